From an optimization exercise on the open Yosys and OpenROAD flow, aimed at small area; shortcuts taken in it are not production practice.
Only simulation tests tie the RTL to the original design; equivalence was not proved.
Order is by start time. A run may have started before the one above it ended, and the first run may already hold edits.
The series may have gaps, and a smaller design here may also do less where the tests do not look.

--- flow/run.sh ---
#!/bin/bash
# synth_recipe.tcl (not shown) runs the flow's synth.tcl, then flattens the netlist and writes it again
# the make line also repeats each setting of config.mk as NAME=value (left out here)
make -C /OpenROAD-flow-scripts/flow DESIGN_CONFIG=/design/flow/config.mk WORK_HOME=/design/flow/orfs CLKGATE_MAP_FILE= SYNTH_SCRIPT=/design/flow/synth_recipe.tcl finish
--- flow/config.mk ---
export PLATFORM = sky130hd
export DESIGN_NAME = calculator_top
export DESIGN_NICKNAME = calculator_top
export VERILOG_FILES = /design/flow/design.v
export SDC_FILE = /design/flow/constraint.sdc
export NUM_CORES = 4
export LEC_CHECK = 0
export CAP_MARGIN = 20
export CORE_MARGIN = 2
export CORE_UTILIZATION = 40
export SLEW_MARGIN = 20
--- flow/constraint.sdc ---
create_clock -name core_clock -period 30.0 [get_ports {clk}]
set_input_delay 6.0000 -clock core_clock [delete_from_list [all_inputs] [get_ports {clk}]]
set_output_delay 6.0000 -clock core_clock [all_outputs]
set_load 0.01 [all_outputs]
--- flow/design.v ---
module pow_module (
    input [3:0] base,
    input [3:0] exp,
    output reg [7:0] result
);
integer i;
always @(*) begin
    result = 8'd1;
    for (i = 0; i < 15; i = i + 1) begin
        if (i < exp)
            result = result * base;
    end
end
endmodule
module alu (
    input [3:0] a,
    input [3:0] b,
    input [2:0] opcode,
    output reg [7:0] result
);
wire [7:0] pow_result;
pow_module u_pow (
    .base(a),
    .exp(b),
    .result(pow_result)
);
always @(*) begin
    case (opcode)
        3'b000: result = a + b;         
        3'b001: result = a - b;         
        3'b010: result = (b != 0) ? (a / b) : 8'b11111111;  
        3'b011: result = a * b;         
        3'b100: result = pow_result;    
        3'b101: result = (a * b) / 4'd100;  
        default: result = 8'b00000000;   
    endcase
end
endmodule
module controller (
    input clk,
    input reset,
    input [3:0] key,
    input key_valid,
    output reg [7:0] result,
    output reg [3:0] op_display  
);
reg [3:0] a, b;
reg [2:0] opcode;
reg [1:0] state;
wire [7:0] alu_result;
localparam STATE_IDLE = 2'b00;
localparam STATE_OP = 2'b01;
localparam STATE_B = 2'b10;
localparam STATE_CALC = 2'b11;
alu u_alu (
    .a(a),
    .b(b),
    .opcode(opcode),
    .result(alu_result)
);
always @(posedge clk or posedge reset) begin
    if (reset) begin
        state <= STATE_IDLE;
        a <= 4'b0000;
        b <= 4'b0000;
        opcode <= 3'b000;
        result <= 8'b00000000;
        op_display <= 4'b0000;  
    end else if (key_valid) begin
        case (state)
            STATE_IDLE: begin
                if (key <= 4'b1001) begin  
                    a <= key;
                    state <= STATE_OP;
                end
            end
            STATE_OP: begin
                if (key >= 4'b1010) begin  
                    case (key)
                        4'b1010: opcode <= 3'b000;  
                        4'b1011: opcode <= 3'b001;  
                        4'b1100: opcode <= 3'b010;  
                        4'b1101: opcode <= 3'b011;  
                        4'b1110: opcode <= 3'b100;  
                        4'b1111: opcode <= 3'b101;  
                    endcase
                    op_display <= key;  
                    state <= STATE_B;
                end
            end
            STATE_B: begin
                if (key <= 4'b1001) begin  
                    b <= key;
                    state <= STATE_CALC;
                end
            end
            STATE_CALC: begin
                result <= alu_result;  
                state <= STATE_IDLE;
            end
        endcase
    end
end
endmodule
module calculator_top (
    input clk,
    input reset,
    input [3:0] row,
    output [3:0] col,
    output [7:0] result,
    output [3:0] op_display  
);
wire [3:0] key;
wire key_valid;
matkey u_keypad (
    .clk(clk),
    .reset(reset),
    .row(row),
    .col(col),
    .key(key),
    .key_valid(key_valid)
);
controller u_controller (
    .clk(clk),
    .reset(reset),
    .key(key),
    .key_valid(key_valid),
    .result(result),
    .op_display(op_display)  
);
endmodule
module matkey (
    input clk,
    input reset,
    input [3:0] row,
    output reg [3:0] col,
    output reg [3:0] key,
    output reg key_valid
);
always @(posedge clk or posedge reset) begin
    if (reset) begin
        col <= 4'b0001;
    end else begin
        col <= {col[2:0], col[3]};     
    end
end
always @(posedge clk) begin
    key_valid <= 0;  
    if (col==4'b0001) begin
        if (row[0]==1) begin key <= 4'b0000; key_valid <= 1; end  
        else if (row[1]==1) begin key <= 4'b0100; key_valid <= 1; end  
        else if (row[2]==1) begin key <= 4'b1000; key_valid <= 1; end  
        else if (row[3]==1) begin key <= 4'b1100; key_valid <= 1; end  
    end
    else if (col==4'b0010) begin
        if (row[0]==1) begin key <= 4'b0001; key_valid <= 1; end  
        else if (row[1]==1) begin key <= 4'b0101; key_valid <= 1; end  
        else if (row[2]==1) begin key <= 4'b1001; key_valid <= 1; end  
        else if (row[3]==1) begin key <= 4'b1101; key_valid <= 1; end  
    end
    else if (col==4'b0100) begin
        if (row[0]==1) begin key <= 4'b0010; key_valid <= 1; end  
        else if (row[1]==1) begin key <= 4'b0110; key_valid <= 1; end  
        else if (row[2]==1) begin key <= 4'b1010; key_valid <= 1; end  
        else if (row[3]==1) begin key <= 4'b1110; key_valid <= 1; end  
    end
    else if (col==4'b1000) begin
        if (row[0]==1) begin key <= 4'b0011; key_valid <= 1; end  
        else if (row[1]==1) begin key <= 4'b0111; key_valid <= 1; end  
        else if (row[2]==1) begin key <= 4'b1011; key_valid <= 1; end  
        else if (row[3]==1) begin key <= 4'b1111; key_valid <= 1; end  
    end
end
endmodule
==> impl_metrics.csv, run 1 <==
group,metric,value,unit
min_path,worstHoldPathType,"reg2reg",
clock_tree,cts_tree,"built",
critical_path,worst_setup_path_start_kind,"register",
synthesis,synth-main-ff-cell,"dfrtp_1",
final_layout,drive_above_1_share,6.190,%
final_layout,final-seq-area,874.6,sq um
clock_tree,cts_buffer_depth,2,
synthesis,ys_seq_elements,34,
clock_tree,ctsResizeCount,0,
floorplan,die_w,185.5,um
place,place_hpwl,25960,um
clock_tree,cts_max_level,2,
synthesis,yosysUniqueCellTypes,87,
sta,finalSetupTns,0,ns
detailed_routing,dr.pass1.iters,5,
synthesis,seq_area_frac_synth,6.580,%
critical_path,end_kind,"register",
clock_tree,cts_setup_buffers,0,
critical_path,cp_slowest_cell,"dfrtp_2",
min_path,holdPathStages,0,
synthesis,async_flop_share,85.29,%
floorplan,rows,66,
critical_path,cp_max_fo,36,
floorplan,start_util,40.60,%
clock_tree,insertion_delay,0.27,ns
place,io_buffers,21,
detailed_routing,vias_per_cell,5.421,
grt,grt_pass1_vias,11570,
critical_path,r2r_cells,106,
clock_tree,clock-sinks,34,
sta,grt_setup_unrepaired,"no",
detailed_routing,drc,0,
detailed_routing,met3_wirelength,1667,um
sta,worst_slew_pin_slew,0.9777,ns
critical_path,worst-r2r-setup-slack,2.73,ns
detailed_routing,drtIter0Drc,767,
floorplan,coreArea,0.03245,sq mm
detailed_routing,met1Wirelength,16490,um
final_layout,final_cell_area,0.01399,sq mm
grt,gr-total-overflow,0,
clock_tree,hold_buffers,0,
final_layout,multi_input_area,0.01132,sq mm
grt,grt_pass1_wl,59310,um
critical_path,critical-path-max-stage-delay,0.79,ns
synthesis,yosys_warnings,5,
synthesis,synth_edf_count,4,
detailed_routing,wl,35050,um
place,placed_cells,2098,
clock_tree,clk_pin_slew_worst_paths,0.05,ns
critical_path,critPathMostFrequentCell,"fa_1",
place,place_congestion,0.8620,
outcome,status,"timing/DRC/antenna clean",
sta,period_share,90.89,%
detailed_routing,num_vias,11420,
sta,clock_skew,0.005150,ns
sta,finalCriticalPeriod,27.27,ns
sta,max_slew_margin,34.82,%
detailed_routing,dr.max_layer_used,"met4",
sta,setup_viol,0,
final_layout,n_fill_cell,3268,
floorplan,pin_count,22,
place,place_area,0.01382,sq mm
final_layout,diodes,0,
grt,grt_usage,21.35,%
synthesis,syn_area,0.01318,sq mm
final_layout,area_delta_synth_final,6.200,%
synthesis,synth_cells,1683,
synthesis,syn_area_per_cell,7.830,sq um
min_path,min_from,"u_keypad.col[0]$_DFF_PP1_",
grt,grt_max_degree,55,
floorplan,die_area,0.03441,sq mm
critical_path,r2r-end,"u_controller.result[7]$_DFFE_PP0P_",
critical_path,timing.rr.start,"u_controller.a[1]$_DFFE_PP0P_",
min_path,min_to,"u_keypad.col[1]$_DFF_PP0_",
sta,max_freq,0.03667,GHz
detailed_routing,met2WireLength,16690,um
detailed_routing,wire_per_inst,16.64,um
final_layout,fin_nets,1965,
final_layout,finalNonFillerCells,2106,
detailed_routing,ant_nets,0,
critical_path,critical_path_class,"reg2reg",
critical_path,cp.required,30.20,ns
grt,grt_antenna_before_repair,0,
critical_path,arrival,27.47,ns
clock_tree,cts_root_buffer,"clkbuf_16",
clock_tree,cts_buffers,5,
sta,finalHoldViolations,0,
job,drv_cap,0,
sta,drv_slew,0,
floorplan,die_y,185.5,um
## logic make-up after synthesis
| kind of cell | after synthesis | share of synthesized area (%) |
|---|---|---|
| AOI/OAI and AO/OA | 316 | 15.95 |
| xor gates and xnor gates | 114 | 7.890 |
| adders and majority gates | 296 | 35.34 |
| buffers and inverters | 263 | 7.710 |
| DFF | 34 | 6.580 |
| muxes | 63 | 5.232 |
| other | 1 | 0.02846 |
| and+or+nand+nor | 596 | 21.27 |
## critical path, delay by kind of cell (launching register included)
kind	cells	cell delay [ns]
fa+ha+maj	32	13.56
compound gates	19	4.92
simple gates	23	3.30
xor+xnor	13	2.49
buf+inv	17	1.30
flops	1	0.79
mux	2	0.79
## through the flow
stage / hold slack (ns) / setup WS [ns] / util (%)
3_3_place_gp: 0.4373 / 3.233 / 42.59
4_1_cts: 0.4491 / 2.769 / 43.12
3_5_place_dp: 0.4418 / 2.850 / 42.59
6_report: 0.4514 / 2.733 / 43.12
2_1_floorplan: 0.4466 / 6.080 / -
5_1_grt: 0.4631 / 0.9812 / 43.12
## final cells by class
class / count / share of cell area (%)
Multi-Input combinational cell: 1389 / 80.87
Sequential cell: 34 / 6.249
Inverter: 193 / 5.177
Tap cell: 442 / 3.952
Timing Repair Buffer: 40 / 2.521
Clock buffer: 7 / 1.019
Clock inverter: 1 / 0.2146
## registers in the layout (all words and copies together) (netlist names)
signal and flops:
u_keypad.col 4, u_controller.op_display 4, u_keypad.key_valid 1, u_controller.result 8
u_keypad.key 4, u_controller.state 2, u_controller.b 4, u_controller.a 4
u_controller.opcode 3
## worst max-delay path by stage
stage | startpoint | endpoint | slack, ns | depth (start not counted)
after detailed placement | u_controller.a[1]$_DFFE_PP0P_ | u_controller.result[7]$_DFFE_PP0P_ | 2.85 | 106
after global routing | u_controller.a[1]$_DFFE_PP0P_ | u_controller.result[7]$_DFFE_PP0P_ | 0.98 | 106
final | u_controller.a[1]$_DFFE_PP0P_ | u_controller.result[7]$_DFFE_PP0P_ | 2.73 | 106
after floorplan | u_controller.b[0]$_DFFE_PP0P_ | u_controller.result[7]$_DFFE_PP0P_ | 6.08 | 105
after global placement | u_controller.a[1]$_DFFE_PP0P_ | u_controller.result[7]$_DFFE_PP0P_ | 3.23 | 106
after CTS | u_controller.a[1]$_DFFE_PP0P_ | u_controller.result[7]$_DFFE_PP0P_ | 2.77 | 106
## layout by cell type, fill, tap and decap left out, types with 6 or more instances in the layout
master	n
and3_1	10
and2_1	92
nor4_1	6
a211oi_1	12
dfrtp_1	24
xor2_1	35
mux2i_1	20
nand2b_1	26
o21bai_1	15
fa_1	127
clkdlybuf4s50_1	21
nor2b_1	7
mux2_2	40
o21a_1	19
buf_4	19
a21o_1	26
a21oi_1	91
nand3_1	27
o21ai_1	14
xnor2_1	76
nor2_1	163
inv_1	187
nor3_1	36
nand2_1	200
o21ai_0	58
o31ai_1	8
o211ai_1	6
ha_1	169
a211o_1	6
or3_1	6
## cell usage after synthesis (19+ instances only)
master	count	area (sq um)
nand3_1	27	135.1
nand2b_1	26	162.7
inv_1	188	705.7
o21a_1	19	142.6
mux2_2	40	450.4
nor3_1	36	180.2
o21ai_0	58	290.3
a21o_1	26	195.2
a21oi_1	91	455.4
and2_1	92	575.6
mux2i_1	20	200.2
ha_1	169	2115
xnor2_1	76	665.6
nand2_1	200	750.7
clkbuf_1	46	172.7
xor2_1	35	306.5
fa_1	127	2542
nor2_1	164	615.6
dfrtp_1	28	700.7
## layer usage
| metal | vias up | GRT usage, % |
|---|---|---|
| li1 | 5564 | - |
| met1 | 5556 | 30.07 |
| met2 | 275 | 37.15 |
| met3 | 21 | 1.291 |
| met4 | 0 | 2.317 |
| met5 | - | 0 |
Power of run 1 is not shown: the default activity estimate is doubtful for this run.
==> run 2, diff against run 1 <==
==> flow/design.v (replaced) <==
module calculator_top (
    input clk,
    input reset,
    input [3:0] row,
    output [3:0] col,
    output [7:0] result,
    output [3:0] op_display
);
reg [1:0] cnt;
reg [3:0] key;
reg key_valid;
reg [1:0] state;
reg [3:0] a;
reg [2:0] op;
reg [7:0] res;
localparam S_IDLE = 2'd0, S_OP = 2'd1, S_B = 2'd2, S_CALC = 2'd3;
assign col = {cnt == 2'd3, cnt == 2'd2, cnt == 2'd1, cnt == 2'd0};
assign op_display = {op[2] | op[1], op};
assign result = res;
wire [1:0] r = row[0] ? 2'd0 : row[1] ? 2'd1 : row[2] ? 2'd2 : 2'd3;
wire digit = (key <= 4'd9);
wire hold_key = (state == S_B && key_valid && digit) || (state == S_CALC && !key_valid);
always @(posedge clk or posedge reset) begin
    if (reset) cnt <= 2'd0;
    else cnt <= cnt + 2'd1;
end
always @(posedge clk) begin
    key_valid <= |row;
    if (!hold_key) key <= {r, cnt};
    if (state == S_IDLE) a <= key;
end
wire [3:0] b = key;
wire [7:0] f;
alu_core u_alu (
    .a0(a[0]), .a1(a[1]), .a2(a[2]), .a3(a[3]),
    .s0(op[0]), .s1(op[1]), .s2(op[2]),
    .b0(b[0]), .b1(b[1]), .b2(b[2]), .b3(b[3]),
    .y0(f[0]), .y1(f[1]), .y2(f[2]), .y3(f[3]),
    .y4(f[4]), .y5(f[5]), .y6(f[6]), .y7(f[7])
);
always @(posedge clk or posedge reset) begin
    if (reset) begin
        state <= S_IDLE;
        op <= 3'd0;
        res <= 8'd0;
    end else if (key_valid) begin
        case (state)
            S_IDLE: if (digit) state <= S_OP;
            S_OP: if (key[3] && (key[2] || key[1])) begin
                op <= key[2:0];
                state <= S_B;
            end
            S_B: if (digit) state <= S_CALC;
            S_CALC: begin
                res <= f;
                state <= S_IDLE;
            end
        endcase
    end
end
endmodule
module alu_core ( 
    a0, a1, a2, a3, s0, s1, s2, b0, b1, b2, b3,
    y0, y1, y2, y3, y4, y5, y6, y7  );
  input  a0, a1, a2, a3, s0, s1, s2, b0, b1, b2, b3;
  output y0, y1, y2, y3, y4, y5, y6, y7;
  wire new_n20, new_n21, new_n22, new_n23, new_n24, new_n25, new_n26,
    new_n27, new_n28, new_n29, new_n30, new_n31, new_n32, new_n33, new_n34,
    new_n35, new_n36, new_n37, new_n38, new_n39, new_n40, new_n41, new_n42,
    new_n43, new_n44, new_n45, new_n46, new_n47, new_n48, new_n49, new_n50,
    new_n51, new_n52, new_n53, new_n54, new_n55, new_n56, new_n57, new_n58,
    new_n59, new_n60, new_n61, new_n62, new_n63, new_n64, new_n65, new_n66,
    new_n67, new_n68, new_n69, new_n70, new_n71, new_n72, new_n73, new_n74,
    new_n75, new_n76, new_n77, new_n78, new_n79, new_n80, new_n81, new_n82,
    new_n83, new_n84, new_n85, new_n86, new_n87, new_n88, new_n89, new_n91,
    new_n92, new_n93, new_n94, new_n95, new_n96, new_n97, new_n98, new_n99,
    new_n100, new_n101, new_n102, new_n103, new_n104, new_n105, new_n106,
    new_n107, new_n108, new_n109, new_n110, new_n111, new_n112, new_n113,
    new_n114, new_n115, new_n116, new_n117, new_n118, new_n119, new_n120,
    new_n121, new_n122, new_n123, new_n124, new_n125, new_n126, new_n127,
    new_n128, new_n129, new_n130, new_n131, new_n132, new_n133, new_n134,
    new_n135, new_n136, new_n137, new_n138, new_n139, new_n140, new_n141,
    new_n142, new_n143, new_n144, new_n145, new_n146, new_n147, new_n148,
    new_n149, new_n150, new_n151, new_n152, new_n153, new_n154, new_n155,
    new_n156, new_n157, new_n158, new_n159, new_n160, new_n161, new_n162,
    new_n163, new_n164, new_n165, new_n166, new_n167, new_n168, new_n169,
    new_n170, new_n171, new_n172, new_n173, new_n174, new_n175, new_n176,
    new_n177, new_n178, new_n179, new_n181, new_n182, new_n183, new_n184,
    new_n185, new_n186, new_n187, new_n188, new_n189, new_n190, new_n191,
    new_n192, new_n193, new_n194, new_n195, new_n196, new_n197, new_n198,
    new_n199, new_n200, new_n201, new_n202, new_n203, new_n204, new_n205,
    new_n206, new_n207, new_n208, new_n209, new_n210, new_n211, new_n212,
    new_n213, new_n214, new_n215, new_n216, new_n217, new_n218, new_n219,
    new_n220, new_n221, new_n222, new_n223, new_n224, new_n225, new_n226,
    new_n227, new_n228, new_n229, new_n230, new_n231, new_n232, new_n233,
    new_n234, new_n235, new_n236, new_n237, new_n238, new_n239, new_n240,
    new_n241, new_n242, new_n243, new_n244, new_n245, new_n247, new_n248,
    new_n249, new_n250, new_n251, new_n252, new_n253, new_n254, new_n255,
    new_n256, new_n257, new_n258, new_n259, new_n260, new_n261, new_n262,
    new_n263, new_n264, new_n265, new_n266, new_n267, new_n268, new_n269,
    new_n270, new_n271, new_n272, new_n273, new_n274, new_n275, new_n276,
    new_n277, new_n278, new_n279, new_n280, new_n281, new_n282, new_n283,
    new_n284, new_n285, new_n286, new_n287, new_n288, new_n289, new_n290,
    new_n291, new_n292, new_n293, new_n294, new_n295, new_n296, new_n297,
    new_n298, new_n299, new_n300, new_n301, new_n302, new_n303, new_n304,
    new_n305, new_n306, new_n307, new_n308, new_n309, new_n310, new_n311,
    new_n312, new_n313, new_n314, new_n315, new_n316, new_n317, new_n318,
    new_n319, new_n320, new_n321, new_n322, new_n323, new_n324, new_n325,
    new_n326, new_n327, new_n328, new_n329, new_n330, new_n331, new_n333,
    new_n334, new_n335, new_n336, new_n337, new_n338, new_n339, new_n340,
    new_n341, new_n342, new_n343, new_n344, new_n345, new_n346, new_n347,
    new_n348, new_n349, new_n350, new_n351, new_n352, new_n353, new_n354,
    new_n355, new_n356, new_n357, new_n358, new_n359, new_n360, new_n361,
    new_n362, new_n363, new_n364, new_n365, new_n366, new_n367, new_n368,
    new_n369, new_n370, new_n371, new_n372, new_n374, new_n375, new_n376,
    new_n377, new_n378, new_n379, new_n380, new_n381, new_n382, new_n383,
    new_n384, new_n385, new_n386, new_n387, new_n388, new_n389, new_n390,
    new_n391, new_n392, new_n393, new_n394, new_n396, new_n397, new_n398,
    new_n399, new_n400, new_n401, new_n402, new_n403, new_n404, new_n405,
    new_n406, new_n407, new_n408, new_n409, new_n410, new_n411, new_n412,
    new_n413, new_n415, new_n416, new_n417, new_n418, new_n419, new_n420,
    new_n421, new_n422, new_n423, new_n424;
  assign new_n20 = a0 & b0;
  assign new_n21 = a2 & ~b2;
  assign new_n22 = b0 & b1;
  assign new_n23 = new_n21 & new_n22;
  assign new_n24 = ~b0 & ~b1;
  assign new_n25 = b2 & ~new_n24;
  assign new_n26 = ~b0 & b3;
  assign new_n27 = ~new_n20 & ~new_n26;
  assign new_n28 = ~a3 & ~s0;
  assign new_n29 = ~new_n25 & new_n27;
  assign new_n30 = ~new_n28 & ~new_n29;
  assign new_n31 = ~a2 & ~b3;
  assign new_n32 = ~b0 & b1;
  assign new_n33 = a0 & new_n31;
  assign new_n34 = ~new_n32 & ~new_n33;
  assign new_n35 = a1 & ~new_n34;
  assign new_n36 = ~b2 & new_n35;
  assign new_n37 = b2 & new_n24;
  assign new_n38 = ~a1 & ~new_n20;
  assign new_n39 = a2 & b2;
  assign new_n40 = ~new_n37 & new_n38;
  assign new_n41 = new_n39 & ~new_n40;
  assign new_n42 = ~new_n22 & new_n41;
  assign new_n43 = ~a1 & new_n23;
  assign new_n44 = ~new_n42 & ~new_n43;
  assign new_n45 = ~new_n36 & new_n44;
  assign new_n46 = ~new_n30 & new_n45;
  assign new_n47 = s0 & ~new_n20;
  assign new_n48 = ~new_n46 & ~new_n47;
  assign new_n49 = ~s1 & new_n48;
  assign new_n50 = a0 & s1;
  assign new_n51 = ~a0 & b0;
  assign new_n52 = ~b1 & ~b3;
  assign new_n53 = ~b2 & new_n52;
  assign new_n54 = ~new_n51 & new_n53;
  assign new_n55 = a1 & b1;
  assign new_n56 = b2 & ~new_n55;
  assign new_n57 = s2 & ~new_n56;
  assign new_n58 = ~b0 & new_n50;
  assign new_n59 = ~new_n57 & new_n58;
  assign new_n60 = a0 & b2;
  assign new_n61 = a2 & b0;
  assign new_n62 = ~new_n60 & ~new_n61;
  assign new_n63 = ~new_n20 & new_n62;
  assign new_n64 = s1 & new_n63;
  assign new_n65 = new_n55 & new_n64;
  assign new_n66 = ~a2 & b2;
  assign new_n67 = new_n20 & new_n66;
  assign new_n68 = s0 & ~new_n67;
  assign new_n69 = ~new_n65 & new_n68;
  assign new_n70 = s2 & ~new_n69;
  assign new_n71 = ~new_n59 & ~new_n70;
  assign new_n72 = ~new_n50 & ~new_n54;
  assign new_n73 = ~s0 & new_n72;
  assign new_n74 = ~new_n71 & ~new_n73;
  assign new_n75 = a1 & ~s1;
  assign new_n76 = s1 & s2;
  assign new_n77 = a0 & new_n76;
  assign new_n78 = new_n60 & new_n75;
  assign new_n79 = ~b2 & new_n77;
  assign new_n80 = ~new_n78 & ~new_n79;
  assign new_n81 = ~a0 & s0;
  assign new_n82 = s1 & ~new_n55;
  assign new_n83 = new_n81 & new_n82;
  assign new_n84 = new_n80 & ~new_n83;
  assign new_n85 = b0 & ~new_n50;
  assign new_n86 = ~s2 & new_n85;
  assign new_n87 = new_n61 & ~new_n84;
  assign new_n88 = ~new_n86 & ~new_n87;
  assign new_n89 = ~new_n49 & ~new_n74;
  assign y0 = ~new_n88 | ~new_n89;
  assign new_n91 = a0 & a2;
  assign new_n92 = b1 & ~b2;
  assign new_n93 = a0 & b1;
  assign new_n94 = b0 & new_n92;
  assign new_n95 = ~new_n93 & ~new_n94;
  assign new_n96 = a1 & new_n76;
  assign new_n97 = ~new_n91 & ~new_n95;
  assign new_n98 = new_n96 & new_n97;
  assign new_n99 = b2 & ~new_n93;
  assign new_n100 = new_n20 & new_n92;
  assign new_n101 = ~new_n99 & ~new_n100;
  assign new_n102 = ~b2 & new_n22;
  assign new_n103 = ~new_n37 & ~new_n102;
  assign new_n104 = a3 & ~s1;
  assign new_n105 = ~s1 & ~b0;
  assign new_n106 = new_n53 & new_n105;
  assign new_n107 = a2 & ~s1;
  assign new_n108 = ~b2 & ~b3;
  assign new_n109 = ~a1 & b0;
  assign new_n110 = new_n107 & new_n108;
  assign new_n111 = ~new_n109 & new_n110;
  assign new_n112 = ~new_n50 & ~new_n53;
  assign new_n113 = ~s2 & ~b1;
  assign new_n114 = a1 & b0;
  assign new_n115 = ~new_n113 & new_n114;
  assign new_n116 = ~new_n112 & new_n115;
  assign new_n117 = ~new_n103 & new_n104;
  assign new_n118 = ~new_n116 & ~new_n117;
  assign new_n119 = ~new_n111 & new_n118;
  assign new_n120 = ~new_n106 & new_n119;
  assign new_n121 = ~s0 & ~new_n120;
  assign new_n122 = ~a1 & ~b1;
  assign new_n123 = ~new_n20 & ~new_n55;
  assign new_n124 = ~new_n122 & ~new_n123;
  assign new_n125 = s0 & b0;
  assign new_n126 = ~new_n124 & ~new_n125;
  assign new_n127 = ~s2 & new_n126;
  assign new_n128 = ~b1 & new_n38;
  assign new_n129 = new_n127 & ~new_n128;
  assign new_n130 = new_n21 & new_n32;
  assign new_n131 = a0 & b3;
  assign new_n132 = a3 & b0;
  assign new_n133 = new_n131 & ~new_n132;
  assign new_n134 = ~new_n130 & ~new_n133;
  assign new_n135 = ~a1 & a2;
  assign new_n136 = b1 & new_n135;
  assign new_n137 = a1 & new_n66;
  assign new_n138 = ~new_n136 & ~new_n137;
  assign new_n139 = ~a0 & ~new_n138;
  assign new_n140 = new_n60 & new_n122;
  assign new_n141 = new_n61 & new_n140;
  assign new_n142 = a3 & ~b3;
  assign new_n143 = b0 & new_n142;
  assign new_n144 = new_n134 & ~new_n139;
  assign new_n145 = ~new_n141 & ~new_n143;
  assign new_n146 = new_n144 & new_n145;
  assign new_n147 = new_n76 & ~new_n146;
  assign new_n148 = new_n99 & new_n114;
  assign new_n149 = ~new_n91 & ~new_n148;
  assign new_n150 = ~new_n32 & new_n91;
  assign new_n151 = s2 & ~new_n150;
  assign new_n152 = ~s1 & ~new_n114;
  assign new_n153 = s2 & ~new_n21;
  assign new_n154 = ~a1 & ~new_n153;
  assign new_n155 = ~new_n152 & ~new_n154;
  assign new_n156 = new_n93 & ~new_n155;
  assign new_n157 = a1 & b2;
  assign new_n158 = ~b0 & new_n157;
  assign new_n159 = a3 & new_n51;
  assign new_n160 = s1 & ~new_n159;
  assign new_n161 = ~new_n158 & new_n160;
  assign new_n162 = ~new_n152 & ~new_n161;
  assign new_n163 = ~b1 & new_n162;
  assign new_n164 = ~a0 & new_n109;
  assign new_n165 = a1 & ~new_n51;
  assign new_n166 = ~new_n164 & ~new_n165;
  assign new_n167 = new_n113 & ~new_n166;
  assign new_n168 = ~new_n76 & new_n115;
  assign new_n169 = ~a0 & new_n168;
  assign new_n170 = ~new_n167 & ~new_n169;
  assign new_n171 = ~new_n163 & new_n170;
  assign new_n172 = ~new_n149 & new_n151;
  assign new_n173 = new_n171 & ~new_n172;
  assign new_n174 = ~new_n156 & new_n173;
  assign new_n175 = ~new_n147 & new_n174;
  assign new_n176 = s0 & ~new_n175;
  assign new_n177 = new_n98 & ~new_n101;
  assign new_n178 = ~new_n176 & ~new_n177;
  assign new_n179 = ~new_n129 & new_n178;
  assign y1 = new_n121 | ~new_n179;
  assign new_n181 = ~new_n21 & ~new_n66;
  assign new_n182 = new_n124 & new_n181;
  assign new_n183 = ~new_n124 & ~new_n181;
  assign new_n184 = ~new_n182 & ~new_n183;
  assign new_n185 = ~s2 & ~new_n184;
  assign new_n186 = new_n61 & ~new_n112;
  assign new_n187 = s1 & new_n36;
  assign new_n188 = ~a0 & new_n187;
  assign new_n189 = ~new_n186 & ~new_n188;
  assign new_n190 = s2 & ~new_n189;
  assign new_n191 = a3 & ~b2;
  assign new_n192 = new_n32 & new_n191;
  assign new_n193 = ~s0 & ~new_n106;
  assign new_n194 = ~s1 & new_n192;
  assign new_n195 = new_n193 & ~new_n194;
  assign new_n196 = new_n39 & ~new_n124;
  assign new_n197 = a1 & new_n23;
  assign new_n198 = ~new_n196 & ~new_n197;
  assign new_n199 = a2 & ~b0;
  assign new_n200 = new_n157 & ~new_n199;
  assign new_n201 = a0 & new_n200;
  assign new_n202 = ~a3 & ~new_n201;
  assign new_n203 = b1 & ~new_n202;
  assign new_n204 = ~a1 & ~a3;
  assign new_n205 = ~new_n38 & ~new_n204;
  assign new_n206 = b3 & new_n205;
  assign new_n207 = new_n198 & ~new_n203;
  assign new_n208 = ~new_n206 & new_n207;
  assign new_n209 = ~new_n32 & new_n166;
  assign new_n210 = ~a2 & ~new_n105;
  assign new_n211 = ~new_n55 & ~new_n105;
  assign new_n212 = b2 & ~new_n211;
  assign new_n213 = new_n55 & ~new_n210;
  assign new_n214 = new_n212 & ~new_n213;
  assign new_n215 = ~new_n197 & ~new_n214;
  assign new_n216 = a0 & ~new_n215;
  assign new_n217 = b0 & ~new_n55;
  assign new_n218 = new_n21 & new_n217;
  assign new_n219 = ~new_n67 & ~new_n218;
  assign new_n220 = ~s1 & ~new_n219;
  assign new_n221 = ~new_n20 & ~new_n61;
  assign new_n222 = new_n75 & new_n221;
  assign new_n223 = b1 & ~new_n60;
  assign new_n224 = new_n222 & new_n223;
  assign new_n225 = s0 & ~new_n220;
  assign new_n226 = ~new_n224 & new_n225;
  assign new_n227 = a1 & new_n113;
  assign new_n228 = ~new_n57 & ~new_n227;
  assign new_n229 = new_n181 & new_n228;
  assign new_n230 = new_n51 & new_n229;
  assign new_n231 = ~a1 & b1;
  assign new_n232 = new_n181 & ~new_n231;
  assign new_n233 = ~a1 & ~new_n181;
  assign new_n234 = ~new_n232 & ~new_n233;
  assign new_n235 = ~new_n22 & new_n234;
  assign new_n236 = ~s2 & new_n235;
  assign new_n237 = ~new_n230 & ~new_n236;
  assign new_n238 = new_n185 & new_n209;
  assign new_n239 = new_n237 & ~new_n238;
  assign new_n240 = new_n226 & new_n239;
  assign new_n241 = ~new_n216 & new_n240;
  assign new_n242 = new_n76 & ~new_n208;
  assign new_n243 = new_n241 & ~new_n242;
  assign new_n244 = ~new_n190 & new_n195;
  assign new_n245 = ~new_n185 & new_n244;
  assign y2 = ~new_n243 & ~new_n245;
  assign new_n247 = ~s2 & b3;
  assign new_n248 = ~a3 & new_n247;
  assign new_n249 = ~a1 & new_n248;
  assign new_n250 = new_n77 & new_n136;
  assign new_n251 = ~new_n249 & ~new_n250;
  assign new_n252 = a0 & a3;
  assign new_n253 = ~new_n150 & ~new_n252;
  assign new_n254 = ~new_n38 & new_n253;
  assign new_n255 = ~new_n39 & ~new_n254;
  assign new_n256 = b1 & ~new_n165;
  assign new_n257 = ~b3 & new_n164;
  assign new_n258 = ~new_n256 & ~new_n257;
  assign new_n259 = new_n39 & new_n258;
  assign new_n260 = ~new_n52 & ~new_n108;
  assign new_n261 = new_n253 & ~new_n260;
  assign new_n262 = ~new_n38 & new_n261;
  assign new_n263 = ~new_n259 & ~new_n262;
  assign new_n264 = b0 & b2;
  assign new_n265 = ~b3 & ~new_n264;
  assign new_n266 = ~new_n99 & ~new_n265;
  assign new_n267 = ~s0 & ~new_n266;
  assign new_n268 = ~new_n54 & ~new_n267;
  assign new_n269 = a3 & ~new_n268;
  assign new_n270 = ~new_n255 & new_n263;
  assign new_n271 = ~new_n269 & ~new_n270;
  assign new_n272 = ~s2 & ~new_n271;
  assign new_n273 = ~new_n55 & new_n101;
  assign new_n274 = a2 & ~new_n273;
  assign new_n275 = ~a2 & new_n131;
  assign new_n276 = ~new_n24 & new_n60;
  assign new_n277 = ~new_n275 & ~new_n276;
  assign new_n278 = a1 & ~new_n277;
  assign new_n279 = new_n91 & new_n114;
  assign new_n280 = ~b3 & new_n279;
  assign new_n281 = ~new_n278 & ~new_n280;
  assign new_n282 = ~new_n274 & new_n281;
  assign new_n283 = ~s2 & ~new_n282;
  assign new_n284 = ~new_n98 & new_n193;
  assign new_n285 = new_n251 & new_n284;
  assign new_n286 = ~new_n20 & ~new_n32;
  assign new_n287 = new_n157 & new_n286;
  assign new_n288 = ~new_n133 & ~new_n287;
  assign new_n289 = ~s1 & ~new_n288;
  assign new_n290 = s0 & ~new_n289;
  assign new_n291 = ~b1 & ~new_n20;
  assign new_n292 = new_n157 & ~new_n291;
  assign new_n293 = s2 & new_n292;
  assign new_n294 = ~b3 & ~new_n293;
  assign new_n295 = s1 & ~new_n294;
  assign new_n296 = a0 & ~s1;
  assign new_n297 = ~new_n24 & new_n296;
  assign new_n298 = a2 & ~new_n297;
  assign new_n299 = new_n61 & ~new_n140;
  assign new_n300 = ~new_n298 & ~new_n299;
  assign new_n301 = ~new_n60 & new_n152;
  assign new_n302 = ~new_n157 & new_n301;
  assign new_n303 = b1 & new_n302;
  assign new_n304 = ~b2 & new_n258;
  assign new_n305 = ~a3 & ~new_n304;
  assign new_n306 = ~s2 & new_n305;
  assign new_n307 = new_n75 & ~new_n101;
  assign new_n308 = ~a2 & ~new_n307;
  assign new_n309 = ~new_n300 & ~new_n303;
  assign new_n310 = ~new_n295 & new_n309;
  assign new_n311 = ~new_n306 & new_n308;
  assign new_n312 = ~new_n310 & ~new_n311;
  assign new_n313 = ~new_n283 & new_n285;
  assign new_n314 = new_n290 & ~new_n312;
  assign new_n315 = ~new_n313 & ~new_n314;
  assign new_n316 = b2 & ~new_n267;
  assign new_n317 = new_n76 & new_n316;
  assign new_n318 = s1 & ~new_n247;
  assign new_n319 = ~new_n131 & ~new_n318;
  assign new_n320 = s0 & ~new_n319;
  assign new_n321 = b0 & ~new_n320;
  assign new_n322 = ~new_n53 & ~new_n77;
  assign new_n323 = ~s0 & new_n322;
  assign new_n324 = a3 & ~new_n323;
  assign new_n325 = ~new_n317 & ~new_n321;
  assign new_n326 = new_n324 & ~new_n325;
  assign new_n327 = new_n26 & ~new_n174;
  assign new_n328 = ~new_n326 & ~new_n327;
  assign new_n329 = new_n174 & ~new_n251;
  assign new_n330 = new_n328 & ~new_n329;
  assign new_n331 = ~new_n315 & new_n330;
  assign y3 = new_n272 | ~new_n331;
  assign new_n333 = ~s1 & ~new_n207;
  assign new_n334 = ~new_n21 & ~new_n258;
  assign new_n335 = ~new_n66 & ~new_n334;
  assign new_n336 = ~b3 & new_n335;
  assign new_n337 = ~a3 & ~s2;
  assign new_n338 = new_n51 & new_n247;
  assign new_n339 = ~new_n337 & ~new_n338;
  assign new_n340 = ~new_n336 & ~new_n339;
  assign new_n341 = s0 & ~new_n340;
  assign new_n342 = ~s1 & ~new_n20;
  assign new_n343 = s2 & ~new_n342;
  assign new_n344 = a3 & new_n343;
  assign new_n345 = ~new_n75 & ~new_n344;
  assign new_n346 = b3 & ~new_n345;
  assign new_n347 = ~new_n333 & new_n341;
  assign new_n348 = ~new_n346 & new_n347;
  assign new_n349 = new_n95 & ~new_n231;
  assign new_n350 = ~b2 & ~new_n51;
  assign new_n351 = ~a1 & ~new_n350;
  assign new_n352 = ~new_n349 & ~new_n351;
  assign new_n353 = ~new_n140 & ~new_n352;
  assign new_n354 = a2 & new_n76;
  assign new_n355 = ~new_n22 & ~new_n91;
  assign new_n356 = b2 & new_n355;
  assign new_n357 = ~a0 & new_n25;
  assign new_n358 = new_n356 & ~new_n357;
  assign new_n359 = ~new_n177 & ~new_n358;
  assign new_n360 = ~s2 & ~new_n264;
  assign new_n361 = s1 & new_n93;
  assign new_n362 = ~new_n360 & new_n361;
  assign new_n363 = ~new_n247 & ~new_n362;
  assign new_n364 = a3 & ~new_n363;
  assign new_n365 = new_n193 & ~new_n364;
  assign new_n366 = ~new_n353 & new_n354;
  assign new_n367 = new_n96 & ~new_n359;
  assign new_n368 = ~new_n366 & ~new_n367;
  assign new_n369 = new_n365 & new_n368;
  assign new_n370 = new_n91 & new_n247;
  assign new_n371 = new_n114 & new_n370;
  assign new_n372 = ~new_n348 & ~new_n369;
  assign y4 = new_n371 | new_n372;
  assign new_n374 = ~b1 & new_n264;
  assign new_n375 = ~new_n275 & ~new_n374;
  assign new_n376 = ~new_n130 & new_n375;
  assign new_n377 = new_n96 & ~new_n376;
  assign new_n378 = b2 & new_n76;
  assign new_n379 = ~new_n253 & new_n378;
  assign new_n380 = new_n107 & new_n124;
  assign new_n381 = ~new_n104 & ~new_n380;
  assign new_n382 = b2 & ~new_n381;
  assign new_n383 = new_n341 & ~new_n382;
  assign new_n384 = ~new_n377 & ~new_n379;
  assign new_n385 = new_n193 & new_n384;
  assign new_n386 = ~new_n383 & ~new_n385;
  assign new_n387 = s0 & new_n107;
  assign new_n388 = b3 & new_n387;
  assign new_n389 = ~s0 & new_n76;
  assign new_n390 = ~b3 & ~new_n22;
  assign new_n391 = new_n389 & ~new_n390;
  assign new_n392 = new_n91 & new_n391;
  assign new_n393 = ~a1 & new_n392;
  assign new_n394 = ~new_n386 & ~new_n388;
  assign y5 = new_n393 | ~new_n394;
  assign new_n396 = new_n52 & new_n63;
  assign new_n397 = new_n356 & ~new_n396;
  assign new_n398 = ~new_n31 & ~new_n52;
  assign new_n399 = new_n20 & new_n398;
  assign new_n400 = ~new_n397 & ~new_n399;
  assign new_n401 = ~b3 & ~new_n37;
  assign new_n402 = new_n91 & ~new_n401;
  assign new_n403 = ~new_n52 & new_n252;
  assign new_n404 = ~new_n192 & ~new_n403;
  assign new_n405 = a1 & ~new_n400;
  assign new_n406 = new_n404 & ~new_n405;
  assign new_n407 = ~new_n402 & new_n406;
  assign new_n408 = ~new_n23 & new_n407;
  assign new_n409 = new_n389 & ~new_n408;
  assign new_n410 = ~new_n193 & ~new_n341;
  assign new_n411 = b3 & new_n104;
  assign new_n412 = s0 & new_n411;
  assign new_n413 = ~new_n409 & ~new_n412;
  assign y6 = new_n410 | ~new_n413;
  assign new_n415 = new_n26 & new_n91;
  assign new_n416 = ~a2 & ~b2;
  assign new_n417 = new_n55 & ~new_n416;
  assign new_n418 = new_n51 & new_n417;
  assign new_n419 = ~new_n184 & new_n252;
  assign new_n420 = ~new_n418 & ~new_n419;
  assign new_n421 = ~new_n415 & new_n420;
  assign new_n422 = ~new_n278 & new_n421;
  assign new_n423 = new_n76 & ~new_n422;
  assign new_n424 = ~s0 & new_n423;
  assign y7 = new_n410 | new_n424;
endmodule
--- a/flow/config.mk
+++ b/flow/config.mk
@@ -5,6 +5,7 @@
 export SDC_FILE = /design/flow/constraint.sdc
 export NUM_CORES = 4
 export LEC_CHECK = 0
+export ABC_AREA = 1
 export CAP_MARGIN = 20
 export CORE_MARGIN = 2
 export CORE_UTILIZATION = 40
==> impl_metrics.csv, run 2 <==
group,metric,value,unit
detailed_routing,wl,8757,um
sta,finalCriticalPeriod,7.800,ns
job,drv_cap,0,
clock_tree,hold_buffers,0,
final_layout,final_common_cell,"nand2_1",
clock_tree,cts_max_level,1,
final_layout,largest_register_ffs,8,
grt,grt_max_degree,20,
clock_tree,cts_tree,"built",
detailed_routing,vias_per_cell,6.053,
synthesis,yosys.area.top_type,"nand2_1",
sta,max_slew_margin,51.76,%
critical_path,cp.required,24.00,ns
synthesis,synth-main-ff-cell,"dfrtp_1",
floorplan,start_util,41.53,%
min_path,worstHoldPathType,"reg2reg",
sta,drv_slew,0,
final_layout,final_cell_mix,"115 x nand2_1, 53 x nor2_1, 34 x nand3_1",
critical_path,arrival,1.80,ns
final_layout,final_cell_area,0.002735,sq mm
clock_tree,cts_root_buffer,"clkbuf_8",
synthesis,yosysUniqueCellTypes,33,
sta,finalHoldViolations,0,
synthesis,synthTopCellsByArea,"nand2_1 18%, dfrtp_1 15%, edfxtp_1 9.8%",
clock_tree,insertion_delay,0.28,ns
synthesis,synth_common_cells,"115 x nand2_1, 53 x nor2_1, 34 x nand3_1, 24 x a21oi_1, 24 x o21ai_0",
detailed_routing,drtIter0Drc,561,
detailed_routing,ant_nets,0,
place,place_hpwl,6536,um
synthesis,synth_cells,403,
detailed_routing,drc,0,
grt,grt_antenna_before_repair,0,
synthesis,synth_edf_count,8,
place,place_congestion,1.085,
floorplan,die_w,82.40,um
critical_path,critical_path_class,"reg2out",
grt,gr-total-overflow,0,
critical_path,worst_setup_path_start_kind,"register",
floorplan,coreArea,0.005921,sq mm
floorplan,rows,28,
critical_path,worst-r2r-setup-slack,27.57,ns
final_layout,fin_nets,431,
clock_tree,ctsResizeCount,0,
final_layout,drive_above_1_share,8.252,%
sta,grt_setup_unrepaired,"no",
synthesis,yosysMostFrequentCell,"nand2_1",
synthesis,syn_area_per_cell,6.101,sq um
floorplan,die_area,0.006790,sq mm
grt,grt_pass1_wl,14100,um
synthesis,synth_top_area_share,17.56,%
final_layout,diodes,0,
final_layout,largestRegisters,"res: 8 flops, a: 4 flops, key: 4 flops",
clock_tree,cts_buffer_depth,2,
clock_tree,cts_setup_buffers,0,
sta,finalSetupTns,0,ns
clock_tree,clk_pin_slew_worst_paths,0.10,ns
final_layout,area_delta_synth_final,11.25,%
sta,clock_skew,0.01232,ns
clock_tree,cts_buffers,3,
synthesis,async_flop_share,62.50,%
place,io_buffers,21,
detailed_routing,wire_per_inst,17.98,um
sta,max_freq,0.1282,GHz
outcome,status,"timing/DRC/antenna clean",
place,place_area,0.002669,sq mm
sta,period_share,26.00,%
critical_path,cp_max_fo,14,
floorplan,pin_count,22,
synthesis,yosys_warnings,1,
synthesis,ys_seq_elements,24,
floorplan,die_y,82.40,um
synthesis,syn_area,0.002459,sq mm
final_layout,top_register,"res",
sta,worst_slew_pin_slew,0.7236,ns
sta,setup_viol,0,
critical_path,end_kind,"output pin",
grt,grt_pass1_vias,2716,
clock_tree,clock-sinks,24,
synthesis,seq_area_frac_synth,25.85,%
detailed_routing,num_vias,2948,
detailed_routing,dr.pass1.iters,5,
grt,grt_usage,27.72,%
## run 2: changes by cell type after synthesis, moves of 85 or more
cell / previous run / this run
ha_1: 169 / 12
fa_1: 127 / 0
and2_1: 92 / 0
inv_1: 188 / 22
nor2_1: 164 / 53
nand2_1: 200 / 115
## run 2: cell type report
class | count | area (sq um)
clock buffers | 4 | 66.31
repair buffers | 22 | 217.7
flip-flops and latches | 24 | 635.6
fillers | 652 | 3186
well taps | 75 | 93.84
inverters | 43 | 161.4
multi-input cells | 319 | 1560
## run 2: critical path: stages (launching register included)
cell,delay (ns)
dfrtp_1,0.68
inv_2,0.19
nand2_1,0.12
clkdlybuf4s50_1,0.53
## run 2: stage by stage
step           instances  worst slack (ns)  hold slack (ns)  util [%]
2_1_floorplan        403             23.26           0.4277         -
3_3_place_gp         483             22.57           0.4699     45.08
3_5_place_dp         483             22.56           0.4725     45.08
4_1_cts              487             22.23           0.5002     46.20
5_1_grt              487             22.13           0.5443     46.20
6_report             487             22.20           0.4966     46.20
## run 2: logic make-up (layout without fill, tap and decap cells)
logic type | Yosys count | after routing | synth area share (%)
AO/OA/AOI/OAI | 82 | 82 | 19.03
XOR/XNOR | 1 | 1 | 0.3563
adder cells (fa/ha/maj) | 12 | 12 | 6.107
buffers and inverters | 60 | 69 | 10.69
flip-flops | 24 | 24 | 25.85
AND/OR/NAND/NOR | 224 | 224 | 37.96
## run 2: final timing paths
kind | cells after the start | end | start
max | 3 | op_display[3] | op[2]$_DFFE_PP0P_
min | 2 | res[2]$_DFFE_PP0P_ | res[2]$_DFFE_PP0P_
max reg2reg | 12 | res[2]$_DFFE_PP0P_ | key[2]$_SDFFCE_PP0N_
min reg2reg | 2 | res[2]$_DFFE_PP0P_ | res[2]$_DFFE_PP0P_
max in group asynchronous | 2 | state[1]$_DFFE_PP0P_ | reset
min in group asynchronous | 2 | res[2]$_DFFE_PP0P_ | reset
## run 2: metal layers
metal | wire length [um] | vias to the layer above | GRT usage (%)
met5 | 0 | - | 0
met2 | 3855 | 229 | 43.06
li1 | - | 1354 | -
met3 | 991 | 52 | 5.543
met4 | 526 | 0 | 16.17
met1 | 3382 | 1313 | 35.56
Power of run 2 is not shown: the default activity estimate is doubtful for this run.
==> run 3, diff against run 2 <==
==> flow/design.v (replaced) <==
module calculator_top (
    input clk,
    input reset,
    input [3:0] row,
    output [3:0] col,
    output [7:0] result,
    output [3:0] op_display
);
reg [1:0] cnt;
reg [3:0] key;
reg key_valid;
reg [1:0] state;
reg [3:0] a;
reg [2:0] op;
reg [7:0] res;
localparam S_IDLE = 2'd0, S_OP = 2'd1, S_B = 2'd2, S_CALC = 2'd3;
assign col = {cnt == 2'd3, cnt == 2'd2, cnt == 2'd1, cnt == 2'd0};
assign op_display = {op[2] | op[1], op};
assign result = res;
wire [1:0] r = row[0] ? 2'd0 : row[1] ? 2'd1 : row[2] ? 2'd2 : 2'd3;
wire digit = (key <= 4'd9);
wire hold_key = (state == S_B && key_valid && digit) || (state == S_CALC && !key_valid);
always @(posedge clk or posedge reset) begin
    if (reset) cnt <= 2'd0;
    else cnt <= cnt + 2'd1;
end
always @(posedge clk) begin
    key_valid <= |row;
    if (!hold_key) key <= {r, cnt};
    if (state == S_IDLE) a <= key;
end
wire [3:0] b = key;
wire [7:0] f;
alu_core u_alu (
    .a0(a[0]), .a1(a[1]), .a2(a[2]), .a3(a[3]),
    .s0(op[0]), .s1(op[1]), .s2(op[2]),
    .b0(b[0]), .b1(b[1]), .b2(b[2]), .b3(b[3]),
    .y0(f[0]), .y1(f[1]), .y2(f[2]), .y3(f[3]),
    .y4(f[4]), .y5(f[5]), .y6(f[6]), .y7(f[7])
);
always @(posedge clk or posedge reset) begin
    if (reset) begin
        state <= S_IDLE;
        op <= 3'd0;
        res <= 8'd0;
    end else if (key_valid) begin
        case (state)
            S_IDLE: if (digit) state <= S_OP;
            S_OP: if (key[3] && (key[2] || key[1])) begin
                op <= key[2:0];
                state <= S_B;
            end
            S_B: if (digit) state <= S_CALC;
            S_CALC: begin
                res <= f;
                state <= S_IDLE;
            end
        endcase
    end
end
endmodule
module alu_core ( 
    a0, a1, a2, a3, s0, s1, s2, b0, b1, b2, b3,
    y0, y1, y2, y3, y4, y5, y6, y7  );
  input  a0, a1, a2, a3, s0, s1, s2, b0, b1, b2, b3;
  output y0, y1, y2, y3, y4, y5, y6, y7;
  wire new_n20, new_n21, new_n22, new_n23, new_n24, new_n25, new_n26,
    new_n27, new_n28, new_n29, new_n30, new_n31, new_n32, new_n33, new_n34,
    new_n35, new_n36, new_n37, new_n38, new_n39, new_n40, new_n41, new_n42,
    new_n43, new_n44, new_n45, new_n46, new_n47, new_n48, new_n49, new_n50,
    new_n51, new_n52, new_n53, new_n54, new_n55, new_n56, new_n57, new_n58,
    new_n59, new_n60, new_n61, new_n62, new_n63, new_n64, new_n65, new_n66,
    new_n67, new_n68, new_n69, new_n70, new_n71, new_n72, new_n73, new_n74,
    new_n75, new_n76, new_n77, new_n78, new_n80, new_n81, new_n82, new_n83,
    new_n84, new_n85, new_n86, new_n87, new_n88, new_n89, new_n90, new_n91,
    new_n92, new_n93, new_n94, new_n95, new_n96, new_n97, new_n98, new_n99,
    new_n100, new_n101, new_n102, new_n103, new_n104, new_n105, new_n106,
    new_n107, new_n108, new_n109, new_n110, new_n111, new_n112, new_n113,
    new_n114, new_n115, new_n116, new_n117, new_n118, new_n119, new_n120,
    new_n121, new_n122, new_n123, new_n124, new_n125, new_n126, new_n127,
    new_n128, new_n129, new_n130, new_n131, new_n132, new_n133, new_n134,
    new_n135, new_n136, new_n137, new_n138, new_n139, new_n140, new_n141,
    new_n142, new_n144, new_n145, new_n146, new_n147, new_n148, new_n149,
    new_n150, new_n151, new_n152, new_n153, new_n154, new_n155, new_n156,
    new_n157, new_n158, new_n159, new_n160, new_n161, new_n162, new_n163,
    new_n164, new_n165, new_n166, new_n167, new_n168, new_n169, new_n170,
    new_n171, new_n172, new_n173, new_n174, new_n176, new_n177, new_n178,
    new_n179, new_n180, new_n181, new_n182, new_n183, new_n184, new_n185,
    new_n186, new_n187, new_n188, new_n189, new_n190, new_n191, new_n192,
    new_n193, new_n194, new_n195, new_n196, new_n197, new_n198, new_n199,
    new_n200, new_n201, new_n203, new_n204, new_n205, new_n206, new_n207,
    new_n208, new_n209, new_n210, new_n211, new_n212, new_n213, new_n214,
    new_n215, new_n216, new_n217, new_n218, new_n219, new_n220, new_n221,
    new_n222, new_n223, new_n224, new_n225, new_n226, new_n227, new_n228,
    new_n229, new_n230, new_n231, new_n233, new_n234, new_n235, new_n236,
    new_n237, new_n238, new_n239, new_n240, new_n241, new_n242, new_n243,
    new_n244, new_n245, new_n246, new_n247, new_n248, new_n249, new_n251,
    new_n252, new_n253, new_n254, new_n255, new_n256, new_n257, new_n258,
    new_n259, new_n260, new_n261, new_n262, new_n263, new_n264, new_n265,
    new_n266, new_n267, new_n268, new_n269, new_n270, new_n271, new_n273,
    new_n274, new_n275, new_n276, new_n277, new_n278, new_n279, new_n280,
    new_n281, new_n282;
  assign new_n20 = ~a2 & b2;
  assign new_n21 = ~b1 & ~b3;
  assign new_n22 = ~new_n20 & new_n21;
  assign new_n23 = ~b0 & ~b3;
  assign new_n24 = a3 & ~new_n23;
  assign new_n25 = ~s0 & ~s1;
  assign new_n26 = s2 & new_n25;
  assign new_n27 = ~new_n22 & ~new_n24;
  assign new_n28 = new_n26 & ~new_n27;
  assign new_n29 = ~b2 & new_n21;
  assign new_n30 = s1 & s2;
  assign new_n31 = ~s0 & new_n30;
  assign new_n32 = ~a0 & ~new_n29;
  assign new_n33 = new_n31 & ~new_n32;
  assign new_n34 = ~a0 & b0;
  assign new_n35 = ~new_n28 & ~new_n33;
  assign new_n36 = ~new_n34 & ~new_n35;
  assign new_n37 = a0 & b2;
  assign new_n38 = a2 & b0;
  assign new_n39 = ~new_n37 & ~new_n38;
  assign new_n40 = a1 & b1;
  assign new_n41 = a0 & b0;
  assign new_n42 = new_n40 & ~new_n41;
  assign new_n43 = a2 & b2;
  assign new_n44 = new_n41 & new_n43;
  assign new_n45 = ~new_n42 & ~new_n44;
  assign new_n46 = ~new_n39 & new_n45;
  assign new_n47 = new_n39 & new_n42;
  assign new_n48 = ~new_n46 & ~new_n47;
  assign new_n49 = s0 & new_n30;
  assign new_n50 = ~new_n48 & new_n49;
  assign new_n51 = s0 & ~s1;
  assign new_n52 = s2 & new_n51;
  assign new_n53 = ~a0 & ~b0;
  assign new_n54 = ~s2 & ~new_n53;
  assign new_n55 = ~new_n41 & new_n54;
  assign new_n56 = new_n41 & new_n52;
  assign new_n57 = ~new_n55 & ~new_n56;
  assign new_n58 = a3 & b2;
  assign new_n59 = b0 & b1;
  assign new_n60 = a2 & ~b2;
  assign new_n61 = new_n59 & new_n60;
  assign new_n62 = a2 & b1;
  assign new_n63 = ~a1 & b0;
  assign new_n64 = ~new_n21 & ~new_n62;
  assign new_n65 = ~new_n63 & ~new_n64;
  assign new_n66 = ~new_n58 & ~new_n61;
  assign new_n67 = ~new_n65 & ~new_n66;
  assign new_n68 = ~b1 & b2;
  assign new_n69 = ~new_n23 & ~new_n68;
  assign new_n70 = b1 & ~new_n60;
  assign new_n71 = a0 & new_n70;
  assign new_n72 = new_n69 & ~new_n71;
  assign new_n73 = a1 & ~new_n20;
  assign new_n74 = ~new_n72 & new_n73;
  assign new_n75 = ~new_n67 & ~new_n74;
  assign new_n76 = new_n26 & ~new_n75;
  assign new_n77 = ~new_n36 & ~new_n50;
  assign new_n78 = new_n57 & new_n77;
  assign y0 = new_n76 | ~new_n78;
  assign new_n80 = a2 & b3;
  assign new_n81 = a1 & b0;
  assign new_n82 = a0 & b1;
  assign new_n83 = ~new_n81 & ~new_n82;
  assign new_n84 = new_n41 & ~new_n83;
  assign new_n85 = ~new_n40 & ~new_n84;
  assign new_n86 = new_n43 & ~new_n85;
  assign new_n87 = ~new_n58 & ~new_n80;
  assign new_n88 = ~new_n86 & new_n87;
  assign new_n89 = ~new_n34 & ~new_n88;
  assign new_n90 = ~new_n20 & ~new_n38;
  assign new_n91 = new_n40 & ~new_n90;
  assign new_n92 = ~a0 & b2;
  assign new_n93 = new_n91 & ~new_n92;
  assign new_n94 = a1 & b3;
  assign new_n95 = ~new_n93 & ~new_n94;
  assign new_n96 = a1 & b2;
  assign new_n97 = new_n40 & new_n41;
  assign new_n98 = ~new_n62 & ~new_n97;
  assign new_n99 = ~new_n44 & new_n98;
  assign new_n100 = ~new_n96 & new_n99;
  assign new_n101 = a3 & b3;
  assign new_n102 = new_n41 & new_n101;
  assign new_n103 = a2 & new_n96;
  assign new_n104 = ~b0 & new_n103;
  assign new_n105 = ~b3 & ~new_n104;
  assign new_n106 = a0 & ~new_n105;
  assign new_n107 = a3 & b0;
  assign new_n108 = ~new_n106 & ~new_n107;
  assign new_n109 = ~new_n102 & ~new_n108;
  assign new_n110 = new_n95 & ~new_n100;
  assign new_n111 = ~new_n89 & new_n110;
  assign new_n112 = ~new_n109 & ~new_n111;
  assign new_n113 = ~b2 & new_n59;
  assign new_n114 = a3 & b1;
  assign new_n115 = b2 & ~new_n59;
  assign new_n116 = ~new_n113 & ~new_n115;
  assign new_n117 = a3 & ~new_n116;
  assign new_n118 = b2 & ~new_n117;
  assign new_n119 = new_n113 & new_n114;
  assign new_n120 = new_n65 & ~new_n118;
  assign new_n121 = ~new_n119 & ~new_n120;
  assign new_n122 = new_n26 & ~new_n121;
  assign new_n123 = s0 & ~b0;
  assign new_n124 = ~new_n41 & ~new_n123;
  assign new_n125 = a1 & ~new_n124;
  assign new_n126 = ~s0 & ~b1;
  assign new_n127 = s0 & b1;
  assign new_n128 = ~new_n126 & ~new_n127;
  assign new_n129 = ~a1 & new_n124;
  assign new_n130 = new_n128 & ~new_n129;
  assign new_n131 = ~new_n125 & ~new_n129;
  assign new_n132 = ~new_n128 & ~new_n131;
  assign new_n133 = ~new_n125 & new_n130;
  assign new_n134 = ~new_n132 & ~new_n133;
  assign new_n135 = ~s2 & new_n134;
  assign new_n136 = new_n33 & new_n81;
  assign new_n137 = new_n52 & ~new_n83;
  assign new_n138 = ~new_n97 & new_n137;
  assign new_n139 = ~new_n136 & ~new_n138;
  assign new_n140 = new_n49 & ~new_n112;
  assign new_n141 = new_n139 & ~new_n140;
  assign new_n142 = ~new_n135 & new_n141;
  assign y1 = new_n122 | ~new_n142;
  assign new_n144 = ~s0 & b2;
  assign new_n145 = s0 & ~b2;
  assign new_n146 = ~new_n144 & ~new_n145;
  assign new_n147 = ~a2 & new_n146;
  assign new_n148 = a2 & ~new_n146;
  assign new_n149 = ~new_n147 & ~new_n148;
  assign new_n150 = ~new_n125 & ~new_n130;
  assign new_n151 = ~new_n149 & new_n150;
  assign new_n152 = ~s2 & ~new_n151;
  assign new_n153 = new_n149 & ~new_n150;
  assign new_n154 = a1 & ~b2;
  assign new_n155 = new_n53 & new_n154;
  assign new_n156 = new_n31 & new_n155;
  assign new_n157 = ~new_n52 & ~new_n156;
  assign new_n158 = ~new_n48 & ~new_n157;
  assign new_n159 = new_n43 & new_n85;
  assign new_n160 = ~new_n102 & ~new_n159;
  assign new_n161 = new_n95 & new_n160;
  assign new_n162 = ~new_n114 & new_n161;
  assign new_n163 = new_n49 & ~new_n162;
  assign new_n164 = new_n26 & new_n29;
  assign new_n165 = b0 & new_n33;
  assign new_n166 = ~new_n164 & ~new_n165;
  assign new_n167 = new_n26 & new_n114;
  assign new_n168 = ~b2 & new_n167;
  assign new_n169 = new_n166 & ~new_n168;
  assign new_n170 = ~a2 & b0;
  assign new_n171 = ~new_n169 & ~new_n170;
  assign new_n172 = new_n152 & ~new_n153;
  assign new_n173 = ~new_n171 & ~new_n172;
  assign new_n174 = ~new_n163 & new_n173;
  assign y2 = new_n158 | ~new_n174;
  assign new_n176 = ~a3 & ~b3;
  assign new_n177 = ~new_n101 & ~new_n176;
  assign new_n178 = s0 & new_n177;
  assign new_n179 = ~s0 & ~new_n177;
  assign new_n180 = ~new_n178 & ~new_n179;
  assign new_n181 = ~new_n148 & ~new_n153;
  assign new_n182 = new_n180 & ~new_n181;
  assign new_n183 = ~new_n180 & new_n181;
  assign new_n184 = ~s2 & ~new_n183;
  assign new_n185 = a0 & a2;
  assign new_n186 = ~new_n53 & ~new_n92;
  assign new_n187 = a1 & new_n186;
  assign new_n188 = ~a1 & new_n185;
  assign new_n189 = ~new_n185 & new_n187;
  assign new_n190 = ~new_n188 & ~new_n189;
  assign new_n191 = ~s0 & b1;
  assign new_n192 = new_n30 & new_n191;
  assign new_n193 = ~a3 & b0;
  assign new_n194 = ~new_n166 & ~new_n193;
  assign new_n195 = ~new_n190 & new_n192;
  assign new_n196 = new_n49 & ~new_n88;
  assign new_n197 = ~new_n195 & ~new_n196;
  assign new_n198 = ~new_n194 & new_n197;
  assign new_n199 = new_n52 & ~new_n112;
  assign new_n200 = ~new_n182 & new_n184;
  assign new_n201 = ~new_n199 & ~new_n200;
  assign y3 = ~new_n198 | ~new_n201;
  assign new_n203 = a3 & ~new_n180;
  assign new_n204 = ~new_n182 & ~new_n203;
  assign new_n205 = ~new_n20 & ~new_n59;
  assign new_n206 = new_n20 & new_n59;
  assign new_n207 = a1 & ~new_n206;
  assign new_n208 = ~new_n205 & new_n207;
  assign new_n209 = ~new_n114 & ~new_n208;
  assign new_n210 = a1 & new_n53;
  assign new_n211 = ~new_n188 & ~new_n210;
  assign new_n212 = ~b2 & ~new_n34;
  assign new_n213 = ~a1 & new_n212;
  assign new_n214 = ~new_n187 & ~new_n213;
  assign new_n215 = new_n62 & ~new_n214;
  assign new_n216 = a0 & ~new_n209;
  assign new_n217 = new_n68 & ~new_n211;
  assign new_n218 = ~new_n216 & ~new_n217;
  assign new_n219 = ~new_n215 & new_n218;
  assign new_n220 = new_n49 & new_n101;
  assign new_n221 = new_n31 & ~new_n219;
  assign new_n222 = new_n52 & ~new_n162;
  assign new_n223 = ~new_n221 & ~new_n222;
  assign new_n224 = ~new_n220 & new_n223;
  assign new_n225 = ~b0 & new_n164;
  assign new_n226 = s0 & ~s2;
  assign new_n227 = new_n204 & new_n226;
  assign new_n228 = ~new_n225 & ~new_n227;
  assign new_n229 = ~s2 & ~new_n204;
  assign new_n230 = ~s0 & new_n229;
  assign new_n231 = new_n224 & ~new_n230;
  assign y4 = ~new_n228 | ~new_n231;
  assign new_n233 = new_n40 & new_n60;
  assign new_n234 = ~new_n81 & ~new_n233;
  assign new_n235 = a1 & ~a2;
  assign new_n236 = b3 & new_n235;
  assign new_n237 = ~b0 & b1;
  assign new_n238 = new_n43 & ~new_n237;
  assign new_n239 = ~new_n58 & ~new_n236;
  assign new_n240 = ~new_n238 & new_n239;
  assign new_n241 = ~b3 & ~new_n59;
  assign new_n242 = new_n188 & ~new_n241;
  assign new_n243 = ~new_n69 & ~new_n234;
  assign new_n244 = a0 & ~new_n240;
  assign new_n245 = ~new_n243 & ~new_n244;
  assign new_n246 = ~new_n242 & new_n245;
  assign new_n247 = new_n31 & ~new_n246;
  assign new_n248 = new_n52 & ~new_n88;
  assign new_n249 = ~new_n247 & ~new_n248;
  assign y5 = ~new_n228 | ~new_n249;
  assign new_n251 = ~new_n80 & ~new_n101;
  assign new_n252 = ~new_n114 & new_n251;
  assign new_n253 = ~b2 & new_n114;
  assign new_n254 = new_n68 & new_n185;
  assign new_n255 = ~new_n253 & ~new_n254;
  assign new_n256 = ~b0 & ~new_n255;
  assign new_n257 = ~a0 & ~b1;
  assign new_n258 = ~new_n38 & new_n257;
  assign new_n259 = ~b3 & ~new_n62;
  assign new_n260 = new_n41 & ~new_n259;
  assign new_n261 = new_n115 & ~new_n258;
  assign new_n262 = ~new_n185 & new_n261;
  assign new_n263 = ~new_n260 & ~new_n262;
  assign new_n264 = a1 & ~new_n263;
  assign new_n265 = a0 & ~new_n252;
  assign new_n266 = ~new_n264 & ~new_n265;
  assign new_n267 = ~new_n256 & new_n266;
  assign new_n268 = ~new_n61 & new_n267;
  assign new_n269 = new_n52 & new_n101;
  assign new_n270 = new_n31 & ~new_n268;
  assign new_n271 = ~new_n269 & ~new_n270;
  assign y6 = ~new_n228 | ~new_n271;
  assign new_n273 = ~new_n40 & ~new_n81;
  assign new_n274 = b2 & ~new_n273;
  assign new_n275 = ~b0 & new_n80;
  assign new_n276 = ~new_n117 & ~new_n275;
  assign new_n277 = ~new_n274 & new_n276;
  assign new_n278 = ~new_n236 & new_n277;
  assign new_n279 = new_n34 & new_n91;
  assign new_n280 = a0 & ~new_n278;
  assign new_n281 = ~new_n279 & ~new_n280;
  assign new_n282 = new_n31 & ~new_n281;
  assign y7 = ~new_n228 | new_n282;
endmodule
==> impl_metrics.csv, run 3 <==
group,metric,value,unit
place,io_buffers,21,
clock_tree,clk_pin_slew_worst_paths,0.10,ns
floorplan,pin_count,22,
detailed_routing,met1Wirelength,2291,um
floorplan,start_util,40.88,%
final_layout,area_delta_synth_final,14.42,%
detailed_routing,num_vias,1974,
sta,worst_slew_pin_slew,0.5989,ns
synthesis,ys_seq_elements,24,
detailed_routing,dr.max_layer_used,"met4",
synthesis,yosysMostFrequentCell,"nand2_1",
synthesis,synth_edf_count,8,
detailed_routing,vias_per_cell,5.062,
final_layout,diodes,0,
critical_path,worst_setup_path_start_kind,"register",
final_layout,final_cell_mix,"86 x nand2_1, 37 x nor2_1, 34 x inv_1",
synthesis,syn_area,0.002048,sq mm
synthesis,synth_common_cells,"86 x nand2_1, 37 x nor2_1, 34 x inv_1, 22 x o21ai_0, 20 x nand3_1",
sta,max_freq,0.1320,GHz
floorplan,rows,26,
clock_tree,insertion_delay,0.28,ns
final_layout,largestRegisters,"res: 8 flops, a: 4 flops, key: 4 flops",
sta,grt_setup_unrepaired,"no",
clock_tree,ctsResizeCount,0,
grt,gr-total-overflow,0,
final_layout,largest_register_ffs,8,
final_layout,final_common_cell,"nand2_1",
clock_tree,cts_max_level,1,
detailed_routing,drtIter0Drc,234,
sta,max_slew_margin,60.07,%
synthesis,syn_area_per_cell,6.715,sq um
critical_path,cp_top_family,"flip-flops",
detailed_routing,wire_per_inst,13.49,um
place,place_congestion,1.004,
clock_tree,cts_buffer_depth,2,
synthesis,synth-main-ff-cell,"dfrtp_1",
sta,period_share,25.26,%
grt,grt_pass1_vias,1832,
detailed_routing,drc,0,
synthesis,synthTopCellsByArea,"dfrtp_1 18%, nand2_1 16%, edfxtp_1 12%",
clock_tree,clock-sinks,24,
critical_path,end_kind,"output pin",
synthesis,synth_top_area_share,18.33,%
place,place_hpwl,4126,um
detailed_routing,ant_nets,0,
critical_path,critical-path-max-stage-delay,0.50,ns
clock_tree,cts_root_buffer,"clkbuf_8",
detailed_routing,wl,5261,um
grt,grt_max_degree,17,
final_layout,drive_above_1_share,6.563,%
floorplan,coreArea,0.005010,sq mm
sta,setup_viol,0,
critical_path,arrival,1.58,ns
job,drv_cap,0,
sta,finalSetupTns,0,ns
outcome,status,"timing/DRC/antenna clean",
synthesis,yosys_warnings,1,
sta,clock_skew,0.005554,ns
synthesis,async_flop_share,62.50,%
critical_path,cp_max_fo,8,
synthesis,yosys.area.top_type,"dfrtp_1",
grt,grt_usage,20.05,%
detailed_routing,met2WireLength,2478,um
floorplan,die_y,75.56,um
synthesis,seq_area_frac_synth,31.03,%
critical_path,cp_cell_sequence,"or2_2 -> clkdlybuf4s50_1",
grt,grt_pass1_wl,8721,um
synthesis,synth_cells,305,
sta,finalCriticalPeriod,7.578,ns
detailed_routing,dr.pass1.iters,5,
critical_path,cp.required,24.00,ns
critical_path,critical_path_class,"reg2out",
final_layout,fin_nets,341,
sta,drv_slew,0,
clock_tree,cts_setup_buffers,0,
floorplan,die_w,75.56,um
critical_path,cp_slowest_cell,"dfrtp_1",
critical_path,cp_num_buf_inv,1,
clock_tree,hold_buffers,0,
sta,finalHoldViolations,0,
synthesis,yosysUniqueCellTypes,36,
grt,grt_antenna_before_repair,0,
detailed_routing,met3_wirelength,349,um
final_layout,top_register,"res",
floorplan,die_area,0.005709,sq mm
min_path,worstHoldPathType,"reg2reg",
clock_tree,cts_buffers,3,
critical_path,worst-r2r-setup-slack,27.50,ns
clock_tree,cts_tree,"built",
[run 3: cell count changes after synthesis, sizes merged, moves of 7 or more]
cell   delta
o21ai    -12
nand2    -29
nand3    -14
nand4     -7
nor2     -18
[run 3: per-stage QoR]
step | worst slack, ns | utilization (%) | hold slack, ns | instance area [sq um] | instances
after detailed placement | 22.75 | 45.45 | 0.5006 | 2277 | 386
after global routing | 22.36 | 46.78 | 0.5434 | 2344 | 390
final | 22.42 | 46.78 | 0.5164 | 2344 | 390
after floorplan | 23.22 | - | 0.4512 | 2048 | 305
after global placement | 22.77 | 45.45 | 0.4900 | 2277 | 386
after CTS | 22.44 | 46.78 | 0.5233 | 2344 | 390
[run 3: path summary, 6_finish.rpt]
path                                 endpoint  cells after the start                from
min reg2reg                res[7]$_DFFE_PP0P_                      2  res[7]$_DFFE_PP0P_
max reg2reg                res[4]$_DFFE_PP0P_                     13    key[0]$_DFFE_PN_
min                        res[7]$_DFFE_PP0P_                      2  res[7]$_DFFE_PP0P_
max in group asynchronous  res[4]$_DFFE_PP0P_                      2               reset
max                             op_display[3]                      2   op[2]$_DFFE_PP0P_
min in group asynchronous   op[1]$_DFFE_PP0P_                      2               reset
[run 3: logic make-up (layout without fill, tap and decap cells)]
| kind of cell | after synthesis | count (layout) | share of synthesized area (%) |
|---|---|---|---|
| adders and majority gates | 14 | 14 | 8.919 |
| DFF | 24 | 24 | 31.03 |
| buffers and inverters | 49 | 64 | 10.51 |
| AOI/OAI and AO/OA | 56 | 56 | 15.27 |
| and+or+nand+nor | 160 | 160 | 33.42 |
| xor gates and xnor gates | 2 | 2 | 0.8554 |
[run 3: routing by layer]
layer / GRT usage [%] / vias to the layer above
met1: 26.31 / 853
met3: 3.307 / 10
met2: 32.95 / 97
li1: - / 1014
met4: 7.992 / 0
met5: 0 / -
[run 3: final cells by class]
cell class                      instances  area, sq um
Clock buffer                            4        66.31
Fill cell                             540         2666
Inverter                               39        146.4
Multi-Input combinational cell        232         1197
Sequential cell                        24        635.6
Tap cell                               70        87.58
Timing Repair Buffer                   21        210.2
[run 3: tightest hold or removal path: stages, from the launching register on]
cell,delay (ns)
dfrtp_1,0.35
nor2_1,0.05
nor2_1,0.08
Power of run 3 is not shown: the default activity estimate is doubtful for this run.
==> run 4, diff against run 3 <==
==> flow/flow/run.sh (new file) <==
#!/bin/bash
# Layout flow: the standard synthesis, then a re-mapping of the combinational logic
# for area (flip-flops untouched), then the standard ORFS flow from the new netlist.
set -euo pipefail
HERE=$(pwd)
R=$HERE/orfs/results/$FLOW_PLATFORM/calculator_top/base
YOSYS=$FLOW_HOME/../tools/install/yosys/bin/yosys
LIB=$FLOW_HOME/platforms/$FLOW_PLATFORM/lib/sky130_fd_sc_hd__tt_025C_1v80.lib

bash standard.sh synth > log_synth.log 2>&1
cp $R/1_2_yosys.v $HERE/netlist_std.v

DU=$(sed 's/^/-dont_use /' flow/dontuse.txt | tr '\n' ' ')
cat > resynth.ys <<YS
read_liberty -ignore_miss_func $LIB
read_verilog $HERE/netlist_std.v
hierarchy -top $FLOW_TOP
setattr -mod -set keep_hierarchy 1 sky130_fd_sc_hd__df* sky130_fd_sc_hd__edf*
flatten
opt_clean -purge
abc -liberty $LIB $DU -script $HERE/flow/area.abc $FLOW_TOP
opt_clean -purge $FLOW_TOP
hilomap -singleton -hicell sky130_fd_sc_hd__conb_1 HI -locell sky130_fd_sc_hd__conb_1 LO $FLOW_TOP
insbuf -buf sky130_fd_sc_hd__buf_4 A X $FLOW_TOP
tee -o $HERE/resynth_stat.txt stat -liberty $LIB $FLOW_TOP
select $FLOW_TOP
write_verilog -noattr -nohex -nodec -selected $HERE/netlist_area.v
YS
$YOSYS -s resynth.ys > log_resynth.log 2>&1

# keep the standard netlist if the re-mapping lost or renamed any flip-flop
grep "sky130_fd_sc_hd__\(df\|edf\)" netlist_std.v | sort > ff_std.txt
grep "sky130_fd_sc_hd__\(df\|edf\)" netlist_area.v | sort > ff_area.txt
if cmp -s ff_std.txt ff_area.txt; then
  cp netlist_area.v $R/1_2_yosys.v
  rm -f $R/1_synth.odb $R/1_synth.sdc
  bash standard.sh synth > log_synth_odb.log 2>&1
fi
bash standard.sh finish > log_finish.log 2>&1
==> flow/flow/area.abc (new file) <==
strash
&get -n
&deepsyn -T 60
&put
dch -f
map -a
topo
==> flow/flow/dontuse.txt (new file) <==
sky130_fd_sc_hd__probe_p_8
sky130_fd_sc_hd__probec_p_8
sky130_fd_sc_hd__lpflow_bleeder_1
sky130_fd_sc_hd__lpflow_clkbufkapwr_1
sky130_fd_sc_hd__lpflow_clkbufkapwr_16
sky130_fd_sc_hd__lpflow_clkbufkapwr_2
sky130_fd_sc_hd__lpflow_clkbufkapwr_4
sky130_fd_sc_hd__lpflow_clkbufkapwr_8
sky130_fd_sc_hd__lpflow_clkinvkapwr_1
sky130_fd_sc_hd__lpflow_clkinvkapwr_16
sky130_fd_sc_hd__lpflow_clkinvkapwr_2
sky130_fd_sc_hd__lpflow_clkinvkapwr_4
sky130_fd_sc_hd__lpflow_clkinvkapwr_8
sky130_fd_sc_hd__lpflow_decapkapwr_12
sky130_fd_sc_hd__lpflow_decapkapwr_3
sky130_fd_sc_hd__lpflow_decapkapwr_4
sky130_fd_sc_hd__lpflow_decapkapwr_6
sky130_fd_sc_hd__lpflow_decapkapwr_8
sky130_fd_sc_hd__lpflow_inputiso0n_1
sky130_fd_sc_hd__lpflow_inputiso0p_1
sky130_fd_sc_hd__lpflow_inputiso1n_1
sky130_fd_sc_hd__lpflow_inputiso1p_1
sky130_fd_sc_hd__lpflow_inputisolatch_1
sky130_fd_sc_hd__lpflow_isobufsrc_1
sky130_fd_sc_hd__lpflow_isobufsrc_16
sky130_fd_sc_hd__lpflow_isobufsrc_2
sky130_fd_sc_hd__lpflow_isobufsrc_4
sky130_fd_sc_hd__lpflow_isobufsrc_8
sky130_fd_sc_hd__lpflow_isobufsrckapwr_16
sky130_fd_sc_hd__lpflow_lsbuf_lh_hl_isowell_tap_1
sky130_fd_sc_hd__lpflow_lsbuf_lh_hl_isowell_tap_2
sky130_fd_sc_hd__lpflow_lsbuf_lh_hl_isowell_tap_4
sky130_fd_sc_hd__lpflow_lsbuf_lh_isowell_4
sky130_fd_sc_hd__lpflow_lsbuf_lh_isowell_tap_1
sky130_fd_sc_hd__lpflow_lsbuf_lh_isowell_tap_2
sky130_fd_sc_hd__lpflow_lsbuf_lh_isowell_tap_4
sky130_fd_sc_hd__fill_1
sky130_fd_sc_hd__fill_2
sky130_fd_sc_hd__fill_4
sky130_fd_sc_hd__fill_8
==> flow/standard.sh (new file) <==
#!/bin/bash
# synth_recipe.tcl (not shown) runs the flow's synth.tcl, then flattens the netlist and writes it again
# the make line also repeats each setting of config.mk as NAME=value (left out here)
make -C /OpenROAD-flow-scripts/flow DESIGN_CONFIG=/design/flow/config.mk WORK_HOME=/design/flow/orfs CLKGATE_MAP_FILE= SYNTH_SCRIPT=/design/flow/synth_recipe.tcl "${@:-finish}"
removed: flow/run.sh
==> impl_metrics.csv, run 4 <==
group,metric,value,unit
final_layout,largest_register_ffs,8,
job,drv_cap,0,
floorplan,pin_count,22,
critical_path,cp.required,24.00,ns
critical_path,cp_cell_sequence,"clkinv_1 -> nand2_1 -> clkdlybuf4s50_1",
sta,max_slew_margin,52.66,%
floorplan,die_area,0.004885,sq mm
sta,setup_viol,0,
sta,finalHoldViolations,0,
grt,gr-total-overflow,0,
clock_tree,cts_buffer_depth,2,
clock_tree,cts_root_buffer,"clkbuf_8",
critical_path,cp_max_fo,7,
critical_path,critical_path_class,"reg2out",
clock_tree,insertion_delay,0.26,ns
sta,hold_slack,0.4969,ns
grt,grt_antenna_before_repair,0,
detailed_routing,wire_per_inst,15.43,um
detailed_routing,drtIter0Drc,260,
critical_path,critical-path-max-stage-delay,0.53,ns
place,placed_cells,313,
final_layout,final-seq-area,635.6,sq um
clock_tree,clk_pin_slew_worst_paths,0.09,ns
grt,grt_usage,20.34,%
synthesis,syn_area_per_cell,6.864,sq um
min_path,min_to,"state[0]$_DFFE_PP0P_",
sta,max_freq,0.1332,GHz
sta,finalSetupTns,0,ns
place,io_buffers,21,
place,place_congestion,0.9880,
final_layout,top_register,"res",
clock_tree,cts_buffers,3,
sta,grt_setup_unrepaired,"no",
detailed_routing,wl,4891,um
sta,worst_slew_pin_slew,0.7046,ns
critical_path,end_kind,"output pin",
min_path,holdPathStages,2,
final_layout,fin_nets,274,
min_path,worstHoldPathType,"reg2reg",
synthesis,synth_cells,253,
synthesis,yosys_warnings,1,
critical_path,worst_setup_path_start_kind,"register",
sta,finalCriticalPeriod,7.507,ns
final_layout,finalNonFillerCells,317,
place,place_hpwl,3701,um
final_layout,area_delta_synth_final,15.06,%
outcome,status,"timing/DRC/antenna clean",
critical_path,r2r_cells,12,
detailed_routing,dr.pass1.iters,5,
final_layout,drive_above_1_share,2.247,%
floorplan,die_y,69.89,um
critical_path,cp_num_buf_inv,2,
clock_tree,cts_max_level,1,
final_layout,multi_input_area,894.6,sq um
floorplan,die_w,69.89,um
clock_tree,hold_buffers,0,
final_layout,n_fill_cell,405,
detailed_routing,ant_nets,0,
sta,period_share,25.02,%
clock_tree,cts_setup_buffers,0,
detailed_routing,num_vias,1872,
floorplan,rows,23,
sta,drv_slew,0,
detailed_routing,vias_per_cell,5.905,
floorplan,coreArea,0.004086,sq mm
sta,clock_skew,0.003551,ns
critical_path,cp_slowest_cell,"clkdlybuf4s50_1",
critical_path,r2r-end,"res[5]$_DFFE_PP0P_",
grt,grt_max_degree,16,
synthesis,syn_area,0.001737,sq mm
min_path,min_from,"key_valid$_DFF_P_",
floorplan,start_util,42.50,%
grt,grt_pass1_wl,8121,um
critical_path,timing.rr.start,"key[0]$_DFFE_PN_",
clock_tree,ctsResizeCount,0,
final_layout,final_common_cell,"nor2_1",
clock_tree,clock-sinks,24,
grt,grt_pass1_vias,1714,
final_layout,diodes,0,
clock_tree,cts_tree,"built",
critical_path,cp_top_family,"buffers and inverters",
final_layout,final_cell_mix,"58 x nor2_1, 35 x nand2_1, 33 x clkinv_1",
final_layout,largestRegisters,"res: 8 flops, a: 4 flops, key: 4 flops",
detailed_routing,drc,0,
critical_path,worst-r2r-setup-slack,26.56,ns
critical_path,arrival,1.51,ns
run 4: changes by cell type in the layout (fill, tap and decap cells not counted), sizes merged, moves of 7 or more:
| cell | before | now |
|---|---|---|
| nand2 | 89 | 35 |
| inv | 38 | 0 |
| clkinv | 1 | 33 |
| nor2 | 39 | 58 |
| nand3 | 20 | 4 |
| ha | 13 | 0 |
| a31oi | 2 | 9 |
run 4: cell type report:
class / instances / share of cell area (%)
Timing Repair Buffer: 21 / 10.52
Clock buffer: 3 / 2.066
Multi-Input combinational cell: 185 / 44.77
Sequential cell: 24 / 31.81
Tap cell: 50 / 3.131
Clock inverter: 1 / 1.503
Inverter: 33 / 6.199
run 4: worst max path at each step:
stage,endpoint,startpoint,slack [ns],cells past startpoint
floorplan,op_display[3],op[2]$_DFFE_PP0P_,23.34,2
global placement,op_display[3],op[2]$_DFFE_PP0P_,22.83,3
global route,op_display[3],op[2]$_DFFE_PP0P_,22.39,3
CTS,op_display[3],op[2]$_DFFE_PP0P_,22.49,3
detailed placement,op_display[3],op[2]$_DFFE_PP0P_,22.78,3
finish,op_display[3],op[2]$_DFFE_PP0P_,22.49,3
run 4: per-stage QoR:
step / utilization [%] / worst slack (ns) / area (sq um)
3_5_place_dp: 47.15 / 22.78 / 1927
3_3_place_gp: 47.15 / 22.83 / 1927
4_1_cts: 48.90 / 22.49 / 1998
6_report: 48.90 / 22.49 / 1998
5_1_grt: 48.90 / 22.39 / 1998
2_1_floorplan: - / 23.34 / 1737
run 4: worst register-to-register path: stages (launching register included):
cell      delay, ns
edfxtp_1       0.68
clkinv_1       0.41
nor2_1         0.41
clkinv_1       0.25
a21oi_1        0.24
clkinv_1       0.10
o21ai_0        0.33
nand2_1        0.10
a21oi_1        0.25
nor2_1         0.07
nor2_1         0.15
a21boi_0       0.21
a31oi_1        0.18
run 4: per-layer routing:
layer / part of all wire, % / wire [um] / global-route usage [%] / vias up
met2: 46 / 2243 / 33.44 / 138
met4: 3.3 / 162 / 4.701 / 0
met1: 42 / 2052 / 27.87 / 808
li1: - / - / - / 904
met3: 8.9 / 433 / 3.752 / 22
met5: 0 / 0 / 0 / -
Power of run 4 is not shown: the default activity estimate is doubtful for this run.
==> run 5, diff against run 4 <==
==> flow/design.v (replaced) <==
module calculator_top (
    input clk,
    input reset,
    input [3:0] row,
    output [3:0] col,
    output [7:0] result,
    output [3:0] op_display
);
reg [1:0] cnt;
reg [3:0] key;
reg key_valid;
reg [1:0] state;
reg [3:0] a;
reg [2:0] op;
reg [7:0] res;
localparam S_IDLE = 2'd0, S_OP = 2'd1, S_B = 2'd2, S_CALC = 2'd3;
assign col = {cnt == 2'd3, cnt == 2'd2, cnt == 2'd1, cnt == 2'd0};
assign op_display = {op[2] | op[1], op};
assign result = res;
wire [1:0] r = row[0] ? 2'd0 : row[1] ? 2'd1 : row[2] ? 2'd2 : 2'd3;
wire digit = (key <= 4'd9);
wire hold_key = (state == S_B && key_valid && digit) || (state == S_CALC && !key_valid);
always @(posedge clk or posedge reset) begin
    if (reset) cnt <= 2'd0;
    else cnt <= cnt + 2'd1;
end
always @(posedge clk) begin
    key_valid <= |row;
    if (!hold_key) key <= {r, cnt};
    if (state == S_IDLE) a <= key;
end
wire [3:0] b = key;
wire [7:0] f;
alu_core u_alu (
    .a0(a[0]), .a1(a[1]), .a2(a[2]), .a3(a[3]),
    .s0(op[0]), .s1(op[1]), .s2(op[2]),
    .b0(b[0]), .b1(b[1]), .b2(b[2]), .b3(b[3]),
    .y0(f[0]), .y1(f[1]), .y2(f[2]), .y3(f[3]),
    .y4(f[4]), .y5(f[5]), .y6(f[6]), .y7(f[7])
);
always @(posedge clk or posedge reset) begin
    if (reset) begin
        state <= S_IDLE;
        op <= 3'd0;
        res <= 8'd0;
    end else if (key_valid) begin
        case (state)
            S_IDLE: if (digit) state <= S_OP;
            S_OP: if (key[3] && (key[2] || key[1])) begin
                op <= key[2:0];
                state <= S_B;
            end
            S_B: if (digit) state <= S_CALC;
            S_CALC: begin
                res <= f;
                state <= S_IDLE;
            end
        endcase
    end
end
endmodule
module alu_core ( 
    a0, a1, a2, a3, s0, s1, s2, b0, b1, b2, b3,
    y0, y1, y2, y3, y4, y5, y6, y7  );
  input  a0, a1, a2, a3, s0, s1, s2, b0, b1, b2, b3;
  output y0, y1, y2, y3, y4, y5, y6, y7;
  wire new_n20, new_n21, new_n22, new_n23, new_n24, new_n25, new_n26,
    new_n27, new_n28, new_n29, new_n30, new_n31, new_n32, new_n33, new_n34,
    new_n35, new_n36, new_n37, new_n38, new_n39, new_n40, new_n41, new_n42,
    new_n43, new_n44, new_n45, new_n46, new_n47, new_n48, new_n49, new_n50,
    new_n51, new_n52, new_n53, new_n54, new_n55, new_n56, new_n57, new_n58,
    new_n59, new_n60, new_n61, new_n62, new_n63, new_n64, new_n65, new_n66,
    new_n67, new_n68, new_n69, new_n70, new_n71, new_n72, new_n73, new_n74,
    new_n75, new_n76, new_n77, new_n78, new_n79, new_n80, new_n81, new_n82,
    new_n83, new_n84, new_n85, new_n86, new_n87, new_n88, new_n89, new_n90,
    new_n92, new_n93, new_n94, new_n95, new_n96, new_n97, new_n98, new_n99,
    new_n100, new_n101, new_n102, new_n103, new_n104, new_n105, new_n106,
    new_n107, new_n108, new_n109, new_n110, new_n111, new_n112, new_n113,
    new_n114, new_n115, new_n116, new_n117, new_n118, new_n119, new_n120,
    new_n121, new_n122, new_n123, new_n124, new_n125, new_n126, new_n127,
    new_n128, new_n129, new_n130, new_n131, new_n132, new_n133, new_n134,
    new_n135, new_n136, new_n137, new_n138, new_n139, new_n140, new_n141,
    new_n142, new_n143, new_n144, new_n145, new_n146, new_n147, new_n148,
    new_n149, new_n150, new_n151, new_n152, new_n153, new_n154, new_n156,
    new_n157, new_n158, new_n159, new_n160, new_n161, new_n162, new_n163,
    new_n164, new_n165, new_n166, new_n167, new_n168, new_n169, new_n170,
    new_n171, new_n172, new_n173, new_n174, new_n175, new_n176, new_n177,
    new_n178, new_n179, new_n180, new_n181, new_n182, new_n183, new_n184,
    new_n185, new_n186, new_n187, new_n189, new_n190, new_n191, new_n192,
    new_n193, new_n194, new_n195, new_n196, new_n197, new_n198, new_n199,
    new_n200, new_n201, new_n202, new_n203, new_n204, new_n205, new_n206,
    new_n207, new_n208, new_n209, new_n210, new_n211, new_n212, new_n214,
    new_n215, new_n216, new_n217, new_n218, new_n219, new_n220, new_n221,
    new_n222, new_n223, new_n224, new_n225, new_n226, new_n227, new_n229,
    new_n230, new_n231, new_n232, new_n233, new_n234, new_n235, new_n236,
    new_n237, new_n238, new_n239, new_n240, new_n241, new_n242, new_n243,
    new_n245, new_n246, new_n247, new_n248, new_n249, new_n250, new_n251,
    new_n252, new_n253, new_n254, new_n255, new_n256, new_n257, new_n259,
    new_n260, new_n261, new_n262, new_n263, new_n264, new_n265, new_n266;
  assign new_n20 = ~a0 & b0;
  assign new_n21 = s0 & ~s1;
  assign new_n22 = s2 & new_n21;
  assign new_n23 = ~s0 & s2;
  assign new_n24 = ~b1 & ~b3;
  assign new_n25 = ~b2 & new_n24;
  assign new_n26 = s1 & new_n23;
  assign new_n27 = new_n23 & new_n25;
  assign new_n28 = a0 & new_n26;
  assign new_n29 = ~new_n27 & ~new_n28;
  assign new_n30 = b0 & new_n22;
  assign new_n31 = new_n29 & ~new_n30;
  assign new_n32 = ~s1 & new_n23;
  assign new_n33 = a1 & ~b2;
  assign new_n34 = ~b0 & ~new_n33;
  assign new_n35 = b0 & new_n33;
  assign new_n36 = ~new_n34 & ~new_n35;
  assign new_n37 = a2 & b1;
  assign new_n38 = a1 & b1;
  assign new_n39 = a3 & b1;
  assign new_n40 = ~new_n38 & ~new_n39;
  assign new_n41 = a0 & ~new_n40;
  assign new_n42 = a1 & b2;
  assign new_n43 = ~a0 & ~new_n38;
  assign new_n44 = new_n42 & new_n43;
  assign new_n45 = ~b2 & new_n37;
  assign new_n46 = ~new_n44 & ~new_n45;
  assign new_n47 = ~new_n41 & new_n46;
  assign new_n48 = ~a1 & ~a2;
  assign new_n49 = a2 & b0;
  assign new_n50 = ~new_n48 & ~new_n49;
  assign new_n51 = ~new_n47 & ~new_n50;
  assign new_n52 = ~a1 & ~b1;
  assign new_n53 = ~new_n38 & ~new_n52;
  assign new_n54 = ~a2 & b2;
  assign new_n55 = ~new_n49 & ~new_n54;
  assign new_n56 = ~a0 & b2;
  assign new_n57 = b1 & ~new_n56;
  assign new_n58 = ~new_n55 & new_n57;
  assign new_n59 = ~b3 & ~new_n58;
  assign new_n60 = a3 & b3;
  assign new_n61 = ~new_n53 & new_n59;
  assign new_n62 = ~new_n60 & ~new_n61;
  assign new_n63 = ~new_n42 & new_n62;
  assign new_n64 = new_n36 & new_n51;
  assign new_n65 = ~new_n20 & ~new_n63;
  assign new_n66 = ~new_n64 & ~new_n65;
  assign new_n67 = a3 & b2;
  assign new_n68 = ~b0 & ~b1;
  assign new_n69 = new_n67 & ~new_n68;
  assign new_n70 = ~new_n54 & ~new_n66;
  assign new_n71 = ~new_n69 & ~new_n70;
  assign new_n72 = a0 & b0;
  assign new_n73 = ~a0 & ~b0;
  assign new_n74 = s0 & s1;
  assign new_n75 = s2 & new_n74;
  assign new_n76 = new_n38 & ~new_n72;
  assign new_n77 = a0 & b2;
  assign new_n78 = ~new_n49 & ~new_n77;
  assign new_n79 = new_n49 & new_n77;
  assign new_n80 = ~new_n78 & ~new_n79;
  assign new_n81 = ~new_n76 & ~new_n80;
  assign new_n82 = new_n76 & new_n80;
  assign new_n83 = ~new_n81 & ~new_n82;
  assign new_n84 = new_n75 & new_n83;
  assign new_n85 = ~new_n72 & ~new_n73;
  assign new_n86 = ~s2 & new_n85;
  assign new_n87 = ~new_n84 & ~new_n86;
  assign new_n88 = ~new_n20 & ~new_n31;
  assign new_n89 = new_n32 & ~new_n71;
  assign new_n90 = ~new_n88 & ~new_n89;
  assign y0 = ~new_n87 | ~new_n90;
  assign new_n92 = ~a3 & ~b3;
  assign new_n93 = ~new_n60 & ~new_n92;
  assign new_n94 = new_n72 & ~new_n93;
  assign new_n95 = a1 & ~new_n73;
  assign new_n96 = a2 & b2;
  assign new_n97 = a3 & b0;
  assign new_n98 = a0 & b3;
  assign new_n99 = new_n95 & new_n96;
  assign new_n100 = ~new_n98 & ~new_n99;
  assign new_n101 = ~new_n97 & new_n100;
  assign new_n102 = ~new_n38 & ~new_n72;
  assign new_n103 = ~new_n52 & ~new_n102;
  assign new_n104 = a2 & b3;
  assign new_n105 = new_n96 & new_n103;
  assign new_n106 = ~new_n104 & ~new_n105;
  assign new_n107 = ~new_n67 & new_n106;
  assign new_n108 = a1 & ~new_n59;
  assign new_n109 = ~new_n37 & ~new_n42;
  assign new_n110 = ~new_n108 & ~new_n109;
  assign new_n111 = a1 & a2;
  assign new_n112 = ~new_n48 & ~new_n111;
  assign new_n113 = ~a2 & ~a3;
  assign new_n114 = a0 & ~new_n113;
  assign new_n115 = new_n36 & ~new_n114;
  assign new_n116 = new_n77 & new_n112;
  assign new_n117 = ~b1 & new_n116;
  assign new_n118 = ~new_n47 & ~new_n115;
  assign new_n119 = ~new_n117 & ~new_n118;
  assign new_n120 = new_n112 & ~new_n119;
  assign new_n121 = new_n94 & new_n120;
  assign new_n122 = ~new_n94 & ~new_n101;
  assign new_n123 = new_n107 & new_n110;
  assign new_n124 = ~new_n122 & ~new_n123;
  assign new_n125 = ~new_n121 & new_n124;
  assign new_n126 = new_n75 & ~new_n125;
  assign new_n127 = ~a0 & ~s0;
  assign new_n128 = b0 & ~new_n127;
  assign new_n129 = a0 & s0;
  assign new_n130 = new_n128 & ~new_n129;
  assign new_n131 = new_n53 & new_n130;
  assign new_n132 = ~s2 & ~new_n131;
  assign new_n133 = ~new_n53 & ~new_n130;
  assign new_n134 = new_n132 & ~new_n133;
  assign new_n135 = a1 & b0;
  assign new_n136 = b1 & new_n129;
  assign new_n137 = new_n135 & ~new_n136;
  assign new_n138 = ~new_n135 & new_n136;
  assign new_n139 = ~new_n137 & ~new_n138;
  assign new_n140 = ~new_n22 & new_n29;
  assign new_n141 = ~new_n139 & ~new_n140;
  assign new_n142 = b0 & b1;
  assign new_n143 = new_n67 & ~new_n142;
  assign new_n144 = ~a1 & b0;
  assign new_n145 = ~new_n24 & ~new_n37;
  assign new_n146 = ~new_n144 & ~new_n145;
  assign new_n147 = b0 & ~new_n52;
  assign new_n148 = a3 & new_n147;
  assign new_n149 = ~new_n146 & ~new_n148;
  assign new_n150 = b2 & ~new_n143;
  assign new_n151 = ~new_n149 & ~new_n150;
  assign new_n152 = new_n32 & new_n151;
  assign new_n153 = ~new_n126 & ~new_n134;
  assign new_n154 = ~new_n141 & new_n153;
  assign y1 = new_n152 | ~new_n154;
  assign new_n156 = ~a2 & ~b2;
  assign new_n157 = ~new_n96 & ~new_n156;
  assign new_n158 = new_n20 & ~new_n53;
  assign new_n159 = ~a1 & b1;
  assign new_n160 = s0 & ~new_n159;
  assign new_n161 = ~s0 & ~new_n103;
  assign new_n162 = ~new_n158 & new_n160;
  assign new_n163 = ~new_n161 & ~new_n162;
  assign new_n164 = ~new_n157 & ~new_n163;
  assign new_n165 = new_n157 & new_n163;
  assign new_n166 = ~new_n164 & ~new_n165;
  assign new_n167 = new_n26 & ~new_n43;
  assign new_n168 = ~b2 & new_n167;
  assign new_n169 = new_n73 & new_n168;
  assign new_n170 = new_n60 & new_n72;
  assign new_n171 = ~new_n39 & ~new_n170;
  assign new_n172 = b2 & ~new_n103;
  assign new_n173 = a2 & new_n172;
  assign new_n174 = new_n171 & ~new_n173;
  assign new_n175 = ~new_n108 & new_n174;
  assign new_n176 = ~b0 & new_n32;
  assign new_n177 = ~new_n49 & ~new_n176;
  assign new_n178 = ~b2 & new_n39;
  assign new_n179 = new_n32 & new_n178;
  assign new_n180 = new_n29 & ~new_n179;
  assign new_n181 = ~new_n177 & ~new_n180;
  assign new_n182 = new_n22 & new_n83;
  assign new_n183 = new_n75 & ~new_n175;
  assign new_n184 = ~new_n182 & ~new_n183;
  assign new_n185 = ~new_n181 & new_n184;
  assign new_n186 = ~s2 & new_n166;
  assign new_n187 = new_n185 & ~new_n186;
  assign y2 = new_n169 | ~new_n187;
  assign new_n189 = new_n22 & ~new_n125;
  assign new_n190 = ~a2 & ~s0;
  assign new_n191 = a2 & s0;
  assign new_n192 = ~new_n190 & ~new_n191;
  assign new_n193 = b2 & new_n192;
  assign new_n194 = ~b2 & ~new_n192;
  assign new_n195 = ~new_n163 & ~new_n193;
  assign new_n196 = ~new_n194 & ~new_n195;
  assign new_n197 = ~new_n93 & ~new_n196;
  assign new_n198 = ~s2 & ~new_n197;
  assign new_n199 = new_n93 & new_n196;
  assign new_n200 = new_n198 & ~new_n199;
  assign new_n201 = ~b0 & new_n25;
  assign new_n202 = new_n32 & new_n201;
  assign new_n203 = a0 & ~new_n112;
  assign new_n204 = new_n57 & ~new_n203;
  assign new_n205 = ~new_n73 & new_n167;
  assign new_n206 = ~new_n29 & new_n97;
  assign new_n207 = new_n204 & new_n205;
  assign new_n208 = ~new_n206 & ~new_n207;
  assign new_n209 = new_n75 & ~new_n107;
  assign new_n210 = new_n208 & ~new_n209;
  assign new_n211 = ~new_n202 & new_n210;
  assign new_n212 = ~new_n189 & ~new_n200;
  assign y3 = ~new_n211 | ~new_n212;
  assign new_n214 = new_n22 & ~new_n175;
  assign new_n215 = new_n26 & ~new_n119;
  assign new_n216 = ~new_n214 & ~new_n215;
  assign new_n217 = ~a3 & ~s0;
  assign new_n218 = a3 & s0;
  assign new_n219 = ~new_n217 & ~new_n218;
  assign new_n220 = b3 & new_n219;
  assign new_n221 = ~new_n196 & ~new_n220;
  assign new_n222 = ~b3 & ~new_n219;
  assign new_n223 = ~s2 & ~new_n222;
  assign new_n224 = ~new_n221 & new_n223;
  assign new_n225 = ~new_n202 & ~new_n224;
  assign new_n226 = new_n60 & new_n75;
  assign new_n227 = new_n225 & ~new_n226;
  assign y4 = ~new_n216 | ~new_n227;
  assign new_n229 = ~s0 & ~s2;
  assign new_n230 = ~new_n225 & ~new_n229;
  assign new_n231 = ~new_n20 & new_n37;
  assign new_n232 = new_n36 & new_n231;
  assign new_n233 = ~new_n48 & new_n98;
  assign new_n234 = ~new_n111 & new_n233;
  assign new_n235 = ~new_n114 & ~new_n135;
  assign new_n236 = ~b1 & ~new_n235;
  assign new_n237 = ~new_n51 & ~new_n236;
  assign new_n238 = b2 & ~new_n237;
  assign new_n239 = ~new_n234 & ~new_n238;
  assign new_n240 = ~new_n232 & new_n239;
  assign new_n241 = new_n26 & ~new_n240;
  assign new_n242 = new_n22 & ~new_n107;
  assign new_n243 = ~new_n230 & ~new_n241;
  assign y5 = new_n242 | ~new_n243;
  assign new_n245 = new_n42 & ~new_n68;
  assign new_n246 = ~new_n98 & ~new_n235;
  assign new_n247 = new_n235 & ~new_n245;
  assign new_n248 = ~new_n246 & ~new_n247;
  assign new_n249 = ~b1 & new_n50;
  assign new_n250 = new_n77 & new_n249;
  assign new_n251 = ~b0 & new_n178;
  assign new_n252 = ~new_n51 & ~new_n248;
  assign new_n253 = ~new_n250 & new_n252;
  assign new_n254 = ~new_n251 & new_n253;
  assign new_n255 = new_n22 & new_n60;
  assign new_n256 = new_n26 & ~new_n254;
  assign new_n257 = ~new_n255 & ~new_n256;
  assign y6 = new_n230 | ~new_n257;
  assign new_n259 = b0 & new_n178;
  assign new_n260 = b3 & new_n50;
  assign new_n261 = ~new_n259 & ~new_n260;
  assign new_n262 = ~a0 & a2;
  assign new_n263 = new_n261 & ~new_n262;
  assign new_n264 = ~new_n245 & new_n263;
  assign new_n265 = ~new_n143 & new_n264;
  assign new_n266 = new_n205 & ~new_n265;
  assign y7 = new_n230 | new_n266;
endmodule
--- a/flow/flow/run.sh
+++ b/flow/flow/run.sh
@@ -11,22 +11,36 @@
 cp $R/1_2_yosys.v $HERE/netlist_std.v
 
 DU=$(sed 's/^/-dont_use /' flow/dontuse.txt | tr '\n' ' ')
-cat > resynth.ys <<YS
+# several seeds of ABC's deep synthesis; keep the smallest result
+best=""; bestA=1e12
+for S in 1 2 3 4; do
+  sed "s/SEED/$S/" flow/area.abc > area_$S.abc
+  cat > resynth_$S.ys <<YS
 read_liberty -ignore_miss_func $LIB
 read_verilog $HERE/netlist_std.v
 hierarchy -top $FLOW_TOP
 setattr -mod -set keep_hierarchy 1 sky130_fd_sc_hd__df* sky130_fd_sc_hd__edf*
 flatten
 opt_clean -purge
-abc -liberty $LIB $DU -script $HERE/flow/area.abc $FLOW_TOP
+abc -liberty $LIB $DU -script $HERE/area_$S.abc $FLOW_TOP
 opt_clean -purge $FLOW_TOP
 hilomap -singleton -hicell sky130_fd_sc_hd__conb_1 HI -locell sky130_fd_sc_hd__conb_1 LO $FLOW_TOP
 insbuf -buf sky130_fd_sc_hd__buf_4 A X $FLOW_TOP
-tee -o $HERE/resynth_stat.txt stat -liberty $LIB $FLOW_TOP
+tee -o $HERE/resynth_stat_$S.txt stat -liberty $LIB $FLOW_TOP
 select $FLOW_TOP
-write_verilog -noattr -nohex -nodec -selected $HERE/netlist_area.v
+write_verilog -noattr -nohex -nodec -selected $HERE/netlist_area_$S.v
 YS
-$YOSYS -s resynth.ys > log_resynth.log 2>&1
+  $YOSYS -s resynth_$S.ys > log_resynth_$S.log 2>&1 &
+done
+wait || true
+for S in 1 2 3 4; do
+  if [ -f netlist_area_$S.v ] && [ -f resynth_stat_$S.txt ]; then
+    A=$(grep -i "chip area" resynth_stat_$S.txt | awk '{print $NF}')
+    if python3 -c "import sys; sys.exit(0 if float('$A') < float('$bestA') else 1)"; then bestA=$A; best=$S; fi
+  fi
+done
+echo "best seed $best area $bestA" > resynth_choice.txt
+if [ -n "$best" ]; then cp netlist_area_$best.v netlist_area.v; else cp netlist_std.v netlist_area.v; fi
 
 # keep the standard netlist if the re-mapping lost or renamed any flip-flop
 grep "sky130_fd_sc_hd__\(df\|edf\)" netlist_std.v | sort > ff_std.txt
@@ -36,4 +50,6 @@
   rm -f $R/1_synth.odb $R/1_synth.sdc
   bash standard.sh synth > log_synth_odb.log 2>&1
 fi
+export BUFFER_PORTS_ARGS="-buffer_cell sky130_fd_sc_hd__buf_1"
+if [ -f flow/cts_args.txt ]; then export CTS_ARGS="$(cat flow/cts_args.txt)"; fi
 bash standard.sh finish > log_finish.log 2>&1
==> flow/flow/area.abc (replaced) <==
strash
&get -n
&deepsyn -T 90 -S SEED
&put
strash
&get -n
&dch -f
&nf -R 1000 -a
&put
topo
==> flow/flow/cts_args.txt (new file) <==
-buf_list sky130_fd_sc_hd__clkbuf_8 -root_buf sky130_fd_sc_hd__clkbuf_8 -dont_use_dummy_load -sink_clustering_size 30 -sink_clustering_max_diameter 200
--- a/flow/config.mk
+++ b/flow/config.mk
@@ -9,4 +9,5 @@
 export CAP_MARGIN = 20
 export CORE_MARGIN = 2
 export CORE_UTILIZATION = 40
+export CTS_BUF_LIST = sky130_fd_sc_hd__clkbuf_8
 export SLEW_MARGIN = 20
==> impl_metrics.csv, run 5 <==
group,metric,value,unit
outcome,status,"timing/DRC/antenna clean",
critical_path,cp.required,24.00,ns
sta,finalCriticalPeriod,7.187,ns
final_layout,final_cell_mix,"41 x nor2_1, 28 x nand2_1, 23 x a21oi_1",
detailed_routing,vias_per_cell,5.937,
place,io_buffers,21,
clock_tree,clock-sinks,24,
place,place_hpwl,3172,um
clock_tree,cts_buffers,3,
synthesis,syn_area,0.001710,sq mm
clock_tree,hold_buffers,0,
synthesis,yosys_warnings,1,
critical_path,cp_top_family,"flip-flops",
min_path,worstHoldPathType,"reg2reg",
critical_path,worst_setup_path_start_kind,"register",
detailed_routing,num_vias,1698,
final_layout,final_common_cell,"nor2_1",
synthesis,synth_cells,223,
clock_tree,cts_setup_buffers,0,
grt,use_met2,29.81,%
floorplan,pin_count,22,
grt,grt_max_degree,20,
floorplan,start_util,42.15,%
floorplan,rows,23,
floorplan,die_w,69.39,um
final_layout,area_delta_synth_final,5.852,%
grt,grt_usage,18.29,%
grt,gr-total-overflow,0,
floorplan,die_area,0.004815,sq mm
clock_tree,insertion_delay,0.27,ns
sta,period_share,23.96,%
grt,grt_antenna_before_repair,0,
clock_tree,cts_tree,"built",
clock_tree,cts_root_buffer,"clkbuf_8",
sta,worst_slew_pin_slew,0.6141,ns
sta,finalHoldViolations,0,
final_layout,largest_register_ffs,8,
place,place_congestion,0.9464,
sta,grt_setup_unrepaired,"no",
floorplan,die_y,69.39,um
detailed_routing,dr.pass1.iters,5,
detailed_routing,drc,0,
critical_path,cp_cell_sequence,"or2_0 -> buf_1",
clock_tree,ctsResizeCount,0,
sta,clock_skew,0.005122,ns
job,drv_cap,0,
critical_path,cp_num_buf_inv,1,
grt,grt_pass1_wl,7134,um
final_layout,largestRegisters,"res: 8 flops, a: 4 flops, key: 4 flops",
grt,use_met3,3.052,%
final_layout,diodes,0,
detailed_routing,wl,4442,um
critical_path,cp_max_fo,14,
clock_tree,clk_pin_slew_worst_paths,0.08,ns
grt,top_usage_layer,"met2",
floorplan,coreArea,0.004058,sq mm
sta,max_freq,0.1391,GHz
sta,max_slew_margin,59.06,%
grt,use_met1,24.25,%
critical_path,cp_slowest_cell,"dfrtp_1",
clock_tree,cts_max_level,1,
detailed_routing,drtIter0Drc,177,
critical_path,end_kind,"output pin",
critical_path,critical-path-max-stage-delay,0.53,ns
final_layout,top_register,"res",
detailed_routing,wire_per_inst,15.53,um
sta,drv_slew,0,
clock_tree,cts_buffer_depth,2,
grt,grt_pass1_vias,1473,
detailed_routing,ant_nets,0,
sta,finalSetupTns,0,ns
critical_path,critical_path_class,"reg2out",
critical_path,arrival,1.19,ns
sta,setup_viol,0,
final_layout,drive_above_1_share,1.271,%
final_layout,fin_nets,244,
synthesis,syn_area_per_cell,7.670,sq um
[run 5: cell type report]
| class | count | area [sq um] |
|---|---|---|
| Fill cell | 394 | 2247 |
| Sequential cell | 24 | 635.6 |
| Multi-Input combinational cell | 181 | 965.9 |
| Clock buffer | 3 | 41.29 |
| Timing Repair Buffer | 21 | 78.83 |
| Tap cell | 50 | 62.56 |
| Inverter | 7 | 26.28 |
[run 5: layer usage]
layer | wire (um) | vias to the layer above | share of wire, %
met1 | 1960 | 764 | 44
li1 | - | 826 | -
met3 | 269 | 18 | 6.1
met2 | 2072 | 90 | 47
met5 | 0 | - | 0
met4 | 140 | 0 | 3.2
[run 5: stage by stage]
step	utilization, %	hold WS [ns]	instance area (sq um)	setup WS, ns	instances
after floorplan	-	0.4715	1710	23.25	223
after global placement	43.60	0.4876	1769	23.12	283
after detailed placement	43.60	0.4956	1769	23.11	283
after CTS	44.62	0.5167	1810	22.81	286
after global routing	44.62	0.5407	1810	22.75	286
final	44.62	0.5064	1810	22.81	286
[run 5: worst paths after layout]
check                                        start                  to  slack, ns  cells after the start
max in group asynchronous                    reset  res[2]$_DFFE_PP0P_      24.02                      2
worst min-delay path            res[5]$_DFFE_PP0P_  res[5]$_DFFE_PP0P_       0.51                      2
min in group asynchronous                    reset  res[0]$_DFFE_PP0P_       5.68                      2
worst max register to register    key[1]$_DFFE_PN_  res[5]$_DFFE_PP0P_      27.05                     11
worst min register to register  res[5]$_DFFE_PP0P_  res[5]$_DFFE_PP0P_       0.51                      2
worst max-delay path             op[2]$_DFFE_PP0P_       op_display[3]      22.81                      2
[run 5: tightest hold or removal path: cells and delay by family (launching register included)]
| kind | cells | cell delay (ns) |
|---|---|---|
| and+or+nand+nor | 2 | 0.13 |
| DFF | 1 | 0.34 |
Power of run 5 is not shown: the default activity estimate is doubtful for this run.
==> run 6, diff against run 5 <==
==> flow/flow/cts_args.txt (replaced) <==
-buf_list sky130_fd_sc_hd__clkbuf_16 -root_buf sky130_fd_sc_hd__clkbuf_16 -dont_use_dummy_load -sink_clustering_size 30
==> impl_metrics.csv, run 6 <==
group,metric,value,unit
detailed_routing,drtIter0Drc,237,
grt,grt_pass1_wl,7238,um
critical_path,critPathLaunch,"op[2]$_DFFE_PP0P_",
sta,finalCriticalPeriod,7.189,ns
min_path,worstHoldPathType,"reg2reg",
clock_tree,insertion_delay,0.26,ns
clock_tree,cts_root_buffer,"clkbuf_16",
place,pre_cts_slack,23.11,ns
sta,worst_slack,22.81,ns
floorplan,die_w,69.39,um
synthesis,syn_area,0.001710,sq mm
detailed_routing,vias_per_cell,6.126,
outcome,status,"timing/DRC/antenna clean",
synthesis,syn_area_per_cell,7.670,sq um
job,drv_cap,0,
clock_tree,cts_setup_buffers,0,
sta,finalSetupTns,0,ns
floorplan,rows,23,
detailed_routing,wl,4564,um
sta,hold_slack,0.5017,ns
final_layout,final_cell_mix,"41 x nor2_1, 28 x nand2_1, 23 x a21oi_1",
detailed_routing,wire_per_inst,15.96,um
grt,grt_pass1_vias,1476,
detailed_routing,drc,0,
sta,finalHoldViolations,0,
grt,grt_max_degree,20,
detailed_routing,dr.pass1.iters,7,
floorplan,pin_count,22,
floorplan,coreArea,0.004058,sq mm
clock_tree,clock-sinks,24,
final_layout,largest_register_ffs,8,
floorplan,start_util,42.15,%
final_layout,fin_nets,244,
critical_path,worst_setup_path_start_kind,"register",
critical_path,arrival,1.19,ns
sta,max_slew_margin,58.17,%
sta,max_freq,0.1391,GHz
place,io_buffers,21,
final_layout,diodes,0,
clock_tree,clk_pin_slew_worst_paths,0.06,ns
floorplan,die_area,0.004815,sq mm
synthesis,synth_cells,223,
sta,clock_skew,0.003789,ns
clock_tree,hold_buffers,0,
grt,gr-total-overflow,0,
clock_tree,cts_buffer_depth,2,
detailed_routing,ant_nets,0,
sta,drv_slew,0,
final_layout,n_fill_cell,387,
critical_path,cp_max_fo,14,
critical_path,timing.rr.start,"key[1]$_DFFE_PN_",
place,place_hpwl,3172,um
sta,period_share,23.96,%
sta,grt_setup_unrepaired,"no",
grt,grt_antenna_before_repair,0,
synthesis,yosys_warnings,1,
final_layout,top_register,"res",
floorplan,die_y,69.39,um
sta,worst_slew_pin_slew,0.6275,ns
detailed_routing,num_vias,1752,
clock_tree,cts_tree,"built",
final_layout,largestRegisters,"res: 8 flops, a: 4 flops, key: 4 flops",
clock_tree,cts_buffers,3,
clock_tree,ctsResizeCount,0,
min_path,min_from,"res[5]$_DFFE_PP0P_",
grt,grt_usage,18.65,%
place,place_congestion,0.9464,
final_layout,area_delta_synth_final,7.827,%
critical_path,critical_path_class,"reg2out",
critical_path,end_kind,"output pin",
sta,setup_viol,0,
clock_tree,cts_max_level,1,
final_layout,final_common_cell,"nor2_1",
final_layout,drive_above_1_share,1.271,%
critical_path,cp.required,24.00,ns
-- run 6: layer usage --
layer | wire (um) | global-route usage, % | vias to the layer above | share of wire [%]
met2 | 2100 | 30.02 | 109 | 46
met1 | 1982 | 25.16 | 792 | 43
met5 | 0 | 0 | - | 0
met3 | 317 | 3.052 | 22 | 6.9
met4 | 164 | 6.972 | 0 | 3.6
li1 | - | - | 829 | -
-- run 6: final timing paths --
path                                       to  slack [ns]  depth (start not counted)
max in group asynchronous  res[3]$_DFFE_PP0P_       24.01                          2
hold / removal             res[5]$_DFFE_PP0P_        0.50                          2
min in group asynchronous  res[0]$_DFFE_PP0P_        5.70                          2
setup / recovery                op_display[3]       22.81                          2
setup reg to reg           res[5]$_DFFE_PP0P_       27.03                         11
hold reg to reg            res[5]$_DFFE_PP0P_        0.50                          2
-- run 6: final cells by class --
class                      instances  area [sq um]  area share [%]
sequential                        24         635.6           34.46
clock buffer                       3         75.07           4.071
timing repair buffer              21         78.83           4.274
inverter                           7         26.28           1.425
multi-input combinational        181         965.9           52.37
tap                               50         62.56           3.392
-- run 6: worst max-delay path: stages (launching register included) --
cell and delay, ns:
dfrtp_1 0.53, or2_0 0.28, buf_1 0.13
-- run 6: per-stage QoR --
stage	area, sq um	utilization, %	instances
after floorplan	1710	-	223
after global placement	1769	43.60	283
after detailed placement	1769	43.60	283
after CTS	1844	45.45	286
after global routing	1844	45.45	286
final	1844	45.45	286
Power of run 6 is not shown: the default activity estimate is doubtful for this run.
==> run 7, diff against run 6 <==
==> flow/design.v (replaced) <==
module calculator_top (
    input clk,
    input reset,
    input [3:0] row,
    output [3:0] col,
    output [7:0] result,
    output [3:0] op_display
);
reg [3:0] a;
reg [1:0] cnt;
reg [3:0] key;
reg key_valid;
reg [2:0] op;
reg [7:0] res;
reg [1:0] state;
wire n0, n1, n2, n3, n4, n5, n6, n7, n8, n9, n10, n11, n12, n13, n14, n15, n16, n17, n18, n19, n20, n21, n22, n23, n24, n25, n26, n27, n28, n29, n30, n31, n32, n33, n34, n35, n36, n37, n38, n39, n40, n41, n42, n43, n44, n45, n46, n47, n48, n49, n50, n51, n52, n53, n54, n55, n56, n57, n58, n59, n60, n61, n62, n63, n64, n65, n66, n67, n68, n69, n70, n71, n72, n73, n74, n75, n76, n77, n78, n79, n80, n81, n82, n83, n84, n85, n86, n87, n88, n89, n90, n91, n92, n93, n94, n95, n96, n97, n98, n99, n100, n101, n102, n103, n104, n105, n106, n107, n108, n109, n110, n111, n112, n113, n114, n115, n116, n117, n118, n119, n120, n121, n122, n123, n124, n125, n126, n127, n128, n129, n130, n131, n132, n133, n134, n135, n136, n137, n138, n139, n140, n141, n142, n143, n144, n145, n146, n147, n148, n149, n150, n151, n152, n153, n154, n155, n156, n157, n158, n159, n160, n161, n162, n163, n164, n165, n166, n167, n168, n169, n170, n171, n172, n173, n174, n175, n176, n177, n178, n179, n180, n181, n182, n183, n184, n185, n186, n187, n188, n189, n190, n191, n192, n193, n194, n195, n196, n197, n198, n199, n200, n201, n202, n203, n204, n205, n206, n207, n208, n209, n210, n211, n212, n213, n214, n215, n216, n217, n218, n219, n220, n221, n222, n223, n224, n225, n226, n227, n228, n229, n230, n231, n232, n233, n234, n235, n236, n237, n238, n239, n240, n241, n242, n243, n244, n245, n246, n247, n248, n249, n250, n251, n252, n253, n254, n255, n256, n257, n258, n259, n260, n261, n262, n263, n264, n265, n266, n267, n268, n269, n270, n271, n272, n273, n274, n275, n276, n277, n278, n279, n280, n281, n282, n283, n284, n285, n286, n287, n288, n289, n290, n291, n292, n293, n294, n295, n296, n297, n298, n299, n300, n301, n302, n303, n304, n305, n306, n307, n308, n309, n310, n311, n312, n313, n314, n315, n316, n317, n318, n319, n320, n321, n322, n323, n324, n325, n326, n327, n328, n329, n330, n331, n332, n333, n334, n335, n336, n337, n338, n339, n340, n341, n342, n343, n344, n345, n346, n347, n348, n349, n350, n351, n352, n353, n354, n355, n356, n357, n358, n359, n360, n361, n362, n363, n364, n365, n366, n367, n368, n369, n370, n371, n372, n373, n374, n375, n376, n377, n378, n379, n380, n381, n382, n383, n384, n385, n386, n387, n388, n389, n390, n391, n392, n393, n394, n395, n396, n397, n398, n399, n400, n401, n402, n403, n404, n405, n406, n407, n408, n409, n410, n411, n412, n413, n414, n415, n416, n417, n418, n419, n420, n421, n422, n423, n424, n425, n426, n427, n428, n429, n430, n431, n432, n433, n434, n435, n436, n437, n438, n439, n440, n441, n442, n443, n444, n445, n446, n447, n448, n449, n450, n451, n452, n453, n454, n455, n456, n457, n458, n459, n460, n461, n462, n463, n464, n465, n466, n467, n468, n469, n470, n471, n472, n473, n474, n475, n476, n477, n478, n479, n480, n481, n482, n483, n484, n485, n486, n487, n488, n489, n490, n491, n492, n493, n494, n495, n496, n497, n498, n499, n500, n501, n502, n503, n504, n505, n506, n507, n508, n509, n510, n511, n512, n513, n514, n515, n516, n517, n518, n519, n520, n521, n522, n523, n524, n525, n526, n527, n528, n529, n530, n531, n532, n533, n534, n535, n536, n537, n538, n539, n540, n541, n542, n543, n544, n545, n546, n547, n548, n549, n550, n551, n552, n553, n554, n555, n556, n557, n558, n559, n560, n561, n562, n563, n564, n565, n566, n567, n568, n569, n570, n571, n572, n573, n574, n575, n576, n577, n578, n579, n580, n581, n582, n583, n584, n585, n586, n587, n588, n589, n590, n591, n592, n593, n594, n595, n596, n597, n598, n599, n600, n601, n602, n603, n604, n605, n606, n607, n608, n609, n610, n611, n612, n613, n614, n615, n616, n617, n618, n619, n620, n621, n622, n623, n624, n625, n626, n627, n628, n629, n630, n631, n632, n633, n634, n635, n636, n637, n638, n639, n640, n641, n642, n643, n644, n645, n646, n647, n648, n649, n650, n651, n652, n653, n654, n655, n656, n657, n658, n659, n660, n661, n662, n663, n664, n665, n666, n667, n668, n669, n670, n671, n672, n673, n674, n675, n676, n677, n678, n679, n680, n681, n682, n683, n684, n685, n686, n687, n688, n689, n690, n691, n692, n693, n694, n695, n696, n697, n698, n699, n700, n701, n702, n703, n704, n705, n706, n707, n708, n709, n710, n711, n712, n713, n714, n715, n716, n717, n718, n719, n720, n721, n722, n723, n724, n725, n726, n727, n728, n729, n730, n731, n732, n733, n734, n735, n736, n737, n738, n739, n740, n741, n742, n743, n744, n745, n746, n747, n748, n749, n750, n751, n752, n753, n754, n755, n756, n757, n758, n759, n760, n761, n762, n763, n764, n765, n766, n767, n768, n769, n770, n771, n772, n773, n774, n775, n776, n777, n778, n779, n780, n781, n782, n783, n784, n785, n786, n787, n788, n789, n790, n791, n792, n793, n794, n795, n796, n797, n798, n799, n800, n801, n802, n803, n804, n805, n806, n807, n808, n809, n810, n811, n812, n813, n814, n815, n816, n817, n818, n819, n820, n821, n822, n823, n824, n825, n826, n827, n828, n829, n830, n831, n832, n833, n834, n835, n836, n837, n838, n839, n840, n841, n842, n843, n844, n845, n846, n847, n848, n849, n850, n851, n852, n853, n854, n855, n856, n857, n858, n859, n860, n861, n862, n863, n864, n865, n866, n867, n868, n869, n870;
  assign n0 = n685  & n686 ;
  assign n689  = n0 & n687 ;
  assign n754  = n1 & n2;
  assign n1 = ~n688 ;
  assign n2 = ~n689 ;
  assign n693  = n3 | n4;
  assign n3 = ~n690 ;
  assign n4 = ~n691 ;
  assign n750  = n5 & n6;
  assign n5 = ~n692 ;
  assign n6 = ~n693 ;
  assign n698  = n7 | n8;
  assign n7 = ~n694 ;
  assign n8 = ~n695 ;
  assign n11 = n9 & n10;
  assign n12 = n696  & n697 ;
  assign n699  = n11 | n12;
  assign n9 = ~n696 ;
  assign n10 = ~n697 ;
  assign n700  = n13 | n14;
  assign n13 = ~n696 ;
  assign n14 = ~n697 ;
  assign n18 = n15 & n16;
  assign n703  = n18 | n17;
  assign n15 = ~n698 ;
  assign n16 = ~n699 ;
  assign n17 = ~n700 ;
  assign n22 = n19 | n20;
  assign n706  = n22 | n21;
  assign n19 = ~n701 ;
  assign n20 = ~n702 ;
  assign n21 = ~n703 ;
  assign n707  = n23 | n24;
  assign n23 = ~n702 ;
  assign n24 = ~n704 ;
  assign n708  = n25 | n26;
  assign n25 = ~n701 ;
  assign n26 = ~n705 ;
  assign n30 = n27 | n28;
  assign n751  = n30 | n29;
  assign n27 = ~n706 ;
  assign n28 = ~n707 ;
  assign n29 = ~n708 ;
  assign n709  = n31 | n32;
  assign n31 = ~n702 ;
  assign n32 = ~n697 ;
  assign n710  = n33 | n34;
  assign n33 = ~n701 ;
  assign n34 = ~n696 ;
  assign n713  = n35 | n36;
  assign n35 = ~n709 ;
  assign n36 = ~n710 ;
  assign n40 = n37 & n38;
  assign n714  = n40 | n39;
  assign n37 = ~n695 ;
  assign n38 = ~n697 ;
  assign n39 = ~n701 ;
  assign n711  = n41 | n42;
  assign n41 = ~n695 ;
  assign n42 = ~n697 ;
  assign n712  = n43 & n44;
  assign n43 = ~n705 ;
  assign n44 = ~n696 ;
  assign n715  = n45 & n46;
  assign n45 = ~n711 ;
  assign n46 = ~n712 ;
  assign n51 = n47 & n48;
  assign n52 = n49 & n50;
  assign n717  = n51 | n52;
  assign n47 = ~n713 ;
  assign n48 = ~n715 ;
  assign n49 = ~n714 ;
  assign n50 = ~n715 ;
  assign n716  = n53 | n54;
  assign n53 = ~n694 ;
  assign n54 = ~n702 ;
  assign n55 = n702  & n716 ;
  assign n56 = n696  & n716 ;
  assign n718  = n55 | n56;
  assign n721  = n57 & n58;
  assign n57 = ~n717 ;
  assign n58 = ~n718 ;
  assign n719  = n59 | n60;
  assign n59 = ~n694 ;
  assign n60 = ~n696 ;
  assign n64 = n61 & n62;
  assign n720  = n64 | n63;
  assign n61 = ~n702 ;
  assign n62 = ~n705 ;
  assign n63 = ~n695 ;
  assign n69 = n65 & n66;
  assign n70 = n67 & n68;
  assign n722  = n69 | n70;
  assign n65 = ~n719 ;
  assign n66 = ~n697 ;
  assign n67 = ~n720 ;
  assign n68 = ~n697 ;
  assign n74 = n71 & n72;
  assign n729  = n74 | n73;
  assign n71 = ~n721 ;
  assign n72 = ~n722 ;
  assign n73 = ~n701 ;
  assign n77 = n702  & n75;
  assign n78 = n76 & n696 ;
  assign n726  = n77 | n78;
  assign n75 = ~n696 ;
  assign n76 = ~n702 ;
  assign n723  = ~n701 ;
  assign n724  = n79 | n80;
  assign n79 = ~n723 ;
  assign n80 = ~n696 ;
  assign n83 = n81 & n82;
  assign n84 = n694  & n724 ;
  assign n727  = n83 | n84;
  assign n81 = ~n694 ;
  assign n82 = ~n724 ;
  assign n725  = n85 & n694 ;
  assign n85 = ~n695 ;
  assign n728  = n86 & n87;
  assign n86 = ~n725 ;
  assign n87 = ~n709 ;
  assign n100 = n88 & n89;
  assign n101 = n90 & n91;
  assign n102 = n92 & n93;
  assign n103 = n94 & n95;
  assign n104 = n96 & n97;
  assign n105 = n98 & n99;
  assign n106 = n100 | n101;
  assign n107 = n106 | n102;
  assign n108 = n107 | n103;
  assign n109 = n108 | n104;
  assign n730  = n109 | n105;
  assign n88 = ~n695 ;
  assign n89 = ~n727 ;
  assign n90 = ~n695 ;
  assign n91 = ~n728 ;
  assign n92 = ~n704 ;
  assign n93 = ~n727 ;
  assign n94 = ~n726 ;
  assign n95 = ~n727 ;
  assign n96 = ~n704 ;
  assign n97 = ~n728 ;
  assign n98 = ~n726 ;
  assign n99 = ~n728 ;
  assign n112 = n690  | n110;
  assign n731  = n112 | n111;
  assign n110 = ~n692 ;
  assign n111 = ~n691 ;
  assign n117 = n113 & n114;
  assign n118 = n115 & n116;
  assign n752  = n117 | n118;
  assign n113 = ~n729 ;
  assign n114 = ~n731 ;
  assign n115 = ~n730 ;
  assign n116 = ~n731 ;
  assign n732  = n690  | n119;
  assign n119 = ~n691 ;
  assign n123 = n120 & n121;
  assign n745  = n123 & n122;
  assign n120 = ~n694 ;
  assign n121 = ~n692 ;
  assign n122 = ~n732 ;
  assign n127 = n124 & n125;
  assign n746  = n127 & n126;
  assign n124 = ~n701 ;
  assign n125 = ~n704 ;
  assign n126 = ~n697 ;
  assign n130 = n690  & n128;
  assign n131 = n129 & n705 ;
  assign n741  = n130 | n131;
  assign n128 = ~n705 ;
  assign n129 = ~n690 ;
  assign n132 = n698  & n700 ;
  assign n133 = n699  & n700 ;
  assign n737  = n132 | n133;
  assign n733  = n134 & n135;
  assign n134 = ~n690 ;
  assign n135 = ~n698 ;
  assign n140 = n136 & n137;
  assign n141 = n138 & n139;
  assign n735  = n140 | n141;
  assign n136 = ~n690 ;
  assign n137 = ~n733 ;
  assign n138 = ~n725 ;
  assign n139 = ~n733 ;
  assign n734  = ~n696 ;
  assign n145 = n142 & n143;
  assign n736  = n145 | n144;
  assign n142 = ~n734 ;
  assign n143 = ~n697 ;
  assign n144 = ~n690 ;
  assign n146 = n699  & n735 ;
  assign n738  = n146 | n736 ;
  assign n150 = n147 & n148;
  assign n739  = n150 | n149;
  assign n147 = ~n690 ;
  assign n148 = ~n737 ;
  assign n149 = ~n738 ;
  assign n153 = n690  & n151;
  assign n154 = n152 & n702 ;
  assign n740  = n153 | n154;
  assign n151 = ~n702 ;
  assign n152 = ~n690 ;
  assign n155 = n701  & n739 ;
  assign n156 = n701  & n740 ;
  assign n157 = n739  & n740 ;
  assign n158 = n155 | n156;
  assign n742  = n158 | n157;
  assign n163 = n159 & n160;
  assign n164 = n161 & n162;
  assign n743  = n163 | n164;
  assign n159 = ~n704 ;
  assign n160 = ~n742 ;
  assign n161 = ~n741 ;
  assign n162 = ~n742 ;
  assign n744  = n165 & n166;
  assign n165 = ~n704 ;
  assign n166 = ~n741 ;
  assign n170 = n167 & n168;
  assign n747  = n170 & n169;
  assign n167 = ~n691 ;
  assign n168 = ~n743 ;
  assign n169 = ~n744 ;
  assign n175 = n171 & n172;
  assign n176 = n173 & n174;
  assign n748  = n175 | n176;
  assign n171 = ~n745 ;
  assign n172 = ~n747 ;
  assign n173 = ~n746 ;
  assign n174 = ~n747 ;
  assign n749  = n177 & n178;
  assign n177 = ~n690 ;
  assign n178 = ~n691 ;
  assign n182 = n179 & n180;
  assign n753  = n182 | n181;
  assign n179 = ~n748 ;
  assign n180 = ~n749 ;
  assign n181 = ~n689 ;
  assign n189 = n183 & n184;
  assign n190 = n189 & n185;
  assign n191 = n186 & n187;
  assign n192 = n191 & n188;
  assign n755  = n190 | n192;
  assign n183 = ~n750 ;
  assign n184 = ~n752 ;
  assign n185 = ~n753 ;
  assign n186 = ~n751 ;
  assign n187 = ~n752 ;
  assign n188 = ~n753 ;
  assign n680 = n193 & n194;
  assign n193 = ~n754 ;
  assign n194 = ~n755 ;
  assign n195 = n701  & n704 ;
  assign n196 = n195 & n685 ;
  assign n197 = n697  & n704 ;
  assign n198 = n197 & n685 ;
  assign n756  = n196 | n198;
  assign n757  = n199 & n200;
  assign n199 = ~n685 ;
  assign n200 = ~n686 ;
  assign n204 = n201 & n202;
  assign n758  = n204 & n203;
  assign n201 = ~n689 ;
  assign n202 = ~n756 ;
  assign n203 = ~n757 ;
  assign n669 = n205 | n206;
  assign n205 = ~n687 ;
  assign n206 = ~n758 ;
  assign n209 = n705  & n207;
  assign n210 = n208 & n704 ;
  assign n759  = n209 | n210;
  assign n207 = ~n704 ;
  assign n208 = ~n705 ;
  assign n213 = n211 & n212;
  assign n214 = n742  & n759 ;
  assign n787  = n213 | n214;
  assign n211 = ~n742 ;
  assign n212 = ~n759 ;
  assign n760  = n215 | n216;
  assign n215 = ~n695 ;
  assign n216 = ~n701 ;
  assign n761  = n217 & n218;
  assign n217 = ~n697 ;
  assign n218 = ~n760 ;
  assign n223 = n219 & n220;
  assign n224 = n221 & n222;
  assign n762  = n223 | n224;
  assign n219 = ~n720 ;
  assign n220 = ~n717 ;
  assign n221 = ~n727 ;
  assign n222 = ~n717 ;
  assign n229 = n225 & n226;
  assign n230 = n227 & n228;
  assign n772  = n229 | n230;
  assign n225 = ~n726 ;
  assign n226 = ~n762 ;
  assign n227 = ~n761 ;
  assign n228 = ~n762 ;
  assign n773  = n231 | n232;
  assign n231 = ~n694 ;
  assign n232 = ~n726 ;
  assign n763  = n233 | n234;
  assign n233 = ~n723 ;
  assign n234 = ~n697 ;
  assign n764  = n235 | n236;
  assign n235 = ~n711 ;
  assign n236 = ~n763 ;
  assign n240 = n237 & n238;
  assign n765  = n240 | n239;
  assign n237 = ~n723 ;
  assign n238 = ~n702 ;
  assign n239 = ~n716 ;
  assign n245 = n241 & n242;
  assign n246 = n243 & n244;
  assign n766  = n245 | n246;
  assign n241 = ~n764 ;
  assign n242 = ~n704 ;
  assign n243 = ~n765 ;
  assign n244 = ~n704 ;
  assign n767  = n766  | n247;
  assign n247 = ~n696 ;
  assign n774  = n248 | n249;
  assign n248 = ~n713 ;
  assign n249 = ~n767 ;
  assign n770  = n250 | n251;
  assign n250 = ~n695 ;
  assign n251 = ~n704 ;
  assign n254 = n252 & n253;
  assign n255 = n694  & n695 ;
  assign n768  = n254 | n255;
  assign n252 = ~n694 ;
  assign n253 = ~n695 ;
  assign n769  = n256 | n257;
  assign n256 = ~n694 ;
  assign n257 = ~n705 ;
  assign n261 = n258 & n259;
  assign n771  = n261 | n260;
  assign n258 = ~n706 ;
  assign n259 = ~n768 ;
  assign n260 = ~n769 ;
  assign n264 = n770  & n262;
  assign n265 = n263 & n771 ;
  assign n775  = n264 | n265;
  assign n262 = ~n771 ;
  assign n263 = ~n770 ;
  assign n271 = n266 & n267;
  assign n272 = n268 & n269;
  assign n273 = n271 | n272;
  assign n784  = n273 | n270;
  assign n266 = ~n774 ;
  assign n267 = ~n751 ;
  assign n268 = ~n772 ;
  assign n269 = ~n773 ;
  assign n270 = ~n775 ;
  assign n274 = n690  & n692 ;
  assign n785  = n274 & n691 ;
  assign n281 = n275 & n276;
  assign n282 = n277 & n278;
  assign n283 = n279 & n280;
  assign n284 = n281 | n282;
  assign n776  = n284 | n283;
  assign n275 = ~n694 ;
  assign n276 = ~n695 ;
  assign n277 = ~n696 ;
  assign n278 = ~n695 ;
  assign n279 = ~n697 ;
  assign n280 = ~n695 ;
  assign n777  = n285 & n286;
  assign n285 = ~n731 ;
  assign n286 = ~n776 ;
  assign n778  = n726  | n287;
  assign n287 = ~n695 ;
  assign n291 = n288 | n289;
  assign n782  = n291 | n290;
  assign n288 = ~n764 ;
  assign n289 = ~n777 ;
  assign n290 = ~n778 ;
  assign n780  = ~n769 ;
  assign n296 = n292 & n293;
  assign n297 = n294 & n295;
  assign n779  = n296 | n297;
  assign n292 = ~n695 ;
  assign n293 = ~n746 ;
  assign n294 = ~n692 ;
  assign n295 = ~n746 ;
  assign n781  = n298 & n299;
  assign n298 = ~n732 ;
  assign n299 = ~n779 ;
  assign n303 = n300 & n301;
  assign n783  = n303 | n302;
  assign n300 = ~n745 ;
  assign n301 = ~n780 ;
  assign n302 = ~n781 ;
  assign n307 = n304 | n305;
  assign n786  = n307 | n306;
  assign n304 = ~n689 ;
  assign n305 = ~n782 ;
  assign n306 = ~n783 ;
  assign n320 = n308 & n309;
  assign n321 = n320 & n310;
  assign n322 = n311 & n312;
  assign n323 = n322 & n313;
  assign n324 = n314 & n315;
  assign n325 = n324 & n316;
  assign n326 = n317 & n318;
  assign n327 = n326 & n319;
  assign n328 = n321 | n323;
  assign n329 = n328 | n325;
  assign n788  = n329 | n327;
  assign n308 = ~n750 ;
  assign n309 = ~n785 ;
  assign n310 = ~n786 ;
  assign n311 = ~n750 ;
  assign n312 = ~n751 ;
  assign n313 = ~n786 ;
  assign n314 = ~n784 ;
  assign n315 = ~n785 ;
  assign n316 = ~n786 ;
  assign n317 = ~n784 ;
  assign n318 = ~n751 ;
  assign n319 = ~n786 ;
  assign n333 = n330 & n331;
  assign n790  = n333 | n332;
  assign n330 = ~n691 ;
  assign n331 = ~n787 ;
  assign n332 = ~n788 ;
  assign n334 = n789  & n790 ;
  assign n335 = n689  & n790 ;
  assign n682 = n334 | n335;
  assign n791  = n336 & n337;
  assign n336 = ~row[0];
  assign n337 = ~row[1];
  assign n792  = n338 & n339;
  assign n338 = ~row[2];
  assign n339 = ~row[3];
  assign n667 = n340 | n341;
  assign n340 = ~n791 ;
  assign n341 = ~n792 ;
  assign n793  = n692  | n691 ;
  assign n800  = n342 | n343;
  assign n342 = ~n705 ;
  assign n343 = ~n704 ;
  assign n794  = n344 & n345;
  assign n344 = ~n694 ;
  assign n345 = ~n697 ;
  assign n795  = n346 & n347;
  assign n346 = ~n710 ;
  assign n347 = ~n794 ;
  assign n348 = n723  & n705 ;
  assign n796  = n348 & n697 ;
  assign n353 = n349 & n350;
  assign n354 = n351 & n352;
  assign n797  = n353 | n354;
  assign n349 = ~n720 ;
  assign n350 = ~n796 ;
  assign n351 = ~n795 ;
  assign n352 = ~n796 ;
  assign n798  = n355 & n356;
  assign n355 = ~n694 ;
  assign n356 = ~n797 ;
  assign n361 = n357 & n358;
  assign n362 = n359 & n360;
  assign n799  = n361 | n362;
  assign n357 = ~n719 ;
  assign n358 = ~n770 ;
  assign n359 = ~n720 ;
  assign n360 = ~n770 ;
  assign n371 = n363 & n364;
  assign n372 = n371 & n365;
  assign n373 = n372 & n366;
  assign n374 = n367 & n368;
  assign n375 = n374 & n369;
  assign n376 = n375 & n370;
  assign n801  = n373 | n376;
  assign n363 = ~n718 ;
  assign n364 = ~n798 ;
  assign n365 = ~n799 ;
  assign n366 = ~n721 ;
  assign n367 = ~n761 ;
  assign n368 = ~n798 ;
  assign n369 = ~n799 ;
  assign n370 = ~n721 ;
  assign n382 = n377 & n378;
  assign n383 = n382 & n379;
  assign n384 = n380 & n381;
  assign n803  = n383 | n384;
  assign n377 = ~n692 ;
  assign n378 = ~n693 ;
  assign n379 = ~n800 ;
  assign n380 = ~n801 ;
  assign n381 = ~n731 ;
  assign n385 = n802  & n753 ;
  assign n386 = n689  & n753 ;
  assign n387 = n802  & n803 ;
  assign n388 = n689  & n803 ;
  assign n389 = n385 | n386;
  assign n390 = n389 | n387;
  assign n679 = n390 | n388;
  assign n393 = n391 & n392;
  assign n394 = n723  & n739 ;
  assign n804  = n393 | n394;
  assign n391 = ~n723 ;
  assign n392 = ~n739 ;
  assign n397 = n395 & n396;
  assign n398 = n702  & n804 ;
  assign n817  = n397 | n398;
  assign n395 = ~n702 ;
  assign n396 = ~n804 ;
  assign n402 = n399 | n400;
  assign n806  = n402 | n401;
  assign n399 = ~n701 ;
  assign n400 = ~n702 ;
  assign n401 = ~n737 ;
  assign n403 = n694  & n695 ;
  assign n805  = n403 & n704 ;
  assign n407 = n404 & n405;
  assign n807  = n407 | n406;
  assign n404 = ~n697 ;
  assign n405 = ~n805 ;
  assign n406 = ~n705 ;
  assign n411 = n408 | n409;
  assign n815  = n411 | n410;
  assign n408 = ~n767 ;
  assign n409 = ~n806 ;
  assign n410 = ~n807 ;
  assign n416 = n412 & n413;
  assign n417 = n414 & n415;
  assign n812  = n416 | n417;
  assign n412 = ~n694 ;
  assign n413 = ~n745 ;
  assign n414 = ~n702 ;
  assign n415 = ~n745 ;
  assign n813  = n418 & n419;
  assign n418 = ~n781 ;
  assign n419 = ~n796 ;
  assign n422 = n420 & n421;
  assign n810  = n422 & n768 ;
  assign n420 = ~n701 ;
  assign n421 = ~n731 ;
  assign n426 = n423 | n424;
  assign n808  = n426 | n425;
  assign n423 = ~n696 ;
  assign n424 = ~n697 ;
  assign n425 = ~n698 ;
  assign n429 = n716  & n427;
  assign n430 = n428 & n760 ;
  assign n809  = n429 | n430;
  assign n427 = ~n760 ;
  assign n428 = ~n716 ;
  assign n433 = n431 & n432;
  assign n434 = n808  & n809 ;
  assign n811  = n433 | n434;
  assign n431 = ~n808 ;
  assign n432 = ~n809 ;
  assign n438 = n435 & n436;
  assign n814  = n438 | n437;
  assign n435 = ~n750 ;
  assign n436 = ~n810 ;
  assign n437 = ~n811 ;
  assign n443 = n439 & n440;
  assign n444 = n443 | n441;
  assign n816  = n444 | n442;
  assign n439 = ~n812 ;
  assign n440 = ~n813 ;
  assign n441 = ~n689 ;
  assign n442 = ~n814 ;
  assign n449 = n445 & n446;
  assign n450 = n447 & n448;
  assign n818  = n449 | n450;
  assign n445 = ~n785 ;
  assign n446 = ~n816 ;
  assign n447 = ~n815 ;
  assign n448 = ~n816 ;
  assign n454 = n451 & n452;
  assign n820  = n454 | n453;
  assign n451 = ~n691 ;
  assign n452 = ~n817 ;
  assign n453 = ~n818 ;
  assign n455 = n819  & n820 ;
  assign n456 = n689  & n820 ;
  assign n670 = n455 | n456;
  assign n821  = n457 | n458;
  assign n457 = ~n686 ;
  assign n458 = ~n756 ;
  assign n822  = n459 & n460;
  assign n459 = ~n687 ;
  assign n460 = ~n821 ;
  assign n462 = n690  & n461;
  assign n463 = n694  & n822 ;
  assign n678 = n462 | n463;
  assign n461 = ~n822 ;
  assign n465 = n692  & n464;
  assign n466 = n697  & n822 ;
  assign n677 = n465 | n466;
  assign n464 = ~n822 ;
  assign n836  = n467 & n468;
  assign n467 = ~n823 ;
  assign n468 = ~n689 ;
  assign n824  = n469 & n470;
  assign n469 = ~n699 ;
  assign n470 = ~n735 ;
  assign n475 = n471 & n472;
  assign n476 = n473 & n474;
  assign n825  = n475 | n476;
  assign n471 = ~n694 ;
  assign n472 = ~n781 ;
  assign n473 = ~n750 ;
  assign n474 = ~n781 ;
  assign n477 = n691  & n825 ;
  assign n478 = n824  & n825 ;
  assign n479 = n691  & n719 ;
  assign n480 = n824  & n719 ;
  assign n481 = n477 | n478;
  assign n482 = n481 | n479;
  assign n826  = n482 | n480;
  assign n487 = n483 & n484;
  assign n488 = n485 & n486;
  assign n834  = n487 | n488;
  assign n483 = ~n699 ;
  assign n484 = ~n826 ;
  assign n485 = ~n735 ;
  assign n486 = ~n826 ;
  assign n830  = n489 & n490;
  assign n489 = ~n692 ;
  assign n490 = ~n732 ;
  assign n495 = n491 & n492;
  assign n496 = n493 & n494;
  assign n827  = n495 | n496;
  assign n491 = ~n702 ;
  assign n492 = ~n780 ;
  assign n493 = ~n696 ;
  assign n494 = ~n780 ;
  assign n497 = n704  & n709 ;
  assign n498 = n697  & n709 ;
  assign n828  = n497 | n498;
  assign n501 = n499 & n500;
  assign n829  = n501 | n694 ;
  assign n499 = ~n723 ;
  assign n500 = ~n705 ;
  assign n506 = n502 & n503;
  assign n507 = n504 & n505;
  assign n831  = n506 | n507;
  assign n502 = ~n828 ;
  assign n503 = ~n829 ;
  assign n504 = ~n763 ;
  assign n505 = ~n827 ;
  assign n832  = n508 | n509;
  assign n508 = ~n830 ;
  assign n509 = ~n831 ;
  assign n514 = n510 | n511;
  assign n515 = n514 | n512;
  assign n833  = n515 | n513;
  assign n510 = ~n695 ;
  assign n511 = ~n697 ;
  assign n512 = ~n750 ;
  assign n513 = ~n719 ;
  assign n519 = n516 | n517;
  assign n835  = n519 | n518;
  assign n516 = ~n689 ;
  assign n517 = ~n832 ;
  assign n518 = ~n833 ;
  assign n526 = n520 & n521;
  assign n527 = n526 & n522;
  assign n528 = n523 & n524;
  assign n529 = n528 & n525;
  assign n837  = n527 | n529;
  assign n520 = ~n784 ;
  assign n521 = ~n834 ;
  assign n522 = ~n835 ;
  assign n523 = ~n785 ;
  assign n524 = ~n834 ;
  assign n525 = ~n835 ;
  assign n671 = n530 & n531;
  assign n530 = ~n836 ;
  assign n531 = ~n837 ;
  assign n843  = n532 & n533;
  assign n532 = ~n838 ;
  assign n533 = ~n689 ;
  assign n538 = n534 & n535;
  assign n539 = n536 & n537;
  assign n839  = n538 | n539;
  assign n534 = ~n704 ;
  assign n535 = ~n795 ;
  assign n536 = ~n718 ;
  assign n537 = ~n795 ;
  assign n543 = n540 & n541;
  assign n840  = n543 | n542;
  assign n540 = ~n703 ;
  assign n541 = ~n708 ;
  assign n542 = ~n839 ;
  assign n548 = n544 & n545;
  assign n549 = n546 & n547;
  assign n841  = n548 | n549;
  assign n544 = ~n703 ;
  assign n545 = ~n840 ;
  assign n546 = ~n796 ;
  assign n547 = ~n840 ;
  assign n553 = n550 & n551;
  assign n842  = n553 | n552;
  assign n550 = ~n695 ;
  assign n551 = ~n718 ;
  assign n552 = ~n841 ;
  assign n558 = n554 & n555;
  assign n559 = n556 & n557;
  assign n844  = n558 | n559;
  assign n554 = ~n777 ;
  assign n555 = ~n753 ;
  assign n556 = ~n842 ;
  assign n557 = ~n753 ;
  assign n676 = n560 & n561;
  assign n560 = ~n843 ;
  assign n561 = ~n844 ;
  assign n847  = n845  & n846 ;
  assign n848  = n562 & n563;
  assign n562 = ~n845 ;
  assign n563 = ~n846 ;
  assign n683 = n564 & n565;
  assign n564 = ~n847 ;
  assign n565 = ~n848 ;
  assign n863  = ~n845 ;
  assign n858  = n566 & n567;
  assign n566 = ~n849 ;
  assign n567 = ~n689 ;
  assign n850  = n568 | n569;
  assign n568 = ~n699 ;
  assign n569 = ~n766 ;
  assign n576 = n570 & n571;
  assign n577 = n572 & n573;
  assign n578 = n574 & n575;
  assign n579 = n576 | n577;
  assign n851  = n579 | n578;
  assign n570 = ~n710 ;
  assign n571 = ~n725 ;
  assign n572 = ~n800 ;
  assign n573 = ~n725 ;
  assign n574 = ~n850 ;
  assign n575 = ~n725 ;
  assign n584 = n580 & n581;
  assign n585 = n582 & n583;
  assign n852  = n584 | n585;
  assign n580 = ~n721 ;
  assign n581 = ~n851 ;
  assign n582 = ~n727 ;
  assign n583 = ~n851 ;
  assign n853  = n586 & n587;
  assign n586 = ~n723 ;
  assign n587 = ~n702 ;
  assign n592 = n588 & n589;
  assign n593 = n590 & n591;
  assign n856  = n592 | n593;
  assign n588 = ~n852 ;
  assign n589 = ~n853 ;
  assign n590 = ~n708 ;
  assign n591 = ~n794 ;
  assign n597 = n594 & n595;
  assign n854  = n597 | n596;
  assign n594 = ~n691 ;
  assign n595 = ~n768 ;
  assign n596 = ~n689 ;
  assign n602 = n598 & n599;
  assign n603 = n600 & n601;
  assign n855  = n602 | n603;
  assign n598 = ~n785 ;
  assign n599 = ~n854 ;
  assign n600 = ~n811 ;
  assign n601 = ~n854 ;
  assign n607 = n604 & n605;
  assign n857  = n607 | n606;
  assign n604 = ~n725 ;
  assign n605 = ~n825 ;
  assign n606 = ~n855 ;
  assign n612 = n608 & n609;
  assign n613 = n610 & n611;
  assign n859  = n612 | n613;
  assign n608 = ~n830 ;
  assign n609 = ~n857 ;
  assign n610 = ~n856 ;
  assign n611 = ~n857 ;
  assign n672 = n614 & n615;
  assign n614 = ~n858 ;
  assign n615 = ~n859 ;
  assign n860  = ~row[1];
  assign n620 = n616 & n617;
  assign n621 = n618 & n619;
  assign n673 = n620 | n621;
  assign n616 = ~row[2];
  assign n617 = ~row[0];
  assign n618 = ~n860 ;
  assign n619 = ~row[0];
  assign n626 = n622 & n623;
  assign n627 = n624 & n625;
  assign n861  = n626 | n627;
  assign n622 = ~n686 ;
  assign n623 = ~n687 ;
  assign n624 = ~n756 ;
  assign n625 = ~n687 ;
  assign n674 = n628 & n629;
  assign n628 = ~n689 ;
  assign n629 = ~n861 ;
  assign n862  = n630 & n631;
  assign n630 = ~n691 ;
  assign n631 = ~n822 ;
  assign n636 = n632 & n633;
  assign n637 = n634 & n635;
  assign n675 = n636 | n637;
  assign n632 = ~n723 ;
  assign n633 = ~n862 ;
  assign n634 = ~n822 ;
  assign n635 = ~n862 ;
  assign n684  = n638 & n639;
  assign n638 = ~n686 ;
  assign n639 = ~n687 ;
  assign n864  = n640 & n641;
  assign n640 = ~n863 ;
  assign n641 = ~n846 ;
  assign n865  = n642 & n846 ;
  assign n642 = ~n845 ;
  assign n646 = n643 | n644;
  assign n866  = n646 | n645;
  assign n643 = ~n705 ;
  assign n644 = ~n704 ;
  assign n645 = ~n785 ;
  assign n651 = n647 & n648;
  assign n652 = n651 | n649;
  assign n867  = n652 | n650;
  assign n647 = ~n731 ;
  assign n648 = ~n772 ;
  assign n649 = ~n866 ;
  assign n650 = ~n689 ;
  assign n657 = n653 & n654;
  assign n658 = n655 & n656;
  assign n869  = n657 | n658;
  assign n653 = ~n750 ;
  assign n654 = ~n867 ;
  assign n655 = ~n815 ;
  assign n656 = ~n867 ;
  assign n870  = n659 & n660;
  assign n659 = ~n868 ;
  assign n660 = ~n689 ;
  assign n665 = n661 & n662;
  assign n666 = n663 & n664;
  assign n681 = n665 | n666;
  assign n661 = ~n748 ;
  assign n662 = ~n870 ;
  assign n663 = ~n869 ;
  assign n664 = ~n870 ;
  assign n668 = ~reset;
  assign op_display = { n793 , n691 , n692 , n690  };
  assign result = { n838 , n802 , n688 , n868 , n789 , n819 , n823 , n849  };
  assign col = { n847 , n865 , n864 , n848  };
  assign n695 = a[0];
  assign n696 = a[1];
  assign n702 = a[2];
  assign n705 = a[3];
  assign n845 = cnt[0];
  assign n846 = cnt[1];
  assign n694 = key[0];
  assign n697 = key[1];
  assign n701 = key[2];
  assign n704 = key[3];
  assign n685 = key_valid;
  assign n690 = op[0];
  assign n692 = op[1];
  assign n691 = op[2];
  assign n849 = res[0];
  assign n823 = res[1];
  assign n819 = res[2];
  assign n789 = res[3];
  assign n868 = res[4];
  assign n688 = res[5];
  assign n802 = res[6];
  assign n838 = res[7];
  assign n686 = state[0];
  assign n687 = state[1];
always @(posedge clk) if (n684) a[0] <= n694;
always @(posedge clk) if (n684) a[1] <= n697;
always @(posedge clk) if (n684) a[2] <= n701;
always @(posedge clk) if (n684) a[3] <= n704;
always @(posedge clk or posedge reset) if (reset) cnt[0] <= 1'b0; else cnt[0] <= n863;
always @(posedge clk or posedge reset) if (reset) cnt[1] <= 1'b0; else cnt[1] <= n683;
always @(posedge clk) if (n669) key[0] <= n845;
always @(posedge clk) if (n669) key[1] <= n846;
always @(posedge clk) if (n669) key[2] <= n673;
always @(posedge clk) if (n669) key[3] <= n791;
always @(posedge clk) key_valid <= n667;
always @(posedge clk or posedge reset) if (reset) op[0] <= 1'b0; else op[0] <= n678;
always @(posedge clk or posedge reset) if (reset) op[1] <= 1'b0; else op[1] <= n677;
always @(posedge clk or posedge reset) if (reset) op[2] <= 1'b0; else op[2] <= n675;
always @(posedge clk or posedge reset) if (reset) res[0] <= 1'b0; else res[0] <= n672;
always @(posedge clk or posedge reset) if (reset) res[1] <= 1'b0; else res[1] <= n671;
always @(posedge clk or posedge reset) if (reset) res[2] <= 1'b0; else res[2] <= n670;
always @(posedge clk or posedge reset) if (reset) res[3] <= 1'b0; else res[3] <= n682;
always @(posedge clk or posedge reset) if (reset) res[4] <= 1'b0; else res[4] <= n681;
always @(posedge clk or posedge reset) if (reset) res[5] <= 1'b0; else res[5] <= n680;
always @(posedge clk or posedge reset) if (reset) res[6] <= 1'b0; else res[6] <= n679;
always @(posedge clk or posedge reset) if (reset) res[7] <= 1'b0; else res[7] <= n676;
always @(posedge clk or posedge reset) if (reset) state[0] <= 1'b0; else state[0] <= n758;
always @(posedge clk or posedge reset) if (reset) state[1] <= 1'b0; else state[1] <= n674;
endmodule
--- a/flow/flow/run.sh
+++ b/flow/flow/run.sh
@@ -13,8 +13,8 @@
 DU=$(sed 's/^/-dont_use /' flow/dontuse.txt | tr '\n' ' ')
 # several seeds of ABC's deep synthesis; keep the smallest result
 best=""; bestA=1e12
-for S in 1 2 3 4; do
-  sed "s/SEED/$S/" flow/area.abc > area_$S.abc
+for S in 0 1 2 3 4; do
+  if [ $S = 0 ]; then cp flow/area_plain.abc area_0.abc; else sed "s/SEED/$S/g" flow/area.abc > area_$S.abc; fi
   cat > resynth_$S.ys <<YS
 read_liberty -ignore_miss_func $LIB
 read_verilog $HERE/netlist_std.v
@@ -33,7 +33,7 @@
   $YOSYS -s resynth_$S.ys > log_resynth_$S.log 2>&1 &
 done
 wait || true
-for S in 1 2 3 4; do
+for S in 0 1 2 3 4; do
   if [ -f netlist_area_$S.v ] && [ -f resynth_stat_$S.txt ]; then
     A=$(grep -i "chip area" resynth_stat_$S.txt | awk '{print $NF}')
     if python3 -c "import sys; sys.exit(0 if float('$A') < float('$bestA') else 1)"; then bestA=$A; best=$S; fi
==> flow/flow/area.abc (replaced) <==
strash
&get -n
&deepsyn -T 40 -S SEED
&deepsyn -T 40 -S 1SEED
&deepsyn -T 40 -S 2SEED
&deepsyn -T 40 -S 3SEED
&put
strash
&get -n
&dch -f
&nf -R 1000 -a
&put
topo
==> flow/flow/area_plain.abc (new file) <==
strash
&get -n
&dch -f
&nf -R 1000 -a
&put
topo
==> flow/flow/cts_args.txt (replaced) <==
-buf_list sky130_fd_sc_hd__clkbuf_8 -root_buf sky130_fd_sc_hd__clkbuf_8 -dont_use_dummy_load -sink_clustering_size 30 -sink_clustering_max_diameter 200
==> impl_metrics.csv, run 7 <==
group,metric,value,unit
critical_path,worst-r2r-setup-slack,26.84,ns
clock_tree,clk_pin_slew_worst_paths,0.08,ns
detailed_routing,dr.max_layer_used,"met4",
critical_path,end_kind,"output pin",
clock_tree,cts_root_buffer,"clkbuf_8",
sta,grt_setup_unrepaired,"no",
final_layout,final_common_cell,"nor2_1",
clock_tree,insertion_delay,0.27,ns
synthesis,yosys_warnings,1,
sta,setup_viol,0,
final_layout,finalNonFillerCells,285,
critical_path,critical_path_class,"reg2out",
critical_path,critical-path-max-stage-delay,0.50,ns
final_layout,fin_nets,243,
clock_tree,hold_buffers,0,
detailed_routing,drtIter0Drc,181,
detailed_routing,wire_per_inst,15.12,um
detailed_routing,dr.pass1.iters,5,
place,place_congestion,0.9259,
sta,worst_slew_pin_slew,0.7129,ns
grt,grt_pass1_wl,7245,um
clock_tree,cts_max_level,1,
place,pre_cts_slack,23.16,ns
sta,finalSetupTns,0,ns
clock_tree,cts_tree,"built",
sta,worst_slack,22.87,ns
min_path,worstHoldPathType,"reg2reg",
critical_path,r2r_cells,13,
critical_path,endpoint,"op_display[3]",
critical_path,cp_slowest_cell,"dfrtp_1",
job,drv_cap,0,
floorplan,die_w,69.23,um
detailed_routing,wl,4308,um
synthesis,syn_area,0.001702,sq mm
grt,grt_max_degree,23,
sta,finalCriticalPeriod,7.133,ns
synthesis,synth_cells,222,
final_layout,diodes,0,
floorplan,die_y,69.23,um
detailed_routing,met1Wirelength,1918,um
critical_path,cp_cell_sequence,"or2_0 -> buf_1",
clock_tree,cts_buffers,3,
critical_path,arrival,1.13,ns
synthesis,syn_area_per_cell,7.665,sq um
detailed_routing,ant_nets,0,
final_layout,n_fill_cell,410,
floorplan,start_util,41.94,%
detailed_routing,vias_per_cell,5.860,
clock_tree,ctsResizeCount,0,
outcome,status,"timing/DRC/antenna clean",
detailed_routing,met3_wirelength,299,um
clock_tree,clock-sinks,24,
final_layout,final_cell_mix,"36 x nor2_1, 32 x nand2_1, 23 x o21ai_0",
grt,gr-total-overflow,0,
final_layout,drive_above_1_share,1.277,%
sta,clock_skew,0.002598,ns
place,placed_cells,282,
critical_path,r2r-end,"res[6]$_DFF_PP0_",
floorplan,pin_count,22,
floorplan,rows,23,
place,place_hpwl,3126,um
critical_path,worst_setup_path_start_kind,"register",
sta,max_slew_margin,52.37,%
critical_path,cp_max_fo,12,
floorplan,coreArea,0.004058,sq mm
critical_path,cp.required,24.00,ns
detailed_routing,drc,0,
grt,grt_antenna_before_repair,0,
critical_path,timing.rr.start,"key[0]$_DFFE_PP_",
clock_tree,cts_setup_buffers,0,
grt,grt_pass1_vias,1562,
clock_tree,cts_buffer_depth,2,
place,io_buffers,21,
detailed_routing,num_vias,1670,
sta,period_share,23.78,%
floorplan,die_area,0.004792,sq mm
detailed_routing,met2WireLength,1987,um
sta,finalHoldViolations,0,
final_layout,area_delta_synth_final,5.882,%
sta,drv_slew,0,
grt,grt_usage,18.34,%
sta,max_freq,0.1402,GHz
==> run 7: worst min-delay path by stage <==
stage / start / slack, ns / cells past startpoint / end
2_1_floorplan: key_valid$_DFF_P_ / 0.46 / 1 / state[0]$_DFF_PP0_
3_3_place_gp: res[2]$_DFF_PP0_ / 0.49 / 1 / res[2]$_DFF_PP0_
3_5_place_dp: res[2]$_DFF_PP0_ / 0.49 / 1 / res[2]$_DFF_PP0_
4_1_cts: key_valid$_DFF_P_ / 0.51 / 1 / state[0]$_DFF_PP0_
5_1_grt: res[2]$_DFF_PP0_ / 0.54 / 1 / res[2]$_DFF_PP0_
6_report: key_valid$_DFF_P_ / 0.51 / 1 / state[0]$_DFF_PP0_
==> run 7: cell type report <==
cell class	count	area (sq um)	share of cell area, %
Clock buffer	3	41.29	2.292
Tap cell	50	62.56	3.472
Inverter	8	30.03	1.667
Timing Repair Buffer	21	78.83	4.375
Sequential cell	24	635.6	35.28
Multi-Input combinational cell	179	953.4	52.92
==> run 7: per-stage QoR <==
stage / area [sq um] / utilization [%] / hold WS [ns]
3_5_place_dp: 1760 / 43.39 / 0.4935
2_1_floorplan: 1702 / - / 0.4639
4_1_cts: 1802 / 44.40 / 0.5094
3_3_place_gp: 1760 / 43.39 / 0.4893
6_report: 1802 / 44.40 / 0.5077
5_1_grt: 1802 / 44.40 / 0.5409
==> run 7: critical path: cells and delay by family, from the launching register on <==
family	cells	cell delay, ns
DFF	1	0.50
buffers and inverters	1	0.12
and+or+nand+nor	1	0.24
==> run 7: per-layer routing <==
layer | GRT usage [%] | vias to the layer above
li1 | - | 818
met1 | 24.56 | 759
met2 | 30.02 | 82
met3 | 2.616 | 11
met4 | 6.972 | 0
met5 | 0 | -
Power of run 7 is not shown: the default activity estimate is doubtful for this run.
==> run 8, diff against run 7 <==
--- a/flow/flow/run.sh
+++ b/flow/flow/run.sh
@@ -13,7 +13,8 @@
 DU=$(sed 's/^/-dont_use /' flow/dontuse.txt | tr '\n' ' ')
 # several seeds of ABC's deep synthesis; keep the smallest result
 best=""; bestA=1e12
-for S in 0 1 2 3 4; do
+for S in 0 1 2 3 4 5 6 7 8; do
+  while [ $(jobs -r | wc -l) -ge 4 ]; do sleep 2; done
   if [ $S = 0 ]; then cp flow/area_plain.abc area_0.abc; else sed "s/SEED/$S/g" flow/area.abc > area_$S.abc; fi
   cat > resynth_$S.ys <<YS
 read_liberty -ignore_miss_func $LIB
@@ -33,7 +34,7 @@
   $YOSYS -s resynth_$S.ys > log_resynth_$S.log 2>&1 &
 done
 wait || true
-for S in 0 1 2 3 4; do
+for S in 0 1 2 3 4 5 6 7 8; do
   if [ -f netlist_area_$S.v ] && [ -f resynth_stat_$S.txt ]; then
     A=$(grep -i "chip area" resynth_stat_$S.txt | awk '{print $NF}')
     if python3 -c "import sys; sys.exit(0 if float('$A') < float('$bestA') else 1)"; then bestA=$A; best=$S; fi
==> flow/flow/area.abc (replaced) <==
strash
&get -n
&deepsyn -T 40 -S SEED
&deepsyn -T 40 -S 1SEED
&deepsyn -T 40 -S 2SEED
&deepsyn -T 40 -S 3SEED
&deepsyn -T 40 -S 4SEED
&deepsyn -T 40 -S 5SEED
&put
strash
&get -n
&dch -f
&nf -R 1000 -a
&put
topo
==> impl_metrics.csv, run 8 <==
group,metric,value,unit
sta,finalHoldViolations,0,
floorplan,die_y,68.96,um
clock_tree,hold_buffers,0,
final_layout,finalNonFillerCells,280,
detailed_routing,wire_per_inst,15.08,um
final_layout,final-seq-area,635.6,sq um
clock_tree,ctsResizeCount,0,
sta,max_slew_margin,50.63,%
sta,grt_setup_unrepaired,"no",
critical_path,r2r_cells,12,
grt,grt_antenna_before_repair,0,
floorplan,die_w,68.96,um
final_layout,final_cell_mix,"36 x nand2_1, 32 x nor2_1, 22 x a21oi_1",
detailed_routing,drtIter0Drc,183,
place,place_congestion,0.8868,
sta,setup_viol,0,
final_layout,final_common_cell,"nand2_1",
sta,finalSetupTns,0,ns
final_layout,multi_input_area,943.4,sq um
critical_path,cp_cell_sequence,"or2_0 -> buf_1",
critical_path,worst-r2r-setup-slack,26.80,ns
synthesis,synth_cells,217,
critical_path,critical_path_class,"reg2out",
clock_tree,insertion_delay,0.26,ns
critical_path,cp_max_fo,13,
sta,period_share,23.88,%
final_layout,area_delta_synth_final,5.930,%
detailed_routing,dr.pass1.iters,5,
critical_path,cp_top_family,"flip-flops",
floorplan,coreArea,0.004029,sq mm
synthesis,syn_area_per_cell,7.778,sq um
clock_tree,cts_tree,"built",
sta,worst_slew_pin_slew,0.7405,ns
final_layout,diodes,0,
clock_tree,cts_buffers,3,
floorplan,rows,23,
sta,drv_slew,0,
synthesis,yosys_warnings,1,
critical_path,cp_num_buf_inv,1,
detailed_routing,ant_nets,0,
clock_tree,cts_root_buffer,"clkbuf_8",
detailed_routing,num_vias,1655,
critical_path,arrival,1.16,ns
min_path,worstHoldPathType,"reg2reg",
grt,grt_usage,19.15,%
clock_tree,cts_max_level,1,
grt,grt_pass1_wl,6789,um
grt,gr-total-overflow,0,
critical_path,crit_cells,2,
grt,grt_max_degree,23,
critical_path,cp_slowest_cell,"dfrtp_1",
detailed_routing,drc,0,
critical_path,cp.required,24.00,ns
final_layout,drive_above_1_share,1.304,%
floorplan,pin_count,22,
final_layout,fin_nets,238,
place,io_buffers,21,
clock_tree,clk_pin_slew_worst_paths,0.09,ns
detailed_routing,vias_per_cell,5.911,
place,placed_cells,277,
sta,finalCriticalPeriod,7.164,ns
job,drv_cap,0,
final_layout,utilization,44.38,%
final_layout,final_cell_area,0.001788,sq mm
synthesis,syn_area,0.001688,sq mm
detailed_routing,wl,4221,um
critical_path,timing.rr.start,"key[0]$_DFFE_PP_",
critical_path,critical-path-max-stage-delay,0.52,ns
clock_tree,cts_setup_buffers,0,
place,place_area,0.001747,sq mm
critical_path,end_kind,"output pin",
critical_path,worst_setup_path_start_kind,"register",
place,place_hpwl,3059,um
final_layout,n_fill_cell,410,
critical_path,r2r-end,"res[7]$_DFF_PP0_",
sta,max_freq,0.1396,GHz
floorplan,start_util,41.89,%
outcome,status,"timing/DRC/antenna clean",
clock_tree,clock-sinks,24,
floorplan,die_area,0.004755,sq mm
critical_path,endpoint,"op_display[3]",
clock_tree,cts_buffer_depth,2,
grt,grt_pass1_vias,1353,
sta,clock_skew,0.008804,ns
min_path,holdPathStages,1,
-- run 8: metrics by stage --
stage          setup WS, ns  hold slack, ns
4_1_cts               22.82          0.5030
6_report              22.84          0.4962
5_1_grt               22.71          0.5350
2_1_floorplan         23.26          0.4639
3_5_place_dp          23.12          0.4820
3_3_place_gp          23.13          0.4770
-- run 8: area by class of cell --
cell class | instances | area share [%]
Multi-Input combinational cell | 175 | 52.76
Clock buffer | 3 | 2.309
Inverter | 7 | 1.470
Tap cell | 50 | 3.499
Timing Repair Buffer | 21 | 4.409
Sequential cell | 24 | 35.55
-- run 8: layer usage --
metal	track usage [%]	part of all wire, %	vias to the layer above
met5	0	0	-
met1	27.40	43	732
met4	7.353	2.9	0
met2	29.21	46	105
met3	2.597	8.4	17
li1	-	-	801
-- run 8: how the worst min path moves through the flow --
stage	startpoint	endpoint	slack [ns]
after global placement	res[2]$_DFF_PP0_	res[2]$_DFF_PP0_	0.48
final	res[2]$_DFF_PP0_	res[2]$_DFF_PP0_	0.50
after floorplan	key_valid$_DFF_P_	state[0]$_DFF_PP0_	0.46
after CTS	res[2]$_DFF_PP0_	res[2]$_DFF_PP0_	0.50
after detailed placement	res[2]$_DFF_PP0_	res[2]$_DFF_PP0_	0.48
after global routing	res[2]$_DFF_PP0_	res[2]$_DFF_PP0_	0.54
Power of run 8 is not shown: the default activity estimate is doubtful for this run.

==> static timing again, ports no longer ideal <==
Ports are ideal in the flow. The routed layouts listed here were re-timed in OpenROAD. Step 1, drivers: a clkbuf_16 drives clk and a buf_2 each remaining input, both assumed. Step 2 times the ports against the registers' clock, not the clock port: input delays grow and output delays shrink by t, the midpoint of the rising clock arrivals with the driver on. a / b / c = ideal ports / drivers / drivers and shift; a / b = the first two.
run	shift t [ns]	setup slack, ns	worst data-port slew with drivers (ns)
run 1	0.303	2.733 / 2.733 / 2.733	0.03
run 2	0.301	22.200 / 22.171 / 22.473	0.03
run 3	0.303	22.422 / 22.395 / 22.698	0.03
run 4	0.285	22.493 / 22.469 / 22.755	0.03
run 5	0.290	22.813 / 22.787 / 23.077	0.03
run 6	0.287	22.811 / 22.781 / 23.068	0.03
run 7	0.291	22.867 / 22.840 / 23.131	0.03
run 8	0.281	22.836 / 22.815 / 23.096	0.03
After both steps setup and hold are still met in every run listed.
